This design comes from an exercise in tuning for small area on the open sky130 flow, not from production work.
Where RTL was checked, it was by simulation tests only, not by an equivalence proof against the original.
Order is by start time. A run may have started before the one above it ended, and the first run may already hold edits.
Not every run is shown, and edits may drop behaviour that the tests do not exercise.
Only the layout flow was run in runs 2 to 5, 8, 9, 11 to 13, 16 to 18, 22 and 23; the RTL was not checked for function there.
The flow treats the clock pin as an ideal source. Dropping or thinning the clock tree relies on that and would not hold on a real chip.

===== config.mk =====
export PLATFORM = sky130hd
export DESIGN_NAME = EECS3216_Project
export DESIGN_NICKNAME = EECS3216_Project
export VERILOG_FILES = /design/flow/design.v
export SDC_FILE = /design/flow/constraint.sdc
export NUM_CORES = 4
export LEC_CHECK = 0
export CAP_MARGIN = 20
export CORE_MARGIN = 2
export CORE_UTILIZATION = 40
export SLEW_MARGIN = 20

===== constraint.sdc =====
create_clock -name core_clock -period 10.0 [get_ports {MAX10_CLK1_50}]
set_input_delay 2.0000 -clock core_clock [delete_from_list [all_inputs] [get_ports {MAX10_CLK1_50}]]
set_output_delay 2.0000 -clock core_clock [all_outputs]
set_load 0.01 [all_outputs]

===== design.v =====
module EECS3216_Project(input MAX10_CLK1_50, input rst, input KEY1, output reg [9:0] LEDR,
								output reg [6:0] HEX0, HEX1, HEX2, HEX3,
								output reg	rdyLight, speedOneLight, speedTwoLight, speedThreeLight);
typedef enum logic [31:0] {rdy, win, lose, speed_one, speed_two, speed_three} state_t;
state_t State, NextState;
localparam [31:0] D_RESET = 32'd200;
localparam [31:0] D_RDY   = 32'd100;
localparam [31:0] D_ONE   = 32'd200;
localparam [31:0] D_TWO   = 32'd100;
localparam [31:0] D_THREE = 32'd50;
reg [31:0] counter;
reg [31:0] D;
integer lightPattern;
integer gameSpeed;
reg pressed;
reg toggle;
reg blink;
reg [31:0] D_v;
reg [31:0] counter_v;
reg blink_v;
	always_ff@(posedge MAX10_CLK1_50)begin
		if (rst) begin
			State <= rdy;
			counter <= 0;
			D <= D_RESET;
			lightPattern <= 0;
			gameSpeed <= 1;
			pressed <= 0;
			toggle <= 1;
			blink <= 1;
			HEX3 <= 7'b1111111;
			HEX2 <= 7'b1111111;
			HEX1 <= 7'b1111111;
			HEX0 <= 7'b1111111;
			LEDR <= 10'd0;
			rdyLight <= 0;
			speedOneLight <= 0;
			speedTwoLight <= 0;
			speedThreeLight <= 0;
		end
		else begin
		State <= NextState;
		D_v = D;
		blink_v = blink;
		pressed <= 0;
		if(KEY1)
			toggle <= 1;
		if(!KEY1 && toggle == 1)begin
			toggle <= 0;
			if(lightPattern != 4) begin 
				gameSpeed <= 0;			 
			end
			else begin
				lightPattern <= 0;
				if(State != speed_three)
					blink_v = 1;
				gameSpeed <= gameSpeed + 1;
			end
		end
		if(State == rdy) begin
			rdyLight <= 0;
			speedOneLight <= 1;
			speedTwoLight <= 1;
			speedThreeLight <= 1;
			D_v = D_RDY;
	   end
		else if(State == speed_one) begin
			rdyLight <= 1;
			speedOneLight <= 0;
			speedTwoLight <= 1;
			speedThreeLight <= 1;
			D_v = D_ONE;
	   end
		else if(State == speed_two) begin
			rdyLight <= 1;
			speedOneLight <= 1;
			speedTwoLight <= 0;
			speedThreeLight <= 1;
			D_v = D_TWO;
	   end
		else if(State == speed_three) begin
			rdyLight <= 1;
			speedOneLight <= 1;
			speedTwoLight <= 1;
			speedThreeLight <= 0;
			D_v = D_THREE;
	   end
		else if (State == lose) begin  
			HEX3 <= 7'b1000111;
			HEX2 <= 7'b1000000;
			HEX1 <= 7'b0010010;
			HEX0 <= 7'b0000110;
		end
		else if (State == win) begin  
			HEX2 <= 7'b0010001;
			HEX1 <= 7'b0001000;
			HEX0 <= 7'b0010001;
		end
		counter_v = counter + 1;
		counter <= counter_v;
		if(counter_v >= (D_v - 1))begin
			counter <= 0;
			if(State == rdy && blink_v == 1) begin
				if(lightPattern < 8) begin		 
					LEDR[5] <= ~LEDR[5];
					lightPattern <= lightPattern + 1;
				end
				else begin
					blink_v = 0;
					LEDR[5] <= 0;
					lightPattern <= 9;
				end
			end
			else if (State != lose && State != win) begin  
				if (lightPattern == 9) begin
					LEDR[0] <= 0;
					LEDR[9] <= 1;
					lightPattern <= 8;
					end
				else if(lightPattern < 9 && lightPattern > 4) begin
					LEDR[lightPattern + 1] <= 0;
					LEDR[lightPattern] <= 1;
					lightPattern <= lightPattern - 1;
					end
				else if (lightPattern == 4)begin
					LEDR[lightPattern + 1] <= 0;
					LEDR[4] <= 1;
					lightPattern <= lightPattern - 1;
					end
				else if (lightPattern < 4 && lightPattern > 0)begin
					LEDR[lightPattern + 1] <= 0;
					LEDR[lightPattern] <= 1;
					lightPattern <= lightPattern - 1;
					end
				else begin
					LEDR[0] <= 1;
					LEDR[1] <= 0;
					lightPattern <= 9;
					end
			end
		end
		D <= D_v;
		blink <= blink_v;
		end
	end
	always_comb begin  
		NextState = State;
		case (State)
			rdy: begin
					if(blink)
						NextState = rdy;
					else
						if(gameSpeed == 1)
							NextState = speed_one;
						else if(gameSpeed == 2)
							NextState = speed_two;
						else if(gameSpeed == 3)
							NextState = speed_three;
					end
			speed_one:
					if(gameSpeed == 0)
						NextState = lose;
					else if(gameSpeed == 2)
						NextState = rdy;
					else
						NextState = speed_one;
			speed_two:
					if(gameSpeed == 0)
						NextState = lose;
					else if (gameSpeed == 3)
						NextState = rdy;
					else
						NextState = speed_two;
			speed_three:
					if(gameSpeed == 0)
						NextState = lose;
					else if (gameSpeed == 4)
						NextState = win;
					else NextState = speed_three;
			default: NextState = State;
		endcase
	end
endmodule

===== run.sh =====
#!/bin/bash
# synth_recipe.tcl (not shown) runs the flow's synth.tcl, then flattens the netlist and writes it again
# the make line also repeats each setting of config.mk as NAME=value (left out here)
make -C /OpenROAD-flow-scripts/flow DESIGN_CONFIG=/design/flow/config.mk WORK_HOME=/design/flow/orfs CLKGATE_MAP_FILE= SYNTH_SCRIPT=/design/flow/synth_recipe.tcl finish

==> results of run 1 <==
## flip-flops by register name (all words and copies together) (netlist names)
signal / flops
State: 3
HEX2: 2
D: 32
speedThreeLight: 1
lightPattern: 32
HEX3: 1
LEDR: 10
HEX1: 1
speedTwoLight: 1
speedOneLight: 1
rdyLight: 1
toggle: 1
blink: 1
gameSpeed: 32
counter: 32
## path summary, 6_finish.rpt
kind | to | slack, ps | cells after the start
hold / removal | D[31] | 500 | 1
setup reg to reg | LEDR[6] | 3090 | 24
hold reg to reg | D[31] | 500 | 1
setup / recovery | LEDR[6] | 3090 | 24
## placed cells by master, fill, tap and decap left out, drive strengths merged, types with 44 or more instances in the layout
| cell type | Yosys | layout |
|---|---|---|
| nor2 | 189 | 189 |
| xor2 | 75 | 75 |
| nand3 | 67 | 67 |
| nor3 | 78 | 78 |
| nand4 | 44 | 44 |
| dfxtp | 151 | 151 |
| nand2 | 148 | 148 |
| o21ai | 112 | 112 |
| xnor2 | 67 | 67 |
| a21oi | 111 | 111 |
| nor4 | 44 | 44 |
## metal layers
layer / share of wire (%) / GRT usage [%] / up-vias / routed length, um
li1: - / - / 5993 / -
met1: 49 / 30.9 / 5676 / 17300
met2: 45 / 33.2 / 357 / 15600
met3: 5.5 / 2.75 / 26 / 1930
met4: 0.78 / 3.90 / 0 / 275
met5: 0 / 0 / - / 0
## critical path: stages (launching register included)
cell and delay, ps:
dfxtp_1 600, inv_1 210, nor2_1 580, nor2_1 100
or2_2 530, nand2_1 180, ha_1 210, o2111ai_1 210
nor2_1 280, nand3_1 160, nor2_1 230, o21ai_0 310
nor4_1 330, xor2_1 180, nand2_1 80, ha_1 310
nand4_1 100, a211o_1 270, a31oi_1 240, o21ai_2 70
buf_4 250, nor3_1 580, nand2_1 250, nor4_1 380
a211oi_1 120
## per-stage QoR
stage	hold WS, ps	cell area [um2]	util (%)	instances	worst slack, ps
6_report	497	13400	43.8	2047	3090
4_1_cts	496	13400	43.8	2047	3180
3_5_place_dp	480	12800	41.9	2015	3200
3_3_place_gp	482	12800	41.9	2015	3450
2_1_floorplan	445	12500	-	1700	4830
5_1_grt	516	13400	43.8	2047	2330
## kinds of logic after synthesis
group / share of synthesized area (%)
flip-flops: 24.3
AND/OR/NAND/NOR: 33.6
other: 0.0301
AO/OA/AOI/OAI: 20.1
XOR/XNOR: 9.98
multiplexers: 1.49
adder cells (fa/ha/maj): 4.40
buffers and inverters: 6.18
## final cells by class
type	count	share of cell area, %
clock buffer	18	3.28
clock inverter	14	1.05
inverter	32	0.896
timing repair buffer	54	3.73
tap	396	3.70
sequential	151	22.5
multi-input combinational	1382	64.8
==> run summary, run 1 <==
min-delay src=D[31]; clock skew=15.4 ps; cell taking the most area after synthesis=dfxtp_1; GP Congestion=approximately 0.87; clock sink total=~150; largest net degree at the start of global routing=70; Remaining DRCs=0; CTS resizes=0; via count=around 12000; clk slew on worst S/H paths=70 ps; Hold Vio Cnt, Final=0; Avg WL per Cell=between 15 and 20 um; final WL=approximately 35 mm; WP data arrival=7200 ps; syn_area_per_cell=7.34 um2; post-route ant nets=0; vias in the first global route=10785; Rows=64; chip width=roughly 180 um; Fin Setup TNS=0 ps; Via density=5.89; Area Growth Syn to Fin=7.62%; Reg area=3020 um2; Synth top area share=between 20% and 30%; critical path capture point type=flop; number of port buffers=40; status=finished clean; top cells by count, synth=186 x nor2_1, 151 x dfxtp_1, 147 x nand2_1; antenna cells=0; synthesized flop and latch total=151; crit path launch=State[0]; CTS Buf Count=17; relative slew slack=between 30% and 40%; post-layout minimum cycle time=about 6900 ps; Die H=approximately 180 um; Yosys Warn Count=1; Worst EP required=10290 ps; synth unique cells=97; H-Tree Depth=4; All-Layer GR Usage=between 20% and 30%; final net count=1684; Max Cap Violations=0; critical path class=reg2reg; dpl hpwl=roughly 25 mm; Synth Cell Area=12500 um2; initial antenna violation count=0; reg2reg start=State[0]; Peak Freq=0.145 GHz; Initial Utilization=40.7%; Slew @ Worst Pin=995 ps; CTS tree=built; DRT Pass-1 Iters=5; die area=32600 um2; setup bufs post-CTS=0; clock latency (worst-skew pair)=roughly 440 ps; RSZ-0062 raised after global routing=no; synth top area cells=dfxtp_1 24%, nor2_1 5.6%, xor2_1 5.3%; CP max FO=27; Post-synth EDFFs=0; Worst Hold Class=reg2reg; CTS root buf=clkbuf_16; Cells after Synth=roughly 1700; Clock Path Buffers=2; Core Area=30600 um2; Multi-input gate area=8690 um2; CP startpoint kind=flop; Main synth FF type=dfxtp_1; fin crit share=~69%; Slew Viols, Final=0; first-pass GRT wire length=57.3 mm; most numerous cell in the Yosys netlist=nor2_1; share of cells above drive strength 1=6.48%; sequential share of the synthesized area=24.3%; Post-synth ARST share=0%; fill count=3139; GRT overflow=0; CTS Hold Buffers Added=0; final setup fails=0; io pins=45; 1st-iter DRT viols=1054
Power of run 1 is not shown: the default activity estimate is doubtful for this run.
==> run 2: changes to the inputs <==
==> design.v (replaced) <==
module EECS3216_Project(input MAX10_CLK1_50, input rst, input KEY1, output reg [9:0] LEDR,
								output reg [6:0] HEX0, HEX1, HEX2, HEX3,
								output reg	rdyLight, speedOneLight, speedTwoLight, speedThreeLight);
localparam [2:0] S_RDY = 3'd0, S_ONE = 3'd1, S_TWO = 3'd2, S_THREE = 3'd3;
localparam [2:0] S_LOSE = 3'd4, S_LOSE_SHOWN = 3'd5, S_WIN = 3'd6, S_WIN_SHOWN = 3'd7;
reg [2:0] st;
reg [7:0] counter;      
reg [3:0] lp;           
reg [2:0] gs;           
reg toggle, blink;
reg [3:0] lights;
wire over = st[2];
wire is_rdy = (st[1:0] == 2'd0);
wire press = !KEY1 && toggle;
wire hit = (lp == 4'd4);
wire good = press && hit;
reg tick;
always @* begin
	case (st[1:0])
		2'd1: tick = counter >= 8'd198;
		2'd3: tick = counter >= 8'd48;
		default: tick = counter >= 8'd98;
	endcase
end
wire blink_v = blink | (good && st[1:0] != 2'd3);
wire blink_tick = tick && !over && is_rdy && blink_v;
wire sweep_tick = tick && !over && !(is_rdy && blink_v);
wire lp_hi = (lp >= 4'd8);
reg [2:0] nst;
always @* begin
	nst = st;
	case (st)
		S_RDY: if (!blink) begin
			if (gs == 3'd1) nst = S_ONE;
			else if (gs == 3'd2) nst = S_TWO;
			else if (gs == 3'd3) nst = S_THREE;
		end
		S_ONE: if (gs == 3'd0) nst = S_LOSE; else if (gs == 3'd2) nst = S_RDY;
		S_TWO: if (gs == 3'd0) nst = S_LOSE; else if (gs == 3'd3) nst = S_RDY;
		S_THREE: if (gs == 3'd0) nst = S_LOSE; else if (gs == 3'd4) nst = S_WIN;
		S_LOSE: nst = S_LOSE_SHOWN;
		S_WIN: nst = S_WIN_SHOWN;
		default: nst = st;
	endcase
end
wire [3:0] lp_dn = (lp == 4'd0) ? 4'd9 : lp - 4'd1;
wire [3:0] lp_up = lp + 4'd1;
integer i;
always @(posedge MAX10_CLK1_50) begin
	if (rst) begin
		st <= S_RDY;
		counter <= 0;
		lp <= 0;
		gs <= 3'd1;
		toggle <= 1;
		blink <= 1;
		LEDR <= 10'd0;
		lights <= 4'b0000;
	end else begin
		st <= nst;
		counter <= tick ? 8'd0 : counter + 8'd1;
		if (KEY1) toggle <= 1;
		if (press) begin
			toggle <= 0;
			if (!hit) gs <= 3'd0;
			else if (gs != 3'd4) gs <= gs + 3'd1;
		end
		if (!over) lights <= ~(4'b0001 << st[1:0]);
		if (blink_tick) begin
			if (!lp_hi) begin
				LEDR[5] <= ~LEDR[5];
				lp <= lp_up;
			end else begin
				LEDR[5] <= 1'b0;
				lp <= 4'd9;
			end
		end else if (sweep_tick) begin
			for (i = 0; i < 10; i = i + 1)
				if (lp == i) LEDR[i] <= 1'b1;
				else if (lp == (i + 9) % 10) LEDR[i] <= 1'b0;
			lp <= lp_dn;
		end else if (good)
			lp <= 4'd0;
		blink <= blink_v && !(blink_tick && lp_hi);
	end
end
always @* begin
	{rdyLight, speedOneLight, speedTwoLight, speedThreeLight} = {lights[0], lights[1], lights[2], lights[3]};
	HEX3 = 7'b1111111; HEX2 = 7'b1111111; HEX1 = 7'b1111111; HEX0 = 7'b1111111;
	if (st == S_LOSE_SHOWN) begin
		HEX3 = 7'b1000111; HEX2 = 7'b1000000; HEX1 = 7'b0010010; HEX0 = 7'b0000110;
	end else if (st == S_WIN_SHOWN) begin
		HEX2 = 7'b0010001; HEX1 = 7'b0001000; HEX0 = 7'b0010001;
	end
end
endmodule
--- a/config.mk
+++ b/config.mk
@@ -5,6 +5,7 @@
 export SDC_FILE = /design/flow/constraint.sdc
 export NUM_CORES = 4
 export LEC_CHECK = 0
+export ABC_AREA = 1
 export CAP_MARGIN = 20
 export CORE_MARGIN = 2
 export CORE_UTILIZATION = 40
==> run summary, run 2 <==
chip width=77.3 um (-57%); leading cell types in the layout, fill and taps excluded=63 x nand2_1, 40 x clkdlybuf4s50_1, 36 x inv_1, 36 x nor2_1, 34 x dfxtp_1; fin crit share=38.2% (-31 points); Slew @ Worst Pin=653 ps (-342 ps); Area Growth Syn to Fin=18.4%; setup bufs post-CTS=0 (unchanged); Hold Vio Cnt, Final=0 (unchanged); Peak Freq=0.262 GHz (+81%); Synth Cell Area=2150 um2 (-83%); status=finished clean; largest net degree at the start of global routing=18 (-74%); CTS Hold Buffers Added=0 (unchanged); CTS Buf Count=5 (-12); clock latency (worst-skew pair)=280 ps (-160 ps); Initial Utilization=41.8% (+1.1 points); number of port buffers=40 (unchanged); Synth top area share=31.6% (+7.4 points); Design Area, Final=2550 um2 (-81%); Worst Hold Class=reg2reg; CP startpoint kind=flop; antenna cells=0 (unchanged); Fin Setup TNS=0 ps (unchanged); critical path class=reg2out; sequential share of the synthesized area=31.6% (+7.4 points); vias in the first global route=1836 (-83%); GRT overflow=0 (unchanged); relative slew slack=56.3% (+23 points); max reg flops=10; CTS resizes=0 (unchanged); synthesized flop and latch total=34 (-77%); Die H=77.3 um (-57%); placed cell area=2410 um2 (-81%); most numerous cell in the Yosys netlist=nand2_1; Top Registers=LEDR (10), counter (8); Avg WL per Cell=11.1 um (-35%); slowest stage delay, CP=540 ps (-60 ps); Core Area=5140 um2 (-83%); Setup WS post-layout=6180 ps (+3090 ps); post-route core utilization=49.5% (+5.7 points); synth top area cells=dfxtp_1 32%, nand2_1 11%, buf_4 9.4%; RSZ-0062 raised after global routing=no; final setup fails=0 (unchanged); io pins=45 (unchanged); post-layout minimum cycle time=3820 ps (-3090 ps); clock sink total=34 (-77%); via count=1912 (-84%); hold path depth=1 (unchanged); syn_area_per_cell=6.87 um2 (-6.4%); CP max FO=8 (-70%); Post-synth EDFFs=0 (unchanged); H-Tree Depth=2 (-2); Yosys Warn Count=1 (unchanged); most flop-heavy register=LEDR; critical path capture point type=primary output; final net count=344 (-80%); final WL=4.45 mm (-87%); DRT Pass-1 Iters=4 (-1); clk slew on worst S/H paths=70 ps (about the same); Max Cap Violations=0 (unchanged); worst reg2reg path depth=10 (-58%); All-Layer GR Usage=15.7% (-5.4 points); commonest non-fill, non-tap cell in the layout=nand2_1; Via density=4.77 (-19%); CTS tree=built; Clock Path Buffers=2 (unchanged); Slowest-stage cell, CP=clkdlybuf4s50_1; Cells after Synth=313 (-82%); Slew Viols, Final=0 (unchanged); Main synth FF type=dfxtp_1; dpl hpwl=3.47 mm (-86%); GP Congestion=0.805 (-7.3%); Post-synth ARST share=0% (unchanged); 1st-iter DRT viols=71 (-93%); initial antenna violation count=0 (unchanged); top cells by count, synth=63 x nand2_1, 36 x inv_1, 36 x nor2_1; synth unique cells=30 (-69%); CTS root buf=clkbuf_8; clock skew=5.57 ps (-9.81 ps); share of cells above drive strength 1=8.76% (+2.3 points); first-pass GRT wire length=7.79 mm (-86%); WP data arrival=1820 ps (-5380 ps); Remaining DRCs=0 (unchanged); Rows=26 (-59%); cell taking the most area after synthesis=dfxtp_1; worst slack at placement=6210 ps (+3010 ps); die area=5980 um2 (-82%); Worst EP required=8000 ps (-2290 ps); post-route ant nets=0 (unchanged); CP Cell Sequence=inv_2 > nor2_2 > nand2_1 > clkdlybuf4s50_1
## run 2: changes by cell type after synthesis, moves of 74 or more
cell | before | now
nor2_1 | 186 | 36
clkbuf_1 | 77 | 3
nand2_1 | 147 | 63
dfxtp_1 | 151 | 34
o21ai_0 | 106 | 13
a21oi_1 | 111 | 25
## run 2: critical path, delay by kind of cell (launching register included)
family        cells  cell delay [ps]
simple gates      2              400
buf+inv           2              650
flops             1              490
## run 2: routing by layer
| metal | share of wire [%] | track usage (%) | up-vias |
|---|---|---|---|
| met4 | 1.1 | 5.00 | 0 |
| met5 | 0 | 0 | - |
| met2 | 47 | 27.0 | 37 |
| li1 | - | - | 1000 |
| met3 | 4.8 | 3.84 | 6 |
| met1 | 47 | 19.3 | 869 |
## run 2: path summary, 6_finish.rpt
path / start / end / slack (ps)
setup / recovery: st[0] / HEX3[5] / 6180
hold / removal: counter[0] / counter[0] / 450
setup reg to reg: lp[0] / LEDR[0] / 8130
hold reg to reg: counter[0] / counter[0] / 450
## run 2: cell families (layout without fill, tap and decap cells)
| family | count (synthesis) | after routing | share of synthesized area, % |
|---|---|---|---|
| adder cells (fa/ha/maj) | 11 | 11 | 6.40 |
| AO/OA/AOI/OAI | 47 | 47 | 12.3 |
| AND/OR/NAND/NOR | 142 | 142 | 29.3 |
| flip-flops | 34 | 34 | 31.6 |
| XOR/XNOR | 5 | 5 | 2.04 |
| buffers and inverters | 73 | 88 | 18.2 |
| other | 1 | 4 | 0.174 |
## run 2: final cells by class
type | count | area, um2
inverter | 40 | 150
tap | 70 | 87.6
clock buffer | 5 | 68.8
timing repair buffer | 40 | 400
multi-input combinational | 209 | 1090
clock inverter | 3 | 68.8
fill | 557 | 2590
sequential | 34 | 681
## run 2: stage by stage
stage | instances | hold WS [ps]
3_5_place_dp | 393 | 442
5_1_grt | 401 | 490
6_report | 401 | 452
3_3_place_gp | 393 | 436
2_1_floorplan | 316 | 417
4_1_cts | 401 | 461
Power of run 2 is not shown: the default activity estimate is doubtful for this run.
==> run 3: changes to the inputs <==
--- a/config.mk
+++ b/config.mk
@@ -5,7 +5,6 @@
 export SDC_FILE = /design/flow/constraint.sdc
 export NUM_CORES = 4
 export LEC_CHECK = 0
-export ABC_AREA = 1
 export CAP_MARGIN = 20
 export CORE_MARGIN = 2
 export CORE_UTILIZATION = 40
==> run summary, run 3 <==
CP delay by family, top=flip-flops; Initial Utilization=40.9% (-0.90 points); final WL=3.99 mm (-10%); clk slew on worst S/H paths=80 ps (about the same); Non-Filler Instances=346 (-14%); Die H=75.8 um (-1.9%); Clock Path Buffers=2 (unchanged); CTS Buf Count=5 (unchanged); Design Area, Final=2460 um2 (-3.5%); DRT Pass-1 Iters=4 (unchanged); placed instance count=337 (-14%); share of cells above drive strength 1=5.07% (-3.7 points); vias in the first global route=1458 (-21%); die area=5750 um2 (-3.8%); GP Congestion=0.793 (-1.5%); Yosys Warn Count=1 (unchanged); dpl hpwl=2.79 mm (-20%); max reg flops=10 (unchanged); fill count=542 (-2.7%); synth unique cells=47 (+57%); final setup fails=0 (unchanged); Rows=26 (unchanged); Hold Crit Endpoint=counter[0]; first-pass GRT wire length=6.58 mm (-16%); leading cell types in the layout, fill and taps excluded=40 x clkdlybuf4s50_1, 34 x dfxtp_1, 25 x nand2_1, 25 x nor2_1, 25 x a21oi_1; Top Registers=LEDR (10), counter (8); Post-synth EDFFs=0 (unchanged); commonest non-fill, non-tap cell in the layout=clkdlybuf4s50_1; clock latency (worst-skew pair)=290 ps (about the same); syn_area_per_cell=7.79 um2 (+13%); Slowest-stage cell, CP=dfxtp_1; final net count=289 (-16%); chip width=75.8 um (-1.9%); 1st-iter DRT viols=65 (-8.5%); top cells by count, synth=34 x dfxtp_1, 27 x buf_4, 25 x a21oi_1, 25 x nand2_1, 25 x nor2_1; CTS resizes=0 (unchanged); sequential share of the synthesized area=33.0% (+1.3 points); Worst EP required=8000 ps (about the same); Post-synth ARST share=0% (unchanged); WP data arrival=1940 ps (+120 ps); worst r2r dst=LEDR[5]; fin crit share=39.4% (+1.2 points); synthesized flop and latch total=34 (unchanged); critical path class=reg2out; Peak Freq=0.254 GHz (-3.2%); H-Tree Depth=2 (unchanged); io pins=45 (unchanged); Max Cap Violations=0 (unchanged); Remaining DRCs=0 (unchanged); Cells after Synth=265 (-15%); Fin Setup TNS=0 ps (unchanged); Synth top area share=33.0% (+1.3 points); Via density=4.87 (+2.1%); placed cell area=2310 um2 (-4.2%); Core Area=5040 um2 (-1.9%); CP max FO=20 (+12); Worst Hold Slack=469 ps (+17.3 ps); largest net degree at the start of global routing=30 (+12); cell taking the most area after synthesis=dfxtp_1; critical path capture point type=primary output; clock skew=6.58 ps (+1.02 ps); clock sink total=34 (unchanged); GRT overflow=0 (unchanged); initial antenna violation count=0 (unchanged); RSZ-0062 raised after global routing=no; Hold Vio Cnt, Final=0 (unchanged); post-route ant nets=0 (unchanged); Synth Cell Area=2060 um2 (-4.0%); Slew Viols, Final=0 (unchanged); number of port buffers=40 (unchanged); Area Growth Syn to Fin=19.0%; Main synth FF type=dfxtp_1; CTS root buf=clkbuf_8; via count=1685 (-12%); min-delay src=counter[0]; most numerous cell in the Yosys netlist=dfxtp_1; synth top area cells=dfxtp_1 33%, buf_4 9.8%, ha_1 6.7%; antenna cells=0 (unchanged); status=finished clean; slowest stage delay, CP=710 ps (+170 ps); hold path depth=1 (unchanged); CTS Hold Buffers Added=0 (unchanged); CTS tree=built; most flop-heavy register=LEDR; relative slew slack=58.4% (+2.1 points); CP Cell Sequence=nor2b_1 > nand2_1 > clkdlybuf4s50_1; Slew @ Worst Pin=624 ps (-29.2 ps); worst reg2reg path depth=7 (-3); post-layout minimum cycle time=3940 ps (+125 ps); All-Layer GR Usage=14.9% (-0.81 points); Worst Hold Class=reg2reg; Avg WL per Cell=11.5 um (+3.9%); reg2reg start=lp[0]; WP buf/inv=1 (-1); setup bufs post-CTS=0 (unchanged); r2r setup slk=7700 ps (-430 ps); CP startpoint kind=flop
run 3: worst max-delay path by stage:
stage          slack (ps)  cells past startpoint   from  endpoint
2_1_floorplan        6710                      5  st[0]   HEX0[4]
5_1_grt              5870                      3  st[0]   HEX3[5]
4_1_cts              6020                      3  st[0]   HEX3[4]
6_report             6060                      3  st[0]   HEX0[4]
3_5_place_dp         6100                      6   KEY1     lp[0]
3_3_place_gp         6170                      6   KEY1     lp[0]
run 3: stage by stage:
| stage | utilization [%] | setup WS, ps |
|---|---|---|
| 2_1_floorplan | - | 6710 |
| 3_3_place_gp | 45.8 | 6170 |
| 3_5_place_dp | 45.8 | 6100 |
| 4_1_cts | 48.5 | 6020 |
| 5_1_grt | 48.7 | 5870 |
| 6_report | 48.7 | 6060 |
run 3: cell families (layout without fill, tap and decap cells):
family          Yosys count  after routing  synth area share (%)
compound gates           62             62                  19.0
xor+xnor                  7              7                  2.97
fa+ha+maj                11             11                  6.67
buf+inv                  52             60                  14.9
flops                    34             34                  33.0
other cells               1              4                 0.182
simple gates             98             98                  23.3
run 3: layer usage:
metal	share of wire [%]	GRT usage [%]	vias up
met5	0	0	-
li1	-	-	898
met2	45	23.0	26
met4	0.68	4.09	0
met3	3.5	5.16	2
met1	51	19.7	759
run 3: final cells by class:
| type | instances | area [um2] | area share (%) |
|---|---|---|---|
| tap | 70 | 87.6 | 3.57 |
| clock inverter | 3 | 68.8 | 2.80 |
| clock buffer | 5 | 68.8 | 2.80 |
| sequential | 34 | 681 | 27.7 |
| timing repair buffer | 42 | 419 | 17.1 |
| multi-input combinational | 182 | 1090 | 44.5 |
| inverter | 10 | 37.5 | 1.53 |
Power of run 3 is not shown: the default activity estimate is doubtful for this run.
==> run 4: changes to the inputs <==
--- a/design.v
+++ b/design.v
@@ -9,6 +9,7 @@
 reg [2:0] gs;           
 reg toggle, blink;
 reg [3:0] lights;
+reg sw, b4, b5;
 wire over = st[2];
 wire is_rdy = (st[1:0] == 2'd0);
 wire press = !KEY1 && toggle;
@@ -26,6 +27,7 @@
 wire blink_tick = tick && !over && is_rdy && blink_v;
 wire sweep_tick = tick && !over && !(is_rdy && blink_v);
 wire lp_hi = (lp >= 4'd8);
+wire led5 = b5 | (sw && hit);
 reg [2:0] nst;
 always @* begin
 	nst = st;
@@ -43,9 +45,6 @@
 		default: nst = st;
 	endcase
 end
-wire [3:0] lp_dn = (lp == 4'd0) ? 4'd9 : lp - 4'd1;
-wire [3:0] lp_up = lp + 4'd1;
-integer i;
 always @(posedge MAX10_CLK1_50) begin
 	if (rst) begin
 		st <= S_RDY;
@@ -54,7 +53,9 @@
 		gs <= 3'd1;
 		toggle <= 1;
 		blink <= 1;
-		LEDR <= 10'd0;
+		sw <= 0;
+		b4 <= 0;
+		b5 <= 0;
 		lights <= 4'b0000;
 	end else begin
 		st <= nst;
@@ -68,23 +69,33 @@
 		if (!over) lights <= ~(4'b0001 << st[1:0]);
 		if (blink_tick) begin
 			if (!lp_hi) begin
-				LEDR[5] <= ~LEDR[5];
-				lp <= lp_up;
+				b5 <= !led5;
+				b4 <= b4 | (sw && lp == 4'd3);
+				sw <= 0;
+				lp <= lp + 4'd1;
 			end else begin
-				LEDR[5] <= 1'b0;
+				b5 <= 0;
 				lp <= 4'd9;
 			end
 		end else if (sweep_tick) begin
-			for (i = 0; i < 10; i = i + 1)
-				if (lp == i) LEDR[i] <= 1'b1;
-				else if (lp == (i + 9) % 10) LEDR[i] <= 1'b0;
-			lp <= lp_dn;
-		end else if (good)
+			sw <= 1;
+			if (lp == 4'd3) b4 <= 0;
+			if (lp == 4'd4) b5 <= 0;
+			lp <= (lp == 4'd0) ? 4'd9 : lp - 4'd1;
+		end else if (good && !over) begin
 			lp <= 4'd0;
+			sw <= 0;
+			b5 <= led5;
+		end
 		blink <= blink_v && !(blink_tick && lp_hi);
 	end
 end
+integer i;
 always @* begin
+	for (i = 0; i < 10; i = i + 1)
+		LEDR[i] = sw && lp == (i + 9) % 10;
+	LEDR[4] = LEDR[4] | b4;
+	LEDR[5] = LEDR[5] | b5;
 	{rdyLight, speedOneLight, speedTwoLight, speedThreeLight} = {lights[0], lights[1], lights[2], lights[3]};
 	HEX3 = 7'b1111111; HEX2 = 7'b1111111; HEX1 = 7'b1111111; HEX0 = 7'b1111111;
 	if (st == S_LOSE_SHOWN) begin
==> flow/run.sh (new file) <==
#!/bin/bash
# Standard layout, with single-drive buffers on the ports and no dummy loads in the clock tree.
set -euo pipefail
export BUFFER_PORTS_ARGS="-buffer_cell sky130_fd_sc_hd__buf_1"
export CTS_ARGS="-sink_clustering_enable -repair_clock_nets -dont_use_dummy_load"
bash standard.sh > standard.log 2>&1
==> standard.sh (new file) <==
#!/bin/bash
# synth_recipe.tcl (not shown) runs the flow's synth.tcl, then flattens the netlist and writes it again
# the make line also repeats each setting of config.mk as NAME=value (left out here)
make -C /OpenROAD-flow-scripts/flow DESIGN_CONFIG=/design/flow/config.mk WORK_HOME=/design/flow/orfs CLKGATE_MAP_FILE= SYNTH_SCRIPT=/design/flow/synth_recipe.tcl "${@:-finish}"
removed: run.sh
==> run summary, run 4 <==
Peak Freq=0.271 GHz (+6.8%); largest net degree at the start of global routing=21 (-30%); CP max FO=11 (-45%); CP startpoint kind=flop; Slowest-stage cell, CP=dfxtp_1; Area Growth Syn to Fin=2.02%; via count=1567 (-7.0%); critical path capture point type=primary output; CP Cell Sequence=inv_1 > ha_1 > a31oi_1 > inv_1 > buf_1; clock sink total=27 (-21%); final WL=3.88 mm (-2.7%); Multi-input gate area=1040 um2 (-4.6%); All-Layer GR Usage=15.5% (+0.62 points); WP buf/inv=3 (+2); CTS root buf=clkbuf_8; CTS resizes=0 (unchanged); chip width=72.1 um (-4.9%); number of port buffers=40 (unchanged); RSZ-0062 raised after global routing=no; Remaining DRCs=0 (unchanged); Slew @ Worst Pin=827 ps (+204 ps); most flop-heavy register=counter; synthesized flop and latch total=27 (-21%); dpl hpwl=2.89 mm (+3.8%); CTS Buf Count=3 (-2); critical path class=reg2out; Rows=24 (-7.7%); Hold Crit Endpoint=counter[0]; Yosys Warn Count=1 (unchanged); sequential share of the synthesized area=29.1% (-3.8 points); commonest non-fill, non-tap cell in the layout=buf_1; reg2reg start=lp[0]; setup bufs post-CTS=0 (unchanged); Cells after Synth=240 (-9.4%); io pins=45 (unchanged); CTS Hold Buffers Added=0 (unchanged); CP delay by family, top=flip-flops; Core Area=4410 um2 (-12%); Hold Vio Cnt, Final=0 (unchanged); worst slack at placement=6560 ps (+465 ps); DRT Pass-1 Iters=4 (unchanged); Clock Path Buffers=2 (unchanged); fin crit share=36.9% (-2.5 points); top cells by count, synth=31 x nor2_1, 27 x dfxtp_1, 26 x buf_4; fill count=475 (-12%); Fin Setup TNS=0 ps (unchanged); Synth Cell Area=1860 um2 (-10%); post-route ant nets=0 (unchanged); clock latency (worst-skew pair)=270 ps (-20 ps); synth top area cells=dfxtp_1 29%, buf_4 11%, ha_1 7.4%; Post-synth ARST share=0% (unchanged); Synth top area share=29.1% (-3.8 points); Main synth FF type=dfxtp_1; GRT overflow=0 (unchanged); relative slew slack=44.8% (-14 points); Die H=72.1 um (-4.9%); clock skew=4.27 ps (-2.31 ps); worst r2r dst=b5; most numerous cell in the Yosys netlist=nor2_1; Setup WS post-layout=6310 ps (+250 ps); status=finished clean; 1st-iter DRT viols=66 (+1.5%); first-pass GRT wire length=6.60 mm (+0.32%); Via density=5.17 (+6.2%); Avg WL per Cell=12.8 um (+11%); syn_area_per_cell=7.73 um2 (-0.76%); final setup fails=0 (unchanged); Max Cap Violations=0 (unchanged); slowest stage delay, CP=430 ps (-280 ps); WP data arrival=1690 ps (-250 ps); min-delay src=counter[0]; worst reg2reg path depth=7 (unchanged); post-layout minimum cycle time=3690 ps (-250 ps); antenna cells=0 (unchanged); Slew Viols, Final=0 (unchanged); max reg flops=8 (-2); initial antenna violation count=0 (unchanged); final net count=267 (-7.6%); clk slew on worst S/H paths=90 ps (about the same); Initial Utilization=42.0% (+1.1 points); Worst Hold Class=reg2reg; Worst path most repeated cell=inv_1; synth unique cells=46 (-2.1%); GP Congestion=0.817 (+2.9%); CTS tree=built; vias in the first global route=1393 (-4.5%); H-Tree Depth=1 (-1); die area=5200 um2 (-9.6%); hold path depth=1 (unchanged); Worst EP required=8000 ps (about the same); share of cells above drive strength 1=4.78% (-0.29 points); Post-synth EDFFs=0 (unchanged); leading cell types in the layout, fill and taps excluded=40 x buf_1, 31 x nor2_1, 27 x dfxtp_1; cell taking the most area after synthesis=dfxtp_1; Reg area=541 um2 (-21%); r2r setup slk=7850 ps (+150 ps); Worst Hold Slack=472 ps (+2.75 ps); Top Registers=counter (8), lights (4), lp (4)
run 4: worst max-delay path by stage:
stage	from	endpoint	slack, ps	depth (start not counted)
6_report	lp[0]	LEDR[5]	6310	5
5_1_grt	lp[0]	LEDR[5]	6090	5
4_1_cts	lp[0]	LEDR[5]	6290	5
3_5_place_dp	rst	counter[6]	6560	4
3_3_place_gp	lp[0]	LEDR[5]	6580	5
2_1_floorplan	lp[0]	LEDR[5]	6710	6
run 4: cells by family after synthesis:
kind of cell | after synthesis | share of synthesized area [%]
and+or+nand+nor | 90 | 23.8
AOI/OAI and AO/OA | 55 | 20.8
buffers and inverters | 49 | 15.2
DFF | 27 | 29.1
adders and majority gates | 11 | 7.42
xor gates and xnor gates | 5 | 2.36
muxes | 2 | 1.08
other | 1 | 0.202
run 4: layout make-up:
class | count | share of cell area [%]
sequential | 27 | 28.6
multi-input combinational | 167 | 55.1
clock buffer | 3 | 2.18
inverter | 14 | 2.78
tap | 52 | 3.44
timing repair buffer | 40 | 7.93
run 4: per-stage QoR:
step	cell area [um2]	instances	utilization (%)
after global placement	1850	300	42.0
after floorplan	1870	243	-
after detailed placement	1850	300	42.0
after global routing	1890	303	42.9
final	1890	303	42.9
after CTS	1890	303	42.9
run 4: per-layer routing:
| layer | up-vias | track usage [%] | part of all wire [%] |
|---|---|---|---|
| met1 | 721 | 22.6 | 50 |
| li1 | 823 | - | - |
| met2 | 21 | 24.0 | 46 |
| met4 | 0 | 1.89 | 0.33 |
| met3 | 2 | 3.61 | 3.2 |
| met5 | - | 0 | 0 |
run 4: worst register-to-register path: cells and delay by family (launching register included):
family | cells | cell delay [ps]
mux | 1 | 220
flops | 1 | 370
buf+inv | 1 | 150
fa+ha+maj | 1 | 390
compound gates | 2 | 350
simple gates | 2 | 610
Power of run 4 is not shown: the default activity estimate is doubtful for this run.
==> run 5: changes to the inputs <==
==> run.sh (new file) <==
#!/bin/bash
# synth_recipe.tcl (not shown) runs the flow's synth.tcl, then flattens the netlist and writes it again
# the make line also repeats each setting of config.mk as NAME=value (left out here)
make -C /OpenROAD-flow-scripts/flow DESIGN_CONFIG=/design/flow/config.mk WORK_HOME=/design/flow/orfs CLKGATE_MAP_FILE= SYNTH_SCRIPT=/design/flow/synth_recipe.tcl finish
removed: flow/run.sh
removed: standard.sh
==> run summary, run 5 <==
vias in the first global route=1485 (+6.6%); most flop-heavy register=counter; H-Tree Depth=1 (unchanged); initial antenna violation count=0 (unchanged); status=finished clean; RSZ-0062 raised after global routing=no; CTS resizes=0 (unchanged); largest net degree at the start of global routing=21 (unchanged); clock latency (worst-skew pair)=270 ps (about the same); final setup fails=0 (unchanged); 1st-iter DRT viols=71 (+7.6%); max reg flops=8 (unchanged); Slew Viols, Final=0 (unchanged); Main synth FF type=dfxtp_1; CP max FO=11 (unchanged); Setup WS post-layout=5940 ps (-365 ps); Core Area=4410 um2 (unchanged); Max Cap Violations=0 (unchanged); syn_area_per_cell=7.73 um2 (unchanged); chip width=72.1 um (unchanged); critical path class=reg2out; synthesized flop and latch total=27 (unchanged); Remaining DRCs=0 (unchanged); clock skew=8.48 ps (+4.20 ps); Initial Utilization=42.0% (unchanged); Hold Vio Cnt, Final=0 (unchanged); CTS root buf=clkbuf_8; Slew @ Worst Pin=668 ps (-159 ps); DRT Pass-1 Iters=4 (unchanged); Fin Setup TNS=0 ps (unchanged); GP Congestion=0.815 (-0.23%); clk slew on worst S/H paths=90 ps (about the same); most numerous cell in the Yosys netlist=nor2_1; Clock Path Buffers=2 (unchanged); io pins=45 (unchanged); post-route ant nets=0 (unchanged); Synth Cell Area=1860 um2 (unchanged); die area=5200 um2 (unchanged); commonest non-fill, non-tap cell in the layout=clkdlybuf4s50_1; number of port buffers=40 (unchanged); Yosys Warn Count=1 (unchanged); Non-Filler Instances=304 (+0.33%); final WL=3.98 mm (+2.4%); post-layout minimum cycle time=4060 ps (+365 ps); top cells by count, synth=31 x nor2_1, 27 x dfxtp_1, 26 x buf_4; leading cell types in the layout, fill and taps excluded=40 x clkdlybuf4s50_1, 31 x nor2_1, 27 x dfxtp_1; critical path capture point type=primary output; Post-synth ARST share=0% (unchanged); WP data arrival=2060 ps (+370 ps); first-pass GRT wire length=6.76 mm (+2.4%); setup bufs post-CTS=0 (unchanged); clock sink total=27 (unchanged); Avg WL per Cell=13.1 um (+2.1%); CTS tree=built; placed instance count=300 (unchanged); relative slew slack=55.3% (+10 points); GRT overflow=0 (unchanged); via count=1588 (+1.3%); Area Growth Syn to Fin=15.8%; All-Layer GR Usage=15.9% (+0.40 points); worst slack at placement=6280 ps (-287 ps); CTS Hold Buffers Added=0 (unchanged); CP startpoint kind=flop; antenna cells=0 (unchanged); CTS Buf Count=3 (unchanged); dpl hpwl=2.97 mm (+2.6%); Synth top area share=29.1% (unchanged); Peak Freq=0.246 GHz (-9.0%); fin crit share=40.6% (+3.6 points); final net count=267 (unchanged); Worst EP required=8000 ps (about the same); Worst Hold Slack=465 ps (-6.62 ps); synth unique cells=46 (unchanged); cell taking the most area after synthesis=dfxtp_1; Via density=5.22 (+1.0%); synth top area cells=dfxtp_1 29%, buf_4 11%, ha_1 7.4%; Worst Hold Class=reg2reg; Die H=72.1 um (unchanged); Top Registers=counter (8), lights (4), lp (4); sequential share of the synthesized area=29.1% (unchanged); Post-synth EDFFs=0 (unchanged); share of cells above drive strength 1=5.16% (+0.38 points); Cells after Synth=240 (unchanged); Rows=24 (unchanged)
==> run 5: kinds of logic after synthesis <==
logic type	share of synthesized area, %
AO/OA/AOI/OAI	20.8
XOR/XNOR	2.36
adder cells (fa/ha/maj)	7.42
buffers and inverters	15.2
flip-flops	29.1
multiplexers	1.08
other	0.202
AND/OR/NAND/NOR	23.8
==> run 5: final timing paths <==
kind              startpoint         end  slack [ps]  cells past startpoint
setup / recovery       lp[0]     LEDR[5]        5940                      5
hold / removal    counter[0]  counter[0]         460                      1
setup reg to reg       lp[0]          b5        7870                      7
hold reg to reg   counter[0]  counter[0]         460                      1
==> run 5: layout make-up <==
class                           instances  area (um2)
Fill cell                             446        2270
Sequential cell                        27         541
Inverter                               14        52.6
Clock inverter                          1        5.00
Multi-Input combinational cell        167        1040
Timing Repair Buffer                   40         400
Tap cell                               52        65.1
Clock buffer                            3        41.3
==> run 5: critical path: stages (launching register included) <==
cell,delay [ps]
dfxtp_1,440
inv_1,130
ha_1,350
a31oi_1,310
inv_1,70
clkdlybuf4s50_1,480
==> run 5: through the flow <==
step	instance area (um2)	util (%)
after floorplan	1870	-
after global placement	2100	47.6
after detailed placement	2100	47.6
after CTS	2150	48.7
after global routing	2150	48.7
final	2150	48.7
==> run 5: metal layers <==
| metal | routed length [um] | GRT usage, % |
|---|---|---|
| met1 | 2040 | 22.8 |
| met4 | 28 | 3.14 |
| met2 | 1770 | 25.1 |
| met3 | 138 | 2.92 |
| met5 | 0 | 0 |
Power of run 5 is not shown: the default activity estimate is doubtful for this run.
==> run 6: changes to the inputs <==
--- a/design.v
+++ b/design.v
@@ -8,9 +8,10 @@
 reg [3:0] lp;           
 reg [2:0] gs;           
 reg toggle, blink;
-reg [3:0] lights;
+reg [1:0] p;
 reg sw, b4, b5;
 wire over = st[2];
+wire first = (p == 2'd3) && (st == S_RDY);
 wire is_rdy = (st[1:0] == 2'd0);
 wire press = !KEY1 && toggle;
 wire hit = (lp == 4'd4);
@@ -56,7 +57,7 @@
 		sw <= 0;
 		b4 <= 0;
 		b5 <= 0;
-		lights <= 4'b0000;
+		p <= 2'd3;
 	end else begin
 		st <= nst;
 		counter <= tick ? 8'd0 : counter + 8'd1;
@@ -66,7 +67,7 @@
 			if (!hit) gs <= 3'd0;
 			else if (gs != 3'd4) gs <= gs + 3'd1;
 		end
-		if (!over) lights <= ~(4'b0001 << st[1:0]);
+		if (!over) p <= st[1:0];
 		if (blink_tick) begin
 			if (!lp_hi) begin
 				b5 <= !led5;
@@ -96,7 +97,10 @@
 		LEDR[i] = sw && lp == (i + 9) % 10;
 	LEDR[4] = LEDR[4] | b4;
 	LEDR[5] = LEDR[5] | b5;
-	{rdyLight, speedOneLight, speedTwoLight, speedThreeLight} = {lights[0], lights[1], lights[2], lights[3]};
+	rdyLight = p != 2'd0 && !first;
+	speedOneLight = p != 2'd1 && !first;
+	speedTwoLight = p != 2'd2 && !first;
+	speedThreeLight = p != 2'd3;
 	HEX3 = 7'b1111111; HEX2 = 7'b1111111; HEX1 = 7'b1111111; HEX0 = 7'b1111111;
 	if (st == S_LOSE_SHOWN) begin
 		HEX3 = 7'b1000111; HEX2 = 7'b1000000; HEX1 = 7'b0010010; HEX0 = 7'b0000110;
==> flow/run.sh (new file) <==
#!/bin/bash
# Own layout flow: the standard flow, with three changes.
#  1. After the standard synthesis, the combinational logic is re-mapped for area with
#     ABC (flow/resynth.sh, script flow/area.abc). Every flip-flop instance is kept as
#     the standard synthesis made it (same names, same cells). The re-mapped netlist is
#     proved equivalent to the standard one (flow/eqcheck.sh), else the standard one is used.
#  2. Ports are buffered with sky130_fd_sc_hd__buf_1 instead of the default buffer.
#  3. The clock tree is built without dummy loads.
# Each tool's output goes to its own log file in this folder.
set -euo pipefail
export BUFFER_PORTS_ARGS="-buffer_cell sky130_fd_sc_hd__buf_1"
export CTS_ARGS="-sink_clustering_enable -repair_clock_nets -dont_use_dummy_load -buf_list sky130_fd_sc_hd__clkbuf_8"
YOSYS=yosys
if ! command -v yosys >/dev/null 2>&1; then YOSYS="$FLOW_HOME/../tools/install/yosys/bin/yosys"; fi
export YOSYS
R=orfs/results/${FLOW_PLATFORM:-sky130hd}/EECS3216_Project/base
bash standard.sh synth > synth_make.log 2>&1
cp $R/1_2_yosys.v std_synth.v
if bash flow/resynth.sh std_synth.v resynth.v "$PWD/flow/area.abc" > resynth.log 2>&1 &&
   bash flow/eqcheck.sh std_synth.v resynth.v > eqcheck.log 2>&1; then
  cp resynth.v $R/1_2_yosys.v
  echo "using re-mapped netlist" > netlist_choice.log
else
  echo "using standard netlist" > netlist_choice.log
fi
touch $R/1_2_yosys.v
bash standard.sh > finish_make.log 2>&1
==> flow/area.abc (new file) <==
strash; &get -n; &deepsyn -T 20; &put; dch -f; amap; topo
==> flow/eqcheck.sh (new file) <==
#!/bin/bash
# eqcheck.sh A.v B.v : prove two mapped netlists equivalent (flops paired by name)
LIB=/OpenROAD-flow-scripts/flow/platforms/sky130hd/lib/sky130_fd_sc_hd__tt_025C_1v80.lib
T=$(mktemp -d "$PWD/tmp.XXXXXX")
cat > $T/e.ys <<EOT
read_liberty -ignore_miss_func $LIB
read_verilog $1
rename EECS3216_Project gold
read_verilog $2
rename EECS3216_Project gate
flatten
rename -hide w:_*
opt_clean -purge
async2sync
equiv_make gold gate eq
hierarchy -top eq
equiv_simple -seq 1
equiv_induct
equiv_status -assert
EOT
"${YOSYS:-yosys}" -q -s $T/e.ys && echo EQUIV_OK
==> flow/resynth.sh (new file) <==
#!/bin/bash
# resynth.sh IN.v OUT.v ABCSCRIPT : re-map the combinational logic of a mapped netlist for area,
# keeping every flip-flop instance (name and cell) as it is.
set -euo pipefail
IN=$1; OUT=$2; SCRIPT=$3
LIB=${LIB:-/OpenROAD-flow-scripts/flow/platforms/sky130hd/lib/sky130_fd_sc_hd__tt_025C_1v80.lib}
DU=""
for c in probe_p_8 probec_p_8 lpflow_bleeder_1 lpflow_clkbufkapwr_1 lpflow_clkbufkapwr_16 lpflow_clkbufkapwr_2 lpflow_clkbufkapwr_4 lpflow_clkbufkapwr_8 lpflow_clkinvkapwr_1 lpflow_clkinvkapwr_16 lpflow_clkinvkapwr_2 lpflow_clkinvkapwr_4 lpflow_clkinvkapwr_8 lpflow_inputiso0n_1 lpflow_inputiso0p_1 lpflow_inputiso1n_1 lpflow_inputiso1p_1 lpflow_isobufsrc_1 lpflow_isobufsrc_16 lpflow_isobufsrc_2 lpflow_isobufsrc_4 lpflow_isobufsrc_8 lpflow_isobufsrckapwr_16; do DU="$DU -dont_use sky130_fd_sc_hd__$c"; done
SEQ=$(grep -o "sky130_fd_sc_hd__[a-z0-9_]*" $IN | sort -u | grep -E "__(s?e?df|dl|sdl)" | tr '\n' ' ')
T=$(mktemp -d "$PWD/tmp.XXXXXX")
cat > $T/r.ys <<EOT
read_liberty -ignore_miss_func $LIB
read_verilog $IN
hierarchy -top EECS3216_Project
setattr -mod -set keep_hierarchy 1 $SEQ
flatten
opt -purge
abc -script $SCRIPT -liberty $LIB $DU
opt_clean -purge
splitnets
opt_clean -purge
hilomap -singleton -hicell sky130_fd_sc_hd__conb_1 HI -locell sky130_fd_sc_hd__conb_1 LO
insbuf -buf sky130_fd_sc_hd__buf_1 A X
opt_clean -purge
select EECS3216_Project
stat -liberty $LIB
write_verilog -selected -noattr -nohex -nodec $OUT
EOT
"${YOSYS:-yosys}" -s $T/r.ys
rm -rf $T
==> standard.sh (new file) <==
#!/bin/bash
# synth_recipe.tcl (not shown) runs the flow's synth.tcl, then flattens the netlist and writes it again
# the make line also repeats each setting of config.mk as NAME=value (left out here)
make -C /OpenROAD-flow-scripts/flow DESIGN_CONFIG=/design/flow/config.mk WORK_HOME=/design/flow/orfs CLKGATE_MAP_FILE= SYNTH_SCRIPT=/design/flow/synth_recipe.tcl "${@:-finish}"
removed: run.sh
==> run summary, run 6 <==
status=finished clean; dpl hpwl=2.18 mm (-27%); Cells after Synth=207 (-14%); 1st-iter DRT viols=39 (-45%); vias in the first global route=1129 (-24%); critical path class=reg2out; first-pass GRT wire length=4.70 mm (-30%); H-Tree Depth=1 (unchanged); CP max FO=5 (-6); Via density=4.95 (-5.3%); post-route ant nets=0 (unchanged); CP startpoint kind=flop; Rows=20 (-17%); Peak Freq=0.280 GHz (+14%); Worst Hold Class=reg2reg; CTS resizes=0 (unchanged); hold path depth=1 (unchanged); Clock Path Buffers=2 (unchanged); worst slack at placement=6460 ps (+179 ps); Avg WL per Cell=10.4 um (-21%); most flop-heavy register=counter; CTS Hold Buffers Added=0 (unchanged); io pins=45 (unchanged); placed cell area=1440 um2 (-31%); clock latency (worst-skew pair)=270 ps (about the same); Hold Vio Cnt, Final=0 (unchanged); min-delay src=counter[0]; Yosys Warn Count=1 (unchanged); WP data arrival=1570 ps (-490 ps); Slew Viols, Final=0 (unchanged); Max Cap Violations=0 (unchanged); Setup WS post-layout=6430 ps (+489 ps); post-layout minimum cycle time=3570 ps (-489 ps); worst r2r dst=lp[2]; largest net degree at the start of global routing=14 (-33%); Hold Crit Endpoint=counter[0]; max reg flops=8 (unchanged); Synth Cell Area=1320 um2 (-29%); Initial Utilization=42.5% (+0.51 points); worst reg2reg path depth=12 (+5); clock skew=2.70 ps (-5.78 ps); Core Area=3100 um2 (-30%); leading cell types in the layout, fill and taps excluded=50 x nor2_1, 40 x buf_1, 26 x clkinv_1; clock sink total=25 (-7.4%); post-route core utilization=47.8% (-0.85 points); reg2reg start=st[1]; setup bufs post-CTS=0 (unchanged); via count=1346 (-15%); DRT Pass-1 Iters=4 (unchanged); clk slew on worst S/H paths=80 ps (about the same); CTS Buf Count=3 (unchanged); die area=3780 um2 (-27%); critical path capture point type=primary output; final net count=233 (-13%); chip width=61.4 um (-15%); Fin Setup TNS=0 ps (unchanged); Area Growth Syn to Fin=12.4%; final setup fails=0 (unchanged); share of cells above drive strength 1=1.32% (-3.8 points); Design Area, Final=1480 um2 (-31%); RSZ-0062 raised after global routing=no; Top Registers=counter (8), lp (4); r2r setup slk=7310 ps (-560 ps); fin crit share=35.7% (-4.9 points); number of port buffers=40 (unchanged); Remaining DRCs=0 (unchanged); antenna cells=0 (unchanged); initial antenna violation count=0 (unchanged); final WL=2.82 mm (-29%); GRT overflow=0 (unchanged); CTS root buf=clkbuf_8; CTS tree=built; Die H=61.4 um (-15%); relative slew slack=61.6% (+6.2 points); Worst EP required=8000 ps (about the same); All-Layer GR Usage=16.4% (+0.47 points); GP Congestion=0.952 (+17%); Slew @ Worst Pin=576 ps (-91.6 ps); commonest non-fill, non-tap cell in the layout=nor2_1; syn_area_per_cell=6.38 um2 (-18%)
## run 6: final cells by class
class,instances,area [um2]
Tap cell,44,55.1
Sequential cell,25,500
Clock buffer,3,41.3
Multi-Input combinational cell,134,639
Inverter,26,97.6
Timing Repair Buffer,40,150
Fill cell,341,1620
## run 6: worst max-delay path by stage
stage	cells past startpoint	slack, ps	endpoint	from
after floorplan	8	6770	b5	KEY1
after global placement	9	6520	lp[2]	KEY1
after detailed placement	9	6460	b5	KEY1
after CTS	6	6420	LEDR[5]	lp[0]
after global routing	6	6270	LEDR[5]	lp[0]
final	6	6430	LEDR[5]	lp[0]
## run 6: metrics by stage
stage	hold slack, ps	instances
final	459	272
after CTS	462	272
after floorplan	418	210
after global routing	508	272
after detailed placement	446	269
after global placement	441	269
## run 6: critical path, cell delays in order, from the launching register on
cell and delay, ps:
dfxtp_1 340, clkinv_1 70, nand2_1 130, nor2_1 240, clkinv_1 120, o21bai_1 220, buf_1 180
## run 6: routing by layer
metal	vias up	track usage (%)	share of wire, %
li1	704	-	-
met1	590	20.3	48
met2	52	28.0	45
met3	0	4.83	6.6
met4	0	3.95	0
met5	-	0	0
Power of run 6 is not shown: the default activity estimate is doubtful for this run.
==> run 7: changes to the inputs <==
--- a/design.v
+++ b/design.v
@@ -5,16 +5,30 @@
 localparam [2:0] S_LOSE = 3'd4, S_LOSE_SHOWN = 3'd5, S_WIN = 3'd6, S_WIN_SHOWN = 3'd7;
 reg [2:0] st;
 reg [7:0] counter;      
-reg [3:0] lp;           
+reg [4:0] lp;
+function automatic is_pos(input [4:0] j, input integer k);
+	case (k)
+		0: is_pos = !j[4] && !j[0];
+		1: is_pos = j[0] && !j[1];
+		2: is_pos = j[1] && !j[2];
+		3: is_pos = j[2] && !j[3];
+		4: is_pos = j[3] && !j[4];
+		5: is_pos = j[4] && j[0];
+		6: is_pos = !j[0] && j[1];
+		7: is_pos = !j[1] && j[2];
+		8: is_pos = !j[2] && j[3];
+		default: is_pos = !j[3] && j[4];
+	endcase
+endfunction
 reg [2:0] gs;           
 reg toggle, blink;
 reg [1:0] p;
-reg sw, b4, b5;
+reg sw, led4, led5;
 wire over = st[2];
 wire first = (p == 2'd3) && (st == S_RDY);
 wire is_rdy = (st[1:0] == 2'd0);
 wire press = !KEY1 && toggle;
-wire hit = (lp == 4'd4);
+wire hit = is_pos(lp, 4);
 wire good = press && hit;
 reg tick;
 always @* begin
@@ -27,8 +41,7 @@
 wire blink_v = blink | (good && st[1:0] != 2'd3);
 wire blink_tick = tick && !over && is_rdy && blink_v;
 wire sweep_tick = tick && !over && !(is_rdy && blink_v);
-wire lp_hi = (lp >= 4'd8);
-wire led5 = b5 | (sw && hit);
+wire lp_hi = lp[4] && !lp[2];    
 reg [2:0] nst;
 always @* begin
 	nst = st;
@@ -50,13 +63,13 @@
 	if (rst) begin
 		st <= S_RDY;
 		counter <= 0;
-		lp <= 0;
+		lp <= 5'b00000;
 		gs <= 3'd1;
 		toggle <= 1;
 		blink <= 1;
 		sw <= 0;
-		b4 <= 0;
-		b5 <= 0;
+		led4 <= 0;
+		led5 <= 0;
 		p <= 2'd3;
 	end else begin
 		st <= nst;
@@ -70,23 +83,23 @@
 		if (!over) p <= st[1:0];
 		if (blink_tick) begin
 			if (!lp_hi) begin
-				b5 <= !led5;
-				b4 <= b4 | (sw && lp == 4'd3);
+				led5 <= !led5;
 				sw <= 0;
-				lp <= lp + 4'd1;
+				lp <= {lp[3:0], !lp[4]};
 			end else begin
-				b5 <= 0;
-				lp <= 4'd9;
+				led5 <= 0;
+				lp <= 5'b10000;
 			end
 		end else if (sweep_tick) begin
 			sw <= 1;
-			if (lp == 4'd3) b4 <= 0;
-			if (lp == 4'd4) b5 <= 0;
-			lp <= (lp == 4'd0) ? 4'd9 : lp - 4'd1;
+			if (hit) led4 <= 1;
+			if (is_pos(lp, 3)) led4 <= 0;
+			if (is_pos(lp, 5)) led5 <= 1;
+			if (hit) led5 <= 0;
+			lp <= {!lp[0], lp[4:1]};
 		end else if (good && !over) begin
-			lp <= 4'd0;
+			lp <= 5'b00000;
 			sw <= 0;
-			b5 <= led5;
 		end
 		blink <= blink_v && !(blink_tick && lp_hi);
 	end
@@ -94,9 +107,9 @@
 integer i;
 always @* begin
 	for (i = 0; i < 10; i = i + 1)
-		LEDR[i] = sw && lp == (i + 9) % 10;
-	LEDR[4] = LEDR[4] | b4;
-	LEDR[5] = LEDR[5] | b5;
+		LEDR[i] = sw && is_pos(lp, (i + 9) % 10);
+	LEDR[4] = led4;
+	LEDR[5] = led5;
 	rdyLight = p != 2'd0 && !first;
 	speedOneLight = p != 2'd1 && !first;
 	speedTwoLight = p != 2'd2 && !first;
==> flow/run.sh (replaced) <==
#!/bin/bash
# Own layout flow: the standard flow, with these changes.
#  1. After the standard synthesis, the combinational logic is re-mapped for area with
#     ABC (flow/resynth.sh, script flow/area.abc, four random seeds, smallest kept). Every
#     flip-flop instance is kept as the standard synthesis made it (same names, same cells).
#     The re-mapped netlist is proved equivalent to the standard one (flow/eqcheck.sh),
#     else the standard one is used.
#  2. Ports are buffered with sky130_fd_sc_hd__buf_1 instead of the default buffer.
#  3. The clock tree is built from clkbuf_8 without dummy loads; its root buffer, which
#     drives only the leaf buffers, is then made a clkbuf_1 (flow/post_cts.tcl).
# Each tool's output goes to its own log file in this folder.
set -euo pipefail
export BUFFER_PORTS_ARGS="-buffer_cell sky130_fd_sc_hd__buf_1"
export CTS_ARGS="-sink_clustering_enable -repair_clock_nets -dont_use_dummy_load -buf_list sky130_fd_sc_hd__clkbuf_8"
export POST_CTS_TCL="$PWD/flow/post_cts.tcl"
YOSYS=yosys
if ! command -v yosys >/dev/null 2>&1; then YOSYS="$FLOW_HOME/../tools/install/yosys/bin/yosys"; fi
export YOSYS
R=orfs/results/${FLOW_PLATFORM:-sky130hd}/EECS3216_Project/base
bash standard.sh synth > synth_make.log 2>&1
cp $R/1_2_yosys.v std_synth.v
for s in 1 2 3 4; do
  sed "s/&deepsyn -T 20/&deepsyn -T 20 -S $s/" flow/area.abc > area_s$s.abc
  ( bash flow/resynth.sh std_synth.v resynth_s$s.v "$PWD/area_s$s.abc" > resynth_s$s.log 2>&1 &&
    bash flow/eqcheck.sh std_synth.v resynth_s$s.v > eqcheck_s$s.log 2>&1 ) || true &
done
wait
best=""; best_area=""
for s in 1 2 3 4; do
  if grep -q EQUIV_OK eqcheck_s$s.log 2>/dev/null; then
    a=$(grep "Chip area" resynth_s$s.log | tail -1 | awk '{print $NF}')
    if [[ -z "$best" ]] || awk "BEGIN{exit !($a < $best_area)}"; then best=$s; best_area=$a; fi
  fi
done
if [[ -n "$best" ]]; then
  cp resynth_s$best.v $R/1_2_yosys.v
  echo "using re-mapped netlist from seed $best, area $best_area" > netlist_choice.log
else
  echo "using standard netlist" > netlist_choice.log
fi
touch $R/1_2_yosys.v
bash standard.sh > finish_make.log 2>&1
==> flow/post_cts.tcl (new file) <==
# After clock tree synthesis: the root clock buffer drives only the leaf clock buffers,
# so the smallest clock buffer is enough for it.
set clk_net [get_nets -of_objects [get_ports MAX10_CLK1_50]]
foreach pin [get_pins -of_objects $clk_net] {
  set inst [get_cells -of_objects $pin]
  if { $inst == "" } { continue }
  set ref [get_property $inst ref_name]
  if { ![string match sky130_fd_sc_hd__clkbuf_* $ref] } { continue }
  set only_bufs 1
  foreach opin [get_pins -of_objects $inst -filter "direction == output"] {
    foreach load [get_pins -of_objects [get_nets -of_objects $opin] -filter "direction == input"] {
      set lref [get_property [get_cells -of_objects $load] ref_name]
      if { ![string match sky130_fd_sc_hd__clkbuf_* $lref] } { set only_bufs 0 }
    }
  }
  if { $only_bufs } {
    puts "post_cts: resizing root clock buffer [get_full_name $inst] from $ref to sky130_fd_sc_hd__clkbuf_1"
    replace_cell $inst sky130_fd_sc_hd__clkbuf_1
  }
}
detailed_placement
check_placement -verbose
==> run summary, run 7 <==
number of port buffers=40 (unchanged); syn_area_per_cell=6.83 um2 (+7.1%); Initial Utilization=41.7% (-0.80 points); Failed at=clock tree synthesis; chip width=60.2 um (-2.0%); dpl hpwl=2.14 mm (-1.9%); Synth Cell Area=1260 um2 (-4.3%); status=aborted with a tool error; Yosys Warn Count=1 (unchanged); Cells after Synth=185 (-11%); io pins=45 (unchanged); GP Congestion=0.816 (-14%); first error message=[ERROR STA-0100] unsupported object type Port.; Die H=60.2 um (-2.0%); Rows=20 (unchanged); placed instance count=245 (-8.9%)
[run 7: worst max-delay path by stage]
stage	startpoint	endpoint	slack (ps)	depth (start not counted)
floorplan	KEY1	lp[4]	6730	9
global placement	KEY1	lp[4]	6410	10
detailed placement	KEY1	lp[4]	6340	10
[run 7: metrics by stage]
stage / util (%) / area, um2 / setup slack [ps]
after floorplan: - / 1270 / 6730
after global placement: 45.5 / 1380 / 6410
after detailed placement: 45.5 / 1380 / 6340
==> run 8: changes to the inputs <==
--- a/design.v
+++ b/design.v
@@ -5,21 +5,7 @@
 localparam [2:0] S_LOSE = 3'd4, S_LOSE_SHOWN = 3'd5, S_WIN = 3'd6, S_WIN_SHOWN = 3'd7;
 reg [2:0] st;
 reg [7:0] counter;      
-reg [4:0] lp;
-function automatic is_pos(input [4:0] j, input integer k);
-	case (k)
-		0: is_pos = !j[4] && !j[0];
-		1: is_pos = j[0] && !j[1];
-		2: is_pos = j[1] && !j[2];
-		3: is_pos = j[2] && !j[3];
-		4: is_pos = j[3] && !j[4];
-		5: is_pos = j[4] && j[0];
-		6: is_pos = !j[0] && j[1];
-		7: is_pos = !j[1] && j[2];
-		8: is_pos = !j[2] && j[3];
-		default: is_pos = !j[3] && j[4];
-	endcase
-endfunction
+reg [3:0] lp;           
 reg [2:0] gs;           
 reg toggle, blink;
 reg [1:0] p;
@@ -28,7 +14,7 @@
 wire first = (p == 2'd3) && (st == S_RDY);
 wire is_rdy = (st[1:0] == 2'd0);
 wire press = !KEY1 && toggle;
-wire hit = is_pos(lp, 4);
+wire hit = (lp == 4'd4);
 wire good = press && hit;
 reg tick;
 always @* begin
@@ -41,7 +27,7 @@
 wire blink_v = blink | (good && st[1:0] != 2'd3);
 wire blink_tick = tick && !over && is_rdy && blink_v;
 wire sweep_tick = tick && !over && !(is_rdy && blink_v);
-wire lp_hi = lp[4] && !lp[2];    
+wire lp_hi = (lp >= 4'd8);
 reg [2:0] nst;
 always @* begin
 	nst = st;
@@ -63,7 +49,7 @@
 	if (rst) begin
 		st <= S_RDY;
 		counter <= 0;
-		lp <= 5'b00000;
+		lp <= 0;
 		gs <= 3'd1;
 		toggle <= 1;
 		blink <= 1;
@@ -85,20 +71,20 @@
 			if (!lp_hi) begin
 				led5 <= !led5;
 				sw <= 0;
-				lp <= {lp[3:0], !lp[4]};
+				lp <= lp + 4'd1;
 			end else begin
 				led5 <= 0;
-				lp <= 5'b10000;
+				lp <= 4'd9;
 			end
 		end else if (sweep_tick) begin
 			sw <= 1;
-			if (hit) led4 <= 1;
-			if (is_pos(lp, 3)) led4 <= 0;
-			if (is_pos(lp, 5)) led5 <= 1;
-			if (hit) led5 <= 0;
-			lp <= {!lp[0], lp[4:1]};
+			if (lp == 4'd4) led4 <= 1;
+			if (lp == 4'd3) led4 <= 0;
+			if (lp == 4'd5) led5 <= 1;
+			if (lp == 4'd4) led5 <= 0;
+			lp <= (lp == 4'd0) ? 4'd9 : lp - 4'd1;
 		end else if (good && !over) begin
-			lp <= 5'b00000;
+			lp <= 4'd0;
 			sw <= 0;
 		end
 		blink <= blink_v && !(blink_tick && lp_hi);
@@ -107,7 +93,7 @@
 integer i;
 always @* begin
 	for (i = 0; i < 10; i = i + 1)
-		LEDR[i] = sw && is_pos(lp, (i + 9) % 10);
+		LEDR[i] = sw && lp == (i + 9) % 10;
 	LEDR[4] = led4;
 	LEDR[5] = led5;
 	rdyLight = p != 2'd0 && !first;
==> run summary, run 8 <==
GP Congestion=0.877 (+7.5%); Die H=60.5 um (+0.42%); number of port buffers=40 (unchanged); dpl hpwl=2.26 mm (+5.8%); io pins=45 (unchanged); syn_area_per_cell=6.61 um2 (-3.3%); Cells after Synth=193 (+4.3%); Initial Utilization=41.8% (about the same); Synth Cell Area=1270 um2 (+0.89%); Yosys Warn Count=1 (unchanged); worst slack at placement=5950 ps (-392 ps); status=aborted with a tool error; chip width=60.5 um (+0.42%); first error message=[ERROR STA-0100] unsupported object type Port.; Failed at=clock tree synthesis; Rows=20 (unchanged)
==> run 8: per-stage QoR <==
stage / std cells / area, um2
2_1_floorplan: 196 / 1290
3_3_place_gp: 253 / 1390
3_5_place_dp: 253 / 1390
==> run 8: how the worst min path moves through the flow <==
stage | cells after the start | from | slack [ps] | end
after floorplan | 1 | counter[0] | 410 | counter[0]
after global placement | 1 | counter[0] | 420 | counter[0]
after detailed placement | 1 | counter[0] | 420 | counter[0]
==> run 9: changes to the inputs <==
--- a/flow/post_cts.tcl
+++ b/flow/post_cts.tcl
@@ -1,6 +1,6 @@
 # After clock tree synthesis: the root clock buffer drives only the leaf clock buffers,
 # so the smallest clock buffer is enough for it.
-set clk_net [get_nets -of_objects [get_ports MAX10_CLK1_50]]
+set clk_net [get_nets MAX10_CLK1_50]
 foreach pin [get_pins -of_objects $clk_net] {
   set inst [get_cells -of_objects $pin]
   if { $inst == "" } { continue }
==> run summary, run 9 <==
placed cell area=1390 um2 (unchanged); Slowest-stage cell, CP=nor2_1; Worst path most repeated cell=nor2_1; fin crit share=a little under two fifths; share of cells above drive strength 1=0.943%; Multi-input gate area=just over 600 um2; Max Cap Violations=0; Cells after Synth=193 (unchanged); final setup fails=0; All-Layer GR Usage=16.9%; chip width=60.5 um (unchanged); Hold Vio Cnt, Final=0; Fin Setup TNS=0 ps; Setup WS post-layout=6260 ps; most flop-heavy register=counter; CP max FO=4; first-pass GRT wire length=4.71 mm; syn_area_per_cell=6.61 um2 (unchanged); status=finished clean; Worst Hold Slack=approximately 440 ps; worst reg2reg path depth=19; final WL=2.81 mm; number of port buffers=40 (unchanged); DRT Pass-1 Iters=4; slowest stage delay, CP=220 ps; GRT overflow=0; initial antenna violation count=0; clock latency (worst-skew pair)=340 ps; via count=1280; Remaining DRCs=0; worst r2r dst=lp[3]; vias in the first global route=between 1000 and 1500; post-layout minimum cycle time=~3700 ps; largest net degree at the start of global routing=15; clk slew on worst S/H paths=around 80 ps; io pins=45 (unchanged); Slew Viols, Final=0; clock skew=8.03 ps; hold path depth=1; Core Area=3050 um2; Via density=around 5.0; clock sink total=25; worst slack at placement=5950 ps (unchanged); leading cell types in the layout, fill and taps excluded=43 x nor2_1, 40 x buf_1, 25 x dfxtp_1; reg2reg start=st[1]; CP Cell Sequence=buf_1 > nand2b_1 > nor2_1 > o21ai_0 > nor2_1 > clkinv_1 > nor2_1 > clkinv_1 > nand2_1 > a21oi_1 > o21ai_0 > a31oi_1 > nor2_1 > nor2_1 > a311oi_1; critical path capture point type=flop; CP startpoint kind=input port; Design Area, Final=1420 um2; Worst EP required=10250 ps; Synth Cell Area=1270 um2 (unchanged); RSZ-0062 raised after global routing=no; post-route ant nets=0; Rows=20 (unchanged); max reg flops=8; GP Congestion=0.877 (unchanged); Area Growth Syn to Fin=11.5%; 1st-iter DRT viols=48; die area=roughly 3700 um2; Top Registers=counter (8), lp (4); CP delay by family, top=simple AND/OR/NAND/NOR gates; final net count=217; min-delay src=counter[0]; Reg area=500 um2; commonest non-fill, non-tap cell in the layout=nor2_1; Die H=60.5 um (unchanged); critical path class=in2reg; r2r setup slk=6580 ps; WP data arrival=3980 ps; Yosys Warn Count=1 (unchanged); CTS tree=built; antenna cells=0; dpl hpwl=2.26 mm (unchanged); Hold Crit Endpoint=counter[0]; Peak Freq=0.268 GHz; fill count=337; Initial Utilization=41.8% (unchanged); Avg WL per Cell=about 11 um; Worst Hold Class=reg2reg; WP buf/inv=3
run 9: through the flow:
step | utilization (%) | std cells
final | 46.6 | 256
after global routing | 46.6 | 256
after detailed placement | 45.5 | 253
after global placement | 45.5 | 253
after floorplan | - | 196
run 9: final cells by class:
type / count / area share [%]
sequential: 25 / 35.2
timing repair buffer: 40 / 10.6
multi-input combinational: 123 / 42.6
tap: 44 / 3.87
clock buffer: 3 / 2.20
inverter: 21 / 5.55
run 9: worst max path at each step:
stage | startpoint | to | slack, ps | cells past startpoint
2_1_floorplan | KEY1 | lp[3] | 6340 | 14
3_5_place_dp | KEY1 | lp[3] | 5950 | 15
3_3_place_gp | KEY1 | lp[3] | 6050 | 15
6_report | KEY1 | lp[3] | 6260 | 15
5_1_grt | KEY1 | lp[3] | 5970 | 15
run 9: metal layers:
metal,up-vias,GRT usage [%],share of wire [%],routed length [um]
met5,-,0,0,0
met4,0,6.52,1.4,40
met3,5,2.56,6.0,168
met2,50,28.1,44,1230
met1,561,22.3,49,1380
li1,664,-,-,-
Power of run 9 is not shown: the default activity estimate is doubtful for this run.
==> run 10: changes to the inputs <==
--- a/design.v
+++ b/design.v
@@ -5,7 +5,21 @@
 localparam [2:0] S_LOSE = 3'd4, S_LOSE_SHOWN = 3'd5, S_WIN = 3'd6, S_WIN_SHOWN = 3'd7;
 reg [2:0] st;
 reg [7:0] counter;      
-reg [3:0] lp;           
+reg [4:0] lp;
+function automatic is_pos(input [4:0] j, input integer k);
+	case (k)
+		0: is_pos = !j[4] && !j[0];
+		1: is_pos = j[0] && !j[1];
+		2: is_pos = j[1] && !j[2];
+		3: is_pos = j[2] && !j[3];
+		4: is_pos = j[3] && !j[4];
+		5: is_pos = j[4] && j[0];
+		6: is_pos = !j[0] && j[1];
+		7: is_pos = !j[1] && j[2];
+		8: is_pos = !j[2] && j[3];
+		default: is_pos = !j[3] && j[4];
+	endcase
+endfunction
 reg [2:0] gs;           
 reg toggle, blink;
 reg [1:0] p;
@@ -14,7 +28,7 @@
 wire first = (p == 2'd3) && (st == S_RDY);
 wire is_rdy = (st[1:0] == 2'd0);
 wire press = !KEY1 && toggle;
-wire hit = (lp == 4'd4);
+wire hit = is_pos(lp, 4);
 wire good = press && hit;
 reg tick;
 always @* begin
@@ -27,7 +41,7 @@
 wire blink_v = blink | (good && st[1:0] != 2'd3);
 wire blink_tick = tick && !over && is_rdy && blink_v;
 wire sweep_tick = tick && !over && !(is_rdy && blink_v);
-wire lp_hi = (lp >= 4'd8);
+wire lp_hi = lp[4] && !lp[2];    
 reg [2:0] nst;
 always @* begin
 	nst = st;
@@ -49,7 +63,7 @@
 	if (rst) begin
 		st <= S_RDY;
 		counter <= 0;
-		lp <= 0;
+		lp <= 5'b00000;
 		gs <= 3'd1;
 		toggle <= 1;
 		blink <= 1;
@@ -71,20 +85,20 @@
 			if (!lp_hi) begin
 				led5 <= !led5;
 				sw <= 0;
-				lp <= lp + 4'd1;
+				lp <= {lp[3:0], !lp[4]};
 			end else begin
 				led5 <= 0;
-				lp <= 4'd9;
+				lp <= 5'b10000;
 			end
 		end else if (sweep_tick) begin
 			sw <= 1;
-			if (lp == 4'd4) led4 <= 1;
-			if (lp == 4'd3) led4 <= 0;
-			if (lp == 4'd5) led5 <= 1;
-			if (lp == 4'd4) led5 <= 0;
-			lp <= (lp == 4'd0) ? 4'd9 : lp - 4'd1;
+			if (hit) led4 <= 1;
+			if (is_pos(lp, 3)) led4 <= 0;
+			if (is_pos(lp, 5)) led5 <= 1;
+			if (hit) led5 <= 0;
+			lp <= {!lp[0], lp[4:1]};
 		end else if (good && !over) begin
-			lp <= 4'd0;
+			lp <= 5'b00000;
 			sw <= 0;
 		end
 		blink <= blink_v && !(blink_tick && lp_hi);
@@ -93,7 +107,7 @@
 integer i;
 always @* begin
 	for (i = 0; i < 10; i = i + 1)
-		LEDR[i] = sw && lp == (i + 9) % 10;
+		LEDR[i] = sw && is_pos(lp, (i + 9) % 10);
 	LEDR[4] = led4;
 	LEDR[5] = led5;
 	rdyLight = p != 2'd0 && !first;
==> run summary, run 10 <==
syn_area_per_cell=6.83 um2 (+3.4%); Setup WS post-layout=6440 ps (+174 ps); Slew @ Worst Pin=around 740 ps; DRT Pass-1 Iters=4 (unchanged); min-delay src=counter[0]; Hold Crit Endpoint=counter[0]; Fin Setup TNS=0 ps (unchanged); Core Area=3030 um2 (-0.82%); commonest non-fill, non-tap cell in the layout=buf_1; WP data arrival=1560 ps (-2420 ps); Design Area, Final=1410 um2 (-0.79%); GP Congestion=0.816 (-7.0%); Avg WL per Cell=10.9 um (-1.2%); placed cell area=1380 um2 (-0.81%); chip width=60.2 um (-0.41%); Yosys Warn Count=1 (unchanged); Die H=60.2 um (-0.41%); final net count=209 (-3.7%); clock sink total=26 (+4.0%); worst reg2reg path depth=11 (-8); Remaining DRCs=0 (unchanged); io pins=45 (unchanged); All-Layer GR Usage=16.1% (-0.81 points); number of port buffers=40 (unchanged); clk slew on worst S/H paths=90 ps (about the same); Peak Freq=0.281 GHz (+4.9%); final setup fails=0 (unchanged); largest net degree at the start of global routing=15 (unchanged); dpl hpwl=2.14 mm (-5.5%); Via density=4.89 (-2.3%); die area=3620 um2 (-0.83%); most flop-heavy register=counter; final WL=2.69 mm (-4.3%); 1st-iter DRT viols=41 (-15%); Cells after Synth=185 (-4.1%); Max Cap Violations=0 (unchanged); slowest stage delay, CP=450 ps (+230 ps); RSZ-0062 raised after global routing=no; critical path class=reg2out; fin crit share=35.6% (-1.7 points); Worst Hold Class=reg2reg; Hold Vio Cnt, Final=0 (unchanged); via count=1212 (-5.3%); r2r setup slk=7660 ps (+1080 ps); GRT overflow=0 (unchanged); Worst EP required=8000 ps (-2250 ps); Initial Utilization=41.7% (about the same); CP Cell Sequence=clkinv_1 > nor2_1 > nand2_1 > buf_1; critical path capture point type=primary output; Slowest-stage cell, CP=dfxtp_1; Rows=20 (unchanged); CP max FO=6 (+2); max reg flops=8 (unchanged); worst slack at placement=6340 ps (+392 ps); first-pass GRT wire length=4.51 mm (-4.2%); leading cell types in the layout, fill and taps excluded=40 x buf_1, 32 x nor2_1, 26 x dfxtp_1; share of cells above drive strength 1=0.980% (+0.037 points); Top Registers=counter (8), lp (5); initial antenna violation count=0 (unchanged); post-layout minimum cycle time=3560 ps (-174 ps); worst r2r dst=lp[4]; Synth Cell Area=1260 um2 (-0.88%); CTS tree=built; CP startpoint kind=flop; vias in the first global route=1083 (-2.1%); status=finished clean; clock latency (worst-skew pair)=340 ps (about the same); clock skew=12.7 ps (+4.71 ps); post-route ant nets=0 (unchanged); antenna cells=0 (unchanged); Area Growth Syn to Fin=11.6% (about the same); hold path depth=1 (unchanged); reg2reg start=st[1]; relative slew slack=50.0%; Slew Viols, Final=0 (unchanged)
==> run 10: cell count changes in the layout (fill, tap and decap cells not counted), sizes merged, moves of 2 or more <==
| cell | previous run | this run |
|---|---|---|
| a31oi | 3 | 1 |
| o211ai | 2 | 0 |
| o221ai | 1 | 3 |
| nor2 | 43 | 32 |
| a221oi | 2 | 0 |
| nor3 | 8 | 12 |
| nand2 | 19 | 15 |
| a32oi | 1 | 3 |
| clkinv | 21 | 23 |
| a211oi | 5 | 3 |
| nand3 | 2 | 5 |
==> run 10: layout make-up <==
| type | count | area (um2) |
|---|---|---|
| fill | 334 | 1620 |
| multi-input combinational | 112 | 567 |
| sequential | 26 | 520 |
| timing repair buffer | 40 | 150 |
| inverter | 23 | 86.3 |
| tap | 44 | 55.1 |
| clock buffer | 3 | 31.3 |
==> run 10: layer usage <==
layer	vias to the layer above	share of wire, %	track usage, %
met5	-	0	0
li1	641	-	-
met2	20	45	24.2
met4	0	1.2	9.21
met3	4	2.9	2.38
met1	547	51	21.8
==> run 10: stage by stage <==
stage / util, % / hold WS (ps) / instances
after global routing: 46.6 / 471 / 248
final: 46.6 / 439 / 248
after detailed placement: 45.5 / 428 / 245
after floorplan: - / 409 / 188
after global placement: 45.5 / 420 / 245
==> run 10: critical path, delay by kind of cell, from the launching register on <==
kind,cells,cell delay [ps]
flops,1,450
simple gates,2,440
buf+inv,2,340
==> run 10: worst max path at each step <==
| stage | from | endpoint | slack [ps] |
|---|---|---|---|
| 2_1_floorplan | KEY1 | lp[4] | 6730 |
| 3_3_place_gp | KEY1 | lp[4] | 6410 |
| 3_5_place_dp | KEY1 | lp[4] | 6340 |
| 5_1_grt | st[1] | HEX1[4] | 6250 |
| 6_report | st[1] | HEX1[4] | 6440 |
Power of run 10 is not shown: the default activity estimate is doubtful for this run.
==> run 11: changes to the inputs <==
--- a/design.v
+++ b/design.v
@@ -30,33 +30,29 @@
 wire press = !KEY1 && toggle;
 wire hit = is_pos(lp, 4);
 wire good = press && hit;
+wire [7:0] c = counter;
 reg tick;
 always @* begin
 	case (st[1:0])
-		2'd1: tick = counter >= 8'd198;
-		2'd3: tick = counter >= 8'd48;
-		default: tick = counter >= 8'd98;
+		2'd1: tick = c[7] & c[6] & c[2] & c[1];
+		2'd3: tick = c[6] | (c[5] & c[4]);
+		default: tick = c[7] | (c[6] & c[5] & (c[4] | c[3] | c[2] | c[1]));
 	endcase
 end
 wire blink_v = blink | (good && st[1:0] != 2'd3);
 wire blink_tick = tick && !over && is_rdy && blink_v;
 wire sweep_tick = tick && !over && !(is_rdy && blink_v);
 wire lp_hi = lp[4] && !lp[2];    
+wire gs_zero = gs == 3'd0;
 reg [2:0] nst;
 always @* begin
 	nst = st;
 	case (st)
-		S_RDY: if (!blink) begin
-			if (gs == 3'd1) nst = S_ONE;
-			else if (gs == 3'd2) nst = S_TWO;
-			else if (gs == 3'd3) nst = S_THREE;
-		end
-		S_ONE: if (gs == 3'd0) nst = S_LOSE; else if (gs == 3'd2) nst = S_RDY;
-		S_TWO: if (gs == 3'd0) nst = S_LOSE; else if (gs == 3'd3) nst = S_RDY;
-		S_THREE: if (gs == 3'd0) nst = S_LOSE; else if (gs == 3'd4) nst = S_WIN;
-		S_LOSE: nst = S_LOSE_SHOWN;
-		S_WIN: nst = S_WIN_SHOWN;
-		default: nst = st;
+		S_RDY: if (!blink && (gs[1] | gs[0])) nst = {1'b0, gs[1:0]};
+		S_ONE: if (gs_zero) nst = S_LOSE; else if (gs[1]) nst = S_RDY;
+		S_TWO: if (gs_zero) nst = S_LOSE; else if (gs[0]) nst = S_RDY;
+		S_THREE: if (gs_zero) nst = S_LOSE; else if (gs[2]) nst = S_WIN;
+		default: nst = {1'b1, st[1], 1'b1};
 	endcase
 end
 always @(posedge MAX10_CLK1_50) begin
@@ -78,7 +74,7 @@
 		if (press) begin
 			toggle <= 0;
 			if (!hit) gs <= 3'd0;
-			else if (gs != 3'd4) gs <= gs + 3'd1;
+			else gs <= {gs[2] | (gs[1] & gs[0]), gs[1] ^ gs[0], !gs[2] & !gs[0]};    
 		end
 		if (!over) p <= st[1:0];
 		if (blink_tick) begin
==> run summary, run 11 <==
status=finished clean; Avg WL per Cell=10.6 um (-2.1%); 1st-iter DRT viols=35 (-15%); io pins=45 (unchanged); largest net degree at the start of global routing=15 (unchanged); WP data arrival=1510 ps (-50 ps); leading cell types in the layout, fill and taps excluded=40 x buf_1, 32 x nor2_1, 26 x dfxtp_1; dpl hpwl=1.99 mm (-6.9%); CP max FO=5 (-1); DRT Pass-1 Iters=4 (unchanged); critical path class=reg2out; via count=1178 (-2.8%); Setup WS post-layout=6490 ps (+55.6 ps); syn_area_per_cell=6.81 um2 (-0.36%); clock sink total=26 (unchanged); final setup fails=0 (unchanged); critical path capture point type=primary output; worst slack at placement=6320 ps (-19.8 ps); Synth Cell Area=1240 um2 (-2.0%); Reg area=520 um2 (unchanged); Yosys Warn Count=1 (unchanged); Worst Hold Slack=450 ps (+10.9 ps); met3 routed WL=105 um (+36%); antenna cells=0 (unchanged); share of cells above drive strength 1=0.995% (+0.015 points); clk slew on worst S/H paths=80 ps (about the same); number of port buffers=40 (unchanged); chip width=59.7 um (-0.92%); Worst Hold Class=reg2reg; clock latency (worst-skew pair)=340 ps (about the same); Peak Freq=0.285 GHz (+1.6%); fill count=320 (-4.2%); WL met2=1.16 mm (-4.8%); clock skew=4.50 ps (-8.23 ps); GRT overflow=0 (unchanged); Max Cap Violations=0 (unchanged); Worst EP required=8000 ps (about the same); CTS tree=built; Cells after Synth=182 (-1.6%); post-layout minimum cycle time=3510 ps (-55.6 ps); max reg flops=8 (unchanged); Rows=20 (unchanged); Initial Utilization=41.3% (-0.49 points); placed cell area=1340 um2 (-2.8%); Multi-input gate area=538 um2 (-5.1%); Remaining DRCs=0 (unchanged); GP Congestion=0.820 (+0.44%); RSZ-0062 raised after global routing=no; final WL=2.49 mm (-7.6%); fin crit share=35.1% (-0.56 points); All-Layer GR Usage=14.8% (-1.3 points); Hold Vio Cnt, Final=0 (unchanged); first-pass GRT wire length=4.07 mm (-9.8%); final net count=206 (-1.4%); vias in the first global route=972 (-10%); Slew Viols, Final=0 (unchanged); M1 wire length=1.19 mm (-13%); die area=3560 um2 (-1.8%); Area Growth Syn to Fin=10.7%; Via density=5.03 (+3.0%); Fin Setup TNS=0 ps (unchanged); commonest non-fill, non-tap cell in the layout=buf_1; most flop-heavy register=counter; initial antenna violation count=0 (unchanged); Top Registers=counter (8), lp (5); Design Area, Final=1370 um2 (-2.8%); CP startpoint kind=flop; Core Area=3000 um2 (-0.83%); post-route ant nets=0 (unchanged); Die H=59.7 um (-0.92%); uppermost layer routed=met4
## run 11: worst paths after layout
kind	startpoint	cells after the start	slack, ps	endpoint
worst max-delay path	st[0]	5	6490	rdyLight
worst min-delay path	counter[0]	1	450	counter[0]
worst max register to register	counter[1]	10	7830	led5
worst min register to register	counter[0]	1	450	counter[0]
## run 11: routing by layer
metal	global-route usage [%]	vias up
li1	-	623
met1	19.2	520
met2	23.9	31
met3	2.60	4
met4	6.67	0
met5	0	-
## run 11: through the flow
step	instances	utilization [%]
global route	234	45.7
global placement	231	44.6
finish	234	45.7
detailed placement	231	44.6
floorplan	185	-
## run 11: cell type report
class,count,share of cell area [%]
tap,33,3.01
clock buffer,3,2.28
multi-input combinational,108,39.2
timing repair buffer,40,10.9
inverter,24,6.57
sequential,26,38.0
## run 11: worst max-delay path, stage by stage (launching register included)
cell      delay [ps]
dfxtp_1          350
nor2_1           250
clkinv_1         130
nor2_1           170
a32oi_1          120
buf_1            140
Power of run 11 is not shown: the default activity estimate is doubtful for this run.
==> run 12: changes to the inputs <==
--- a/design.v
+++ b/design.v
@@ -39,7 +39,7 @@
 		default: tick = c[7] | (c[6] & c[5] & (c[4] | c[3] | c[2] | c[1]));
 	endcase
 end
-wire blink_v = blink | (good && st[1:0] != 2'd3);
+wire blink_v = blink | good;
 wire blink_tick = tick && !over && is_rdy && blink_v;
 wire sweep_tick = tick && !over && !(is_rdy && blink_v);
 wire lp_hi = lp[4] && !lp[2];    
==> run summary, run 12 <==
Via density=5.12 (+1.7%); antenna cells=0 (unchanged); Die H=59.6 um (-0.14%); critical path class=reg2out; Slew Viols, Final=0 (unchanged); Worst EP required=8000 ps (about the same); clock latency (worst-skew pair)=360 ps (+20 ps); relative slew slack=between 60% and 70%; commonest non-fill, non-tap cell in the layout=buf_1; CP max FO=9 (+4); leading cell types in the layout, fill and taps excluded=40 x buf_1, 28 x nor2_1, 26 x dfxtp_1; fin crit share=35.1% (+0.040 points); final setup fails=0 (unchanged); worst reg2reg path depth=7 (-3); Initial Utilization=41.1% (-0.13 points); most flop-heavy register=counter; Rows=20 (unchanged); clock skew=2.20 ps (-2.30 ps); number of port buffers=40 (unchanged); GRT overflow=0 (unchanged); reg2reg start=counter[1]; critical path capture point type=primary output; status=finished clean; Avg WL per Cell=11.5 um (+8.4%); initial antenna violation count=0 (unchanged); Worst Hold Slack=449 ps (-0.652 ps); CTS tree=built; Area Growth Syn to Fin=10.7% (about the same); Slew @ Worst Pin=509 ps; dpl hpwl=2.00 mm (+0.38%); syn_area_per_cell=6.98 um2 (+2.5%); fill count=322 (+0.63%); Synth Cell Area=1230 um2 (-0.30%); die area=3550 um2 (-0.28%); All-Layer GR Usage=15.2% (+0.36 points); clk slew on worst S/H paths=80 ps (about the same); via count=1172 (-0.51%); chip width=59.6 um (-0.14%); 1st-iter DRT viols=30 (-14%); hold path depth=1 (unchanged); worst r2r dst=led5; post-layout minimum cycle time=3510 ps (+4.02 ps); worst slack at placement=6210 ps (-112 ps); GP Congestion=0.850 (+3.7%); post-route ant nets=0 (unchanged); Top Registers=counter (8), lp (5); Hold Vio Cnt, Final=0 (unchanged); Fin Setup TNS=0 ps (unchanged); first-pass GRT wire length=4.22 mm (+3.5%); r2r setup slk=7560 ps (-270 ps); largest net degree at the start of global routing=14 (-1); clock sink total=26 (unchanged); DRT Pass-1 Iters=4 (unchanged); Setup WS post-layout=6490 ps (-4.02 ps); WP data arrival=1510 ps (about the same); Cells after Synth=177 (-2.7%); RSZ-0062 raised after global routing=no; Peak Freq=0.285 GHz (-0.11%); crit path launch=st[0]; share of cells above drive strength 1=1.02% (+0.025 points); io pins=45 (unchanged); vias in the first global route=946 (-2.7%); CP startpoint kind=flop; Remaining DRCs=0 (unchanged); critical path capture point=rdyLight; max reg flops=8 (unchanged); final WL=2.64 mm (+6.1%); Worst Hold Class=reg2reg; Yosys Warn Count=1 (unchanged); Max Cap Violations=0 (unchanged); final net count=201 (-2.4%); Core Area=3000 um2 (unchanged)
[run 12: cell types whose count changed in the layout (fill, tap and decap cells not counted), moves of 2 or more]
cell / before / now
clkinv_1: 24 / 21
nand2_1: 10 / 12
a21oi_1: 7 / 3
nor2_1: 32 / 28
a31oi_1: 3 / 1
nor3_1: 15 / 12
or4_1: 1 / 3
o21ai_0: 13 / 16
or2_0: 2 / 4
[run 12: through the flow]
stage,utilization (%),cell area (um2),cells
after floorplan,-,1250,180
after global placement,44.5,1340,226
after detailed placement,44.5,1340,226
after global routing,45.5,1370,229
final,45.5,1370,229
[run 12: layout make-up]
cell class	count	area, um2	area share, %
clock buffer	3	31.3	2.29
inverter	21	78.8	5.76
multi-input combinational	106	546	39.9
sequential	26	520	38.1
tap	33	41.3	3.02
timing repair buffer	40	150	11.0
[run 12: worst max-delay path, stage by stage (launching register included)]
cell      delay (ps)
dfxtp_1          400
nor2_1           170
clkinv_1         130
nor2_1           190
a32oi_1          130
buf_1            140
[run 12: worst min path at each step]
stage          startpoint  slack [ps]    endpoint
6_report       counter[0]         450  counter[0]
5_1_grt        counter[0]         460  counter[0]
3_5_place_dp   counter[0]         430  counter[0]
3_3_place_gp   counter[0]         430  counter[0]
2_1_floorplan  counter[0]         410  counter[0]
[run 12: layer usage]
metal / global-route usage (%) / part of all wire [%]
met1: 21.7 / 48
met2: 23.7 / 47
met3: 2.62 / 4.7
met4: 3.81 / 0.83
met5: 0 / 0
Power of run 12 is not shown: the default activity estimate is doubtful for this run.
==> run 13: changes to the inputs <==
==> flow/run.sh (replaced) <==
#!/bin/bash
# Own layout flow: the standard flow, with these changes.
#  1. After the standard synthesis, the combinational logic is re-mapped for area with
#     ABC (flow/resynth.sh, script flow/area.abc, eight random seeds, smallest kept). Every
#     flip-flop instance is kept as the standard synthesis made it (same names, same cells).
#     The re-mapped netlist is proved equivalent to the standard one (flow/eqcheck.sh),
#     else the standard one is used.
#  2. Ports are buffered with sky130_fd_sc_hd__buf_1 instead of the default buffer.
#  3. The clock tree is built without dummy loads, then (flow/post_cts.tcl) replaced by a
#     single clkbuf_16, fed from the clock port, driving every register.
# Each tool's output goes to its own log file in this folder.
set -euo pipefail
export BUFFER_PORTS_ARGS="-buffer_cell sky130_fd_sc_hd__buf_1"
export CTS_ARGS="-sink_clustering_enable -repair_clock_nets -dont_use_dummy_load -buf_list sky130_fd_sc_hd__clkbuf_8"
export POST_CTS_TCL="$PWD/flow/post_cts.tcl"
YOSYS=yosys
if ! command -v yosys >/dev/null 2>&1; then YOSYS="$FLOW_HOME/../tools/install/yosys/bin/yosys"; fi
export YOSYS
R=orfs/results/${FLOW_PLATFORM:-sky130hd}/EECS3216_Project/base
bash standard.sh synth > synth_make.log 2>&1
cp $R/1_2_yosys.v std_synth.v
SEEDS="1 2 3 4 5 6 7 8"
for wave in "1 2 3 4" "5 6 7 8"; do
  for s in $wave; do
    sed "s/&deepsyn -T 10/&deepsyn -T 10 -S $s/" flow/area.abc > area_s$s.abc
    ( bash flow/resynth.sh std_synth.v resynth_s$s.v "$PWD/area_s$s.abc" > resynth_s$s.log 2>&1 &&
      bash flow/eqcheck.sh std_synth.v resynth_s$s.v > eqcheck_s$s.log 2>&1 ) || true &
  done
  wait
done
best=""; best_area=""
for s in $SEEDS; do
  if grep -q EQUIV_OK eqcheck_s$s.log 2>/dev/null; then
    a=$(grep "Chip area" resynth_s$s.log | tail -1 | awk '{print $NF}')
    if [[ -z "$best" ]] || awk "BEGIN{exit !($a < $best_area)}"; then best=$s; best_area=$a; fi
  fi
done
if [[ -n "$best" ]]; then
  cp resynth_s$best.v $R/1_2_yosys.v
  echo "using re-mapped netlist from seed $best, area $best_area" > netlist_choice.log
else
  echo "using standard netlist" > netlist_choice.log
fi
touch $R/1_2_yosys.v
bash standard.sh > finish_make.log 2>&1
==> flow/area.abc (replaced) <==
strash; &get -n; &deepsyn -T 10; &put; dch -f; amap; topo
==> flow/post_cts.tcl (replaced) <==
# After clock tree synthesis: drive every register from a single clkbuf_16 fed straight
# from the clock port, in place of the small tree (a root buffer feeding leaf buffers)
# that clock_tree_synthesis builds for so few registers.
if { ![info exists ::post_cts_buf] } { set ::post_cts_buf sky130_fd_sc_hd__clkbuf_16 }
set port_net [get_nets MAX10_CLK1_50]
set root ""
foreach pin [get_pins -of_objects $port_net] {
  set inst [get_cells -of_objects $pin]
  if { [string match sky130_fd_sc_hd__clkbuf_* [get_property $inst ref_name]] } { set root $inst }
}
proc out_net { inst } {
  return [get_nets -of_objects [get_pins -of_objects $inst -filter "direction == output"]]
}
if { $root != "" } {
  set leaves {}
  set other 0
  foreach load [get_pins -of_objects [out_net $root] -filter "direction == input"] {
    set li [get_cells -of_objects $load]
    if { [string match sky130_fd_sc_hd__clkbuf_* [get_property $li ref_name]] } {
      lappend leaves $li
    } else { set other 1 }
  }
  if { !$other && [llength $leaves] >= 1 } {
    set keep [lindex $leaves 0]
    set keep_net [out_net $keep]
    foreach li [lrange $leaves 1 end] {
      set n [out_net $li]
      foreach sink [get_pins -of_objects $n -filter "direction == input"] {
        disconnect_pin $n $sink
        connect_pin $keep_net $sink
      }
      set in_pin [get_pins -of_objects $li -filter "direction == input"]
      disconnect_pin [out_net $root] $in_pin
      delete_instance $li
      delete_net $n
    }
    # feed the kept buffer from the port and drop the root buffer
    set keep_in [get_pins -of_objects $keep -filter "direction == input"]
    set root_net [out_net $root]
    disconnect_pin $root_net $keep_in
    delete_instance $root
    delete_net $root_net
    connect_pin $port_net $keep_in
    replace_cell $keep $::post_cts_buf
    # move it to the middle of its registers; detailed_placement legalizes it
    set block [ord::get_db_block]
    set dbkeep [$block findInst [get_full_name $keep]]
    set sx 0; set sy 0; set n 0
    foreach it [[$block findNet [get_full_name $keep_net]] getITerms] {
      set ii [$it getInst]
      if { $ii == $dbkeep } { continue }
      set loc [$ii getLocation]
      incr sx [lindex $loc 0]; incr sy [lindex $loc 1]; incr n
    }
    if { $n > 0 } {
      $dbkeep setLocation [expr {$sx / $n}] [expr {$sy / $n}]
      $dbkeep setPlacementStatus PLACED
    }
    puts "post_cts: registers now driven by [get_full_name $keep] ($::post_cts_buf) from the clock port"
  }
}
detailed_placement
check_placement -verbose
==> run summary, run 13 <==
status=finished clean; 1st-iter DRT viols=12 (-60%); fin crit share=34.3% (-0.84 points); dpl hpwl=2.01 mm (+0.48%); antenna cells=0 (unchanged); Avg WL per Cell=10.8 um (-6.4%); Hold Vio Cnt, Final=0 (unchanged); largest net degree at the start of global routing=27 (+13); CP Cell Sequence=buf_1 > nand2b_1 > nor2_1 > nor2_1 > nor2_1 > nor4_1 > clkinv_1 > o31ai_1; Worst path most repeated cell=nor2_1; Max Cap Violations=0 (unchanged); RSZ-0062 raised after global routing=no; final net count=202 (+0.50%); Fin Setup TNS=0 ps (unchanged); All-Layer GR Usage=15.1% (-0.11 points); WP data arrival=3510 ps (+2000 ps); DRT Pass-1 Iters=4 (unchanged); critical path capture point type=flop; commonest non-fill, non-tap cell in the layout=buf_1; max reg flops=8 (unchanged); Multi-input gate area=537 um2 (-1.6%); leading cell types in the layout, fill and taps excluded=40 x buf_1, 30 x nor2_1, 26 x dfxtp_1; vias in the first global route=1018 (+7.6%); post-layout minimum cycle time=3430 ps (-83.9 ps); Area Growth Syn to Fin=10.3%; GP Congestion=0.784 (-7.8%); relative slew slack=60.7% (-5.4 points); post-route ant nets=0 (unchanged); hold path depth=1 (unchanged); Worst Hold Class=reg2reg; worst reg2reg path depth=6 (-1); CP max FO=5 (-4); Rows=20 (unchanged); Slowest-stage cell, CP=nor4_1; fill count=317 (-1.6%); Remaining DRCs=0 (unchanged); Reg area=520 um2 (unchanged); critical path depth in cells=8 (+3); Synth Cell Area=1230 um2 (-0.71%); Slew @ Worst Pin=584 ps (+74.9 ps); CP startpoint kind=input port; chip width=59.4 um (-0.34%); syn_area_per_cell=6.81 um2 (-2.4%); CP delay by family, top=simple AND/OR/NAND/NOR gates; die area=3520 um2 (-0.67%); GRT overflow=0 (unchanged); most flop-heavy register=counter; clk slew on worst S/H paths=100 ps (+20 ps); clock sink total=26 (unchanged); Core Area=2980 um2 (-0.83%); WP buf/inv=2 (unchanged); Die H=59.4 um (-0.34%); Worst EP required=10080 ps (+2080 ps); initial antenna violation count=0 (unchanged); Top Registers=counter (8), lp (5); clock latency (worst-skew pair)=160 ps (-200 ps); final WL=2.48 mm (-6.0%); final setup fails=0 (unchanged); clock skew=2.84 ps (+0.638 ps); number of port buffers=40 (unchanged); Yosys Warn Count=1 (unchanged); slowest stage delay, CP=450 ps (+50 ps); Slew Viols, Final=0 (unchanged); via count=1185 (+1.1%); Cells after Synth=180 (+1.7%); Initial Utilization=41.2% (+0.051 points); io pins=45 (unchanged); Via density=5.15 (+0.67%); first-pass GRT wire length=4.19 mm (-0.64%); Peak Freq=0.292 GHz (+2.4%); share of cells above drive strength 1=0.508% (-0.51 points); critical path class=in2reg
## run 13: final cells by class
type                       count  share of cell area, %
clock buffer                   1                   1.85
sequential                    26                   38.5
timing repair buffer          40                   11.1
tap                           33                   3.05
inverter                      21                   5.83
multi-input combinational    109                   39.7
## run 13: worst paths after layout
path | from | to | slack (ps)
setup / recovery | KEY1 | led5 | 6570
hold / removal | counter[0] | counter[0] | 440
setup reg to reg | st[0] | led5 | 7820
hold reg to reg | counter[0] | counter[0] | 440
## run 13: through the flow
stage                     setup WS, ps  hold slack (ps)  instance area, um2  util, %  cells
after floorplan                   6720              409                1240        -    183
after detailed placement          6410              431                1330     44.6    229
final                             6570              443                1350     45.4    230
after global routing              6290              488                1350     45.4    230
after global placement            6480              416                1330     44.6    229
## run 13: layer usage
metal	share of wire, %	track usage, %	up-vias	wire length [um]
li1	-	-	613	-
met1	46	18.6	520	1140
met2	47	26.5	50	1160
met3	6.4	2.18	2	160
met4	0.89	5.19	0	22
met5	0	0	-	0
Power of run 13 is not shown: the default activity estimate is doubtful for this run.
==> run 14: changes to the inputs <==
--- a/design.v
+++ b/design.v
@@ -5,31 +5,32 @@
 localparam [2:0] S_LOSE = 3'd4, S_LOSE_SHOWN = 3'd5, S_WIN = 3'd6, S_WIN_SHOWN = 3'd7;
 reg [2:0] st;
 reg [7:0] counter;      
-reg [4:0] lp;
-function automatic is_pos(input [4:0] j, input integer k);
-	case (k)
-		0: is_pos = !j[4] && !j[0];
-		1: is_pos = j[0] && !j[1];
-		2: is_pos = j[1] && !j[2];
-		3: is_pos = j[2] && !j[3];
-		4: is_pos = j[3] && !j[4];
-		5: is_pos = j[4] && j[0];
-		6: is_pos = !j[0] && j[1];
-		7: is_pos = !j[1] && j[2];
-		8: is_pos = !j[2] && j[3];
-		default: is_pos = !j[3] && j[4];
-	endcase
-endfunction
+reg [3:0] lp;
+localparam [3:0] Z9 = 4'd15;
 reg [2:0] gs;           
 reg toggle, blink;
 reg [1:0] p;
-reg sw, led4, led5;
+reg led4, led5;
 wire over = st[2];
-wire first = (p == 2'd3) && (st == S_RDY);
+wire first = p[1] & p[0] & !st[2] & !st[0];    
 wire is_rdy = (st[1:0] == 2'd0);
 wire press = !KEY1 && toggle;
-wire hit = is_pos(lp, 4);
+wire hit = lp[2] & !lp[1] & !lp[0];        
 wire good = press && hit;
+wire lp_hi = lp[3];                        
+wire at0 = !lp[3] & !lp[2] & !lp[1] & !lp[0];
+wire at1 = !lp[3] & !lp[2] & !lp[1] & lp[0];
+wire at2 = !lp[2] & lp[1] & !lp[0];
+wire at3 = !lp[2] & lp[1] & lp[0];
+wire at5 = lp[2] & !lp[1] & lp[0];
+wire at6 = lp[2] & lp[1] & !lp[0];
+wire at7 = !lp[3] & lp[2] & lp[1] & lp[0];
+wire at8 = lp[3] & !lp[0];
+wire at9 = lp[3] & !lp[1] & lp[0];
+wire [3:0] lp_dn = lp[3] ? {lp[0], !lp[0], !lp[0], !lp[0]}
+                         : {at0, lp[2] & (lp[1] | lp[0]), (lp[1] & lp[0]) | hit, !lp[0]};
+wire [3:0] lp_up = lp[3] ? {1'b1, !lp[0], !lp[0], 1'b1}
+                         : {lp[2] & lp[1] & lp[0], lp[2] ^ (lp[1] & lp[0]), lp[1] ^ lp[0], !lp[0]};
 wire [7:0] c = counter;
 reg tick;
 always @* begin
@@ -42,7 +43,6 @@
 wire blink_v = blink | good;
 wire blink_tick = tick && !over && is_rdy && blink_v;
 wire sweep_tick = tick && !over && !(is_rdy && blink_v);
-wire lp_hi = lp[4] && !lp[2];    
 wire gs_zero = gs == 3'd0;
 reg [2:0] nst;
 always @* begin
@@ -59,11 +59,10 @@
 	if (rst) begin
 		st <= S_RDY;
 		counter <= 0;
-		lp <= 5'b00000;
+		lp <= 0;
 		gs <= 3'd1;
 		toggle <= 1;
 		blink <= 1;
-		sw <= 0;
 		led4 <= 0;
 		led5 <= 0;
 		p <= 2'd3;
@@ -78,34 +77,30 @@
 		end
 		if (!over) p <= st[1:0];
 		if (blink_tick) begin
-			if (!lp_hi) begin
-				led5 <= !led5;
-				sw <= 0;
-				lp <= {lp[3:0], !lp[4]};
-			end else begin
-				led5 <= 0;
-				lp <= 5'b10000;
-			end
+			lp <= lp_up;
+			led5 <= !lp_hi & !led5;
 		end else if (sweep_tick) begin
-			sw <= 1;
 			if (hit) led4 <= 1;
-			if (is_pos(lp, 3)) led4 <= 0;
-			if (is_pos(lp, 5)) led5 <= 1;
+			if (at3) led4 <= 0;
+			if (at5) led5 <= 1;
 			if (hit) led5 <= 0;
-			lp <= {!lp[0], lp[4:1]};
-		end else if (good && !over) begin
-			lp <= 5'b00000;
-			sw <= 0;
-		end
+			lp <= lp_dn;
+		end else if (good && !over)
+			lp <= 4'd0;
 		blink <= blink_v && !(blink_tick && lp_hi);
 	end
 end
-integer i;
 always @* begin
-	for (i = 0; i < 10; i = i + 1)
-		LEDR[i] = sw && is_pos(lp, (i + 9) % 10);
+	LEDR[0] = at9;                         
+	LEDR[1] = !blink && at0;
+	LEDR[2] = !blink && at1;
+	LEDR[3] = !blink && at2;
 	LEDR[4] = led4;
 	LEDR[5] = led5;
+	LEDR[6] = !blink && at5;
+	LEDR[7] = !blink && at6;
+	LEDR[8] = !blink && at7;
+	LEDR[9] = !blink && at8;
 	rdyLight = p != 2'd0 && !first;
 	speedOneLight = p != 2'd1 && !first;
 	speedTwoLight = p != 2'd2 && !first;
==> flow/run.sh (replaced) <==
#!/bin/bash
# Own layout flow: the standard flow, with these changes.
#  1. After the standard synthesis, the combinational logic is re-mapped for area with
#     ABC (flow/resynth.sh, script flow/area.abc, twelve random tries, smallest kept). Every
#     flip-flop instance is kept as the standard synthesis made it (same names, same cells).
#     The re-mapped netlist is proved equivalent to the standard one (flow/eqcheck.sh),
#     else the standard one is used.
#  2. Ports are buffered with sky130_fd_sc_hd__buf_1 instead of the default buffer.
#  3. The clock tree is built without dummy loads, then (flow/post_cts.tcl) replaced by a
#     single clkbuf_16, fed from the clock port, driving every register.
# Each tool's output goes to its own log file in this folder.
set -euo pipefail
export BUFFER_PORTS_ARGS="-buffer_cell sky130_fd_sc_hd__buf_1"
export CTS_ARGS="-sink_clustering_enable -repair_clock_nets -dont_use_dummy_load -buf_list sky130_fd_sc_hd__clkbuf_8"
export POST_CTS_TCL="$PWD/flow/post_cts.tcl"
YOSYS=yosys
if ! command -v yosys >/dev/null 2>&1; then YOSYS="$FLOW_HOME/../tools/install/yosys/bin/yosys"; fi
export YOSYS
R=orfs/results/${FLOW_PLATFORM:-sky130hd}/EECS3216_Project/base
bash standard.sh synth > synth_make.log 2>&1
cp $R/1_2_yosys.v std_synth.v
# twelve tries: seeds 1..8 with "amap -m", seeds 1..4 with "amap"
TRIES="m1 m2 m3 m4 m5 m6 m7 m8 a1 a2 a3 a4"
for wave in "m1 m2 m3 m4" "m5 m6 m7 m8" "a1 a2 a3 a4"; do
  for t in $wave; do
    s=${t:1}
    if [[ ${t:0:1} == m ]]; then m="amap -m"; else m="amap"; fi
    sed -e "s/&deepsyn -T 10/\&deepsyn -T 10 -S $s/" -e "s/amap/$m/" flow/area.abc > area_$t.abc
    ( bash flow/resynth.sh std_synth.v resynth_$t.v "$PWD/area_$t.abc" > resynth_$t.log 2>&1 &&
      bash flow/eqcheck.sh std_synth.v resynth_$t.v > eqcheck_$t.log 2>&1 ) || true &
  done
  wait
done
best=""; best_area=""
for s in $TRIES; do
  if grep -q EQUIV_OK eqcheck_$s.log 2>/dev/null; then
    a=$(grep "Chip area" resynth_$s.log | tail -1 | awk '{print $NF}')
    if [[ -z "$best" ]] || awk "BEGIN{exit !($a < $best_area)}"; then best=$s; best_area=$a; fi
  fi
done
if [[ -n "$best" ]]; then
  cp resynth_$best.v $R/1_2_yosys.v
  echo "using re-mapped netlist from try $best, area $best_area" > netlist_choice.log
else
  echo "using standard netlist" > netlist_choice.log
fi
touch $R/1_2_yosys.v
bash standard.sh > finish_make.log 2>&1
==> run summary, run 14 <==
status=finished clean; Slowest-stage cell, CP=clkinv_1; share of cells above drive strength 1=0.500% (-0.0076 points); clock sink total=24 (-7.7%); Rows=19 (-5.0%); r2r setup slk=7640 ps (-180 ps); reg2reg start=st[0]; syn_area_per_cell=6.64 um2 (-2.5%); io pins=45 (unchanged); clock latency (worst-skew pair)=150 ps (about the same); DRT Pass-1 Iters=4 (unchanged); Hold Vio Cnt, Final=0 (unchanged); GP Congestion=0.862 (+9.9%); 1st-iter DRT viols=52 (+40); CP delay by family, top=buffers and inverters; Via density=5.25 (+1.9%); Peak Freq=0.294 GHz (+0.77%); worst r2r dst=lp[1]; Remaining DRCs=0 (unchanged); All-Layer GR Usage=15.8% (+0.72 points); Avg WL per Cell=10.9 um (+1.5%); CP Cell Sequence=buf_1 > clkinv_1 > nand4_1 > o21ai_0 > o21ai_0 > o221ai_1; antenna cells=0 (unchanged); leading cell types in the layout, fill and taps excluded=40 x buf_1, 33 x nor2_1, 24 x dfxtp_1; fin crit share=34.0% (-0.26 points); WP buf/inv=2 (unchanged); chip width=59.1 um (-0.43%); GRT overflow=0 (unchanged); Area Growth Syn to Fin=10.2%; max reg flops=8 (unchanged); Top Registers=counter (8), lp (4); die area=3490 um2 (-0.86%); CP startpoint kind=input port; crit path launch=rst; first-pass GRT wire length=4.37 mm (+4.3%); critical path capture point=lp[1]; largest net degree at the start of global routing=25 (-7.4%); Worst path most repeated cell=o21ai_0; commonest non-fill, non-tap cell in the layout=buf_1; critical path class=in2reg; vias in the first global route=993 (-2.5%); post-route ant nets=0 (unchanged); final net count=205 (+1.5%); Synth Cell Area=1210 um2 (-0.92%); via count=1213 (+2.4%); most flop-heavy register=counter; final setup fails=0 (unchanged); worst reg2reg path depth=10 (+4); Cells after Synth=183 (+1.7%); critical path capture point type=flop; Worst Hold Class=reg2reg; clock skew=1.63 ps (-1.21 ps); final WL=2.53 mm (+1.9%); initial antenna violation count=0 (unchanged); Core Area=2830 um2 (-5.0%); WP data arrival=3430 ps (-80 ps); RSZ-0062 raised after global routing=no; post-layout minimum cycle time=3400 ps (-26.3 ps); Initial Utilization=42.9% (+1.8 points); Yosys Warn Count=1 (unchanged); CP max FO=9 (+4); Worst EP required=10030 ps (-50 ps); clk slew on worst S/H paths=90 ps (about the same); Slew Viols, Final=0 (unchanged); Max Cap Violations=0 (unchanged); dpl hpwl=2.01 mm (about the same); number of port buffers=40 (unchanged); slowest stage delay, CP=320 ps (-130 ps); Die H=59.1 um (-0.43%); critical path depth in cells=6 (-2); Fin Setup TNS=0 ps (unchanged)
-- run 14: routing by layer --
metal  global-route usage [%]  part of all wire [%]  up-vias
met4                     5.19                   1.2        0
met3                     1.31                   5.4        2
met2                     24.9                    43       57
li1                         -                     -      625
met5                        0                     0        -
met1                     22.7                    51      529
-- run 14: per-stage QoR --
stage	area [um2]	hold slack, ps	setup slack [ps]	util [%]	instances
finish	1340	442	6600	47.3	231
global route	1340	468	6330	47.3	231
detailed placement	1310	425	6450	46.4	230
global placement	1310	421	6560	46.4	230
floorplan	1230	409	6820	-	186
-- run 14: how the worst min path moves through the flow --
stage                           from          to  slack [ps]  depth (start not counted)
final                     counter[0]  counter[0]         440                          1
after floorplan           counter[0]  counter[0]         410                          1
after detailed placement  counter[0]  counter[0]         420                          1
after global placement    counter[0]  counter[0]         420                          1
after global routing      counter[0]  counter[0]         470                          1
-- run 14: layout make-up --
cell class                 instances  area [um2]
clock buffer                       1        25.0
fill                             296        1490
inverter                          23        86.3
multi-input combinational        112         558
sequential                        24         480
tap                               31        38.8
timing repair buffer              40         150
Power of run 14 is not shown: the default activity estimate is doubtful for this run.
==> run 15: changes to the inputs <==
--- a/config.mk
+++ b/config.mk
@@ -6,6 +6,6 @@
 export NUM_CORES = 4
 export LEC_CHECK = 0
 export CAP_MARGIN = 20
-export CORE_MARGIN = 2
-export CORE_UTILIZATION = 40
+export CORE_AREA = 3 3 63 63
+export DIE_AREA = 0 0 66 66
 export SLEW_MARGIN = 20
==> run summary, run 15 <==
Remaining DRCs=0 (unchanged); fin crit share=34.5% (+0.50 points); 1st-iter DRT viols=80 (+54%); syn_area_per_cell=6.55 um2 (-1.3%); DRT Pass-1 Iters=5 (+1); final net count=207 (+0.98%); critical path capture point type=primary output; RSZ-0062 raised after global routing=no; die area=4360 um2 (+25%); clock skew=2.56 ps (+0.927 ps); Worst Hold Class=reg2reg; post-route core utilization=40.0% (-7.3 points); max reg flops=8 (unchanged); Via density=4.71 (-10%); antenna cells=0 (unchanged); WP data arrival=1450 ps (-1980 ps); chip width=66 um (+12%); number of port buffers=40 (unchanged); GP Congestion=0.861 (about the same); status=finished clean; Synth Cell Area=1210 um2 (-0.21%); leading cell types in the layout, fill and taps excluded=40 x buf_1, 38 x nor2_1, 24 x dfxtp_1; first-pass GRT wire length=4.22 mm (-3.5%); Max Cap Violations=0 (unchanged); Slew Viols, Final=0 (unchanged); post-layout minimum cycle time=3450 ps (+50.5 ps); worst slack at placement=6550 ps (+107 ps); Reg area=480 um2 (unchanged); GRT overflow=0 (unchanged); final WL=2.47 mm (-2.3%); CP max FO=5 (-4); Cells after Synth=185 (+1.1%); worst reg2reg path depth=9 (-1); Yosys Warn Count=1 (unchanged); most flop-heavy register=counter; All-Layer GR Usage=12.0% (-3.7 points); via count=1169 (-3.6%); Setup WS post-layout=6550 ps (-50.5 ps); Avg WL per Cell=9.96 um (-9.0%); vias in the first global route=977 (-1.6%); clock sink total=24 (unchanged); share of cells above drive strength 1=0.495% (-0.0050 points); Peak Freq=0.290 GHz (-1.5%); Multi-input gate area=567 um2 (+1.6%); relative slew slack=61.3%; fill count=365 (+23%); initial antenna violation count=0 (unchanged); commonest non-fill, non-tap cell in the layout=buf_1; CP startpoint kind=flop; final setup fails=0 (unchanged); io pins=45 (unchanged); Rows=21 (+2); Slew @ Worst Pin=slightly below 600 ps; Area Growth Syn to Fin=11.8%; largest net degree at the start of global routing=25 (unchanged); Hold Vio Cnt, Final=0 (unchanged); Core Area=3390 um2 (+20%); clk slew on worst S/H paths=90 ps (about the same); dpl hpwl=1.95 mm (-2.8%); critical path class=reg2out; post-route ant nets=0 (unchanged); clock latency (worst-skew pair)=160 ps (about the same); hold path depth=1 (unchanged); Fin Setup TNS=0 ps (unchanged); Worst EP required=8000 ps (-2030 ps); Top Registers=counter (8), lp (4); Die H=66 um (+12%); Initial Utilization=35.8% (-7.2 points)
## run 15: cell types whose count changed in the layout (fill, tap and decap cells not counted), sizes merged, moves of 2 or more
cell    change
nand4       -3
nor2b       -2
a222oi      +3
nand3       -2
a21oi       +4
o221ai      -4
nor3        +4
nor2        +5
clkinv      -3
## run 15: critical path, cell delays in order, from the launching register on
cell      delay, ps
dfxtp_1         420
clkinv_1        130
nor2_1          210
clkinv_1        120
nor4_1          230
buf_1           180
## run 15: through the flow
step / instance area [um2] / cells / hold WS, ps
3_3_place_gp: 1330 / 247 / 425
5_1_grt: 1360 / 248 / 471
3_5_place_dp: 1330 / 247 / 431
6_report: 1360 / 248 / 442
2_1_floorplan: 1220 / 188 / 409
## run 15: path summary, 6_finish.rpt
| kind | start | endpoint | slack [ps] |
|---|---|---|---|
| worst max register to register | counter[3] | led5 | 7630 |
| worst max-delay path | lp[1] | LEDR[8] | 6550 |
| worst min-delay path | counter[0] | counter[0] | 440 |
| worst min register to register | counter[0] | counter[0] | 440 |
## run 15: area by class of cell
type	count	area share [%]
repair buffers	40	11.1
multi-input cells	117	41.8
flip-flops and latches	24	35.5
well taps	46	4.25
clock buffers	1	1.85
inverters	20	5.54
## run 15: layer usage
| metal | wire length, um | track usage [%] | up-vias | part of all wire (%) |
|---|---|---|---|---|
| li1 | - | - | 634 | - |
| met1 | 1250 | 16.6 | 498 | 50 |
| met2 | 1020 | 18.9 | 35 | 41 |
| met3 | 166 | 1.53 | 2 | 6.7 |
| met4 | 36 | 4.82 | 0 | 1.5 |
| met5 | 0 | 0 | - | 0 |
Power of run 15 is not shown: the default activity estimate is doubtful for this run.
==> run 16: changes to the inputs <==
--- a/design.v
+++ b/design.v
@@ -1,18 +1,16 @@
 module EECS3216_Project(input MAX10_CLK1_50, input rst, input KEY1, output reg [9:0] LEDR,
 								output reg [6:0] HEX0, HEX1, HEX2, HEX3,
 								output reg	rdyLight, speedOneLight, speedTwoLight, speedThreeLight);
-localparam [2:0] S_RDY = 3'd0, S_ONE = 3'd1, S_TWO = 3'd2, S_THREE = 3'd3;
-localparam [2:0] S_LOSE = 3'd4, S_LOSE_SHOWN = 3'd5, S_WIN = 3'd6, S_WIN_SHOWN = 3'd7;
+localparam [2:0] S_RDY = 3'd0, S_ONE = 3'd1, S_TWO = 3'd2, S_THREE = 3'd3, S_WIN = 3'd4;
 reg [2:0] st;
 reg [7:0] counter;      
 reg [3:0] lp;
 localparam [3:0] Z9 = 4'd15;
 reg [2:0] gs;           
 reg toggle, blink;
-reg [1:0] p;
+reg m;
 reg led4, led5;
 wire over = st[2];
-wire first = p[1] & p[0] & !st[2] & !st[0];    
 wire is_rdy = (st[1:0] == 2'd0);
 wire press = !KEY1 && toggle;
 wire hit = lp[2] & !lp[1] & !lp[0];        
@@ -49,10 +47,10 @@
 	nst = st;
 	case (st)
 		S_RDY: if (!blink && (gs[1] | gs[0])) nst = {1'b0, gs[1:0]};
-		S_ONE: if (gs_zero) nst = S_LOSE; else if (gs[1]) nst = S_RDY;
-		S_TWO: if (gs_zero) nst = S_LOSE; else if (gs[0]) nst = S_RDY;
-		S_THREE: if (gs_zero) nst = S_LOSE; else if (gs[2]) nst = S_WIN;
-		default: nst = {1'b1, st[1], 1'b1};
+		S_ONE: if (gs_zero) nst = {1'b1, st[1:0]}; else if (gs[1]) nst = S_RDY;
+		S_TWO: if (gs_zero) nst = {1'b1, st[1:0]}; else if (gs[0]) nst = S_RDY;
+		S_THREE: if (gs_zero) nst = {1'b1, st[1:0]}; else if (gs[2]) nst = S_WIN;
+		default: nst = st;
 	endcase
 end
 always @(posedge MAX10_CLK1_50) begin
@@ -65,7 +63,7 @@
 		blink <= 1;
 		led4 <= 0;
 		led5 <= 0;
-		p <= 2'd3;
+		m <= 1;
 	end else begin
 		st <= nst;
 		counter <= tick ? 8'd0 : counter + 8'd1;
@@ -75,7 +73,7 @@
 			if (!hit) gs <= 3'd0;
 			else gs <= {gs[2] | (gs[1] & gs[0]), gs[1] ^ gs[0], !gs[2] & !gs[0]};    
 		end
-		if (!over) p <= st[1:0];
+		m <= nst != st;
 		if (blink_tick) begin
 			lp <= lp_up;
 			led5 <= !lp_hi & !led5;
@@ -90,6 +88,8 @@
 		blink <= blink_v && !(blink_tick && lp_hi);
 	end
 end
+reg [1:0] q;
+reg first;
 always @* begin
 	LEDR[0] = at9;                         
 	LEDR[1] = !blink && at0;
@@ -101,15 +101,25 @@
 	LEDR[7] = !blink && at6;
 	LEDR[8] = !blink && at7;
 	LEDR[9] = !blink && at8;
-	rdyLight = p != 2'd0 && !first;
-	speedOneLight = p != 2'd1 && !first;
-	speedTwoLight = p != 2'd2 && !first;
-	speedThreeLight = p != 2'd3;
+	first = 0;
+	if (over) q = (st[1:0] == 2'd0) ? 2'd3 : st[1:0];
+	else if (!m) q = st[1:0];
+	else if (st[1:0] != 2'd0) q = 2'd0;            
+	else begin                                      
+		first = !gs[1];                             
+		q = {gs[1] & gs[0], gs[1] & !gs[0]};
+	end
+	rdyLight = q != 2'd0 && !first;
+	speedOneLight = q != 2'd1 && !first;
+	speedTwoLight = q != 2'd2 && !first;
+	speedThreeLight = q != 2'd3 && !first;
 	HEX3 = 7'b1111111; HEX2 = 7'b1111111; HEX1 = 7'b1111111; HEX0 = 7'b1111111;
-	if (st == S_LOSE_SHOWN) begin
-		HEX3 = 7'b1000111; HEX2 = 7'b1000000; HEX1 = 7'b0010010; HEX0 = 7'b0000110;
-	end else if (st == S_WIN_SHOWN) begin
-		HEX2 = 7'b0010001; HEX1 = 7'b0001000; HEX0 = 7'b0010001;
+	if (over && !m) begin
+		if (st[1:0] != 2'd0) begin
+			HEX3 = 7'b1000111; HEX2 = 7'b1000000; HEX1 = 7'b0010010; HEX0 = 7'b0000110;
+		end else begin
+			HEX2 = 7'b0010001; HEX1 = 7'b0001000; HEX0 = 7'b0010001;
+		end
 	end
 end
 endmodule
==> run summary, run 16 <==
1st-iter DRT viols=54 (-33%); Reg area=460 um2 (-4.2%); r2r setup slk=7780 ps (+150 ps); Rows=21 (unchanged); Worst Hold Class=reg2reg; Cells after Synth=189 (+2.2%); GP Congestion=0.866 (+0.59%); commonest non-fill, non-tap cell in the layout=buf_1; post-layout minimum cycle time=3590 ps (+144 ps); share of cells above drive strength 1=0.485% (-0.0096 points); dpl hpwl=2.16 mm (+11%); GRT overflow=0 (unchanged); critical path class=reg2out; leading cell types in the layout, fill and taps excluded=40 x buf_1, 35 x nor2_1, 23 x dfxtp_1; final setup fails=0 (unchanged); clk slew on worst S/H paths=90 ps (about the same); antenna cells=0 (unchanged); Remaining DRCs=0 (unchanged); vias in the first global route=1033 (+5.7%); clock skew=3.72 ps (+1.17 ps); critical path capture point type=primary output; max reg flops=8 (unchanged); Via density=4.98 (+5.6%); CP startpoint kind=flop; io pins=45 (unchanged); initial antenna violation count=0 (unchanged); first-pass GRT wire length=4.57 mm (+8.5%); Core Area=3390 um2 (unchanged); status=finished clean; post-route ant nets=0 (unchanged); Slew Viols, Final=0 (unchanged); syn_area_per_cell=6.54 um2 (-0.20%); critical path capture point=HEX3[3]; chip width=66 um (unchanged); RSZ-0062 raised after global routing=no; worst reg2reg path depth=9 (unchanged); reg2reg start=counter[1]; fin crit share=35.9% (+1.4 points); DRT Pass-1 Iters=4 (-1); Area Growth Syn to Fin=11.5%; Initial Utilization=36.5% (+0.70 points); Hold Vio Cnt, Final=0 (unchanged); clock latency (worst-skew pair)=150 ps (about the same); worst r2r dst=lp[2]; crit path launch=st[0]; WP data arrival=1590 ps (+140 ps); Synth Cell Area=1240 um2 (+2.0%); clock sink total=23 (-4.2%); Max Cap Violations=0 (unchanged); Avg WL per Cell=10.7 um (+7.6%); final net count=211 (+1.9%); Worst EP required=8000 ps (about the same); All-Layer GR Usage=12.9% (+0.81 points); Multi-input gate area=603 um2 (+6.4%); final WL=2.70 mm (+9.3%); largest net degree at the start of global routing=24 (-4.0%); Top Registers=counter (8), lp (4); Die H=66 um (unchanged); fill count=364 (-0.27%); via count=1254 (+7.3%); Fin Setup TNS=0 ps (unchanged); die area=4360 um2 (unchanged); Yosys Warn Count=1 (unchanged); most flop-heavy register=counter; number of port buffers=40 (unchanged); Peak Freq=0.278 GHz (-4.0%); CP max FO=8 (+3)
## run 16: changes by cell type in the layout (fill, tap and decap cells not counted), moves of 3 or more
cell,change
nand3_1,+4
nor3_1,-3
o21a_1,+3
nor4_1,+3
a21oi_1,-4
o21ai_0,-3
a31oi_1,+4
nor2_1,-3
## run 16: worst max-delay path, stage by stage, from the launching register on
cell and delay, ps:
dfxtp_1 390, nor2_1 310, clkinv_1 270, nand3_1 270
buf_1 180
## run 16: per-layer routing
layer / global-route usage (%) / share of wire (%)
met1: 18.3 / 50
met2: 20.2 / 41
met3: 1.70 / 7.6
met4: 3.81 / 1.8
met5: 0 / 0
## run 16: through the flow
| step | cells | setup slack, ps | cell area, um2 | hold WS, ps | utilization [%] |
|---|---|---|---|---|---|
| 2_1_floorplan | 192 | 6780 | 1250 | 410 | - |
| 3_3_place_gp | 251 | 6640 | 1350 | 422 | 39.9 |
| 3_5_place_dp | 251 | 6620 | 1350 | 428 | 39.9 |
| 5_1_grt | 252 | 6290 | 1380 | 477 | 40.7 |
| 6_report | 252 | 6410 | 1380 | 440 | 40.7 |
## run 16: how the worst min path moves through the flow
stage                           from         end  slack (ps)  cells after the start
final                     counter[0]  counter[0]         440                      1
after global routing      counter[0]  counter[0]         480                      1
after detailed placement  counter[0]  counter[0]         430                      1
after global placement    counter[0]  counter[0]         420                      1
after floorplan           counter[0]  counter[0]         410                      1
## run 16: final cells by class
type,count,area share [%]
inverter,22,5.99
clock buffer,1,1.81
timing repair buffer,40,10.9
multi-input combinational,120,43.7
tap,46,4.17
sequential,23,33.4
Power of run 16 is not shown: the default activity estimate is doubtful for this run.
==> run 17: changes to the inputs <==
==> design.v (replaced) <==
module EECS3216_Project(input MAX10_CLK1_50, input rst, input KEY1, output reg [9:0] LEDR,
								output reg [6:0] HEX0, HEX1, HEX2, HEX3,
								output reg	rdyLight, speedOneLight, speedTwoLight, speedThreeLight);
localparam [2:0] S_RDY = 3'd0, S_ONE = 3'd1, S_TWO = 3'd2, S_THREE = 3'd3;
localparam [2:0] S_LOSE = 3'd4, S_LOSE_SHOWN = 3'd5, S_WIN = 3'd6, S_WIN_SHOWN = 3'd7;
reg [2:0] st;
reg [7:0] counter;      
reg [3:0] lp;
localparam [3:0] Z9 = 4'd11;
localparam [3:0] LP0 = 4'd0;
reg [2:0] gs;           
reg toggle, blink;
reg [1:0] p;
reg led4, led5;
wire over = st[2];
wire first = p[1] & p[0] & !st[2] & !st[0];    
wire is_rdy = (st[1:0] == 2'd0);
wire press = !KEY1 && toggle;
wire hit = (lp[0] & !lp[1] & lp[2] & !lp[3]);        
wire good = press && hit;
wire lp_hi = (!lp[2] & lp[3]);    
wire at0 = (!lp[0] & !lp[2] & !lp[3]);
wire at1 = (lp[0] & !lp[1] & !lp[2] & !lp[3]);
wire at2 = (lp[1] & !lp[2] & !lp[3]);
wire at3 = (lp[1] & lp[2]);
wire at5 = (!lp[0] & lp[2] & !lp[3]);
wire at6 = (!lp[0] & lp[2] & lp[3]);
wire at7 = (lp[0] & lp[2] & lp[3]);
wire at8 = (lp[0] & !lp[1] & !lp[2] & lp[3]);
wire at9 = (!lp[0] & !lp[2] & lp[3]);
wire [3:0] lp_dn = {((!lp[0] & !lp[2]) | (lp[0] & lp[3])), ((!lp[1] & lp[2]) | (lp[0] & !lp[1] & lp[3])), ((lp[0] & lp[2] & !lp[3])), ((lp[2] & !lp[3]) | (lp[1]) | (!lp[2] & lp[3]))};
wire [3:0] lp_up = {((!lp[0] & lp[2]) | (lp[3])), ((lp[2] & !lp[3]) | (!lp[0] & lp[2]) | (lp[1])), ((lp[0] & !lp[2])), ((lp[0] & !lp[2]) | (lp[1]) | (!lp[2] & !lp[3]) | (lp[2] & lp[3]))};
wire [7:0] c = counter;
reg tick;
always @* begin
	case (st[1:0])
		2'd1: tick = c[7] & c[6] & c[2] & c[1];
		2'd3: tick = c[6] | (c[5] & c[4]);
		default: tick = c[7] | (c[6] & c[5] & (c[4] | c[3] | c[2] | c[1]));
	endcase
end
wire blink_v = blink | good;
wire blink_tick = tick && !over && is_rdy && blink_v;
wire sweep_tick = tick && !over && !(is_rdy && blink_v);
wire gs_zero = gs == 3'd0;
reg [2:0] nst;
always @* begin
	nst = st;
	case (st)
		S_RDY: if (!blink && (gs[1] | gs[0])) nst = {1'b0, gs[1:0]};
		S_ONE: if (gs_zero) nst = S_LOSE; else if (gs[1]) nst = S_RDY;
		S_TWO: if (gs_zero) nst = S_LOSE; else if (gs[0]) nst = S_RDY;
		S_THREE: if (gs_zero) nst = S_LOSE; else if (gs[2]) nst = S_WIN;
		default: nst = {1'b1, st[1], 1'b1};
	endcase
end
always @(posedge MAX10_CLK1_50) begin
	if (rst) begin
		st <= S_RDY;
		counter <= 0;
		lp <= LP0;
		gs <= 3'd1;
		toggle <= 1;
		blink <= 1;
		led4 <= 0;
		led5 <= 0;
		p <= 2'd3;
	end else begin
		st <= nst;
		counter <= tick ? 8'd0 : counter + 8'd1;
		if (KEY1) toggle <= 1;
		if (press) begin
			toggle <= 0;
			if (!hit) gs <= 3'd0;
			else gs <= {gs[2] | (gs[1] & gs[0]), gs[1] ^ gs[0], !gs[2] & !gs[0]};    
		end
		if (!over) p <= st[1:0];
		if (blink_tick) begin
			lp <= lp_up;
			led5 <= !lp_hi & !led5;
		end else if (sweep_tick) begin
			if (hit) led4 <= 1;
			if (at3) led4 <= 0;
			if (at5) led5 <= 1;
			if (hit) led5 <= 0;
			lp <= lp_dn;
		end else if (good && !over)
			lp <= LP0;
		blink <= blink_v && !(blink_tick && lp_hi);
	end
end
always @* begin
	LEDR[0] = at9;                         
	LEDR[1] = !blink && at0;
	LEDR[2] = !blink && at1;
	LEDR[3] = !blink && at2;
	LEDR[4] = led4;
	LEDR[5] = led5;
	LEDR[6] = !blink && at5;
	LEDR[7] = !blink && at6;
	LEDR[8] = !blink && at7;
	LEDR[9] = !blink && at8;
	rdyLight = p != 2'd0 && !first;
	speedOneLight = p != 2'd1 && !first;
	speedTwoLight = p != 2'd2 && !first;
	speedThreeLight = p != 2'd3;
	HEX3 = 7'b1111111; HEX2 = 7'b1111111; HEX1 = 7'b1111111; HEX0 = 7'b1111111;
	if (st == S_LOSE_SHOWN) begin
		HEX3 = 7'b1000111; HEX2 = 7'b1000000; HEX1 = 7'b0010010; HEX0 = 7'b0000110;
	end else if (st == S_WIN_SHOWN) begin
		HEX2 = 7'b0010001; HEX1 = 7'b0001000; HEX0 = 7'b0010001;
	end
end
endmodule
==> run summary, run 17 <==
status=finished clean; commonest non-fill, non-tap cell in the layout=buf_1; share of cells above drive strength 1=0.503% (+0.017 points); Slowest-stage cell, CP=dfxtp_1; final setup fails=0 (unchanged); post-route ant nets=0 (unchanged); slowest stage delay, CP=440 ps (+50 ps); CP delay by family, top=buffers and inverters; Worst EP required=8000 ps (about the same); io pins=45 (unchanged); Die H=66 um (unchanged); Remaining DRCs=0 (unchanged); most flop-heavy register=counter; via count=1166 (-7.0%); clk slew on worst S/H paths=90 ps (about the same); Max Cap Violations=0 (unchanged); Avg WL per Cell=10.3 um (-4.0%); initial antenna violation count=0 (unchanged); antenna cells=0 (unchanged); Core Area=3390 um2 (unchanged); Yosys Warn Count=1 (unchanged); largest net degree at the start of global routing=25 (+4.2%); die area=4360 um2 (unchanged); Synth Cell Area=1220 um2 (-1.4%); WP buf/inv=3 (+1); CP max FO=6 (-2); first-pass GRT wire length=4.15 mm (-9.4%); Top Registers=counter (8), lp (4); Peak Freq=0.285 GHz (+2.4%); Slew Viols, Final=0 (unchanged); dpl hpwl=2.06 mm (-4.8%); 1st-iter DRT viols=31 (-43%); critical path capture point type=primary output; Rows=21 (unchanged); fin crit share=35.1% (-0.84 points); clock latency (worst-skew pair)=150 ps (about the same); post-layout minimum cycle time=3510 ps (-83.5 ps); Fin Setup TNS=0 ps (unchanged); Cells after Synth=182 (-3.7%); Via density=4.76 (-4.4%); CP Cell Sequence=clkinv_1 > nor2_1 > clkinv_1 > nor4_1 > buf_1; number of port buffers=40 (unchanged); Area Growth Syn to Fin=11.7%; DRT Pass-1 Iters=4 (unchanged); GP Congestion=0.873 (+0.80%); WP data arrival=1510 ps (-80 ps); clock sink total=24 (+4.3%); GRT overflow=0 (unchanged); clock skew=1.56 ps (-2.17 ps); Worst Hold Class=reg2reg; final WL=2.52 mm (-6.7%); leading cell types in the layout, fill and taps excluded=40 x buf_1, 30 x nor2_1, 25 x clkinv_1; CP startpoint kind=flop; RSZ-0062 raised after global routing=no; chip width=66 um (unchanged); vias in the first global route=952 (-7.8%); max reg flops=8 (unchanged); Worst path most repeated cell=clkinv_1; final net count=204 (-3.3%); syn_area_per_cell=6.70 um2 (+2.4%); fill count=344 (-5.5%); Hold Vio Cnt, Final=0 (unchanged); Initial Utilization=36.0% (-0.52 points); All-Layer GR Usage=11.5% (-1.3 points); critical path class=reg2out
## run 17: cell count changes in the layout (fill, tap and decap cells not counted), sizes merged, moves of 3 or more
cell	delta
a31oi	-3
clkinv	+3
nand2	-3
nand3	-4
nor2	-5
nor3	+3
o21a	-4
o22ai	+3
## run 17: final cells by class
| type | instances | area [um2] | share of cell area (%) |
|---|---|---|---|
| Clock buffer | 1 | 25.0 | 1.84 |
| Tap cell | 46 | 57.6 | 4.23 |
| Inverter | 25 | 93.8 | 6.89 |
| Timing Repair Buffer | 40 | 150 | 11.0 |
| Multi-Input combinational cell | 109 | 554 | 40.7 |
| Sequential cell | 24 | 480 | 35.3 |
## run 17: routing by layer
metal / up-vias / track usage [%] / routed length (um)
li1: 631 / - / -
met1: 507 / 16.5 / 1280
met2: 26 / 18.5 / 1130
met3: 2 / 1.70 / 103
met4: 0 / 2.03 / 10
met5: - / 0 / 0
## run 17: path summary, 6_finish.rpt
path,from,endpoint,slack [ps],cells after the start
setup / recovery,lp[0],LEDR[9],6490,5
hold / removal,counter[0],counter[0],440,1
setup reg to reg,st[0],led5,7590,11
hold reg to reg,counter[0],counter[0],440,1
## run 17: through the flow
stage	instances	instance area (um2)	util, %	hold slack (ps)	setup slack, ps
after floorplan	185	1230	-	409	6740
after global placement	244	1340	39.4	426	6510
after detailed placement	244	1340	39.4	426	6480
after global routing	245	1360	40.2	478	6290
final	245	1360	40.2	443	6490
## run 17: worst reg2reg max path: stages, from the launching register on
cell      delay [ps]
dfxtp_1          460
clkinv_1         170
nor2_1           210
a222oi_1         170
nor2_1           240
clkinv_1         160
nor2_1           170
o21ai_0          160
o31ai_1          280
o22ai_1          110
nand3_1           80
o31ai_1           60
Power of run 17 is not shown: the default activity estimate is doubtful for this run.
==> run 18: changes to the inputs <==
--- a/design.v
+++ b/design.v
@@ -6,7 +6,7 @@
 reg [2:0] st;
 reg [7:0] counter;      
 reg [3:0] lp;
-localparam [3:0] Z9 = 4'd11;
+localparam [3:0] Z9 = 4'd13;
 localparam [3:0] LP0 = 4'd0;
 reg [2:0] gs;           
 reg toggle, blink;
@@ -16,20 +16,20 @@
 wire first = p[1] & p[0] & !st[2] & !st[0];    
 wire is_rdy = (st[1:0] == 2'd0);
 wire press = !KEY1 && toggle;
-wire hit = (lp[0] & !lp[1] & lp[2] & !lp[3]);        
+wire hit = (lp[0] & !lp[1] & !lp[3]);        
 wire good = press && hit;
-wire lp_hi = (!lp[2] & lp[3]);    
-wire at0 = (!lp[0] & !lp[2] & !lp[3]);
-wire at1 = (lp[0] & !lp[1] & !lp[2] & !lp[3]);
-wire at2 = (lp[1] & !lp[2] & !lp[3]);
-wire at3 = (lp[1] & lp[2]);
-wire at5 = (!lp[0] & lp[2] & !lp[3]);
-wire at6 = (!lp[0] & lp[2] & lp[3]);
-wire at7 = (lp[0] & lp[2] & lp[3]);
-wire at8 = (lp[0] & !lp[1] & !lp[2] & lp[3]);
-wire at9 = (!lp[0] & !lp[2] & lp[3]);
-wire [3:0] lp_dn = {((!lp[0] & !lp[2]) | (lp[0] & lp[3])), ((!lp[1] & lp[2]) | (lp[0] & !lp[1] & lp[3])), ((lp[0] & lp[2] & !lp[3])), ((lp[2] & !lp[3]) | (lp[1]) | (!lp[2] & lp[3]))};
-wire [3:0] lp_up = {((!lp[0] & lp[2]) | (lp[3])), ((lp[2] & !lp[3]) | (!lp[0] & lp[2]) | (lp[1])), ((lp[0] & !lp[2])), ((lp[0] & !lp[2]) | (lp[1]) | (!lp[2] & !lp[3]) | (lp[2] & lp[3]))};
+wire lp_hi = (lp[0] & lp[1] & !lp[3]) | (lp[0] & !lp[2]);    
+wire at0 = (!lp[0] & !lp[1] & !lp[3]);
+wire at1 = (lp[1] & !lp[2] & lp[3]);
+wire at2 = (!lp[0] & lp[2] & !lp[3]);
+wire at3 = (lp[0] & lp[1] & lp[3]);
+wire at5 = (!lp[0] & !lp[1] & lp[3]);
+wire at6 = (lp[1] & !lp[2] & !lp[3]);
+wire at7 = (!lp[0] & lp[2] & lp[3]);
+wire at8 = (lp[0] & lp[1] & !lp[3]);
+wire at9 = (lp[0] & !lp[2]);
+wire [3:0] lp_dn = {((!lp[3])), ((!lp[1] & lp[3]) | (lp[0])), ((lp[2]) | (lp[0])), ((!lp[1]))};
+wire [3:0] lp_up = {((lp[0] & !lp[1]) | (!lp[3])), ((lp[1])), ((!lp[0])), ((lp[0] & !lp[2]) | (lp[1] & lp[2]))};
 wire [7:0] c = counter;
 reg tick;
 always @* begin
==> run summary, run 18 <==
Worst Hold Slack=457 ps (+13.3 ps); WP data arrival=1390 ps (-120 ps); Synth top area share=30.8%; Post-synth EDFFs=0; Worst EP required=8000 ps (about the same); worst slack at placement=6540 ps (+57.6 ps); Cells after Synth=202 (+11%); worst reg2reg path depth=5 (-6); Worst Hold Class=reg2reg; status=finished clean; clock sink total=24 (unchanged); sequential share of the synthesized area=30.8%; Setup WS post-layout=6610 ps (+119 ps); Synth Cell Area=1560 um2 (+28%); max reg flops=8 (unchanged); leading cell types in the layout, fill and taps excluded=40 x buf_1, 24 x nor2_1, 24 x dfxtp_1; Post-synth ARST share=0%; post-route core utilization=45.8% (+5.6 points); critical path capture point type=primary output; CP startpoint kind=flop; first-pass GRT wire length=4.94 mm (+19%); vias in the first global route=1089 (+14%); final net count=217 (+6.4%); hold path depth=1 (unchanged); clock skew=1.69 ps (+0.133 ps); All-Layer GR Usage=13.8% (+2.3 points); Via density=5.05 (+6.1%); Initial Utilization=46.0% (+10 points); Rows=21 (unchanged); Fin Setup TNS=0 ps (unchanged); Core Area=3390 um2 (unchanged); synth top area cells=dfxtp_1 31%, buf_4 14%, nor2_1 5.8%; Peak Freq=0.295 GHz (+3.5%); Hold Crit Endpoint=counter[0]; 1st-iter DRT viols=100 (+220%); reg2reg start=st[1]; Slowest-stage cell, CP=dfxtp_1; Die H=66 um (unchanged); Area Growth Syn to Fin=-0.561%; Main synth FF type=dfxtp_1; CP max FO=18 (+12); r2r setup slk=8020 ps (+430 ps); final WL=2.88 mm (+14%); largest net degree at the start of global routing=25 (unchanged); fin crit share=33.9% (-1.2 points); io pins=45 (unchanged); post-layout minimum cycle time=3390 ps (-119 ps); most flop-heavy register=counter; CP delay by family, top=flip-flops; clock latency (worst-skew pair)=150 ps (about the same); min-delay src=counter[0]; Slew @ Worst Pin=~660 ps; Max Cap Violations=0 (unchanged); GP Congestion=0.798 (-8.6%); initial antenna violation count=0 (unchanged); DRT Pass-1 Iters=4 (unchanged); share of cells above drive strength 1=5.74% (+5.2 points); relative slew slack=55.9%; syn_area_per_cell=7.72 um2 (+15%); Hold Vio Cnt, Final=0 (unchanged); most numerous cell in the Yosys netlist=buf_4; WP buf/inv=1 (-2); synth unique cells=45; worst r2r dst=led4; number of port buffers=40 (unchanged); GRT overflow=0 (unchanged); commonest non-fill, non-tap cell in the layout=buf_1; synthesized flop and latch total=24; dpl hpwl=2.15 mm (+4.6%); Slew Viols, Final=0 (unchanged); Avg WL per Cell=11.3 um (+9.6%); cell taking the most area after synthesis=dfxtp_1; chip width=66 um (unchanged); die area=4360 um2 (unchanged); final setup fails=0 (unchanged); antenna cells=0 (unchanged); CP Cell Sequence=nand3_1 > buf_1; slowest stage delay, CP=700 ps (+260 ps); Yosys Warn Count=1 (unchanged); post-route ant nets=0 (unchanged); clk slew on worst S/H paths=90 ps (about the same); RSZ-0062 raised after global routing=no; critical path class=reg2out; top cells by count, synth=29 x buf_4, 24 x dfxtp_1, 24 x nor2_1; via count=1288 (+10%); Remaining DRCs=0 (unchanged)
## run 18: layout make-up
type / instances / area, um2
Clock buffer: 1 / 25.0
Tap cell: 46 / 57.6
Timing Repair Buffer: 40 / 150
Sequential cell: 24 / 480
Multi-Input combinational cell: 135 / 805
Fill cell: 340 / 1840
Inverter: 9 / 33.8
## run 18: cells by family (layout without fill, tap and decap cells)
kind of cell    after synthesis  after routing  synth area share (%)
simple gates                 80             80                  25.5
fa+ha+maj                     3              3                  2.41
compound gates               42             42                  19.3
other cells                   1              4                 0.240
flops                        24             24                  30.8
buf+inv                      46             50                  18.4
xor+xnor                      6              6                  3.37
## run 18: how the worst max path moves through the flow
stage | to | start | cells after the start
3_3_place_gp | flop | KEY1 | 6
6_report | HEX3[4] | st[0] | 2
5_1_grt | HEX2[4] | st[0] | 2
2_1_floorplan | HEX0[4] | st[0] | 4
3_5_place_dp | flop | KEY1 | 6
## run 18: metrics by stage
| step | cells | area, um2 |
|---|---|---|
| 3_3_place_gp | 254 | 1530 |
| 3_5_place_dp | 254 | 1530 |
| 6_report | 255 | 1550 |
| 5_1_grt | 255 | 1550 |
| 2_1_floorplan | 205 | 1570 |
## run 18: routing by layer
layer / share of wire, % / vias to the layer above / track usage (%)
met2: 43 / 33 / 22.5
met5: 0 / - / 0
met1: 50 / 574 / 19.4
met4: 0.73 / 0 / 3.05
met3: 5.3 / 2 / 1.70
li1: - / 679 / -
## run 18: worst register-to-register path, cell delays in order, from the launching register on
cell and delay, ps:
dfxtp_1 550, inv_1 200, o221ai_2 240, nand3_2 250, or4_1 520, a31oi_1 160
Power of run 18 is not shown: the default activity estimate is doubtful for this run.
==> run 19: changes to the inputs <==
--- a/design.v
+++ b/design.v
@@ -6,8 +6,7 @@
 reg [2:0] st;
 reg [7:0] counter;      
 reg [3:0] lp;
-localparam [3:0] Z9 = 4'd13;
-localparam [3:0] LP0 = 4'd0;
+localparam [3:0] Z9 = 4'd15;
 reg [2:0] gs;           
 reg toggle, blink;
 reg [1:0] p;
@@ -16,20 +15,22 @@
 wire first = p[1] & p[0] & !st[2] & !st[0];    
 wire is_rdy = (st[1:0] == 2'd0);
 wire press = !KEY1 && toggle;
-wire hit = (lp[0] & !lp[1] & !lp[3]);        
+wire hit = lp[2] & !lp[1] & !lp[0];        
 wire good = press && hit;
-wire lp_hi = (lp[0] & lp[1] & !lp[3]) | (lp[0] & !lp[2]);    
-wire at0 = (!lp[0] & !lp[1] & !lp[3]);
-wire at1 = (lp[1] & !lp[2] & lp[3]);
-wire at2 = (!lp[0] & lp[2] & !lp[3]);
-wire at3 = (lp[0] & lp[1] & lp[3]);
-wire at5 = (!lp[0] & !lp[1] & lp[3]);
-wire at6 = (lp[1] & !lp[2] & !lp[3]);
-wire at7 = (!lp[0] & lp[2] & lp[3]);
-wire at8 = (lp[0] & lp[1] & !lp[3]);
-wire at9 = (lp[0] & !lp[2]);
-wire [3:0] lp_dn = {((!lp[3])), ((!lp[1] & lp[3]) | (lp[0])), ((lp[2]) | (lp[0])), ((!lp[1]))};
-wire [3:0] lp_up = {((lp[0] & !lp[1]) | (!lp[3])), ((lp[1])), ((!lp[0])), ((lp[0] & !lp[2]) | (lp[1] & lp[2]))};
+wire lp_hi = lp[3];                        
+wire at0 = !lp[3] & !lp[2] & !lp[1] & !lp[0];
+wire at1 = !lp[3] & !lp[2] & !lp[1] & lp[0];
+wire at2 = !lp[2] & lp[1] & !lp[0];
+wire at3 = !lp[2] & lp[1] & lp[0];
+wire at5 = lp[2] & !lp[1] & lp[0];
+wire at6 = lp[2] & lp[1] & !lp[0];
+wire at7 = !lp[3] & lp[2] & lp[1] & lp[0];
+wire at8 = lp[3] & !lp[0];
+wire at9 = lp[3] & !lp[1] & lp[0];
+wire [3:0] lp_dn = lp[3] ? {lp[0], !lp[0], !lp[0], !lp[0]}
+                         : {at0, lp[2] & (lp[1] | lp[0]), (lp[1] & lp[0]) | hit, !lp[0]};
+wire [3:0] lp_up = lp[3] ? {1'b1, !lp[0], !lp[0], 1'b1}
+                         : {lp[2] & lp[1] & lp[0], lp[2] ^ (lp[1] & lp[0]), lp[1] ^ lp[0], !lp[0]};
 wire [7:0] c = counter;
 reg tick;
 always @* begin
@@ -58,7 +59,7 @@
 	if (rst) begin
 		st <= S_RDY;
 		counter <= 0;
-		lp <= LP0;
+		lp <= 0;
 		gs <= 3'd1;
 		toggle <= 1;
 		blink <= 1;
@@ -85,7 +86,7 @@
 			if (hit) led5 <= 0;
 			lp <= lp_dn;
 		end else if (good && !over)
-			lp <= LP0;
+			lp <= 4'd0;
 		blink <= blink_v && !(blink_tick && lp_hi);
 	end
 end
--- a/flow/run.sh
+++ b/flow/run.sh
@@ -1,7 +1,7 @@
 #!/bin/bash
 # Own layout flow: the standard flow, with these changes.
 #  1. After the standard synthesis, the combinational logic is re-mapped for area with
-#     ABC (flow/resynth.sh, script flow/area.abc, twelve random tries, smallest kept). Every
+#     ABC (flow/resynth.sh, script flow/area.abc, sixteen random tries, smallest kept). Every
 #     flip-flop instance is kept as the standard synthesis made it (same names, same cells).
 #     The re-mapped netlist is proved equivalent to the standard one (flow/eqcheck.sh),
 #     else the standard one is used.
@@ -19,13 +19,16 @@
 R=orfs/results/${FLOW_PLATFORM:-sky130hd}/EECS3216_Project/base
 bash standard.sh synth > synth_make.log 2>&1
 cp $R/1_2_yosys.v std_synth.v
-# twelve tries: seeds 1..8 with "amap -m", seeds 1..4 with "amap"
-TRIES="m1 m2 m3 m4 m5 m6 m7 m8 a1 a2 a3 a4"
-for wave in "m1 m2 m3 m4" "m5 m6 m7 m8" "a1 a2 a3 a4"; do
+# sixteen tries: seeds 1..8 with "amap -m", seeds 1..4 with "amap", seeds 9..12 with
+# "amap -m" and a longer search
+TRIES="m1 m2 m3 m4 m5 m6 m7 m8 a1 a2 a3 a4 l9 l10 l11 l12"
+for wave in "m1 m2 m3 m4" "m5 m6 m7 m8" "a1 a2 a3 a4" "l9 l10 l11 l12"; do
   for t in $wave; do
     s=${t:1}
-    if [[ ${t:0:1} == m ]]; then m="amap -m"; else m="amap"; fi
-    sed -e "s/&deepsyn -T 10/\&deepsyn -T 10 -S $s/" -e "s/amap/$m/" flow/area.abc > area_$t.abc
+    T=10; m="amap -m"
+    if [[ ${t:0:1} == a ]]; then m="amap"; fi
+    if [[ ${t:0:1} == l ]]; then T=30; fi
+    sed -e "s/&deepsyn -T 10/\&deepsyn -T $T -S $s/" -e "s/amap/$m/" flow/area.abc > area_$t.abc
     ( bash flow/resynth.sh std_synth.v resynth_$t.v "$PWD/area_$t.abc" > resynth_$t.log 2>&1 &&
       bash flow/eqcheck.sh std_synth.v resynth_$t.v > eqcheck_$t.log 2>&1 ) || true &
   done
==> run summary, run 19 <==
status=finished clean; commonest non-fill, non-tap cell in the layout=buf_1; Worst EP required=10030 ps (+2030 ps); Cells after Synth=183 (-9.4%); dpl hpwl=2.02 mm (-5.8%); vias in the first global route=954 (-12%); critical path class=in2reg; Core Area=3390 um2 (unchanged); Avg WL per Cell=10.4 um (-8.2%); clk slew on worst S/H paths=90 ps (about the same); Area Growth Syn to Fin=11.7%; Fin Setup TNS=0 ps (unchanged); CP max FO=9 (-9); post-route ant nets=0 (unchanged); Die H=66 um (unchanged); Max Cap Violations=0 (unchanged); 1st-iter DRT viols=52 (-48%); Synth Cell Area=1210 um2 (-22%); DRT Pass-1 Iters=4 (unchanged); post-layout minimum cycle time=3400 ps (+5.86 ps); CP startpoint kind=input port; first-pass GRT wire length=4.21 mm (-15%); Remaining DRCs=0 (unchanged); Worst Hold Class=reg2reg; final WL=2.55 mm (-11%); WP data arrival=3430 ps (+2040 ps); initial antenna violation count=0 (unchanged); RSZ-0062 raised after global routing=no; chip width=66 um (unchanged); final setup fails=0 (unchanged); All-Layer GR Usage=12.0% (-1.8 points); max reg flops=8 (unchanged); Rows=21 (unchanged); GRT overflow=0 (unchanged); clock sink total=24 (unchanged); Initial Utilization=35.8% (-10 points); Via density=4.85 (-4.0%); antenna cells=0 (unchanged); fin crit share=34.0% (+0.059 points); GP Congestion=0.852 (+6.7%); number of port buffers=40 (unchanged); Hold Vio Cnt, Final=0 (unchanged); most flop-heavy register=counter; share of cells above drive strength 1=0.500% (-5.2 points); leading cell types in the layout, fill and taps excluded=40 x buf_1, 33 x nor2_1, 24 x dfxtp_1; final net count=205 (-5.5%); fill count=368 (+8.2%); largest net degree at the start of global routing=25 (unchanged); io pins=45 (unchanged); die area=4360 um2 (unchanged); clock skew=2.86 ps (+1.17 ps); clock latency (worst-skew pair)=150 ps (about the same); Top Registers=counter (8), lp (4); critical path capture point type=flop; Yosys Warn Count=1 (unchanged); Peak Freq=0.294 GHz (-0.17%); via count=1193 (-7.4%); syn_area_per_cell=6.64 um2 (-14%); Slew Viols, Final=0 (unchanged)
## run 19: cell types whose count changed in the layout (fill, tap and decap cells not counted), moves of 4 or more
| cell | previous run | this run |
|---|---|---|
| o21ai_0 | 11 | 15 |
| nor2_1 | 24 | 33 |
| inv_1 | 9 | 0 |
| clkinv_1 | 0 | 23 |
| a21oi_1 | 11 | 4 |
| xnor2_1 | 4 | 0 |
| nand2b_1 | 7 | 0 |
| o221ai_1 | 0 | 5 |
## run 19: layout make-up
type	instances	area (um2)	area share, %
well taps	46	57.6	4.24
inverters	23	86.3	6.36
repair buffers	40	150	11.1
multi-input cells	112	558	41.1
flip-flops and latches	24	480	35.4
clock buffers	1	25.0	1.84
## run 19: worst paths after layout
path               from         end  slack, ps  cells after the start
min reg2reg  counter[0]  counter[0]        440                      1
max reg2reg       st[0]       lp[1]       7670                     10
min          counter[0]  counter[0]        440                      1
max                 rst       lp[1]       6600                      6
## run 19: metrics by stage
step / instance area, um2 / hold WS [ps] / std cells / setup slack [ps] / utilization, %
after detailed placement: 1330 / 434 / 245 / 6460 / 39.3
after global routing: 1360 / 460 / 246 / 6430 / 40.1
after floorplan: 1230 / 409 / 186 / 6820 / -
final: 1360 / 440 / 246 / 6600 / 40.1
after global placement: 1330 / 425 / 245 / 6540 / 39.3
## run 19: critical path, stage by stage
cell and delay (ps):
buf_1 300, clkinv_1 310, nand4_1 240, o21ai_0 160
o21ai_0 270, o221ai_1 150
## run 19: routing by layer
metal  vias to the layer above  share of wire, %  track usage, %
met2                        42                39            18.1
met4                         0               1.5            4.57
met3                         2               7.8            2.04
li1                        626                 -               -
met1                       523                51            17.0
met5                         -                 0               0
Power of run 19 is not shown: the default activity estimate is doubtful for this run.
==> run 20: changes to the inputs <==
--- a/flow/run.sh
+++ b/flow/run.sh
@@ -12,6 +12,7 @@
 set -euo pipefail
 export BUFFER_PORTS_ARGS="-buffer_cell sky130_fd_sc_hd__buf_1"
 export CTS_ARGS="-sink_clustering_enable -repair_clock_nets -dont_use_dummy_load -buf_list sky130_fd_sc_hd__clkbuf_8"
+export SKIP_REPAIR_TIE_FANOUT=1
 export POST_CTS_TCL="$PWD/flow/post_cts.tcl"
 YOSYS=yosys
 if ! command -v yosys >/dev/null 2>&1; then YOSYS="$FLOW_HOME/../tools/install/yosys/bin/yosys"; fi
==> run summary, run 20 <==
status=finished clean; Max Cap Violations=0 (unchanged); RSZ-0062 raised after global routing=no; post-route ant nets=0 (unchanged); commonest non-fill, non-tap cell in the layout=buf_1; Hold Vio Cnt, Final=0 (unchanged); clock sink total=24 (unchanged); final WL=2.49 mm (-2.2%); Non-Filler Instances=245 (-0.41%); fill count=374 (+1.6%); leading cell types in the layout, fill and taps excluded=40 x buf_1, 38 x nor2_1, 24 x dfxtp_1; GRT overflow=0 (unchanged); Slew Viols, Final=0 (unchanged); Worst EP required=8000 ps (-2030 ps); clock latency (worst-skew pair)=150 ps (about the same); initial antenna violation count=0 (unchanged); Design Area, Final=1340 um2 (-1.0%); clock skew=1.71 ps (-1.15 ps); most flop-heavy register=counter; Remaining DRCs=0 (unchanged); r2r setup slk=7630 ps (-40 ps); final setup fails=0 (unchanged); placed instance count=244 (-0.41%); antenna cells=0 (unchanged); syn_area_per_cell=6.55 um2 (-1.3%); CP max FO=5 (-4); All-Layer GR Usage=11.7% (-0.31 points); CP startpoint kind=flop; vias in the first global route=950 (-0.42%); max reg flops=8 (unchanged); Worst Hold Class=reg2reg; clk slew on worst S/H paths=90 ps (about the same); DRT Pass-1 Iters=5 (+1); Rows=21 (unchanged); Yosys Warn Count=1 (unchanged); worst reg2reg path depth=9 (-1); number of port buffers=40 (unchanged); final net count=204 (-0.49%); Peak Freq=0.290 GHz (-1.6%); Hold Crit Endpoint=counter[0]; io pins=45 (unchanged); Via density=4.75 (-2.0%); chip width=66 um (unchanged); share of cells above drive strength 1=0.503% (+0.0025 points); WP data arrival=1450 ps (-1980 ps); Area Growth Syn to Fin=10.8%; placed cell area=1320 um2 (-1.0%); dpl hpwl=1.98 mm (-2.4%); Synth Cell Area=1210 um2 (-0.21%); Initial Utilization=35.8% (-0.074 points); min-delay src=counter[0]; Top Registers=counter (8), lp (4); critical path class=reg2out; fin crit share=34.5% (+0.56 points); critical path capture point type=primary output; Die H=66 um (unchanged); die area=4360 um2 (unchanged); Cells after Synth=185 (+1.1%); Avg WL per Cell=10.2 um (-1.8%); post-layout minimum cycle time=3450 ps (+56.0 ps); first-pass GRT wire length=4.13 mm (-2.0%); Fin Setup TNS=0 ps (unchanged); largest net degree at the start of global routing=25 (unchanged); reg2reg start=counter[3]; Core Area=3390 um2 (unchanged); 1st-iter DRT viols=26 (-50%); Slew @ Worst Pin=588 ps; worst r2r dst=led5; relative slew slack=between 60% and 70%; via count=1164 (-2.4%); hold path depth=1 (unchanged); GP Congestion=0.843 (-1.0%)
## run 20: changes by cell type in the layout (fill, tap and decap cells not counted), moves of 2 or more
cell / change
nand3_1: -2
conb_1: -3
nand4_1: -3
nor2b_1: -2
o221ai_1: -4
a21oi_1: +4
a222oi_1: +3
clkinv_1: -3
nor3_1: +4
nor2_1: +5
## run 20: worst max-delay path by stage
| stage | startpoint | to | depth (start not counted) |
|---|---|---|---|
| floorplan | lp[1] | LEDR[8] | 4 |
| global placement | KEY1 | lp[2] | 10 |
| detailed placement | KEY1 | lp[2] | 10 |
| global route | lp[1] | LEDR[8] | 5 |
| finish | lp[1] | LEDR[8] | 5 |
## run 20: routing by layer
metal  GRT usage (%)  vias up  wire length [um]
met5               0        -                 0
met4            3.05        0                30
met3            1.70        2               168
met2            19.1       32              1060
met1            16.1      495              1240
li1                -      635                 -
## run 20: cell type report
class / count / area (um2) / area share, %
Timing Repair Buffer: 40 / 150 / 11.2
Tap cell: 46 / 57.6 / 4.28
Clock buffer: 1 / 25.0 / 1.86
Multi-Input combinational cell: 114 / 556 / 41.3
Sequential cell: 24 / 480 / 35.8
Inverter: 20 / 75.1 / 5.59
## run 20: stage by stage
stage | setup slack [ps] | util [%] | hold slack [ps]
final | 6550 | 39.6 | 440
after global routing | 6400 | 39.6 | 493
after detailed placement | 6590 | 38.9 | 426
after global placement | 6610 | 38.9 | 421
after floorplan | 6860 | - | 409
## run 20: worst max-delay path, cell delays in order (launching register included)
cell	delay, ps
dfxtp_1	410
clkinv_1	130
nor2_1	200
clkinv_1	120
nor4_1	260
buf_1	180
Power of run 20 is not shown: the default activity estimate is doubtful for this run.
==> run 21: changes to the inputs <==
--- a/flow/run.sh
+++ b/flow/run.sh
@@ -7,7 +7,8 @@
 #     else the standard one is used.
 #  2. Ports are buffered with sky130_fd_sc_hd__buf_1 instead of the default buffer.
 #  3. The clock tree is built without dummy loads, then (flow/post_cts.tcl) replaced by a
-#     single clkbuf_16, fed from the clock port, driving every register.
+#     single buf_12, fed from the clock port, driving every register.
+#  4. The constant outputs share the one tie cell the synthesis makes (no tie fanout repair).
 # Each tool's output goes to its own log file in this folder.
 set -euo pipefail
 export BUFFER_PORTS_ARGS="-buffer_cell sky130_fd_sc_hd__buf_1"
--- a/flow/post_cts.tcl
+++ b/flow/post_cts.tcl
@@ -1,7 +1,7 @@
-# After clock tree synthesis: drive every register from a single clkbuf_16 fed straight
+# After clock tree synthesis: drive every register from a single buf_12 fed straight
 # from the clock port, in place of the small tree (a root buffer feeding leaf buffers)
 # that clock_tree_synthesis builds for so few registers.
-if { ![info exists ::post_cts_buf] } { set ::post_cts_buf sky130_fd_sc_hd__clkbuf_16 }
+if { ![info exists ::post_cts_buf] } { set ::post_cts_buf sky130_fd_sc_hd__buf_12 }
 set port_net [get_nets MAX10_CLK1_50]
 set root ""
 foreach pin [get_pins -of_objects $port_net] {
==> run summary, run 21 <==
status=finished clean; most flop-heavy register=counter; number of port buffers=40 (unchanged); Cells after Synth=185 (unchanged); Slew Viols, Final=0 (unchanged); clock sink total=24 (unchanged); share of cells above drive strength 1=0.503% (unchanged); Top Registers=counter (8), lp (4); relative slew slack=60.9% (+0.12 points); DRT Pass-1 Iters=4 (-1); final net count=204 (unchanged); Max Cap Violations=0 (unchanged); worst r2r dst=led5; Avg WL per Cell=10.2 um (-0.28%); CP Cell Sequence=clkinv_1 > nor2_1 > clkinv_1 > nor4_1 > buf_1; vias in the first global route=942 (-0.84%); GP Congestion=0.843 (unchanged); final setup fails=0 (unchanged); dpl hpwl=1.98 mm (unchanged); chip width=66 um (unchanged); fill count=374 (unchanged); fin crit share=34.4% (-0.13 points); Hold Crit Endpoint=counter[0]; Remaining DRCs=0 (unchanged); Via density=4.74 (-0.17%); r2r setup slk=7620 ps (about the same); via count=1162 (-0.17%); clk slew on worst S/H paths=90 ps (about the same); clock latency (worst-skew pair)=130 ps (-20 ps); worst reg2reg path depth=9 (unchanged); initial antenna violation count=0 (unchanged); Initial Utilization=35.8% (unchanged); hold path depth=1 (unchanged); syn_area_per_cell=6.55 um2 (unchanged); leading cell types in the layout, fill and taps excluded=40 x buf_1, 38 x nor2_1, 24 x dfxtp_1; Synth Cell Area=1210 um2 (unchanged); Hold Vio Cnt, Final=0 (unchanged); Rows=21 (unchanged); CP startpoint kind=flop; Slowest-stage cell, CP=dfxtp_1; All-Layer GR Usage=11.6% (-0.071 points); Slew @ Worst Pin=587 ps (-1.81 ps); slowest stage delay, CP=410 ps (about the same); clock skew=1.97 ps (+0.262 ps); Worst EP required=8000 ps (about the same); first-pass GRT wire length=4.10 mm (-0.68%); Core Area=3390 um2 (unchanged); RSZ-0062 raised after global routing=no; GRT overflow=0 (unchanged); antenna cells=0 (unchanged); post-layout minimum cycle time=3440 ps (-13.1 ps); min-delay src=counter[0]; largest net degree at the start of global routing=25 (unchanged); post-route ant nets=0 (unchanged); Area Growth Syn to Fin=10.4%; CP max FO=5 (unchanged); Worst Hold Class=reg2reg; Fin Setup TNS=0 ps (unchanged); io pins=45 (unchanged); post-route core utilization=39.5% (-0.15 points); critical path capture point type=primary output; Yosys Warn Count=1 (unchanged); WP data arrival=1440 ps (about the same); commonest non-fill, non-tap cell in the layout=buf_1; critical path class=reg2out; Peak Freq=0.291 GHz (+0.38%); final WL=2.49 mm (-0.28%); Worst path most repeated cell=clkinv_1; die area=4360 um2 (unchanged); reg2reg start=counter[3]; Die H=66 um (unchanged); 1st-iter DRT viols=44 (+69%); max reg flops=8 (unchanged)
## run 21: final cells by class
type | count | area [um2] | area share, %
repair buffers | 40 | 150 | 11.2
well taps | 46 | 57.6 | 4.30
inverters | 20 | 75.1 | 5.61
clock buffers | 1 | 20.0 | 1.50
multi-input cells | 114 | 556 | 41.5
flip-flops and latches | 24 | 480 | 35.9
## run 21: worst max-delay path by stage
| stage | to | slack (ps) | from | cells past startpoint |
|---|---|---|---|---|
| 2_1_floorplan | LEDR[8] | 6860 | lp[1] | 4 |
| 3_3_place_gp | lp[2] | 6610 | KEY1 | 10 |
| 3_5_place_dp | lp[2] | 6590 | KEY1 | 10 |
| 5_1_grt | lp[2] | 6420 | KEY1 | 10 |
| 6_report | LEDR[8] | 6560 | lp[1] | 5 |
## run 21: worst max-delay path: cells and delay by family (launching register included)
kind	cells	cell delay (ps)
buffers and inverters	3	430
flip-flops	1	410
AND/OR/NAND/NOR	2	460
## run 21: stage by stage
step                      setup WS [ps]  cell area [um2]  instances  hold WS (ps)
after floorplan                    6860             1210        185           409
after global placement             6610             1320        244           421
final                              6560             1340        245           440
after global routing               6420             1340        245           494
after detailed placement           6590             1320        244           426
## run 21: per-layer routing
metal	routed length (um)	up-vias	GRT usage (%)
met5	0	-	0
met4	30	0	3.05
met3	152	2	1.70
met2	1050	30	18.9
met1	1250	493	16.1
li1	-	637	-
Power of run 21 is not shown: the default activity estimate is doubtful for this run.
==> run 22: changes to the inputs <==
--- a/design.v
+++ b/design.v
@@ -35,9 +35,10 @@
 reg tick;
 always @* begin
 	case (st[1:0])
+		2'd0: tick = c[7] | (c[6] & c[5] & (c[4] | c[3] | c[2] | c[1]));
 		2'd1: tick = c[7] & c[6] & c[2] & c[1];
-		2'd3: tick = c[6] | (c[5] & c[4]);
-		default: tick = c[7] | (c[6] & c[5] & (c[4] | c[3] | c[2] | c[1]));
+		2'd2: tick = c[6] & c[5] & c[1];
+		default: tick = c[5] & c[4];
 	endcase
 end
 wire blink_v = blink | good;
==> run summary, run 22 <==
Fin Setup TNS=0 ps (unchanged); Worst path most repeated cell=nor3_1; CP max FO=4 (-1); Cells after Synth=181 (-2.2%); Slew Viols, Final=0 (unchanged); Worst Hold Class=reg2reg; CP Cell Sequence=buf_1 > nand2b_1 > nor3_1 > nor2_1 > nor3_1 > clkinv_1 > o21ai_0 > a21oi_1 > o221ai_1; Max Cap Violations=0 (unchanged); dpl hpwl=2.05 mm (+3.7%); Synth Cell Area=1210 um2 (+0.21%); Rows=21 (unchanged); number of port buffers=40 (unchanged); GRT overflow=0 (unchanged); Die H=66 um (unchanged); CP startpoint kind=input port; GP Congestion=0.845 (+0.28%); clock skew=1.50 ps (-0.470 ps); Hold Vio Cnt, Final=0 (unchanged); WP data arrival=3680 ps (+2240 ps); 1st-iter DRT viols=67 (+52%); All-Layer GR Usage=12.7% (+1.1 points); critical path class=in2reg; clock sink total=24 (unchanged); Via density=4.76 (+0.26%); Top Registers=counter (8), lp (4); antenna cells=0 (unchanged); vias in the first global route=998 (+5.9%); via count=1146 (-1.4%); leading cell types in the layout, fill and taps excluded=40 x buf_1, 37 x nor2_1, 24 x dfxtp_1; fill count=379 (+1.3%); post-layout minimum cycle time=3630 ps (+187 ps); commonest non-fill, non-tap cell in the layout=buf_1; die area=4360 um2 (unchanged); largest net degree at the start of global routing=25 (unchanged); Core Area=3390 um2 (unchanged); chip width=66 um (unchanged); DRT Pass-1 Iters=4 (unchanged); post-route ant nets=0 (unchanged); Remaining DRCs=0 (unchanged); slowest stage delay, CP=420 ps (about the same); io pins=45 (unchanged); Slowest-stage cell, CP=nor3_1; WP buf/inv=2 (-1); initial antenna violation count=0 (unchanged); Reg area=480 um2 (unchanged); Initial Utilization=35.8% (+0.074 points); Avg WL per Cell=10.8 um (+5.9%); final WL=2.59 mm (+4.2%); fin crit share=36.3% (+1.9 points); Multi-input gate area=562 um2 (+1.1%); first-pass GRT wire length=4.46 mm (+8.8%); final net count=200 (-2.0%); clk slew on worst S/H paths=90 ps (about the same); max reg flops=8 (unchanged); Worst EP required=10060 ps (+2060 ps); Peak Freq=0.276 GHz (-5.1%); status=finished clean; share of cells above drive strength 1=0.513% (+0.010 points); Area Growth Syn to Fin=10.4% (about the same); critical path capture point type=flop; most flop-heavy register=counter; clock latency (worst-skew pair)=130 ps (about the same); CP delay by family, top=simple AND/OR/NAND/NOR gates; final setup fails=0 (unchanged); RSZ-0062 raised after global routing=no; Yosys Warn Count=1 (unchanged); syn_area_per_cell=6.71 um2 (+2.4%)
-- run 22: layout make-up --
class                      count  share of cell area (%)
multi-input combinational    111                    41.9
sequential                    24                    35.8
timing repair buffer          40                    11.2
inverter                      19                    5.32
tap                           46                    4.29
clock buffer                   1                    1.49
-- run 22: path summary, 6_finish.rpt --
check	slack, ps	start	depth (start not counted)	endpoint
min	460	counter[0]	1	counter[0]
min reg2reg	460	counter[0]	1	counter[0]
max reg2reg	7650	st[0]	9	lp[2]
max	6370	KEY1	9	lp[2]
-- run 22: worst register-to-register path, stage by stage, from the launching register on --
cell,delay [ps]
dfxtp_1,390
or2_0,310
o32ai_1,130
a31oi_1,80
or3_1,380
nor3_1,380
clkinv_1,190
o21ai_0,190
a21oi_1,80
o221ai_1,150
-- run 22: stage by stage --
step / instance area [um2] / hold WS, ps / std cells / setup WS (ps) / util (%)
2_1_floorplan: 1210 / 418 / 181 / 6610 / -
3_3_place_gp: 1320 / 453 / 240 / 6250 / 39.0
3_5_place_dp: 1320 / 452 / 240 / 6290 / 39.0
5_1_grt: 1340 / 497 / 241 / 6170 / 39.6
6_report: 1340 / 461 / 241 / 6370 / 39.6
-- run 22: metal layers --
layer,global-route usage [%],routed length (um),vias to the layer above
met5,0,0,-
met4,3.30,22,0
met3,2.04,129,2
met2,21.4,1160,26
met1,16.9,1280,502
li1,-,-,616
Power of run 22 is not shown: the default activity estimate is doubtful for this run.
==> run 23: changes to the inputs <==
==> design.v: back to that of run 17 <==
==> run summary, run 23 <==
status=finished clean; min-delay src=counter[0]; final setup fails=0 (unchanged); CP max FO=5 (+1); Slew @ Worst Pin=508 ps; Die H=66 um (unchanged); GRT met2 Usage=19.9% (-1.5 points); M3 GR Usage=1.53% (-0.51 points); Hold Crit Endpoint=counter[0]; worst slack at placement=6540 ps (+254 ps); final net count=205 (+2.5%); WP data arrival=1370 ps (-2310 ps); relative slew slack=66.1%; clock latency (worst-skew pair)=130 ps (about the same); hold path depth=1 (unchanged); reg2reg start=lp[2]; die area=4360 um2 (unchanged); critical path class=reg2out; DRT Pass-1 Iters=4 (unchanged); Initial Utilization=35.8% (-0.074 points); GP Congestion=0.830 (-1.9%); first-pass GRT wire length=4.32 mm (-3.1%); Synth Cell Area=1210 um2 (-0.21%); Core Area=3390 um2 (unchanged); CP startpoint kind=flop; via count=1149 (+0.26%); Avg WL per Cell=10.2 um (-5.3%); vias in the first global route=1014 (+1.6%); commonest non-fill, non-tap cell in the layout=buf_1; 1st-iter DRT viols=52 (-22%); largest net degree at the start of global routing=25 (unchanged); Peak Freq=0.297 GHz (+7.7%); critical path capture point type=primary output; RSZ-0062 raised after global routing=no; worst reg2reg path depth=11 (+2); Worst Hold Class=reg2reg; clock skew=4.46 ps (+2.96 ps); clock sink total=24 (unchanged); Fin Setup TNS=0 ps (unchanged); All-Layer GR Usage=12.1% (-0.66 points); final WL=2.51 mm (-3.3%); GRT overflow=0 (unchanged); met1 usage=16.8% (-0.051 points); leading cell types in the layout, fill and taps excluded=40 x buf_1, 36 x nor2_1, 24 x clkinv_1, 24 x dfxtp_1, 16 x o21ai_0; Hold Vio Cnt, Final=0 (unchanged); fin crit share=33.7% (-2.6 points); Max Cap Violations=0 (unchanged); Yosys Warn Count=1 (unchanged); number of port buffers=40 (unchanged); Via density=4.67 (-1.8%); Worst EP required=8000 ps (-2060 ps); clk slew on worst S/H paths=90 ps (about the same); post-route ant nets=0 (unchanged); initial antenna violation count=0 (unchanged); most flop-heavy register=counter; r2r setup slk=7780 ps (+130 ps); antenna cells=0 (unchanged); share of cells above drive strength 1=0.500% (-0.013 points); Rows=21 (unchanged); worst r2r dst=lp[3]; syn_area_per_cell=6.52 um2 (-2.9%); max reg flops=8 (unchanged); Area Growth Syn to Fin=10.4% (about the same); Cells after Synth=186 (+2.8%); post-layout minimum cycle time=3370 ps (-259 ps); Top Registers=counter (8), lp (4); Setup WS post-layout=6630 ps (+259 ps); Slew Viols, Final=0 (unchanged); chip width=66 um (unchanged); grt peak-use layer=met2; Remaining DRCs=0 (unchanged); io pins=45 (unchanged); dpl hpwl=2.06 mm (+0.52%); fill count=392 (+3.4%)
==> run 23: cell count changes in the layout (fill, tap and decap cells not counted), moves of 2 or more <==
cell      change
a31oi_1       -2
o21ai_0       +7
a22oi_1       +2
o21bai_1      -2
and2_0        -2
clkinv_1      +5
o32ai_1       -3
nand3_1       +3
a21oi_1       +5
nor3_1        -8
nor2b_1       +2
==> run 23: stage by stage <==
step                hold WS, ps  utilization (%)  instances  instance area (um2)
floorplan                   409                -        186                 1210
global placement            426             38.9        245                 1320
detailed placement          429             38.9        245                 1320
global route                471             39.5        246                 1340
finish                      445             39.5        246                 1340
==> run 23: routing by layer <==
metal | part of all wire [%] | vias to the layer above
met1 | 52 | 501
met5 | 0 | -
met2 | 43 | 19
met3 | 4.1 | 2
li1 | - | 627
met4 | 0.68 | 0
==> run 23: worst max path at each step <==
stage          startpoint      end  slack [ps]  cells after the start
2_1_floorplan        KEY1    lp[3]        6810                      8
3_3_place_gp         KEY1    lp[0]        6550                      9
3_5_place_dp         KEY1    lp[3]        6540                      9
5_1_grt             lp[2]  LEDR[6]        6400                      5
6_report            lp[2]  LEDR[6]        6630                      5
==> run 23: worst max-delay path, stage by stage (launching register included) <==
cell      delay [ps]
dfxtp_1          370
clkinv_1         140
nor2_1           250
clkinv_1         130
nor3_1           170
buf_1            170
==> run 23: layout make-up <==
class | count | area (um2) | share of cell area [%]
clock buffer | 1 | 20.0 | 1.50
multi-input combinational | 111 | 541 | 40.4
timing repair buffer | 40 | 150 | 11.2
sequential | 24 | 480 | 35.9
tap | 46 | 57.6 | 4.30
inverter | 24 | 90.1 | 6.73
Power of run 23 is not shown: the default activity estimate is doubtful for this run.

==> port drivers added, routing unchanged <==
The results above use ideal ports. As a check the final layouts listed here were re-extracted and re-timed, cells and wires unchanged.
Step 1 sets driving cells, clkbuf_16 on the clock port and buf_2 on the other inputs (assumed; they add their load-dependent delay and slew).
Step 2, shift: input delay + t, output delay - t, t = (earliest + latest rising clock arrival at the registers) / 2. This alone moves slack from input paths to output paths.
Three values: ideal ports, drivers, drivers and shift; two values: the first two.
run	t (ns)	setup slack, ns	worst setup path after step 2	worst slew at a driven data input, ns
run 1	0.473	3.088 / 3.088 / 3.088	register to register	0.03
run 2	0.307	6.182 / 6.156 / 6.244	input to register	0.03
run 3	0.311	6.058 / 6.030 / 6.113	input to register	0.03
run 4	0.291	6.307 / 6.282 / 6.563	input to register	0.03
run 5	0.297	5.943 / 5.917 / 6.214	register to output	0.03
run 6	0.287	6.432 / 6.409 / 6.433	input to register	0.03
run 9	0.358	6.264 / 6.266 / 5.908	input to register	0.03
run 10	0.349	6.438 / 6.418 / 6.327	input to register	0.03
run 11	0.359	6.494 / 6.473 / 6.322	input to register	0.03
run 12	0.376	6.490 / 6.469 / 6.132	input to register	0.03
run 13	0.186	6.574 / 6.580 / 6.393	input to register	0.03
run 14	0.180	6.600 / 6.604 / 6.424	input to register	0.03
run 15	0.185	6.549 / 6.519 / 6.563	input to register	0.03
run 16	0.180	6.406 / 6.377 / 6.557	register to output	0.03
run 17	0.180	6.489 / 6.462 / 6.488	input to register	0.03
run 18	0.180	6.609 / 6.581 / 6.543	input to register	0.03
run 19	0.184	6.603 / 6.612 / 6.428	input to register	0.03
run 20	0.182	6.547 / 6.516 / 6.572	input to register	0.03
run 21	0.159	6.560 / 6.527 / 6.564	input to register	0.03
run 22	0.162	6.373 / 6.386 / 6.224	input to register	0.03
run 23	0.158	6.632 / 6.603 / 6.546	input to register	0.03
After both steps every run listed still meets setup and hold. The setup slack of run 12, which loses most, moves by -0.021 ns with the drivers and by -0.358 ns with both steps.
